What follows belongs to an exercise in optimizing a design on an open flow for a short achievable clock period and few clock cycles; a production flow would make more cautious choices.
Where RTL was checked, it was by simulation tests only, not by an equivalence proof against the original.
Order is by start time. A run may have started before the one above it ended, and the first run may already hold edits.
The series may have gaps, and a smaller design here may also do less where the tests do not look.
Function not checked in run 1: the RTL went through the layout flow alone.
Power figures rest on the tool's default switching activity, not on a simulated workload.

`design/flow/design.v`:
```
module alu (
  input [32-1:0] a, b, 
  input [6-1:0] s,
  output [32-1:0] y,
  output zero );
  assign y = s==6'b100000 ? a+b:
	  s==6'b100010 ? a-b:
	  s==6'b100100 ? a & b:
	  s==6'b100101 ? a | b:
	  s==6'b100110 ? a ^ b:
	  s==6'b100111 ? ~ (a | b):
	  b;
  assign zero = (y == 32'b0);
endmodule
module rfile (
 input clk,
 input [5-1:0] a1, a2, a3,
 output [32-1:0] rd1, rd2,
 input [32-1:0] wd3,
 input we3);
	reg [32-1:0] rf[0:32-1];
	assign rd1 = |a1 == 0 ? 0 : rf[a1];
	assign rd2 = |a2 == 0 ? 0 : rf[a2];
	always @(negedge clk) 
		if(we3) rf[a3] <= wd3;
endmodule
module mipse(
input clk, rst_n,
input [32-1:0] instr,
input [32-1:0] readdata,
output reg [32-1:0] pc,
output [32-1:0] aluout,
output [32-1:0] writedata,
output memwrite);
reg [32-1:0] pcplus4D ;
wire [32-1:0] pcplus4F ;
wire [32-1:0] pcbranchD ;
reg [32-1:0] instrD ;
wire stall;
wire btakenD;
assign pcplus4F = pc + 4;
always @(posedge clk or negedge rst_n)
begin 
   if(!rst_n) instrD <= 0;
   else if(!stall) instrD <= instr;
end
always @(posedge clk or negedge rst_n)
begin 
   if(!rst_n) pcplus4D <= 0;
   else if(!stall) pcplus4D <= pcplus4F;
end
always @(posedge clk or negedge rst_n)
begin 
   if(!rst_n) pc <= 0;
   else if(!stall & btakenD)
     pc <= pcbranchD;
   else if(!stall)
     pc <= pcplus4F;
end
wire [5-1:0] rsD, rdD, rtD, cadrW;
wire [6-1:0] opcodeD;
wire [5-1:0] shamtD;
wire [6-1:0] funcD;
wire sw_opD, addi_opD, lw_opD, alu_opD;
wire lui_opD, ori_opD, beq_opD, bne_opD, branchD;
wire grade_opD;
wire regwriteD, memtoregD;
wire [6-1:0] alucomD;
wire [16-1:0] immD;
reg [5-1:0] writeregW;
wire [32-1:0] rd1D, rd2D, rd1fD, rd2fD;
wire memwriteD;
wire slti_opD;
reg [5-1:0] rsE, rtE, rdE;
wire [32-1:0] signimmD;
reg [32-1:0] signimmE, rd1E, rd2E;
wire [32-1:0] resultW;
reg [6-1:0] alucomE;
reg regwriteE, memtoregE, alusrcE, regdstE;
reg memtoregM;
reg memwriteE;
reg regwriteW;
reg [5-1:0] writeregM;
reg regwriteM;
reg [32-1:0] aluoutM;
wire mult_opD;
reg mult_opE;
wire [32-1:0] multoutE;
reg grade_opE;
wire [2:0] gradeoutE;
reg slti_opE;
wire [5-1:0] writeregE;
wire lwstall, branchstall;
assign {opcodeD, rsD, rtD, rdD, shamtD, funcD} = instrD;
assign immD = instrD[16-1:0];
assign sw_opD = (opcodeD == 6'b101011);
assign lw_opD = (opcodeD == 6'b100011);
assign alu_opD = (opcodeD == 6'b000000) & (
		(funcD[5:3] == 3'b100)|(funcD == 6'b011000) );
assign mult_opD = (opcodeD == 6'b000000) & (funcD == 6'b011000);
assign addi_opD = (opcodeD == 6'b001000);
assign ori_opD = (opcodeD == 6'b001101);
assign lui_opD = (opcodeD == 6'b001111);
assign grade_opD = (opcodeD == 6'b101100);
assign slti_opD = (opcodeD == 6'b001010);
assign beq_opD = (opcodeD == 6'b000100);
assign bne_opD = (opcodeD == 6'b000101);
assign branchD = beq_opD | bne_opD;
assign memwriteD = sw_opD | grade_opD;
rfile rfile_1(.clk(clk), .rd1(rd1D), .a1(rsD), .rd2(rd2D), .a2(rtD),
    .wd3(resultW), .a3(writeregW), .we3(regwriteW));
assign alucomD = (addi_opD|lw_opD|sw_opD|grade_opD) ?
		6'b100000: ori_opD ? 6'b100101:
		(lui_opD) ? 6'b000001: (slti_opD) ? 6'b100010: funcD;
assign regwriteD = lw_opD | alu_opD | lui_opD | addi_opD | ori_opD | slti_opD ;
assign memtoregD = lw_opD ;
assign lwstall = ( (rsD == rtE) | (rtD == rtE) ) & memtoregE ;
assign branchstall = (branchD & regwriteE & (writeregE == rsD | writeregE == rtD)) |
				(branchD & memtoregM & (writeregM == rsD | writeregM == rtD)) ;
assign stall = lwstall | branchstall;
assign rd1fD = (rsD !=0) & (rsD == writeregM) & regwriteM  ? aluoutM: rd1D ;
assign rd2fD = (rtD !=0) & (rtD == writeregM) & regwriteM  ? aluoutM: rd2D ;
assign btakenD = beq_opD & (rd1fD == rd2fD) | bne_opD & (rd1fD != rd2fD);
assign signimmD = ori_opD ?  {16'b0,immD} :
				lui_opD ? {immD, 16'b0} :
				{{16{immD[15]}},immD} ;
assign pcbranchD = pcplus4D + {signimmD[29:0],2'b00};
always @(posedge clk) begin
  if(!stall) begin
	slti_opE <= slti_opD;
	grade_opE <= grade_opD;
	mult_opE <= mult_opD;
	rd1E <= rd1fD;
	rd2E <= rd2fD;
	signimmE <= signimmD;
	alucomE <= alucomD;
	alusrcE <= ~alu_opD;
	regdstE <= alu_opD;  end
end
always @(posedge clk or negedge rst_n) begin
	if(!rst_n) begin
		rsE <= 0;
		rtE <= 0;
		rdE <= 0;
		memtoregE <= 0;
		regwriteE <= 0;
		memwriteE <= 0; end
	else if(stall) begin
		rsE <= 0;
		rtE <= 0;
		rdE <= 0;
		memtoregE <= 0;
		regwriteE <= 0;
		memwriteE <= 0; end
	else begin
		rsE <= rsD;
		rtE <= rtD;
		rdE <= rdD;
		memtoregE <= memtoregD;
		regwriteE <= regwriteD;
		memwriteE <= memwriteD; end
end
wire [32-1:0] srcaE, writedataE, srcbE, aluoutE;
reg [32-1:0] writedataM;
reg memwriteM;
assign srcaE = regwriteM & rsE!=0 & writeregM == rsE  ? aluoutM :
				regwriteW & rsE!=0 & writeregW == rsE ? resultW : rd1E;
assign writedataE = regwriteM & rtE!=0 & writeregM == rtE ? aluoutM :
				regwriteW & rtE!=0 & writeregW == rtE ? resultW : rd2E;
assign srcbE = alusrcE ? signimmE : writedataE;
assign writeregE = regdstE ? rdE: rtE;
assign multoutE = srcaE * srcbE;
assign gradeoutE =
	(writedataE >= 85) ? 5:
	(writedataE < 85 && writedataE >= 60) ? 4:
	(writedataE < 60 && writedataE >= 40) ? 3:
	(writedataE < 40 && writedataE >= 10) ? 2:
	1;
alu alu_1(.a(srcaE), .b(srcbE), .s(alucomE), .y(aluoutE));
always @(posedge clk) begin
	if(slti_opE) aluoutM <= {31'b0,aluoutE[31]};
	else if(mult_opE) aluoutM <= multoutE;
	else aluoutM <= aluoutE;
		memtoregM <= memtoregE;
	if(grade_opE) writedataM <= {{(32-3){1'b0}}, gradeoutE};
	else writedataM <= writedataE;
		writeregM <= writeregE;
end
always @(posedge clk or negedge rst_n) begin
	if(!rst_n) begin
		regwriteM <= 0;
		memwriteM <= 0; end
	else begin
		regwriteM <= regwriteE;
		memwriteM <= memwriteE; end
end
reg [32-1:0] readdataW, aluoutW;
reg memtoregW;
assign aluout = aluoutM;
assign writedata = writedataM;
assign memwrite = memwriteM;
always @(posedge clk) begin
	readdataW <= readdata;
	aluoutW <= aluoutM;
	memtoregW <= memtoregM;
	writeregW <= writeregM;
end
always @(posedge clk or negedge rst_n) begin
	if(!rst_n) 
		regwriteW <= 0;
	else 
		regwriteW <= regwriteM;
end
assign resultW = memtoregW ? readdataW: aluoutW;
endmodule
```
`design/flow/run.sh`:
```
#!/bin/bash
# synth_recipe.tcl (not shown) runs the flow's synth.tcl, then flattens the netlist and writes it again
# the make line also repeats each setting of config.mk as NAME=value (left out here)
make -C /OpenROAD-flow-scripts/flow DESIGN_CONFIG=/design/flow/config.mk WORK_HOME=/design/flow/orfs CLKGATE_MAP_FILE= SYNTH_SCRIPT=/design/flow/synth_recipe.tcl finish
```
`design/flow/config.mk`:
```
export PLATFORM = sky130hd
export DESIGN_NAME = mipse
export DESIGN_NICKNAME = mipse
export VERILOG_FILES = /design/flow/design.v
export SDC_FILE = /design/flow/constraint.sdc
export NUM_CORES = 4
export LEC_CHECK = 0
export CAP_MARGIN = 20
export CORE_MARGIN = 2
export CORE_UTILIZATION = 40
export SLEW_MARGIN = 20
```
`design/flow/constraint.sdc`:
```
create_clock -name core_clock -period 10.0 [get_ports {clk}]
set_input_delay 2.0000 -clock core_clock [delete_from_list [all_inputs] [get_ports {clk}]]
set_output_delay 2.0000 -clock core_clock [all_outputs]
set_load 0.01 [all_outputs]
```
==> summary.txt, run 1 <==
setup ws final slightly above 0.2 ns; power density over the cells just under 400 mW/mm^2; Max-cap violations 0; worst r2r path cells 14; io pins 163; HP Start memtoregM$_DFF_P_; pin count of the biggest net entering global routing 122; Worst-Margin Slew approximately 1.1 ns; first-pass GRT wire length ~430000 um; Final Cell Area 0.1008 mm^2; Core Util, Final 0.4799; arrival time worst endpoint roughly 10 ns; launch point of the worst path rfile_1.rf[31][26]$_DFFE_NP_; drt drc 0; die width ~460 um; Hold Fails Final Rpt 0; antenna viol nets, final 0; via count 61240; Gate power share 0.625; Synth Flop Type edfxtp_1; clock sinks about 1400; CP required roughly 11 ns; slew margin rel. 0.2454; clock slew at reported path FFs about 0.060 ns; leakage just over 40 nW; part of the power in registers 0.176; CTS Buffer Depth 3; Core Rows roughly 170; Layout Nets 8301; Area growth syn-to-layout 19.09%; Clk Latency, worst-skew pair between 0.8 and 0.9 ns; HP Class reg2reg; switch share 0.4645; first drt pass iteration count 6; top cell type's share of synthesized area 0.4014; Post-synth EDFFs 1131; GP Congestion around 0.99; PortBufs roughly 160; Int Power 0.02114 W; grt ovf 0; Area after DPL just over 0.09 mm^2; Crit Path Class reg2reg; CTS H-tree depth 4; initial antenna violation count 14; Die Span Y approximately 460 um; cell depth of the worst hold path 0; pre-CTS WS approximately 0.29 ns; GRT Overall Usage 0.2747; vias in the first global route 63740; core area about 0.21 mm^2; DR vias/cell 5.820; FFs w/ async S/R, synth 0.08429; drt wl/cell approximately 28 um; Seq/Total Area, Yosys 0.4691; Synth Area per Inst roughly 13 um^2; setup TNS 0 ns; most common cell after layout, fill and taps aside inv_1; Root Buffer Master clkbuf_16; CP startpoint kind flip-flop; CTS tree yes; Mapped Cells between 6000 and 7000; RSZ-0062 raised after global routing false; layout cells sized above 1 0.1851; DRT Wirelength 299000 um; Hold Path Sink memtoregW$_DFF_P_; status timing/DRC/antenna clean; Starting Density 0.4029; Clock Skews between 0.08 and 0.09 ns; Initial DRC Count 7062; Clock power frac 0.199; Final Max Tran Viols 0; most frequent cells in the layout inv_1 (1613), edfxtp_1 (1131), mux4_2 (640), nor2_1 (500), nand2_1 (461); Psw between 0.015 and 0.02 W; maximum vdd drop approximately 0.0015 V; HPWL Detailed between 200000 and 250000 um; Distinct cells, synth 93; Die ar. roughly 0.22 mm^2; Pwr Total ~0.039 W; CP endpoint kind flip-flop; critical-path cell list mux4_2, mux4_2, nand2_1, o21ai_0, a22o_1, xor2_1, nor4_1, nand4_1, nor2_1, buf_4, xnor2_1, nor2b_4, nand2_1, mux2_2; area leader, netlist edfxtp_1; peak per-stage delay on the critical path around 0.55 ns; crit-path max FO 11; slowest CP cell nor4_1; CTS Buf Count 159; Synth warnings 2; R2R setup slack 0.21 ns; synth top area cells edfxtp_1 (40%), mux4_2 (17%), fa_1 (9.7%); Worst R2R End pc[1]$_DFFE_PN0P_; final setup violation count 0; Synth Cell Area 0.08461 mm^2; synthesized flop and latch total 1388; FF-to-FF Start rfile_1.rf[31][26]$_DFFE_NP_
cells by family after synthesis:
logic type,count (synthesis),synth area share
AO/OA/AOI/OAI,878,0.06665
adder cells (fa/ha/maj),659,0.1339
AND/OR/NAND/NOR,1355,0.06993
buffers and inverters,980,0.04547
multiplexers,789,0.1896
flip-flops,1388,0.4691
XOR/XNOR,241,0.02529
worst max-delay path by stage:
stage / end / slack (ns) / depth (start not counted)
final: pc[1]$_DFFE_PN0P_ / 0.21 / 14
after global routing: aluoutM[28]$_SDFF_PP0_ / 0.008 / 36
after CTS: pc[1]$_DFFE_PN0P_ / 0.33 / 14
after detailed placement: aluoutM[28]$_SDFF_PP0_ / 0.29 / 32
after global placement: aluoutM[28]$_SDFF_PP0_ / 0.22 / 34
after floorplan: aluoutM[31]$_SDFF_PP0_ / 0.97 / 39
per-layer routing:
layer,wire [um],GRT usage,up-vias
li1,-,-,25700
met3,26870,0.06198,683
met4,15600,0.1500,2
met1,113000,0.3464,31520
met2,143500,0.4400,3332
met5,11,0,-
cells in the mapped netlist, drive strengths merged, types with 63 or more instances:
master	number
edfxtp	1131
mux4	640
inv	580
nor2	537
nand2	461
fa	411
o21ai	291
ha	248
clkbuf	244
a21oi	215
buf	147
xnor2	143
dfxtp	140
dfrtp	117
xor2	97
mux2	92
a22o	67
nor3	63
through the flow:
step,instances,hold WS (ns)
2_1_floorplan,6290,0.3249
3_3_place_gp,9185,0.3476
3_5_place_dp,9192,0.3504
4_1_cts,10510,0.3573
5_1_grt,10520,0.3588
6_report,10520,0.3539
state kept, by name, summed over array words and instances, names as in the netlist, 6 cells and up:
name / cells
rfile_1.rf: 1024
aluoutM: 32
aluoutW: 32
instrD: 32
pc: 32
pcplus4D: 32
rd1E: 32
rd2E: 32
readdataW: 32
signimmE: 32
writedataM: 32
alucomE: 6
timing repair:
| item | 4_1_cts | 5_1_grt |
|---|---|---|
| hold buffers | 0 | 0 |
| resized for setup | 0 | 3 |
| setup buffers | 0 | 5 |
| setup endpoints to repair | 0 | 3 |
power groups by stage:
stage / Sequential (W) / Combinational, W / Clock, W
after floorplan: 0.00692 / 0.0157 / 0.000606
after global placement: 0.00703 / 0.0240 / 0.000606
after detailed placement: 0.00703 / 0.0242 / 0.000606
after CTS: 0.00695 / 0.0244 / 0.00804
after global routing: 0.00697 / 0.0268 / 0.00859
final: 0.00695 / 0.0247 / 0.00787
area by class of cell:
cell class | instances | area [um^2]
Antenna cell | 10 | 25.02
Clock buffer | 179 | 4156
Clock inverter | 1136 | 5328
Fill cell | 18530 | 109200
Inverter | 588 | 2215
Multi-Input combinational cell | 3922 | 41410
Sequential cell | 1388 | 39730
Tap cell | 2805 | 3510
Timing Repair Buffer | 493 | 4399
critical path, delay by kind of cell, from the launching register on:
kind | cells | cell delay [ns]
buffers and inverters | 1 | 0.21
AO/OA/AOI/OAI | 2 | 0.55
XOR/XNOR | 2 | 0.26
flip-flops | 1 | 0.39
multiplexers | 3 | 1.43
AND/OR/NAND/NOR | 6 | 1.84
==> run 2, diff against run 1 <==
==> design/flow/design.v (replaced) <==
module alu (
  input [32-1:0] a, b,
  input [32-1:0] la, lb,
  input sub, slti, logic_op,
  input [2:0] lsel,            
  output [32-1:0] y);
  wire [32-1:0] sum = a + (sub ? ~b : b) + {31'b0, sub};
  reg [32-1:0] ly;
  always @* begin
    case (lsel)
      3'd0: ly = la & lb;
      3'd1: ly = la | lb;
      3'd2: ly = la ^ lb;
      3'd3: ly = ~(la | lb);
      default: ly = lb;
    endcase
  end
  assign y = logic_op ? ly : slti ? {31'b0, sum[31]} : sum;
endmodule
module mul_s1(input [31:0] a, input [31:0] b, output [166:0] cs);
  wire neg0 = b[1];
  wire one0 = b[0] ^ 1'b0;
  wire two0 = (b[1] & ~b[0] & ~1'b0) | (~b[1] & b[0] & 1'b0);
  wire pp1 = (one0 & a[0]) ^ neg0;
  wire pp2 = ((one0 & a[1]) | (two0 & a[0])) ^ neg0;
  wire pp3 = ((one0 & a[2]) | (two0 & a[1])) ^ neg0;
  wire pp4 = ((one0 & a[3]) | (two0 & a[2])) ^ neg0;
  wire pp5 = ((one0 & a[4]) | (two0 & a[3])) ^ neg0;
  wire pp6 = ((one0 & a[5]) | (two0 & a[4])) ^ neg0;
  wire pp7 = ((one0 & a[6]) | (two0 & a[5])) ^ neg0;
  wire pp8 = ((one0 & a[7]) | (two0 & a[6])) ^ neg0;
  wire pp9 = ((one0 & a[8]) | (two0 & a[7])) ^ neg0;
  wire pp10 = ((one0 & a[9]) | (two0 & a[8])) ^ neg0;
  wire pp11 = ((one0 & a[10]) | (two0 & a[9])) ^ neg0;
  wire pp12 = ((one0 & a[11]) | (two0 & a[10])) ^ neg0;
  wire pp13 = ((one0 & a[12]) | (two0 & a[11])) ^ neg0;
  wire pp14 = ((one0 & a[13]) | (two0 & a[12])) ^ neg0;
  wire pp15 = ((one0 & a[14]) | (two0 & a[13])) ^ neg0;
  wire pp16 = ((one0 & a[15]) | (two0 & a[14])) ^ neg0;
  wire pp17 = ((one0 & a[16]) | (two0 & a[15])) ^ neg0;
  wire pp18 = ((one0 & a[17]) | (two0 & a[16])) ^ neg0;
  wire pp19 = ((one0 & a[18]) | (two0 & a[17])) ^ neg0;
  wire pp20 = ((one0 & a[19]) | (two0 & a[18])) ^ neg0;
  wire pp21 = ((one0 & a[20]) | (two0 & a[19])) ^ neg0;
  wire pp22 = ((one0 & a[21]) | (two0 & a[20])) ^ neg0;
  wire pp23 = ((one0 & a[22]) | (two0 & a[21])) ^ neg0;
  wire pp24 = ((one0 & a[23]) | (two0 & a[22])) ^ neg0;
  wire pp25 = ((one0 & a[24]) | (two0 & a[23])) ^ neg0;
  wire pp26 = ((one0 & a[25]) | (two0 & a[24])) ^ neg0;
  wire pp27 = ((one0 & a[26]) | (two0 & a[25])) ^ neg0;
  wire pp28 = ((one0 & a[27]) | (two0 & a[26])) ^ neg0;
  wire pp29 = ((one0 & a[28]) | (two0 & a[27])) ^ neg0;
  wire pp30 = ((one0 & a[29]) | (two0 & a[28])) ^ neg0;
  wire pp31 = ((one0 & a[30]) | (two0 & a[29])) ^ neg0;
  wire pp32 = ((one0 & a[31]) | (two0 & a[30])) ^ neg0;
  wire neg1 = b[3];
  wire one1 = b[2] ^ b[1];
  wire two1 = (b[3] & ~b[2] & ~b[1]) | (~b[3] & b[2] & b[1]);
  wire pp33 = (one1 & a[0]) ^ neg1;
  wire pp34 = ((one1 & a[1]) | (two1 & a[0])) ^ neg1;
  wire pp35 = ((one1 & a[2]) | (two1 & a[1])) ^ neg1;
  wire pp36 = ((one1 & a[3]) | (two1 & a[2])) ^ neg1;
  wire pp37 = ((one1 & a[4]) | (two1 & a[3])) ^ neg1;
  wire pp38 = ((one1 & a[5]) | (two1 & a[4])) ^ neg1;
  wire pp39 = ((one1 & a[6]) | (two1 & a[5])) ^ neg1;
  wire pp40 = ((one1 & a[7]) | (two1 & a[6])) ^ neg1;
  wire pp41 = ((one1 & a[8]) | (two1 & a[7])) ^ neg1;
  wire pp42 = ((one1 & a[9]) | (two1 & a[8])) ^ neg1;
  wire pp43 = ((one1 & a[10]) | (two1 & a[9])) ^ neg1;
  wire pp44 = ((one1 & a[11]) | (two1 & a[10])) ^ neg1;
  wire pp45 = ((one1 & a[12]) | (two1 & a[11])) ^ neg1;
  wire pp46 = ((one1 & a[13]) | (two1 & a[12])) ^ neg1;
  wire pp47 = ((one1 & a[14]) | (two1 & a[13])) ^ neg1;
  wire pp48 = ((one1 & a[15]) | (two1 & a[14])) ^ neg1;
  wire pp49 = ((one1 & a[16]) | (two1 & a[15])) ^ neg1;
  wire pp50 = ((one1 & a[17]) | (two1 & a[16])) ^ neg1;
  wire pp51 = ((one1 & a[18]) | (two1 & a[17])) ^ neg1;
  wire pp52 = ((one1 & a[19]) | (two1 & a[18])) ^ neg1;
  wire pp53 = ((one1 & a[20]) | (two1 & a[19])) ^ neg1;
  wire pp54 = ((one1 & a[21]) | (two1 & a[20])) ^ neg1;
  wire pp55 = ((one1 & a[22]) | (two1 & a[21])) ^ neg1;
  wire pp56 = ((one1 & a[23]) | (two1 & a[22])) ^ neg1;
  wire pp57 = ((one1 & a[24]) | (two1 & a[23])) ^ neg1;
  wire pp58 = ((one1 & a[25]) | (two1 & a[24])) ^ neg1;
  wire pp59 = ((one1 & a[26]) | (two1 & a[25])) ^ neg1;
  wire pp60 = ((one1 & a[27]) | (two1 & a[26])) ^ neg1;
  wire pp61 = ((one1 & a[28]) | (two1 & a[27])) ^ neg1;
  wire pp62 = ((one1 & a[29]) | (two1 & a[28])) ^ neg1;
  wire neg2 = b[5];
  wire one2 = b[4] ^ b[3];
  wire two2 = (b[5] & ~b[4] & ~b[3]) | (~b[5] & b[4] & b[3]);
  wire pp63 = (one2 & a[0]) ^ neg2;
  wire pp64 = ((one2 & a[1]) | (two2 & a[0])) ^ neg2;
  wire pp65 = ((one2 & a[2]) | (two2 & a[1])) ^ neg2;
  wire pp66 = ((one2 & a[3]) | (two2 & a[2])) ^ neg2;
  wire pp67 = ((one2 & a[4]) | (two2 & a[3])) ^ neg2;
  wire pp68 = ((one2 & a[5]) | (two2 & a[4])) ^ neg2;
  wire pp69 = ((one2 & a[6]) | (two2 & a[5])) ^ neg2;
  wire pp70 = ((one2 & a[7]) | (two2 & a[6])) ^ neg2;
  wire pp71 = ((one2 & a[8]) | (two2 & a[7])) ^ neg2;
  wire pp72 = ((one2 & a[9]) | (two2 & a[8])) ^ neg2;
  wire pp73 = ((one2 & a[10]) | (two2 & a[9])) ^ neg2;
  wire pp74 = ((one2 & a[11]) | (two2 & a[10])) ^ neg2;
  wire pp75 = ((one2 & a[12]) | (two2 & a[11])) ^ neg2;
  wire pp76 = ((one2 & a[13]) | (two2 & a[12])) ^ neg2;
  wire pp77 = ((one2 & a[14]) | (two2 & a[13])) ^ neg2;
  wire pp78 = ((one2 & a[15]) | (two2 & a[14])) ^ neg2;
  wire pp79 = ((one2 & a[16]) | (two2 & a[15])) ^ neg2;
  wire pp80 = ((one2 & a[17]) | (two2 & a[16])) ^ neg2;
  wire pp81 = ((one2 & a[18]) | (two2 & a[17])) ^ neg2;
  wire pp82 = ((one2 & a[19]) | (two2 & a[18])) ^ neg2;
  wire pp83 = ((one2 & a[20]) | (two2 & a[19])) ^ neg2;
  wire pp84 = ((one2 & a[21]) | (two2 & a[20])) ^ neg2;
  wire pp85 = ((one2 & a[22]) | (two2 & a[21])) ^ neg2;
  wire pp86 = ((one2 & a[23]) | (two2 & a[22])) ^ neg2;
  wire pp87 = ((one2 & a[24]) | (two2 & a[23])) ^ neg2;
  wire pp88 = ((one2 & a[25]) | (two2 & a[24])) ^ neg2;
  wire pp89 = ((one2 & a[26]) | (two2 & a[25])) ^ neg2;
  wire pp90 = ((one2 & a[27]) | (two2 & a[26])) ^ neg2;
  wire neg3 = b[7];
  wire one3 = b[6] ^ b[5];
  wire two3 = (b[7] & ~b[6] & ~b[5]) | (~b[7] & b[6] & b[5]);
  wire pp91 = (one3 & a[0]) ^ neg3;
  wire pp92 = ((one3 & a[1]) | (two3 & a[0])) ^ neg3;
  wire pp93 = ((one3 & a[2]) | (two3 & a[1])) ^ neg3;
  wire pp94 = ((one3 & a[3]) | (two3 & a[2])) ^ neg3;
  wire pp95 = ((one3 & a[4]) | (two3 & a[3])) ^ neg3;
  wire pp96 = ((one3 & a[5]) | (two3 & a[4])) ^ neg3;
  wire pp97 = ((one3 & a[6]) | (two3 & a[5])) ^ neg3;
  wire pp98 = ((one3 & a[7]) | (two3 & a[6])) ^ neg3;
  wire pp99 = ((one3 & a[8]) | (two3 & a[7])) ^ neg3;
  wire pp100 = ((one3 & a[9]) | (two3 & a[8])) ^ neg3;
  wire pp101 = ((one3 & a[10]) | (two3 & a[9])) ^ neg3;
  wire pp102 = ((one3 & a[11]) | (two3 & a[10])) ^ neg3;
  wire pp103 = ((one3 & a[12]) | (two3 & a[11])) ^ neg3;
  wire pp104 = ((one3 & a[13]) | (two3 & a[12])) ^ neg3;
  wire pp105 = ((one3 & a[14]) | (two3 & a[13])) ^ neg3;
  wire pp106 = ((one3 & a[15]) | (two3 & a[14])) ^ neg3;
  wire pp107 = ((one3 & a[16]) | (two3 & a[15])) ^ neg3;
  wire pp108 = ((one3 & a[17]) | (two3 & a[16])) ^ neg3;
  wire pp109 = ((one3 & a[18]) | (two3 & a[17])) ^ neg3;
  wire pp110 = ((one3 & a[19]) | (two3 & a[18])) ^ neg3;
  wire pp111 = ((one3 & a[20]) | (two3 & a[19])) ^ neg3;
  wire pp112 = ((one3 & a[21]) | (two3 & a[20])) ^ neg3;
  wire pp113 = ((one3 & a[22]) | (two3 & a[21])) ^ neg3;
  wire pp114 = ((one3 & a[23]) | (two3 & a[22])) ^ neg3;
  wire pp115 = ((one3 & a[24]) | (two3 & a[23])) ^ neg3;
  wire pp116 = ((one3 & a[25]) | (two3 & a[24])) ^ neg3;
  wire neg4 = b[9];
  wire one4 = b[8] ^ b[7];
  wire two4 = (b[9] & ~b[8] & ~b[7]) | (~b[9] & b[8] & b[7]);
  wire pp117 = (one4 & a[0]) ^ neg4;
  wire pp118 = ((one4 & a[1]) | (two4 & a[0])) ^ neg4;
  wire pp119 = ((one4 & a[2]) | (two4 & a[1])) ^ neg4;
  wire pp120 = ((one4 & a[3]) | (two4 & a[2])) ^ neg4;
  wire pp121 = ((one4 & a[4]) | (two4 & a[3])) ^ neg4;
  wire pp122 = ((one4 & a[5]) | (two4 & a[4])) ^ neg4;
  wire pp123 = ((one4 & a[6]) | (two4 & a[5])) ^ neg4;
  wire pp124 = ((one4 & a[7]) | (two4 & a[6])) ^ neg4;
  wire pp125 = ((one4 & a[8]) | (two4 & a[7])) ^ neg4;
  wire pp126 = ((one4 & a[9]) | (two4 & a[8])) ^ neg4;
  wire pp127 = ((one4 & a[10]) | (two4 & a[9])) ^ neg4;
  wire pp128 = ((one4 & a[11]) | (two4 & a[10])) ^ neg4;
  wire pp129 = ((one4 & a[12]) | (two4 & a[11])) ^ neg4;
  wire pp130 = ((one4 & a[13]) | (two4 & a[12])) ^ neg4;
  wire pp131 = ((one4 & a[14]) | (two4 & a[13])) ^ neg4;
  wire pp132 = ((one4 & a[15]) | (two4 & a[14])) ^ neg4;
  wire pp133 = ((one4 & a[16]) | (two4 & a[15])) ^ neg4;
  wire pp134 = ((one4 & a[17]) | (two4 & a[16])) ^ neg4;
  wire pp135 = ((one4 & a[18]) | (two4 & a[17])) ^ neg4;
  wire pp136 = ((one4 & a[19]) | (two4 & a[18])) ^ neg4;
  wire pp137 = ((one4 & a[20]) | (two4 & a[19])) ^ neg4;
  wire pp138 = ((one4 & a[21]) | (two4 & a[20])) ^ neg4;
  wire pp139 = ((one4 & a[22]) | (two4 & a[21])) ^ neg4;
  wire pp140 = ((one4 & a[23]) | (two4 & a[22])) ^ neg4;
  wire neg5 = b[11];
  wire one5 = b[10] ^ b[9];
  wire two5 = (b[11] & ~b[10] & ~b[9]) | (~b[11] & b[10] & b[9]);
  wire pp141 = (one5 & a[0]) ^ neg5;
  wire pp142 = ((one5 & a[1]) | (two5 & a[0])) ^ neg5;
  wire pp143 = ((one5 & a[2]) | (two5 & a[1])) ^ neg5;
  wire pp144 = ((one5 & a[3]) | (two5 & a[2])) ^ neg5;
  wire pp145 = ((one5 & a[4]) | (two5 & a[3])) ^ neg5;
  wire pp146 = ((one5 & a[5]) | (two5 & a[4])) ^ neg5;
  wire pp147 = ((one5 & a[6]) | (two5 & a[5])) ^ neg5;
  wire pp148 = ((one5 & a[7]) | (two5 & a[6])) ^ neg5;
  wire pp149 = ((one5 & a[8]) | (two5 & a[7])) ^ neg5;
  wire pp150 = ((one5 & a[9]) | (two5 & a[8])) ^ neg5;
  wire pp151 = ((one5 & a[10]) | (two5 & a[9])) ^ neg5;
  wire pp152 = ((one5 & a[11]) | (two5 & a[10])) ^ neg5;
  wire pp153 = ((one5 & a[12]) | (two5 & a[11])) ^ neg5;
  wire pp154 = ((one5 & a[13]) | (two5 & a[12])) ^ neg5;
  wire pp155 = ((one5 & a[14]) | (two5 & a[13])) ^ neg5;
  wire pp156 = ((one5 & a[15]) | (two5 & a[14])) ^ neg5;
  wire pp157 = ((one5 & a[16]) | (two5 & a[15])) ^ neg5;
  wire pp158 = ((one5 & a[17]) | (two5 & a[16])) ^ neg5;
  wire pp159 = ((one5 & a[18]) | (two5 & a[17])) ^ neg5;
  wire pp160 = ((one5 & a[19]) | (two5 & a[18])) ^ neg5;
  wire pp161 = ((one5 & a[20]) | (two5 & a[19])) ^ neg5;
  wire pp162 = ((one5 & a[21]) | (two5 & a[20])) ^ neg5;
  wire neg6 = b[13];
  wire one6 = b[12] ^ b[11];
  wire two6 = (b[13] & ~b[12] & ~b[11]) | (~b[13] & b[12] & b[11]);
  wire pp163 = (one6 & a[0]) ^ neg6;
  wire pp164 = ((one6 & a[1]) | (two6 & a[0])) ^ neg6;
  wire pp165 = ((one6 & a[2]) | (two6 & a[1])) ^ neg6;
  wire pp166 = ((one6 & a[3]) | (two6 & a[2])) ^ neg6;
  wire pp167 = ((one6 & a[4]) | (two6 & a[3])) ^ neg6;
  wire pp168 = ((one6 & a[5]) | (two6 & a[4])) ^ neg6;
  wire pp169 = ((one6 & a[6]) | (two6 & a[5])) ^ neg6;
  wire pp170 = ((one6 & a[7]) | (two6 & a[6])) ^ neg6;
  wire pp171 = ((one6 & a[8]) | (two6 & a[7])) ^ neg6;
  wire pp172 = ((one6 & a[9]) | (two6 & a[8])) ^ neg6;
  wire pp173 = ((one6 & a[10]) | (two6 & a[9])) ^ neg6;
  wire pp174 = ((one6 & a[11]) | (two6 & a[10])) ^ neg6;
  wire pp175 = ((one6 & a[12]) | (two6 & a[11])) ^ neg6;
  wire pp176 = ((one6 & a[13]) | (two6 & a[12])) ^ neg6;
  wire pp177 = ((one6 & a[14]) | (two6 & a[13])) ^ neg6;
  wire pp178 = ((one6 & a[15]) | (two6 & a[14])) ^ neg6;
  wire pp179 = ((one6 & a[16]) | (two6 & a[15])) ^ neg6;
  wire pp180 = ((one6 & a[17]) | (two6 & a[16])) ^ neg6;
  wire pp181 = ((one6 & a[18]) | (two6 & a[17])) ^ neg6;
  wire pp182 = ((one6 & a[19]) | (two6 & a[18])) ^ neg6;
  wire neg7 = b[15];
  wire one7 = b[14] ^ b[13];
  wire two7 = (b[15] & ~b[14] & ~b[13]) | (~b[15] & b[14] & b[13]);
  wire pp183 = (one7 & a[0]) ^ neg7;
  wire pp184 = ((one7 & a[1]) | (two7 & a[0])) ^ neg7;
  wire pp185 = ((one7 & a[2]) | (two7 & a[1])) ^ neg7;
  wire pp186 = ((one7 & a[3]) | (two7 & a[2])) ^ neg7;
  wire pp187 = ((one7 & a[4]) | (two7 & a[3])) ^ neg7;
  wire pp188 = ((one7 & a[5]) | (two7 & a[4])) ^ neg7;
  wire pp189 = ((one7 & a[6]) | (two7 & a[5])) ^ neg7;
  wire pp190 = ((one7 & a[7]) | (two7 & a[6])) ^ neg7;
  wire pp191 = ((one7 & a[8]) | (two7 & a[7])) ^ neg7;
  wire pp192 = ((one7 & a[9]) | (two7 & a[8])) ^ neg7;
  wire pp193 = ((one7 & a[10]) | (two7 & a[9])) ^ neg7;
  wire pp194 = ((one7 & a[11]) | (two7 & a[10])) ^ neg7;
  wire pp195 = ((one7 & a[12]) | (two7 & a[11])) ^ neg7;
  wire pp196 = ((one7 & a[13]) | (two7 & a[12])) ^ neg7;
  wire pp197 = ((one7 & a[14]) | (two7 & a[13])) ^ neg7;
  wire pp198 = ((one7 & a[15]) | (two7 & a[14])) ^ neg7;
  wire pp199 = ((one7 & a[16]) | (two7 & a[15])) ^ neg7;
  wire pp200 = ((one7 & a[17]) | (two7 & a[16])) ^ neg7;
  wire neg8 = b[17];
  wire one8 = b[16] ^ b[15];
  wire two8 = (b[17] & ~b[16] & ~b[15]) | (~b[17] & b[16] & b[15]);
  wire pp201 = (one8 & a[0]) ^ neg8;
  wire pp202 = ((one8 & a[1]) | (two8 & a[0])) ^ neg8;
  wire pp203 = ((one8 & a[2]) | (two8 & a[1])) ^ neg8;
  wire pp204 = ((one8 & a[3]) | (two8 & a[2])) ^ neg8;
  wire pp205 = ((one8 & a[4]) | (two8 & a[3])) ^ neg8;
  wire pp206 = ((one8 & a[5]) | (two8 & a[4])) ^ neg8;
  wire pp207 = ((one8 & a[6]) | (two8 & a[5])) ^ neg8;
  wire pp208 = ((one8 & a[7]) | (two8 & a[6])) ^ neg8;
  wire pp209 = ((one8 & a[8]) | (two8 & a[7])) ^ neg8;
  wire pp210 = ((one8 & a[9]) | (two8 & a[8])) ^ neg8;
  wire pp211 = ((one8 & a[10]) | (two8 & a[9])) ^ neg8;
  wire pp212 = ((one8 & a[11]) | (two8 & a[10])) ^ neg8;
  wire pp213 = ((one8 & a[12]) | (two8 & a[11])) ^ neg8;
  wire pp214 = ((one8 & a[13]) | (two8 & a[12])) ^ neg8;
  wire pp215 = ((one8 & a[14]) | (two8 & a[13])) ^ neg8;
  wire pp216 = ((one8 & a[15]) | (two8 & a[14])) ^ neg8;
  wire neg9 = b[19];
  wire one9 = b[18] ^ b[17];
  wire two9 = (b[19] & ~b[18] & ~b[17]) | (~b[19] & b[18] & b[17]);
  wire pp217 = (one9 & a[0]) ^ neg9;
  wire pp218 = ((one9 & a[1]) | (two9 & a[0])) ^ neg9;
  wire pp219 = ((one9 & a[2]) | (two9 & a[1])) ^ neg9;
  wire pp220 = ((one9 & a[3]) | (two9 & a[2])) ^ neg9;
  wire pp221 = ((one9 & a[4]) | (two9 & a[3])) ^ neg9;
  wire pp222 = ((one9 & a[5]) | (two9 & a[4])) ^ neg9;
  wire pp223 = ((one9 & a[6]) | (two9 & a[5])) ^ neg9;
  wire pp224 = ((one9 & a[7]) | (two9 & a[6])) ^ neg9;
  wire pp225 = ((one9 & a[8]) | (two9 & a[7])) ^ neg9;
  wire pp226 = ((one9 & a[9]) | (two9 & a[8])) ^ neg9;
  wire pp227 = ((one9 & a[10]) | (two9 & a[9])) ^ neg9;
  wire pp228 = ((one9 & a[11]) | (two9 & a[10])) ^ neg9;
  wire pp229 = ((one9 & a[12]) | (two9 & a[11])) ^ neg9;
  wire pp230 = ((one9 & a[13]) | (two9 & a[12])) ^ neg9;
  wire neg10 = b[21];
  wire one10 = b[20] ^ b[19];
  wire two10 = (b[21] & ~b[20] & ~b[19]) | (~b[21] & b[20] & b[19]);
  wire pp231 = (one10 & a[0]) ^ neg10;
  wire pp232 = ((one10 & a[1]) | (two10 & a[0])) ^ neg10;
  wire pp233 = ((one10 & a[2]) | (two10 & a[1])) ^ neg10;
  wire pp234 = ((one10 & a[3]) | (two10 & a[2])) ^ neg10;
  wire pp235 = ((one10 & a[4]) | (two10 & a[3])) ^ neg10;
  wire pp236 = ((one10 & a[5]) | (two10 & a[4])) ^ neg10;
  wire pp237 = ((one10 & a[6]) | (two10 & a[5])) ^ neg10;
  wire pp238 = ((one10 & a[7]) | (two10 & a[6])) ^ neg10;
  wire pp239 = ((one10 & a[8]) | (two10 & a[7])) ^ neg10;
  wire pp240 = ((one10 & a[9]) | (two10 & a[8])) ^ neg10;
  wire pp241 = ((one10 & a[10]) | (two10 & a[9])) ^ neg10;
  wire pp242 = ((one10 & a[11]) | (two10 & a[10])) ^ neg10;
  wire neg11 = b[23];
  wire one11 = b[22] ^ b[21];
  wire two11 = (b[23] & ~b[22] & ~b[21]) | (~b[23] & b[22] & b[21]);
  wire pp243 = (one11 & a[0]) ^ neg11;
  wire pp244 = ((one11 & a[1]) | (two11 & a[0])) ^ neg11;
  wire pp245 = ((one11 & a[2]) | (two11 & a[1])) ^ neg11;
  wire pp246 = ((one11 & a[3]) | (two11 & a[2])) ^ neg11;
  wire pp247 = ((one11 & a[4]) | (two11 & a[3])) ^ neg11;
  wire pp248 = ((one11 & a[5]) | (two11 & a[4])) ^ neg11;
  wire pp249 = ((one11 & a[6]) | (two11 & a[5])) ^ neg11;
  wire pp250 = ((one11 & a[7]) | (two11 & a[6])) ^ neg11;
  wire pp251 = ((one11 & a[8]) | (two11 & a[7])) ^ neg11;
  wire pp252 = ((one11 & a[9]) | (two11 & a[8])) ^ neg11;
  wire neg12 = b[25];
  wire one12 = b[24] ^ b[23];
  wire two12 = (b[25] & ~b[24] & ~b[23]) | (~b[25] & b[24] & b[23]);
  wire pp253 = (one12 & a[0]) ^ neg12;
  wire pp254 = ((one12 & a[1]) | (two12 & a[0])) ^ neg12;
  wire pp255 = ((one12 & a[2]) | (two12 & a[1])) ^ neg12;
  wire pp256 = ((one12 & a[3]) | (two12 & a[2])) ^ neg12;
  wire pp257 = ((one12 & a[4]) | (two12 & a[3])) ^ neg12;
  wire pp258 = ((one12 & a[5]) | (two12 & a[4])) ^ neg12;
  wire pp259 = ((one12 & a[6]) | (two12 & a[5])) ^ neg12;
  wire pp260 = ((one12 & a[7]) | (two12 & a[6])) ^ neg12;
  wire neg13 = b[27];
  wire one13 = b[26] ^ b[25];
  wire two13 = (b[27] & ~b[26] & ~b[25]) | (~b[27] & b[26] & b[25]);
  wire pp261 = (one13 & a[0]) ^ neg13;
  wire pp262 = ((one13 & a[1]) | (two13 & a[0])) ^ neg13;
  wire pp263 = ((one13 & a[2]) | (two13 & a[1])) ^ neg13;
  wire pp264 = ((one13 & a[3]) | (two13 & a[2])) ^ neg13;
  wire pp265 = ((one13 & a[4]) | (two13 & a[3])) ^ neg13;
  wire pp266 = ((one13 & a[5]) | (two13 & a[4])) ^ neg13;
  wire neg14 = b[29];
  wire one14 = b[28] ^ b[27];
  wire two14 = (b[29] & ~b[28] & ~b[27]) | (~b[29] & b[28] & b[27]);
  wire pp267 = (one14 & a[0]) ^ neg14;
  wire pp268 = ((one14 & a[1]) | (two14 & a[0])) ^ neg14;
  wire pp269 = ((one14 & a[2]) | (two14 & a[1])) ^ neg14;
  wire pp270 = ((one14 & a[3]) | (two14 & a[2])) ^ neg14;
  wire neg15 = b[31];
  wire one15 = b[30] ^ b[29];
  wire two15 = (b[31] & ~b[30] & ~b[29]) | (~b[31] & b[30] & b[29]);
  wire pp271 = (one15 & a[0]) ^ neg15;
  wire pp272 = ((one15 & a[1]) | (two15 & a[0])) ^ neg15;
  wire s273 = pp25 ^ pp55;
  wire c274 = pp25 & pp55;
  wire s275 = pp26 ^ pp56;
  wire c276 = pp26 & pp56;
  wire s277 = pp27 ^ pp57 ^ pp85;
  wire c278 = (pp27 & pp57) | (pp27 & pp85) | (pp57 & pp85);
  wire s279 = pp111 ^ pp135;
  wire c280 = pp111 & pp135;
  wire s281 = pp28 ^ pp58 ^ pp86;
  wire c282 = (pp28 & pp58) | (pp28 & pp86) | (pp58 & pp86);
  wire s283 = pp112 ^ pp136;
  wire c284 = pp112 & pp136;
  wire s285 = pp29 ^ pp59 ^ pp87;
  wire c286 = (pp29 & pp59) | (pp29 & pp87) | (pp59 & pp87);
  wire s287 = pp113 ^ pp137 ^ pp159;
  wire c288 = (pp113 & pp137) | (pp113 & pp159) | (pp137 & pp159);
  wire s289 = pp179 ^ pp197;
  wire c290 = pp179 & pp197;
  wire s291 = pp30 ^ pp60 ^ pp88;
  wire c292 = (pp30 & pp60) | (pp30 & pp88) | (pp60 & pp88);
  wire s293 = pp114 ^ pp138 ^ pp160;
  wire c294 = (pp114 & pp138) | (pp114 & pp160) | (pp138 & pp160);
  wire s295 = pp180 ^ pp198;
  wire c296 = pp180 & pp198;
  wire s297 = pp31 ^ pp61 ^ pp89;
  wire c298 = (pp31 & pp61) | (pp31 & pp89) | (pp61 & pp89);
  wire s299 = pp115 ^ pp139 ^ pp161;
  wire c300 = (pp115 & pp139) | (pp115 & pp161) | (pp139 & pp161);
  wire s301 = pp181 ^ pp199 ^ pp215;
  wire c302 = (pp181 & pp199) | (pp181 & pp215) | (pp199 & pp215);
  wire s303 = pp229 ^ pp241;
  wire c304 = pp229 & pp241;
  wire s305 = pp32 ^ pp62 ^ pp90;
  wire c306 = (pp32 & pp62) | (pp32 & pp90) | (pp62 & pp90);
  wire s307 = pp116 ^ pp140 ^ pp162;
  wire c308 = (pp116 & pp140) | (pp116 & pp162) | (pp140 & pp162);
  wire s309 = pp182 ^ pp200 ^ pp216;
  wire c310 = (pp182 & pp200) | (pp182 & pp216) | (pp200 & pp216);
  wire s311 = pp230 ^ pp242;
  wire c312 = pp230 & pp242;
  wire s313 = pp17 ^ pp47;
  wire c314 = pp17 & pp47;
  wire s315 = pp18 ^ pp48;
  wire c316 = pp18 & pp48;
  wire s317 = pp19 ^ pp49 ^ pp77;
  wire c318 = (pp19 & pp49) | (pp19 & pp77) | (pp49 & pp77);
  wire s319 = pp103 ^ pp127;
  wire c320 = pp103 & pp127;
  wire s321 = pp20 ^ pp50 ^ pp78;
  wire c322 = (pp20 & pp50) | (pp20 & pp78) | (pp50 & pp78);
  wire s323 = pp104 ^ pp128;
  wire c324 = pp104 & pp128;
  wire s325 = pp21 ^ pp51 ^ pp79;
  wire c326 = (pp21 & pp51) | (pp21 & pp79) | (pp51 & pp79);
  wire s327 = pp105 ^ pp129 ^ pp151;
  wire c328 = (pp105 & pp129) | (pp105 & pp151) | (pp129 & pp151);
  wire s329 = pp171 ^ pp189;
  wire c330 = pp171 & pp189;
  wire s331 = pp22 ^ pp52 ^ pp80;
  wire c332 = (pp22 & pp52) | (pp22 & pp80) | (pp52 & pp80);
  wire s333 = pp106 ^ pp130 ^ pp152;
  wire c334 = (pp106 & pp130) | (pp106 & pp152) | (pp130 & pp152);
  wire s335 = pp172 ^ pp190;
  wire c336 = pp172 & pp190;
  wire s337 = pp23 ^ pp53 ^ pp81;
  wire c338 = (pp23 & pp53) | (pp23 & pp81) | (pp53 & pp81);
  wire s339 = pp107 ^ pp131 ^ pp153;
  wire c340 = (pp107 & pp131) | (pp107 & pp153) | (pp131 & pp153);
  wire s341 = pp173 ^ pp191 ^ pp207;
  wire c342 = (pp173 & pp191) | (pp173 & pp207) | (pp191 & pp207);
  wire s343 = pp221 ^ pp233;
  wire c344 = pp221 & pp233;
  wire s345 = pp24 ^ pp54 ^ pp82;
  wire c346 = (pp24 & pp54) | (pp24 & pp82) | (pp54 & pp82);
  wire s347 = pp108 ^ pp132 ^ pp154;
  wire c348 = (pp108 & pp132) | (pp108 & pp154) | (pp132 & pp154);
  wire s349 = pp174 ^ pp192 ^ pp208;
  wire c350 = (pp174 & pp192) | (pp174 & pp208) | (pp192 & pp208);
  wire s351 = pp222 ^ pp234;
  wire c352 = pp222 & pp234;
  wire s353 = s273 ^ pp83 ^ pp109;
  wire c354 = (s273 & pp83) | (s273 & pp109) | (pp83 & pp109);
  wire s355 = pp133 ^ pp155 ^ pp175;
  wire c356 = (pp133 & pp155) | (pp133 & pp175) | (pp155 & pp175);
  wire s357 = pp193 ^ pp209 ^ pp223;
  wire c358 = (pp193 & pp209) | (pp193 & pp223) | (pp209 & pp223);
  wire s359 = pp235 ^ pp245 ^ pp253;
  wire c360 = (pp235 & pp245) | (pp235 & pp253) | (pp245 & pp253);
  wire s361 = s275 ^ pp84 ^ pp110;
  wire c362 = (s275 & pp84) | (s275 & pp110) | (pp84 & pp110);
  wire s363 = pp134 ^ pp156 ^ pp176;
  wire c364 = (pp134 & pp156) | (pp134 & pp176) | (pp156 & pp176);
  wire s365 = pp194 ^ pp210 ^ pp224;
  wire c366 = (pp194 & pp210) | (pp194 & pp224) | (pp210 & pp224);
  wire s367 = pp236 ^ pp246 ^ pp254;
  wire c368 = (pp236 & pp246) | (pp236 & pp254) | (pp246 & pp254);
  wire s369 = s277 ^ s279 ^ pp157;
  wire c370 = (s277 & s279) | (s277 & pp157) | (s279 & pp157);
  wire s371 = pp177 ^ pp195 ^ pp211;
  wire c372 = (pp177 & pp195) | (pp177 & pp211) | (pp195 & pp211);
  wire s373 = pp225 ^ pp237 ^ pp247;
  wire c374 = (pp225 & pp237) | (pp225 & pp247) | (pp237 & pp247);
  wire s375 = pp255 ^ pp261 ^ neg13;
  wire c376 = (pp255 & pp261) | (pp255 & neg13) | (pp261 & neg13);
  wire s377 = s281 ^ s283 ^ pp158;
  wire c378 = (s281 & s283) | (s281 & pp158) | (s283 & pp158);
  wire s379 = pp178 ^ pp196 ^ pp212;
  wire c380 = (pp178 & pp196) | (pp178 & pp212) | (pp196 & pp212);
  wire s381 = pp226 ^ pp238 ^ pp248;
  wire c382 = (pp226 & pp238) | (pp226 & pp248) | (pp238 & pp248);
  wire s383 = pp256 ^ pp262 ^ c278;
  wire c384 = (pp256 & pp262) | (pp256 & c278) | (pp262 & c278);
  wire s385 = s285 ^ s287 ^ s289;
  wire c386 = (s285 & s287) | (s285 & s289) | (s287 & s289);
  wire s387 = pp213 ^ pp227 ^ pp239;
  wire c388 = (pp213 & pp227) | (pp213 & pp239) | (pp227 & pp239);
  wire s389 = pp249 ^ pp257 ^ pp263;
  wire c390 = (pp249 & pp257) | (pp249 & pp263) | (pp257 & pp263);
  wire s391 = pp267 ^ neg14 ^ c282;
  wire c392 = (pp267 & neg14) | (pp267 & c282) | (neg14 & c282);
  wire s393 = s291 ^ s293 ^ s295;
  wire c394 = (s291 & s293) | (s291 & s295) | (s293 & s295);
  wire s395 = pp214 ^ pp228 ^ pp240;
  wire c396 = (pp214 & pp228) | (pp214 & pp240) | (pp228 & pp240);
  wire s397 = pp250 ^ pp258 ^ pp264;
  wire c398 = (pp250 & pp258) | (pp250 & pp264) | (pp258 & pp264);
  wire s399 = pp268 ^ c286 ^ c288;
  wire c400 = (pp268 & c286) | (pp268 & c288) | (c286 & c288);
  wire s401 = s297 ^ s299 ^ s301;
  wire c402 = (s297 & s299) | (s297 & s301) | (s299 & s301);
  wire s403 = s303 ^ pp251 ^ pp259;
  wire c404 = (s303 & pp251) | (s303 & pp259) | (pp251 & pp259);
  wire s405 = pp265 ^ pp269 ^ pp271;
  wire c406 = (pp265 & pp269) | (pp265 & pp271) | (pp269 & pp271);
  wire s407 = neg15 ^ c292 ^ c294;
  wire c408 = (neg15 & c292) | (neg15 & c294) | (c292 & c294);
  wire s409 = s305 ^ s307 ^ s309;
  wire c410 = (s305 & s307) | (s305 & s309) | (s307 & s309);
  wire s411 = s311 ^ pp252 ^ pp260;
  wire c412 = (s311 & pp252) | (s311 & pp260) | (pp252 & pp260);
  wire s413 = pp266 ^ pp270 ^ pp272;
  wire c414 = (pp266 & pp270) | (pp266 & pp272) | (pp270 & pp272);
  wire s415 = c298 ^ c300 ^ c302;
  wire c416 = (c298 & c300) | (c298 & c302) | (c300 & c302);
  wire s417 = pp11 ^ pp41;
  wire c418 = pp11 & pp41;
  wire s419 = pp12 ^ pp42;
  wire c420 = pp12 & pp42;
  wire s421 = pp13 ^ pp43 ^ pp71;
  wire c422 = (pp13 & pp43) | (pp13 & pp71) | (pp43 & pp71);
  wire s423 = pp97 ^ pp121;
  wire c424 = pp97 & pp121;
  wire s425 = pp14 ^ pp44 ^ pp72;
  wire c426 = (pp14 & pp44) | (pp14 & pp72) | (pp44 & pp72);
  wire s427 = pp98 ^ pp122;
  wire c428 = pp98 & pp122;
  wire s429 = pp15 ^ pp45 ^ pp73;
  wire c430 = (pp15 & pp45) | (pp15 & pp73) | (pp45 & pp73);
  wire s431 = pp99 ^ pp123 ^ pp145;
  wire c432 = (pp99 & pp123) | (pp99 & pp145) | (pp123 & pp145);
  wire s433 = pp165 ^ pp183;
  wire c434 = pp165 & pp183;
  wire s435 = pp16 ^ pp46 ^ pp74;
  wire c436 = (pp16 & pp46) | (pp16 & pp74) | (pp46 & pp74);
  wire s437 = pp100 ^ pp124 ^ pp146;
  wire c438 = (pp100 & pp124) | (pp100 & pp146) | (pp124 & pp146);
  wire s439 = pp166 ^ pp184;
  wire c440 = pp166 & pp184;
  wire s441 = s313 ^ pp75 ^ pp101;
  wire c442 = (s313 & pp75) | (s313 & pp101) | (pp75 & pp101);
  wire s443 = pp125 ^ pp147 ^ pp167;
  wire c444 = (pp125 & pp147) | (pp125 & pp167) | (pp147 & pp167);
  wire s445 = pp185 ^ pp201 ^ neg8;
  wire c446 = (pp185 & pp201) | (pp185 & neg8) | (pp201 & neg8);
  wire s447 = s315 ^ pp76 ^ pp102;
  wire c448 = (s315 & pp76) | (s315 & pp102) | (pp76 & pp102);
  wire s449 = pp126 ^ pp148 ^ pp168;
  wire c450 = (pp126 & pp148) | (pp126 & pp168) | (pp148 & pp168);
  wire s451 = pp186 ^ pp202 ^ c314;
  wire c452 = (pp186 & pp202) | (pp186 & c314) | (pp202 & c314);
  wire s453 = s317 ^ s319 ^ pp149;
  wire c454 = (s317 & s319) | (s317 & pp149) | (s319 & pp149);
  wire s455 = pp169 ^ pp187 ^ pp203;
  wire c456 = (pp169 & pp187) | (pp169 & pp203) | (pp187 & pp203);
  wire s457 = pp217 ^ neg9 ^ c316;
  wire c458 = (pp217 & neg9) | (pp217 & c316) | (neg9 & c316);
  wire s459 = s321 ^ s323 ^ pp150;
  wire c460 = (s321 & s323) | (s321 & pp150) | (s323 & pp150);
  wire s461 = pp170 ^ pp188 ^ pp204;
  wire c462 = (pp170 & pp188) | (pp170 & pp204) | (pp188 & pp204);
  wire s463 = pp218 ^ c318 ^ c320;
  wire c464 = (pp218 & c318) | (pp218 & c320) | (c318 & c320);
  wire s465 = s325 ^ s327 ^ s329;
  wire c466 = (s325 & s327) | (s325 & s329) | (s327 & s329);
  wire s467 = pp205 ^ pp219 ^ pp231;
  wire c468 = (pp205 & pp219) | (pp205 & pp231) | (pp219 & pp231);
  wire s469 = neg10 ^ c322 ^ c324;
  wire c470 = (neg10 & c322) | (neg10 & c324) | (c322 & c324);
  wire s471 = s331 ^ s333 ^ s335;
  wire c472 = (s331 & s333) | (s331 & s335) | (s333 & s335);
  wire s473 = pp206 ^ pp220 ^ pp232;
  wire c474 = (pp206 & pp220) | (pp206 & pp232) | (pp220 & pp232);
  wire s475 = c326 ^ c328 ^ c330;
  wire c476 = (c326 & c328) | (c326 & c330) | (c328 & c330);
  wire s477 = s337 ^ s339 ^ s341;
  wire c478 = (s337 & s339) | (s337 & s341) | (s339 & s341);
  wire s479 = s343 ^ pp243 ^ neg11;
  wire c480 = (s343 & pp243) | (s343 & neg11) | (pp243 & neg11);
  wire s481 = c332 ^ c334 ^ c336;
  wire c482 = (c332 & c334) | (c332 & c336) | (c334 & c336);
  wire s483 = s345 ^ s347 ^ s349;
  wire c484 = (s345 & s347) | (s345 & s349) | (s347 & s349);
  wire s485 = s351 ^ pp244 ^ c338;
  wire c486 = (s351 & pp244) | (s351 & c338) | (pp244 & c338);
  wire s487 = c340 ^ c342 ^ c344;
  wire c488 = (c340 & c342) | (c340 & c344) | (c342 & c344);
  wire s489 = s353 ^ s355 ^ s357;
  wire c490 = (s353 & s355) | (s353 & s357) | (s355 & s357);
  wire s491 = s359 ^ neg12 ^ c346;
  wire c492 = (s359 & neg12) | (s359 & c346) | (neg12 & c346);
  wire s493 = c348 ^ c350 ^ c352;
  wire c494 = (c348 & c350) | (c348 & c352) | (c350 & c352);
  wire s495 = s361 ^ s363 ^ s365;
  wire c496 = (s361 & s363) | (s361 & s365) | (s363 & s365);
  wire s497 = s367 ^ c274 ^ c354;
  wire c498 = (s367 & c274) | (s367 & c354) | (c274 & c354);
  wire s499 = c356 ^ c358 ^ c360;
  wire c500 = (c356 & c358) | (c356 & c360) | (c358 & c360);
  wire s501 = s369 ^ s371 ^ s373;
  wire c502 = (s369 & s371) | (s369 & s373) | (s371 & s373);
  wire s503 = s375 ^ c276 ^ c362;
  wire c504 = (s375 & c276) | (s375 & c362) | (c276 & c362);
  wire s505 = c364 ^ c366 ^ c368;
  wire c506 = (c364 & c366) | (c364 & c368) | (c366 & c368);
  wire s507 = s377 ^ s379 ^ s381;
  wire c508 = (s377 & s379) | (s377 & s381) | (s379 & s381);
  wire s509 = s383 ^ c280 ^ c370;
  wire c510 = (s383 & c280) | (s383 & c370) | (c280 & c370);
  wire s511 = c372 ^ c374 ^ c376;
  wire c512 = (c372 & c374) | (c372 & c376) | (c374 & c376);
  wire s513 = s385 ^ s387 ^ s389;
  wire c514 = (s385 & s387) | (s385 & s389) | (s387 & s389);
  wire s515 = s391 ^ c284 ^ c378;
  wire c516 = (s391 & c284) | (s391 & c378) | (c284 & c378);
  wire s517 = c380 ^ c382 ^ c384;
  wire c518 = (c380 & c382) | (c380 & c384) | (c382 & c384);
  wire s519 = s393 ^ s395 ^ s397;
  wire c520 = (s393 & s395) | (s393 & s397) | (s395 & s397);
  wire s521 = s399 ^ c290 ^ c386;
  wire c522 = (s399 & c290) | (s399 & c386) | (c290 & c386);
  wire s523 = c388 ^ c390 ^ c392;
  wire c524 = (c388 & c390) | (c388 & c392) | (c390 & c392);
  wire s525 = s401 ^ s403 ^ s405;
  wire c526 = (s401 & s403) | (s401 & s405) | (s403 & s405);
  wire s527 = s407 ^ c296 ^ c394;
  wire c528 = (s407 & c296) | (s407 & c394) | (c296 & c394);
  wire s529 = c396 ^ c398 ^ c400;
  wire c530 = (c396 & c398) | (c396 & c400) | (c398 & c400);
  wire s531 = s409 ^ s411 ^ s413;
  wire c532 = (s409 & s411) | (s409 & s413) | (s411 & s413);
  wire s533 = s415 ^ c304 ^ c402;
  wire c534 = (s415 & c304) | (s415 & c402) | (c304 & c402);
  wire s535 = c404 ^ c406 ^ c408;
  wire c536 = (c404 & c406) | (c404 & c408) | (c406 & c408);
  assign cs = {c530, c528, c526, s535, s533, s531, c524, c522, c520, s529, s527, s525, c518, c516, c514, s523, s521, s519, c512, c510, c508, s517, s515, s513, c506, c504, c502, s511, s509, s507, c500, c498, c496, s505, s503, s501, c494, c492, c490, s499, s497, s495, c488, c486, c484, s493, s491, s489, c482, c480, c478, s487, s485, s483, c476, c474, c472, s481, s479, s477, c470, c468, c466, s475, s473, s471, c464, c462, c460, s469, s467, s465, c458, c456, c454, s463, s461, s459, c452, c450, c448, s457, s455, s453, c446, c444, c442, s451, s449, s447, c440, c438, c436, s445, s443, s441, c434, c432, c430, s439, s437, s435, c428, c426, neg7, s433, s431, s429, c424, c422, pp164, pp144, s427, s425, c420, neg6, pp163, pp143, s423, s421, c418, pp142, pp120, pp96, pp70, s419, neg5, pp141, pp119, pp95, pp69, s417, pp118, pp94, pp68, pp40, pp10, neg4, pp117, pp93, pp67, pp39, pp9, pp92, pp66, pp38, pp8, neg3, pp91, pp65, pp37, pp7, pp64, pp36, pp6, neg2, pp63, pp35, pp5, pp34, pp4, neg1, pp33, pp3, pp2, neg0, pp1};
endmodule
module mul_s2(input [166:0] cs, output [31:0] p);
  wire v0 = cs[0];
  wire v1 = cs[1];
  wire v2 = cs[2];
  wire v3 = cs[3];
  wire v4 = cs[4];
  wire v5 = cs[5];
  wire v6 = cs[6];
  wire v7 = cs[7];
  wire v8 = cs[8];
  wire v9 = cs[9];
  wire v10 = cs[10];
  wire v11 = cs[11];
  wire v12 = cs[12];
  wire v13 = cs[13];
  wire v14 = cs[14];
  wire v15 = cs[15];
  wire v16 = cs[16];
  wire v17 = cs[17];
  wire v18 = cs[18];
  wire v19 = cs[19];
  wire v20 = cs[20];
  wire v21 = cs[21];
  wire v22 = cs[22];
  wire v23 = cs[23];
  wire v24 = cs[24];
  wire v25 = cs[25];
  wire v26 = cs[26];
  wire v27 = cs[27];
  wire v28 = cs[28];
  wire v29 = cs[29];
  wire v30 = cs[30];
  wire v31 = cs[31];
  wire v32 = cs[32];
  wire v33 = cs[33];
  wire v34 = cs[34];
  wire v35 = cs[35];
  wire v36 = cs[36];
  wire v37 = cs[37];
  wire v38 = cs[38];
  wire v39 = cs[39];
  wire v40 = cs[40];
  wire v41 = cs[41];
  wire v42 = cs[42];
  wire v43 = cs[43];
  wire v44 = cs[44];
  wire v45 = cs[45];
  wire v46 = cs[46];
  wire v47 = cs[47];
  wire v48 = cs[48];
  wire v49 = cs[49];
  wire v50 = cs[50];
  wire v51 = cs[51];
  wire v52 = cs[52];
  wire v53 = cs[53];
  wire v54 = cs[54];
  wire v55 = cs[55];
  wire v56 = cs[56];
  wire v57 = cs[57];
  wire v58 = cs[58];
  wire v59 = cs[59];
  wire v60 = cs[60];
  wire v61 = cs[61];
  wire v62 = cs[62];
  wire v63 = cs[63];
  wire v64 = cs[64];
  wire v65 = cs[65];
  wire v66 = cs[66];
  wire v67 = cs[67];
  wire v68 = cs[68];
  wire v69 = cs[69];
  wire v70 = cs[70];
  wire v71 = cs[71];
  wire v72 = cs[72];
  wire v73 = cs[73];
  wire v74 = cs[74];
  wire v75 = cs[75];
  wire v76 = cs[76];
  wire v77 = cs[77];
  wire v78 = cs[78];
  wire v79 = cs[79];
  wire v80 = cs[80];
  wire v81 = cs[81];
  wire v82 = cs[82];
  wire v83 = cs[83];
  wire v84 = cs[84];
  wire v85 = cs[85];
  wire v86 = cs[86];
  wire v87 = cs[87];
  wire v88 = cs[88];
  wire v89 = cs[89];
  wire v90 = cs[90];
  wire v91 = cs[91];
  wire v92 = cs[92];
  wire v93 = cs[93];
  wire v94 = cs[94];
  wire v95 = cs[95];
  wire v96 = cs[96];
  wire v97 = cs[97];
  wire v98 = cs[98];
  wire v99 = cs[99];
  wire v100 = cs[100];
  wire v101 = cs[101];
  wire v102 = cs[102];
  wire v103 = cs[103];
  wire v104 = cs[104];
  wire v105 = cs[105];
  wire v106 = cs[106];
  wire v107 = cs[107];
  wire v108 = cs[108];
  wire v109 = cs[109];
  wire v110 = cs[110];
  wire v111 = cs[111];
  wire v112 = cs[112];
  wire v113 = cs[113];
  wire v114 = cs[114];
  wire v115 = cs[115];
  wire v116 = cs[116];
  wire v117 = cs[117];
  wire v118 = cs[118];
  wire v119 = cs[119];
  wire v120 = cs[120];
  wire v121 = cs[121];
  wire v122 = cs[122];
  wire v123 = cs[123];
  wire v124 = cs[124];
  wire v125 = cs[125];
  wire v126 = cs[126];
  wire v127 = cs[127];
  wire v128 = cs[128];
  wire v129 = cs[129];
  wire v130 = cs[130];
  wire v131 = cs[131];
  wire v132 = cs[132];
  wire v133 = cs[133];
  wire v134 = cs[134];
  wire v135 = cs[135];
  wire v136 = cs[136];
  wire v137 = cs[137];
  wire v138 = cs[138];
  wire v139 = cs[139];
  wire v140 = cs[140];
  wire v141 = cs[141];
  wire v142 = cs[142];
  wire v143 = cs[143];
  wire v144 = cs[144];
  wire v145 = cs[145];
  wire v146 = cs[146];
  wire v147 = cs[147];
  wire v148 = cs[148];
  wire v149 = cs[149];
  wire v150 = cs[150];
  wire v151 = cs[151];
  wire v152 = cs[152];
  wire v153 = cs[153];
  wire v154 = cs[154];
  wire v155 = cs[155];
  wire v156 = cs[156];
  wire v157 = cs[157];
  wire v158 = cs[158];
  wire v159 = cs[159];
  wire v160 = cs[160];
  wire v161 = cs[161];
  wire v162 = cs[162];
  wire v163 = cs[163];
  wire v164 = cs[164];
  wire v165 = cs[165];
  wire v166 = cs[166];
  wire s1 = v15 ^ v16;
  wire c2 = v15 & v16;
  wire s3 = v20 ^ v21;
  wire c4 = v20 & v21;
  wire s5 = v24 ^ v25 ^ v26;
  wire c6 = (v24 & v25) | (v24 & v26) | (v25 & v26);
  wire s7 = v27 ^ v28;
  wire c8 = v27 & v28;
  wire s9 = v30 ^ v31 ^ v32;
  wire c10 = (v30 & v31) | (v30 & v32) | (v31 & v32);
  wire s11 = v33 ^ v34;
  wire c12 = v33 & v34;
  wire s13 = v35 ^ v36 ^ v37;
  wire c14 = (v35 & v36) | (v35 & v37) | (v36 & v37);
  wire s15 = v38 ^ v39 ^ v40;
  wire c16 = (v38 & v39) | (v38 & v40) | (v39 & v40);
  wire s17 = v41 ^ v42 ^ v43;
  wire c18 = (v41 & v42) | (v41 & v43) | (v42 & v43);
  wire s19 = v44 ^ v45 ^ v46;
  wire c20 = (v44 & v45) | (v44 & v46) | (v45 & v46);
  wire s21 = v47 ^ v48 ^ v49;
  wire c22 = (v47 & v48) | (v47 & v49) | (v48 & v49);
  wire s23 = v50 ^ v51 ^ v52;
  wire c24 = (v50 & v51) | (v50 & v52) | (v51 & v52);
  wire s25 = v53 ^ v54 ^ v55;
  wire c26 = (v53 & v54) | (v53 & v55) | (v54 & v55);
  wire s27 = v56 ^ v57 ^ v58;
  wire c28 = (v56 & v57) | (v56 & v58) | (v57 & v58);
  wire s29 = v59 ^ v60 ^ v61;
  wire c30 = (v59 & v60) | (v59 & v61) | (v60 & v61);
  wire s31 = v62 ^ v63 ^ v64;
  wire c32 = (v62 & v63) | (v62 & v64) | (v63 & v64);
  wire s33 = v65 ^ v66 ^ v67;
  wire c34 = (v65 & v66) | (v65 & v67) | (v66 & v67);
  wire s35 = v68 ^ v69 ^ v70;
  wire c36 = (v68 & v69) | (v68 & v70) | (v69 & v70);
  wire s37 = v71 ^ v72 ^ v73;
  wire c38 = (v71 & v72) | (v71 & v73) | (v72 & v73);
  wire s39 = v74 ^ v75 ^ v76;
  wire c40 = (v74 & v75) | (v74 & v76) | (v75 & v76);
  wire s41 = v77 ^ v78 ^ v79;
  wire c42 = (v77 & v78) | (v77 & v79) | (v78 & v79);
  wire s43 = v80 ^ v81 ^ v82;
  wire c44 = (v80 & v81) | (v80 & v82) | (v81 & v82);
  wire s45 = v83 ^ v84 ^ v85;
  wire c46 = (v83 & v84) | (v83 & v85) | (v84 & v85);
  wire s47 = v86 ^ v87 ^ v88;
  wire c48 = (v86 & v87) | (v86 & v88) | (v87 & v88);
  wire s49 = v89 ^ v90 ^ v91;
  wire c50 = (v89 & v90) | (v89 & v91) | (v90 & v91);
  wire s51 = v92 ^ v93 ^ v94;
  wire c52 = (v92 & v93) | (v92 & v94) | (v93 & v94);
  wire s53 = v95 ^ v96 ^ v97;
  wire c54 = (v95 & v96) | (v95 & v97) | (v96 & v97);
  wire s55 = v98 ^ v99 ^ v100;
  wire c56 = (v98 & v99) | (v98 & v100) | (v99 & v100);
  wire s57 = v101 ^ v102 ^ v103;
  wire c58 = (v101 & v102) | (v101 & v103) | (v102 & v103);
  wire s59 = v104 ^ v105 ^ v106;
  wire c60 = (v104 & v105) | (v104 & v106) | (v105 & v106);
  wire s61 = v107 ^ v108 ^ v109;
  wire c62 = (v107 & v108) | (v107 & v109) | (v108 & v109);
  wire s63 = v110 ^ v111 ^ v112;
  wire c64 = (v110 & v111) | (v110 & v112) | (v111 & v112);
  wire s65 = v113 ^ v114 ^ v115;
  wire c66 = (v113 & v114) | (v113 & v115) | (v114 & v115);
  wire s67 = v116 ^ v117 ^ v118;
  wire c68 = (v116 & v117) | (v116 & v118) | (v117 & v118);
  wire s69 = v119 ^ v120 ^ v121;
  wire c70 = (v119 & v120) | (v119 & v121) | (v120 & v121);
  wire s71 = v122 ^ v123 ^ v124;
  wire c72 = (v122 & v123) | (v122 & v124) | (v123 & v124);
  wire s73 = v125 ^ v126 ^ v127;
  wire c74 = (v125 & v126) | (v125 & v127) | (v126 & v127);
  wire s75 = v128 ^ v129 ^ v130;
  wire c76 = (v128 & v129) | (v128 & v130) | (v129 & v130);
  wire s77 = v131 ^ v132 ^ v133;
  wire c78 = (v131 & v132) | (v131 & v133) | (v132 & v133);
  wire s79 = v134 ^ v135 ^ v136;
  wire c80 = (v134 & v135) | (v134 & v136) | (v135 & v136);
  wire s81 = v137 ^ v138 ^ v139;
  wire c82 = (v137 & v138) | (v137 & v139) | (v138 & v139);
  wire s83 = v140 ^ v141 ^ v142;
  wire c84 = (v140 & v141) | (v140 & v142) | (v141 & v142);
  wire s85 = v143 ^ v144 ^ v145;
  wire c86 = (v143 & v144) | (v143 & v145) | (v144 & v145);
  wire s87 = v146 ^ v147 ^ v148;
  wire c88 = (v146 & v147) | (v146 & v148) | (v147 & v148);
  wire s89 = v149 ^ v150 ^ v151;
  wire c90 = (v149 & v150) | (v149 & v151) | (v150 & v151);
  wire s91 = v152 ^ v153 ^ v154;
  wire c92 = (v152 & v153) | (v152 & v154) | (v153 & v154);
  wire s93 = v155 ^ v156 ^ v157;
  wire c94 = (v155 & v156) | (v155 & v157) | (v156 & v157);
  wire s95 = v158 ^ v159 ^ v160;
  wire c96 = (v158 & v159) | (v158 & v160) | (v159 & v160);
  wire s97 = v161 ^ v162 ^ v163;
  wire c98 = (v161 & v162) | (v161 & v163) | (v162 & v163);
  wire s99 = v164 ^ v165 ^ v166;
  wire c100 = (v164 & v165) | (v164 & v166) | (v165 & v166);
  wire s101 = v8 ^ v9;
  wire c102 = v8 & v9;
  wire s103 = v12 ^ v13;
  wire c104 = v12 & v13;
  wire s105 = s1 ^ v17 ^ v18;
  wire c106 = (s1 & v17) | (s1 & v18) | (v17 & v18);
  wire s107 = s3 ^ v22 ^ v23;
  wire c108 = (s3 & v22) | (s3 & v23) | (v22 & v23);
  wire s109 = s5 ^ s7 ^ v29;
  wire c110 = (s5 & s7) | (s5 & v29) | (s7 & v29);
  wire s111 = s9 ^ s11 ^ c6;
  wire c112 = (s9 & s11) | (s9 & c6) | (s11 & c6);
  wire s113 = s13 ^ s15 ^ c10;
  wire c114 = (s13 & s15) | (s13 & c10) | (s15 & c10);
  wire s115 = s17 ^ s19 ^ c14;
  wire c116 = (s17 & s19) | (s17 & c14) | (s19 & c14);
  wire s117 = s21 ^ s23 ^ c18;
  wire c118 = (s21 & s23) | (s21 & c18) | (s23 & c18);
  wire s119 = s25 ^ s27 ^ c22;
  wire c120 = (s25 & s27) | (s25 & c22) | (s27 & c22);
  wire s121 = s29 ^ s31 ^ c26;
  wire c122 = (s29 & s31) | (s29 & c26) | (s31 & c26);
  wire s123 = s33 ^ s35 ^ c30;
  wire c124 = (s33 & s35) | (s33 & c30) | (s35 & c30);
  wire s125 = s37 ^ s39 ^ c34;
  wire c126 = (s37 & s39) | (s37 & c34) | (s39 & c34);
  wire s127 = s41 ^ s43 ^ c38;
  wire c128 = (s41 & s43) | (s41 & c38) | (s43 & c38);
  wire s129 = s45 ^ s47 ^ c42;
  wire c130 = (s45 & s47) | (s45 & c42) | (s47 & c42);
  wire s131 = s49 ^ s51 ^ c46;
  wire c132 = (s49 & s51) | (s49 & c46) | (s51 & c46);
  wire s133 = s53 ^ s55 ^ c50;
  wire c134 = (s53 & s55) | (s53 & c50) | (s55 & c50);
  wire s135 = s57 ^ s59 ^ c54;
  wire c136 = (s57 & s59) | (s57 & c54) | (s59 & c54);
  wire s137 = s61 ^ s63 ^ c58;
  wire c138 = (s61 & s63) | (s61 & c58) | (s63 & c58);
  wire s139 = s65 ^ s67 ^ c62;
  wire c140 = (s65 & s67) | (s65 & c62) | (s67 & c62);
  wire s141 = s69 ^ s71 ^ c66;
  wire c142 = (s69 & s71) | (s69 & c66) | (s71 & c66);
  wire s143 = s73 ^ s75 ^ c70;
  wire c144 = (s73 & s75) | (s73 & c70) | (s75 & c70);
  wire s145 = s77 ^ s79 ^ c74;
  wire c146 = (s77 & s79) | (s77 & c74) | (s79 & c74);
  wire s147 = s81 ^ s83 ^ c78;
  wire c148 = (s81 & s83) | (s81 & c78) | (s83 & c78);
  wire s149 = s85 ^ s87 ^ c82;
  wire c150 = (s85 & s87) | (s85 & c82) | (s87 & c82);
  wire s151 = s89 ^ s91 ^ c86;
  wire c152 = (s89 & s91) | (s89 & c86) | (s91 & c86);
  wire s153 = s93 ^ s95 ^ c90;
  wire c154 = (s93 & s95) | (s93 & c90) | (s95 & c90);
  wire s155 = s97 ^ s99 ^ c94;
  wire c156 = (s97 & s99) | (s97 & c94) | (s99 & c94);
  wire s157 = v3 ^ v4;
  wire c158 = v3 & v4;
  wire s159 = v6 ^ v7;
  wire c160 = v6 & v7;
  wire s161 = s101 ^ v10 ^ v11;
  wire c162 = (s101 & v10) | (s101 & v11) | (v10 & v11);
  wire s163 = s103 ^ v14 ^ c102;
  wire c164 = (s103 & v14) | (s103 & c102) | (v14 & c102);
  wire s165 = s105 ^ v19 ^ c104;
  wire c166 = (s105 & v19) | (s105 & c104) | (v19 & c104);
  wire s167 = s107 ^ c2 ^ c106;
  wire c168 = (s107 & c2) | (s107 & c106) | (c2 & c106);
  wire s169 = s109 ^ c4 ^ c108;
  wire c170 = (s109 & c4) | (s109 & c108) | (c4 & c108);
  wire s171 = s111 ^ c8 ^ c110;
  wire c172 = (s111 & c8) | (s111 & c110) | (c8 & c110);
  wire s173 = s113 ^ c12 ^ c112;
  wire c174 = (s113 & c12) | (s113 & c112) | (c12 & c112);
  wire s175 = s115 ^ c16 ^ c114;
  wire c176 = (s115 & c16) | (s115 & c114) | (c16 & c114);
  wire s177 = s117 ^ c20 ^ c116;
  wire c178 = (s117 & c20) | (s117 & c116) | (c20 & c116);
  wire s179 = s119 ^ c24 ^ c118;
  wire c180 = (s119 & c24) | (s119 & c118) | (c24 & c118);
  wire s181 = s121 ^ c28 ^ c120;
  wire c182 = (s121 & c28) | (s121 & c120) | (c28 & c120);
  wire s183 = s123 ^ c32 ^ c122;
  wire c184 = (s123 & c32) | (s123 & c122) | (c32 & c122);
  wire s185 = s125 ^ c36 ^ c124;
  wire c186 = (s125 & c36) | (s125 & c124) | (c36 & c124);
  wire s187 = s127 ^ c40 ^ c126;
  wire c188 = (s127 & c40) | (s127 & c126) | (c40 & c126);
  wire s189 = s129 ^ c44 ^ c128;
  wire c190 = (s129 & c44) | (s129 & c128) | (c44 & c128);
  wire s191 = s131 ^ c48 ^ c130;
  wire c192 = (s131 & c48) | (s131 & c130) | (c48 & c130);
  wire s193 = s133 ^ c52 ^ c132;
  wire c194 = (s133 & c52) | (s133 & c132) | (c52 & c132);
  wire s195 = s135 ^ c56 ^ c134;
  wire c196 = (s135 & c56) | (s135 & c134) | (c56 & c134);
  wire s197 = s137 ^ c60 ^ c136;
  wire c198 = (s137 & c60) | (s137 & c136) | (c60 & c136);
  wire s199 = s139 ^ c64 ^ c138;
  wire c200 = (s139 & c64) | (s139 & c138) | (c64 & c138);
  wire s201 = s141 ^ c68 ^ c140;
  wire c202 = (s141 & c68) | (s141 & c140) | (c68 & c140);
  wire s203 = s143 ^ c72 ^ c142;
  wire c204 = (s143 & c72) | (s143 & c142) | (c72 & c142);
  wire s205 = s145 ^ c76 ^ c144;
  wire c206 = (s145 & c76) | (s145 & c144) | (c76 & c144);
  wire s207 = s147 ^ c80 ^ c146;
  wire c208 = (s147 & c80) | (s147 & c146) | (c80 & c146);
  wire s209 = s149 ^ c84 ^ c148;
  wire c210 = (s149 & c84) | (s149 & c148) | (c84 & c148);
  wire s211 = s151 ^ c88 ^ c150;
  wire c212 = (s151 & c88) | (s151 & c150) | (c88 & c150);
  wire s213 = s153 ^ c92 ^ c152;
  wire c214 = (s153 & c92) | (s153 & c152) | (c92 & c152);
  wire s215 = s155 ^ c96 ^ c154;
  wire c216 = (s155 & c96) | (s155 & c154) | (c96 & c154);
  wire [31:0] ra = {s215, s213, s211, s209, s207, s205, s203, s201, s199, s197, s195, s193, s191, s189, s187, s185, s183, s181, s179, s177, s175, s173, s171, s169, s167, s165, s163, s161, s159, s157, v2, v0};
  wire [31:0] rb = {c214, c212, c210, c208, c206, c204, c202, c200, c198, c196, c194, c192, c190, c188, c186, c184, c182, c180, c178, c176, c174, c172, c170, c168, c166, c164, c162, c160, c158, v5, 1'b0, v1};
  assign p = ra + rb;
endmodule
module rfile (
 input clk,
 input [5-1:0] a1, a2, a3,
 output [32-1:0] rd1, rd2,
 input [32-1:0] wd3,
 input we3);
	reg [32-1:0] rf[1:32-1];
	assign rd1 = a1 == 0 ? 0 : rf[a1];
	assign rd2 = a2 == 0 ? 0 : rf[a2];
	always @(posedge clk)
		if(we3 && a3 != 0) rf[a3] <= wd3;
endmodule
module mipse(
input clk, rst_n,
input [32-1:0] instr,
input [32-1:0] readdata,
output reg [32-1:0] pc,
output [32-1:0] aluout,
output [32-1:0] writedata,
output memwrite);
reg [32-1:0] instrD, pcplus4D;
wire stall, mispredE, predD;
wire [32-1:0] pcplus4F = pc + 4;
wire [32-1:0] targetD, redirE;
always @(posedge clk or negedge rst_n) begin
  if (!rst_n) pc <= 0;
  else if (mispredE) pc <= redirE;
  else if (!stall) pc <= predD ? targetD : pcplus4F;
end
always @(posedge clk or negedge rst_n) begin
  if (!rst_n) begin
    instrD <= 0;
    pcplus4D <= 0;
  end else if (!stall) begin
    instrD <= mispredE ? 32'b0 : instr;
    pcplus4D <= pcplus4F;
  end
end
wire [6-1:0] opD = instrD[31:26];
wire [5-1:0] rsD = instrD[25:21], rtD = instrD[20:16], rdD = instrD[15:11];
wire [5:0] fnD = instrD[5:0];
wire [16-1:0] immD = instrD[15:0];
wire rtypeD = (opD == 6'b000000);
wire r_aluD = rtypeD & (fnD[5:3] == 3'b100);
wire r_logD = r_aluD & fnD[2];
wire multD = rtypeD & (fnD == 6'b011000);
wire lwD = (opD == 6'b100011);
wire swD = (opD == 6'b101011);
wire gradeD = (opD == 6'b101100);
wire luiD = (opD == 6'b001111);
wire addiD = (opD == 6'b001000);
wire oriD = (opD == 6'b001101);
wire sltiD = (opD == 6'b001010);
wire beqD = (opD == 6'b000100);
wire bneD = (opD == 6'b000101);
wire branchD = beqD | bneD;
wire [5-1:0] dstD = rtypeD ? rdD : rtD;
wire wrD = (lwD | r_aluD | multD | luiD | addiD | oriD | sltiD) & (dstD != 0);
wire memwD = swD | gradeD;
wire subD = (r_aluD & ~fnD[2] & fnD[1]) | sltiD;
wire logicD = r_logD | oriD | luiD;
wire [2:0] lselD = r_aluD ? {1'b0, fnD[1:0]} : oriD ? 3'd1 : 3'd4;
wire [32-1:0] immxD = oriD ? {16'b0, immD} :
                           luiD ? {immD, 16'b0} :
                           {{16{immD[15]}}, immD};
wire [32-1:0] sextD = {{16{immD[15]}}, immD};
assign targetD = pcplus4D + {sextD[29:0], 2'b00};
assign predD = branchD & immD[15];
wire usesA = ~luiD;
wire usesB = rtypeD | swD | gradeD | branchD;
wire fastA = r_logD | oriD;
wire fastB = r_logD | swD;
reg wrE, memwE, lwE, multE, branchE;
reg [5-1:0] dstE;
reg wrM, memwM, lwM, multM;
reg [5-1:0] dstM;
reg wrW;
reg [5-1:0] dstW;
reg [32-1:0] resultW;
wire matchAE = usesA & wrE & (dstE == rsD);
wire matchBE = usesB & wrE & (dstE == rtD);
assign stall = (matchAE & (multE | (lwE & ~fastA))) |
               (matchBE & (multE | (lwE & ~fastB)));
wire fAM_D = matchAE & ~lwE;
wire fARD_D = matchAE & lwE;
wire fAW_D = ~matchAE & wrM & (dstM == rsD);
wire fBM_D = matchBE & ~lwE;
wire fBRD_D = matchBE & lwE;
wire fBW_D = ~matchBE & wrM & (dstM == rtD);
wire [32-1:0] rf1, rf2;
rfile rfile_1(.clk(clk), .a1(rsD), .rd1(rf1), .a2(rtD), .rd2(rf2),
    .wd3(resultW), .a3(dstW), .we3(wrW));
wire [32-1:0] rd1D = (wrW & (dstW == rsD)) ? resultW : rf1;
wire [32-1:0] rd2D = (wrW & (dstW == rtD)) ? resultW : rf2;
reg [32-1:0] rd1E, rd2E, immE, targetE;
reg subE, sltiE, logicE, useImmE, gradeE, bneE, predE;
reg [2:0] lselE;
reg fAM, fARD, fAW, fBM, fBRD, fBW;
always @(posedge clk) begin
  if (!stall) begin
    rd1E <= rd1D;
    rd2E <= rd2D;
    immE <= immxD;
    targetE <= targetD;
    subE <= subD;
    sltiE <= sltiD;
    logicE <= logicD;
    lselE <= lselD;
    useImmE <= ~rtypeD;
    gradeE <= gradeD;
    bneE <= bneD;
    predE <= predD;
    dstE <= dstD;
    fAM <= fAM_D; fARD <= fARD_D; fAW <= fAW_D;
    fBM <= fBM_D; fBRD <= fBRD_D; fBW <= fBW_D;
  end
end
always @(posedge clk or negedge rst_n) begin
  if (!rst_n) begin
    wrE <= 0; memwE <= 0; lwE <= 0; multE <= 0; branchE <= 0;
  end else if (stall) begin
    wrE <= 0; memwE <= 0; lwE <= 0; multE <= 0; branchE <= 0;
  end else begin
    wrE <= wrD; memwE <= memwD; lwE <= lwD; multE <= multD; branchE <= branchD;
  end
end
reg [32-1:0] aluoutM, writedataM;
reg [167-1:0] csM;
wire [32-1:0] srcA = fAM ? aluoutM : fAW ? resultW : rd1E;
wire [32-1:0] srcB = fBM ? aluoutM : fBW ? resultW : rd2E;
wire [32-1:0] op2 = useImmE ? immE : srcB;
wire [32-1:0] la = fARD ? readdata : srcA;
wire [32-1:0] lb = fBRD ? readdata : op2;
wire [32-1:0] aluoutE;
alu alu_1(.a(srcA), .b(op2), .la(la), .lb(lb), .sub(subE), .slti(sltiE),
    .logic_op(logicE), .lsel(lselE), .y(aluoutE));
wire [2:0] gradeoutE =
	(srcB >= 85) ? 3'd5 :
	(srcB >= 60) ? 3'd4 :
	(srcB >= 40) ? 3'd3 :
	(srcB >= 10) ? 3'd2 : 3'd1;
wire [32-1:0] wdE = gradeE ? {29'b0, gradeoutE} : fBRD ? readdata : srcB;
wire eqE = (srcA == srcB);
wire takenE = bneE ? ~eqE : eqE;
assign mispredE = branchE & (takenE ^ predE);
assign redirE = predE ? pcplus4D : targetE;
wire [167-1:0] csE;
mul_s1 mul_s1_1(.a(srcA), .b(srcB), .cs(csE));
always @(posedge clk) begin
  aluoutM <= aluoutE;
  writedataM <= wdE;
  csM <= csE;
  dstM <= dstE;
  lwM <= lwE;
  multM <= multE;
end
always @(posedge clk or negedge rst_n) begin
  if (!rst_n) begin
    wrM <= 0; memwM <= 0;
  end else begin
    wrM <= wrE; memwM <= memwE;
  end
end
assign aluout = aluoutM;
assign writedata = writedataM;
assign memwrite = memwM;
wire [32-1:0] multP;
mul_s2 mul_s2_1(.cs(csM), .p(multP));
wire [32-1:0] resultM = lwM ? readdata : multM ? multP : aluoutM;
always @(posedge clk) begin
  resultW <= resultM;
  dstW <= dstM;
end
always @(posedge clk or negedge rst_n) begin
  if (!rst_n) wrW <= 0;
  else wrW <= wrM;
end
endmodule
--- a/design/flow/config.mk
+++ b/design/flow/config.mk
@@ -9,3 +9,4 @@
 export CORE_MARGIN = 2
 export CORE_UTILIZATION = 40
+export SETUP_SLACK_MARGIN = 5
 export SLEW_MARGIN = 20
==> summary.txt, run 2 <==
Synth Area per Inst 12.45 um^2 (was 13.45 um^2); synthesized flop and latch total 1520 (was 1388); drt drc 0 (unchanged); min cycle time layout between 4 and 5 ns; Layout fillers 18940 (was 18530); status timing/DRC/antenna clean (unchanged); layout cells sized above 1 0.1427 (was 0.1851); Core Rows 169 (was 168); synth top area cells edfxtp_1 (40%), mux4_2 (10%), dfxtp_1 (6.4%) (was edfxtp_1 (40%), mux4_2 (17%), fa_1 (9.7%)); Core Util, Final 0.4525 (was 0.4799); leakage 34.73 nW (was 41.55 nW); Synth Flop Type edfxtp_1 (unchanged); pin count of the biggest net entering global routing 127 (was 122); Distinct cells, synth 86 (was 93); final worst path period share 0.4978; crit-path most repeated cell fa_1; CTS H-tree depth 4 (unchanged); initial antenna violation count 12 (was 14); Hold Fails Final Rpt 0 (unchanged); CP required 10.63 ns (was 10.67 ns); CP bufs+invs 2 (was 1); CTS Buffer Depth 3 (unchanged); grt ovf 0 (unchanged); Worst R2R End resultW[26]$_DFF_P_ (was pc[1]$_DFFE_PN0P_); DRT Wirelength 297600 um (was 299000 um); Mapped Cells 6855 (was 6290); Synth Cell Area 0.08536 mm^2 (was 0.08461 mm^2); Crit Path Class reg2reg (unchanged); setup TNS 0 ns (unchanged); most common cell after layout, fill and taps aside edfxtp_1 (was inv_1); most frequent cells in the layout edfxtp_1 (1141), nand2_1 (540), mux2i_1 (419), inv_1 (384), mux4_2 (381) (was inv_1 (1613), edfxtp_1 (1131), mux4_2 (640), nor2_1 (500), nand2_1 (461)); Max Clk Rate around 200 MHz; first drt pass iteration count 7 (was 6); RSZ-0062 raised after global routing true (was false); slowest CP cell o21ai_0 (was nor4_1); maximum vdd drop 0.0009167 V (was 0.001490 V); Post-synth EDFFs 1141 (was 1131); most instantiated cells after synthesis edfxtp_1 (1141), nand2_1 (541), mux2i_1 (420) (was edfxtp_1 (1131), mux4_2 (640), inv_1 (571)); worst hold margin 0.3615 ns (was 0.3539 ns); area leader, netlist edfxtp_1 (unchanged); Synth warnings 3 (was 2); worst r2r path cells 14 (unchanged); HP Start memwE$_DFF_PN0_ (was memtoregM$_DFF_P_); io pins 163 (unchanged); critical-path cell list inv_1, fa_1, inv_1, fa_1, fa_1, ha_1, and3_1, a221o_1, a21oi_1, a31oi_4, a21o_1, a21oi_1, xor2_2, o21ai_0 (was mux4_2, mux4_2, nand2_1, o21ai_0, a22o_1, xor2_1, nor4_1, nand4_1, nor2_1, buf_4, xnor2_1, nor2b_4, nand2_1, mux2_2); slew margin rel. 0.2065 (was 0.2454); via count 60580 (was 61240); HPWL Detailed 190400 um (was 204300 um); Area after DPL 0.09023 mm^2 (was 0.09120 mm^2); Final Cell Area 0.09597 mm^2 (was 0.1008 mm^2); power density over the cells 342.0 mW/mm^2 (was 391.8 mW/mm^2); clock slew at reported path FFs 0.06 ns (about the same); Top delay family on crit path compound AO/OA/AOI/OAI gates (was simple AND/OR/NAND/NOR gates); clock sinks 1520 (was 1388); Starting Density 0.4025 (was 0.4029); drt wl/cell 30.26 um (was 28.42 um); Clock Skews 0.03301 ns (was 0.08465 ns); crit-path max FO 5 (was 11); HP Class reg2reg (unchanged); GP Congestion 0.9710 (was 0.9898); DR vias/cell 6.159 (was 5.820); CTS tree yes (unchanged); core area 0.2121 mm^2 (was 0.2100 mm^2); Seq/Total Area, Yosys 0.4964 (was 0.4691); Clk Latency, worst-skew pair 0.84 ns (was 0.83 ns); Root Buffer Master clkbuf_16 (unchanged); max reg flops 992 (was 1024); CTS Buf Count 167 (was 159); GRT Overall Usage 0.2683 (was 0.2747); final setup violation count 0 (unchanged); Layout Nets 7327 (was 8301); Final Max Tran Viols 0 (unchanged); Worst-Margin Slew 1.157 ns (was 1.129 ns); Area growth syn-to-layout 12.43% (was 19.09%); Max-cap violations 0 (unchanged); Die ar. 0.2171 mm^2 (was 0.2152 mm^2); Most flops, register rfile_1.rf (unchanged); Die Span Y 465.9 um (was 463.9 um); largest registers rfile_1.rf: 992 flops, csM: 167 flops; Pwr Total 0.03282 W (was 0.03948 W); die width 465.9 um (was 463.9 um); Hold Path Sink memwM$_DFF_PN0_ (was memtoregW$_DFF_P_); first-pass GRT wire length 424700 um (was 429000 um); antenna viol nets, final 0 (unchanged); CP startpoint kind flip-flop (unchanged); FF-to-FF Start csM[47]$_DFF_P_ (was rfile_1.rf[31][26]$_DFFE_NP_); top cell type's share of synthesized area 0.4014 (about the same); Initial DRC Count 7760 (was 7062); CP endpoint kind flip-flop (unchanged); arrival time worst endpoint 5.61 ns (was 10.47 ns); vias in the first global route 59980 (was 63740); cell depth of the worst hold path 0 (unchanged); PortBufs 162 (unchanged); FFs w/ async S/R, synth 0.06842 (was 0.08429); count leader, synth edfxtp_1 (unchanged); peak per-stage delay on the critical path 0.70 ns (was 0.55 ns); R2R setup slack 5.02 ns (was 0.21 ns)
[run 2: routing by layer]
metal	track usage	vias to the layer above	share of wire
met4	0.1194	12	0.050
met3	0.05364	687	0.093
li1	-	25540	-
met1	0.3609	31040	0.40
met5	0	-	0.00025
met2	0.4204	3298	0.46
[run 2: cells by family (layout without fill, tap and decap cells)]
family | count (synthesis) | in the layout | share of synthesized area
DFF | 1520 | 1520 | 0.4964
AOI/OAI and AO/OA | 1479 | 1479 | 0.1150
and+or+nand+nor | 1208 | 1208 | 0.06281
buffers and inverters | 911 | 1066 | 0.04163
muxes | 873 | 873 | 0.1612
xor gates and xnor gates | 471 | 471 | 0.04833
adders and majority gates | 393 | 393 | 0.07458
other | 0 | 5 | 0
[run 2: cell type report]
cell class,instances,area [um^2],area share
diodes,5,12.51,0.0001304
clock buffers,226,4573,0.04765
clock inverters,85,830.8,0.008657
inverters,407,1551,0.01617
multi-input cells,4424,39920,0.4159
flip-flops and latches,1520,42410,0.4419
well taps,2821,3530,0.03678
repair buffers,345,3128,0.03259
repair inverters,3,15.01,0.0001565
[run 2: worst max-delay path by stage]
stage	startpoint	endpoint	slack, ns	cells after the start
floorplan	instrD[26]$_DFFE_PN0P_	bneE$_DFFE_PP_	5.44	10
global placement	fAW$_DFFE_PP_	aluoutM[30]$_DFF_P_	4.03	16
detailed placement	fAW$_DFFE_PP_	aluoutM[31]$_DFF_P_	3.89	14
CTS	csM[47]$_DFF_P_	resultW[28]$_DFF_P_	5.00	15
global route	csM[47]$_DFF_P_	resultW[26]$_DFF_P_	4.88	14
finish	csM[47]$_DFF_P_	resultW[26]$_DFF_P_	5.02	14
[run 2: stage by stage]
step                setup slack, ns  instances
floorplan                     5.438       6855
global placement              4.027       9503
detailed placement            3.888       9504
CTS                           5.000       9829
global route                  4.877       9832
finish                        5.022       9836
[run 2: repair_timing]
action / in CTS / in global routing
endpoints found under the setup margin: 157 / 37
endpoints found under the hold margin: 0 / 0
gates resized for setup: 22 / 21
hold buffers: 0 / 0
setup buffers: 12 / 0
pin swaps: 1 / 3
gates cloned: 2 / 1
[run 2: power by group]
part | switching [W] | leakage [nW] | internal (W)
Combinational | 0.0114 | 18.0 | 0.00655
Sequential | 0.000625 | 14.1 | 0.00807
Clock | 0.00266 | 2.65 | 0.00351
Testbench counts for the RTL of run 2, summed over its fixed seeds: cycles 16,224.
==> run 3, diff against run 2 <==
==> design/flow/flow/run.sh (new file) <==
#!/bin/bash
set -euo pipefail
cd "$(dirname "$0")/.."
MARGIN=$(cat flow/margin.txt)
bash standard.sh SETUP_SLACK_MARGIN=$MARGIN finish > make_finish.log 2>&1
==> design/flow/flow/margin.txt (new file) <==
6.5
==> design/flow/standard.sh (new file) <==
#!/bin/bash
# synth_recipe.tcl (not shown) runs the flow's synth.tcl, then flattens the netlist and writes it again
# the make line also repeats each setting of config.mk as NAME=value (left out here)
make -C /OpenROAD-flow-scripts/flow DESIGN_CONFIG=/design/flow/config.mk WORK_HOME=/design/flow/orfs CLKGATE_MAP_FILE= SYNTH_SCRIPT=/design/flow/synth_recipe.tcl "${@:-finish}"
--- a/design/flow/config.mk
+++ b/design/flow/config.mk
@@ -9,4 +9,3 @@
 export CORE_MARGIN = 2
 export CORE_UTILIZATION = 40
-export SETUP_SLACK_MARGIN = 5
 export SLEW_MARGIN = 20
removed: design/flow/run.sh
==> summary.txt, run 3 <==
Die ar. 0.2171 mm^2 (unchanged); Synth Cell Area 0.08536 mm^2 (unchanged); Worst-Margin Slew 1.181 ns (was 1.157 ns); Final Max Tran Viols 0 (unchanged); min cycle time layout 4.581 ns (was 4.978 ns); Layout Nets 7696 (was 7327); Synth warnings 3 (unchanged); final worst path period share 0.4581 (was 0.4978); most frequent cells in the layout edfxtp_1 (1141), nand2_1 (518), mux2i_1 (402), mux4_2 (381), inv_1 (352) (was edfxtp_1 (1141), nand2_1 (540), mux2i_1 (419), inv_1 (384), mux4_2 (381)); part of the power in registers 0.219 (was 0.265); via count 63210 (was 60580); Initial DRC Count 8020 (was 7760); Psw 0.01812 W (was 0.01469 W); synth top area cells edfxtp_1 (40%), mux4_2 (10%), dfxtp_1 (6.4%) (unchanged); Multi-input gate area 0.04346 mm^2 (was 0.03992 mm^2); met2 Resource Use GR 0.4329 (was 0.4204); GP Congestion 0.9551 (was 0.9710); Max Clk Rate 218.3 MHz (was 200.9 MHz); Root Buffer Master clkbuf_16 (unchanged); DRT Wirelength 316300 um (was 297600 um); Layout Cells excl Fill 10200 (was 9836); setup TNS 0 ns (unchanged); Gate power share 0.623 (was 0.547); slew margin rel. 0.2108 (was 0.2065); Distinct cells, synth 86 (unchanged); Int Power 0.02272 W (was 0.01813 W); CTS Buffer Depth 3 (unchanged); worst r2r path cells 15 (was 14); post-cts hold buffer count 0 (unchanged); DR vias/cell 6.195 (was 6.159); Most flops, register rfile_1.rf (unchanged); antenna viol nets, final 0 (unchanged); Crit Path Class reg2reg (unchanged); PortBufs 162 (unchanged); cell depth of the worst hold path 0 (unchanged); CTS H-tree depth 4 (unchanged); R2R setup slack 5.42 ns (was 5.02 ns); Layout fillers 18010 (was 18940); CP endpoint kind flip-flop (unchanged); Die Span Y 465.9 um (unchanged); Core Util, Final 0.4910 (was 0.4525); Max-cap violations 0 (unchanged); pin count of the biggest net entering global routing 121 (was 127); drt drc 0 (unchanged); clock sinks 1520 (unchanged); Synth Area per Inst 12.45 um^2 (unchanged); met1 Usage GRT 0.3795 (was 0.3609); power density over the cells 392.2 mW/mm^2 (was 342.0 mW/mm^2); Mapped Cells 6855 (unchanged); largest registers rfile_1.rf: 992 flops, csM: 167 flops (unchanged); HP Class reg2reg (unchanged); CP required 10.68 ns (was 10.63 ns); first drt pass iteration count 7 (unchanged); GRT Overall Usage 0.2845 (was 0.2683); first-pass GRT wire length 446800 um (was 424700 um); leakage 38.05 nW (was 34.73 nW); CTS Buf Count 168 (was 167); FFs w/ async S/R, synth 0.06842 (unchanged); area of all sequential standard cells 0.04260 mm^2 (was 0.04241 mm^2); drt wl/cell 31.00 um (was 30.26 um); core area 0.2121 mm^2 (unchanged); count leader, synth edfxtp_1 (unchanged); top cell type's share of synthesized area 0.4014 (unchanged); vias in the first global route 62190 (was 59980); clock slew at reported path FFs 0.06 ns (about the same); Worst R2R End resultW[28]$_DFF_P_ (was resultW[26]$_DFF_P_); status timing/DRC/antenna clean (unchanged); HP Start memwE$_DFF_PN0_ (unchanged); Synth Flop Type edfxtp_1 (unchanged); Placed Cells 9484 (was 9504); maximum vdd drop 0.001800 V (was 0.0009167 V); FF-to-FF Start csM[41]$_DFF_P_ (was csM[47]$_DFF_P_); layout cells sized above 1 0.2764 (was 0.1427); grt ovf 0 (unchanged); Hold Fails Final Rpt 0 (unchanged); switch share 0.4437 (was 0.4476); Core Rows 169 (unchanged); arrival time worst endpoint 5.26 ns (was 5.61 ns); CTS tree yes (unchanged); Seq/Total Area, Yosys 0.4964 (unchanged); synthesized flop and latch total 1520 (unchanged); Hold Path Sink memwM$_DFF_PN0_ (unchanged); most instantiated cells after synthesis edfxtp_1 (1141), nand2_1 (541), mux2i_1 (420) (unchanged); Clock power frac 0.158 (was 0.188); initial antenna violation count 8 (was 12); Post-synth EDFFs 1141 (unchanged); Starting Density 0.4025 (unchanged); M3 GR Usage 0.06644 (was 0.05364); CP startpoint kind flip-flop (unchanged); HPWL Detailed 186600 um (was 190400 um); most crowded layer after global routing met2 (unchanged); Clock Skews 0.04614 ns (was 0.03301 ns); crit-path max FO 3 (was 5); RSZ-0062 raised after global routing true (unchanged); area leader, netlist edfxtp_1 (unchanged); max reg flops 992 (unchanged); Area after DPL 0.09054 mm^2 (was 0.09023 mm^2); most common cell after layout, fill and taps aside edfxtp_1 (unchanged); Final Cell Area 0.1041 mm^2 (was 0.09597 mm^2); Clk Latency, worst-skew pair 0.84 ns (about the same); final setup violation count 0 (unchanged); io pins 163 (unchanged); Area growth syn-to-layout 21.99% (was 12.43%); worst hold margin 0.3507 ns (was 0.3615 ns); die width 465.9 um (unchanged)
[run 3: metal layers]
layer / share of wire / vias up
li1: - / 26360
met1: 0.39 / 32110
met2: 0.44 / 3808
met3: 0.10 / 915
met4: 0.062 / 8
met5: 0.00047 / -
[run 3: power groups by stage]
stage	Clock, W	Combinational (W)	Sequential (W)
2_1_floorplan	0	0.0114	0.00881
3_3_place_gp	0	0.0171	0.00909
3_5_place_dp	0	0.0173	0.00912
4_1_cts	0.00651	0.0233	0.00893
5_1_grt	0.00675	0.0270	0.00903
6_report	0.00644	0.0255	0.00895
[run 3: how the worst max path moves through the flow]
stage	from	endpoint	depth (start not counted)
floorplan	csM[44]$_DFF_P_	resultW[28]$_DFF_P_	15
global placement	fBM$_DFFE_PP_	csM[149]$_DFF_P_	13
detailed placement	resultW[6]$_DFF_P_	pc[20]$_DFFE_PN0P_	11
CTS	csM[41]$_DFF_P_	resultW[30]$_DFF_P_	15
global route	csM[38]$_DFF_P_	resultW[30]$_DFF_P_	15
finish	csM[41]$_DFF_P_	resultW[28]$_DFF_P_	15
[run 3: repair_timing]
action	4_1_cts	5_1_grt
hold endpoints to repair	0	0
endpoints found under the setup margin	545	296
cloned	41	0
pin swaps	212	217
buffers inserted	289	74
resized for setup	1074	306
[run 3: final cells by class]
cell class                      instances  share of cell area
Clock inverter                        100             0.01110
Timing Repair inverter                  5           0.0002764
Antenna cell                            4          0.00009613
Multi-Input combinational cell       4442              0.4174
Sequential cell                      1520              0.4091
Tap cell                             2821             0.03390
Inverter                              407             0.01605
Timing Repair Buffer                  693             0.06859
Clock buffer                          211             0.04350
[run 3: metrics by stage]
step	setup WS, ns	power, W
floorplan	6.021	0.02016
global placement	4.709	0.02614
detailed placement	4.568	0.02637
CTS	5.410	0.03879
global route	5.337	0.04281
finish	5.419	0.04084
[run 3: critical path, stage by stage, from the launching register on]
cell and delay [ns]:
dfxtp_2 0.32, inv_2 0.03, fa_1 0.53, inv_1 0.06, fa_2 0.52, fa_1 0.45, ha_4 0.25, and3_4 0.18
a221o_1 0.34, a21oi_2 0.21, a31oi_4 0.16, a21o_4 0.28, a211oi_2 0.27, xnor2_2 0.20, mux2_2 0.31, mux2_2 0.31
[run 3: logic make-up (layout without fill, tap and decap cells)]
group / Yosys count / count (layout) / share of synthesized area
compound gates: 1479 / 1481 / 0.1150
simple gates: 1208 / 1224 / 0.06281
mux: 873 / 873 / 0.1612
flops: 1520 / 1520 / 0.4964
fa+ha+maj: 393 / 393 / 0.07458
xor+xnor: 471 / 471 / 0.04833
buf+inv: 911 / 1416 / 0.04163
other cells: 0 / 4 / 0
==> run 4, diff against run 3 <==
--- a/design/flow/design.v
+++ b/design/flow/design.v
@@ -995,11 +995,22 @@
 module rfile (
  input clk,
- input [5-1:0] a1, a2, a3,
+ input [32-1:1] s1, s2,
+ input [5-1:0] a3,
  output [32-1:0] rd1, rd2,
  input [32-1:0] wd3,
  input we3);
 	reg [32-1:0] rf[1:32-1];
-	assign rd1 = a1 == 0 ? 0 : rf[a1];
-	assign rd2 = a2 == 0 ? 0 : rf[a2];
+	reg [32-1:0] r1, r2;
+	integer i;
+	always @* begin
+		r1 = 0;
+		r2 = 0;
+		for (i = 1; i < 32; i = i + 1) begin
+			r1 = r1 | ({32{s1[i]}} & rf[i]);
+			r2 = r2 | ({32{s2[i]}} & rf[i]);
+		end
+	end
+	assign rd1 = r1;
+	assign rd2 = r2;
 	always @(posedge clk)
 		if(we3 && a3 != 0) rf[a3] <= wd3;
@@ -1022,13 +1033,32 @@
   else if (!stall) pc <= predD ? targetD : pcplus4F;
 end
+reg validD;
 always @(posedge clk or negedge rst_n) begin
   if (!rst_n) begin
     instrD <= 0;
     pcplus4D <= 0;
+    validD <= 0;
   end else if (!stall) begin
-    instrD <= mispredE ? 32'b0 : instr;
+    instrD <= instr;
     pcplus4D <= pcplus4F;
+    validD <= ~mispredE;
   end
 end
+reg [32-1:1] sel1D, sel2D;
+reg byp1D, byp2D;
+wire wrM_w;
+wire [5-1:0] dstM_w;
+wire [5-1:0] rsF = instr[25:21], rtF = instr[20:16];
+wire [5-1:0] rsH = instrD[25:21], rtH = instrD[20:16];
+integer k;
+always @(posedge clk) begin
+  if (!stall)
+    for (k = 1; k < 32; k = k + 1) begin
+      sel1D[k] <= (rsF == k);
+      sel2D[k] <= (rtF == k);
+    end
+  byp1D <= wrM_w & (dstM_w == (stall ? rsH : rsF));
+  byp2D <= wrM_w & (dstM_w == (stall ? rtH : rtF));
+end
 wire [6-1:0] opD = instrD[31:26];
 wire [5-1:0] rsD = instrD[25:21], rtD = instrD[20:16], rdD = instrD[15:11];
@@ -1050,6 +1080,6 @@
 wire branchD = beqD | bneD;
 wire [5-1:0] dstD = rtypeD ? rdD : rtD;
-wire wrD = (lwD | r_aluD | multD | luiD | addiD | oriD | sltiD) & (dstD != 0);
-wire memwD = swD | gradeD;
+wire wrD = validD & (lwD | r_aluD | multD | luiD | addiD | oriD | sltiD) & (dstD != 0);
+wire memwD = validD & (swD | gradeD);
 wire subD = (r_aluD & ~fnD[2] & fnD[1]) | sltiD;
 wire logicD = r_logD | oriD | luiD;
@@ -1060,5 +1090,5 @@
 wire [32-1:0] sextD = {{16{immD[15]}}, immD};
 assign targetD = pcplus4D + {sextD[29:0], 2'b00};
-assign predD = branchD & immD[15];
+assign predD = validD & branchD & immD[15];
 wire usesA = ~luiD;
 wire usesB = rtypeD | swD | gradeD | branchD;
@@ -1067,9 +1097,10 @@
 reg wrE, memwE, lwE, multE, branchE;
 reg [5-1:0] dstE;
-reg wrM, memwM, lwM, multM;
+reg wrM, memwM, lwM, multM, aluM;
 reg [5-1:0] dstM;
 reg wrW;
 reg [5-1:0] dstW;
-reg [32-1:0] resultW;
+reg [32-1:0] resultW;   
+reg [32-1:0] wdW;       
 wire matchAE = usesA & wrE & (dstE == rsD);
 wire matchBE = usesB & wrE & (dstE == rtD);
@@ -1083,12 +1114,12 @@
 wire fBW_D = ~matchBE & wrM & (dstM == rtD);
 wire [32-1:0] rf1, rf2;
-rfile rfile_1(.clk(clk), .a1(rsD), .rd1(rf1), .a2(rtD), .rd2(rf2),
-    .wd3(resultW), .a3(dstW), .we3(wrW));
-wire [32-1:0] rd1D = (wrW & (dstW == rsD)) ? resultW : rf1;
-wire [32-1:0] rd2D = (wrW & (dstW == rtD)) ? resultW : rf2;
+rfile rfile_1(.clk(clk), .s1(sel1D), .rd1(rf1), .s2(sel2D), .rd2(rf2),
+    .wd3(wdW), .a3(dstW), .we3(wrW));
+wire [32-1:0] rd1D = byp1D ? wdW : rf1;
+wire [32-1:0] rd2D = byp2D ? wdW : rf2;
 reg [32-1:0] rd1E, rd2E, immE, targetE;
-reg subE, sltiE, logicE, useImmE, gradeE, bneE, predE;
+reg subE, sltiE, logicE, useImmE, gradeE, kE, predE;
 reg [2:0] lselE;
-reg fAM, fARD, fAW, fBM, fBRD, fBW;
+reg fAM, fARD, fAW, fAR, fBM, fBRD, fBW, fBR;
 always @(posedge clk) begin
   if (!stall) begin
@@ -1103,9 +1134,9 @@
     useImmE <= ~rtypeD;
     gradeE <= gradeD;
-    bneE <= bneD;
+    kE <= bneD ^ predD;
     predE <= predD;
     dstE <= dstD;
-    fAM <= fAM_D; fARD <= fARD_D; fAW <= fAW_D;
-    fBM <= fBM_D; fBRD <= fBRD_D; fBW <= fBW_D;
+    fAM <= fAM_D; fARD <= fARD_D; fAW <= fAW_D; fAR <= ~fAM_D & ~fAW_D;
+    fBM <= fBM_D; fBRD <= fBRD_D; fBW <= fBW_D; fBR <= ~fBM_D & ~fBW_D;
   end
 end
@@ -1116,11 +1147,14 @@
     wrE <= 0; memwE <= 0; lwE <= 0; multE <= 0; branchE <= 0;
   end else begin
-    wrE <= wrD; memwE <= memwD; lwE <= lwD; multE <= multD; branchE <= branchD;
+    wrE <= wrD; memwE <= memwD; lwE <= validD & lwD; multE <= validD & multD;
+    branchE <= validD & branchD;
   end
 end
 reg [32-1:0] aluoutM, writedataM;
 reg [167-1:0] csM;
-wire [32-1:0] srcA = fAM ? aluoutM : fAW ? resultW : rd1E;
-wire [32-1:0] srcB = fBM ? aluoutM : fBW ? resultW : rd2E;
+wire [32-1:0] srcA = ({32{fAM}} & aluoutM) | ({32{fAW}} & resultW) |
+                          ({32{fAR}} & rd1E);
+wire [32-1:0] srcB = ({32{fBM}} & aluoutM) | ({32{fBW}} & resultW) |
+                          ({32{fBR}} & rd2E);
 wire [32-1:0] op2 = useImmE ? immE : srcB;
 wire [32-1:0] la = fARD ? readdata : srcA;
@@ -1136,6 +1170,5 @@
 wire [32-1:0] wdE = gradeE ? {29'b0, gradeoutE} : fBRD ? readdata : srcB;
 wire eqE = (srcA == srcB);
-wire takenE = bneE ? ~eqE : eqE;
-assign mispredE = branchE & (takenE ^ predE);
+assign mispredE = branchE & (eqE ^ kE);
 assign redirE = predE ? pcplus4D : targetE;
 wire [167-1:0] csE;
@@ -1148,5 +1181,8 @@
   lwM <= lwE;
   multM <= multE;
+  aluM <= ~lwE & ~multE;
 end
+assign wrM_w = wrM;
+assign dstM_w = dstM;
 always @(posedge clk or negedge rst_n) begin
   if (!rst_n) begin
@@ -1161,7 +1197,9 @@
 wire [32-1:0] multP;
 mul_s2 mul_s2_1(.cs(csM), .p(multP));
-wire [32-1:0] resultM = lwM ? readdata : multM ? multP : aluoutM;
+wire [32-1:0] resultM = ({32{lwM}} & readdata) | ({32{multM}} & multP) |
+                             ({32{aluM}} & aluoutM);
 always @(posedge clk) begin
   resultW <= resultM;
+  if (wrM) wdW <= resultM;
   dstW <= dstM;
 end
==> summary.txt, run 4 <==
status timing/DRC/antenna clean (unchanged); Multi-input gate area 0.03612 mm^2 (was 0.04346 mm^2); final setup violation count 0 (unchanged); FFs w/ async S/R, synth 0.06481 (was 0.06842); min cycle time layout 4.574 ns (was 4.581 ns); Core Util, Final 0.4972 (was 0.4910); HPWL Detailed 224200 um (was 186600 um); CTS Buf Count 172 (was 168); clock sinks 1620 (was 1520); met1 Usage GRT 0.4420 (was 0.3795); peak per-stage delay on the critical path 0.73 ns (was 0.53 ns); CTS Buffer Depth 3 (unchanged); met2 Resource Use GR 0.4960 (was 0.4329); top cell type's share of synthesized area 0.4547 (was 0.4014); Max-cap violations 0 (unchanged); CTS H-tree depth 4 (unchanged); pin count of the biggest net entering global routing 97 (was 121); PortBufs 162 (unchanged); CP required 10.80 ns (was 10.68 ns); max reg flops 992 (unchanged); most common cell after layout, fill and taps aside edfxtp_1 (unchanged); launch point of the worst path fAR$_DFFE_PN_ (was csM[41]$_DFF_P_); CP endpoint kind flip-flop (unchanged); Die Span Y 455.9 um (was 465.9 um); synthesized flop and latch total 1620 (was 1520); io pins 163 (unchanged); Distinct cells, synth 86 (unchanged); crit-path max FO 32 (was 3); most frequent cells in the layout edfxtp_1 (1237), buf_4 (455), a22oi_1 (378), inv_1 (354), a221oi_1 (323) (was edfxtp_1 (1141), nand2_1 (518), mux2i_1 (402), mux4_2 (381), inv_1 (352)); Synth Area per Inst 11.99 um^2 (was 12.45 um^2); power density over the cells 423.0 mW/mm^2 (was 392.2 mW/mm^2); Initial DRC Count 13900 (was 8020); most instantiated cells after synthesis edfxtp_1 (1237), clkbuf_1 (419), a22oi_1 (416) (was edfxtp_1 (1141), nand2_1 (541), mux2i_1 (420)); area leader, netlist edfxtp_1 (unchanged); Die ar. 0.2079 mm^2 (was 0.2171 mm^2); CP startpoint kind flip-flop (unchanged); slowest CP cell clkinv_1 (was fa_1); arrival time worst endpoint 5.37 ns (was 5.26 ns); DRT Wirelength 383600 um (was 316300 um); initial antenna violation count 34 (was 8); Final Max Tran Viols 0 (unchanged); vias in the first global route 67270 (was 62190); Seq/Total Area, Yosys 0.5550 (was 0.4964); drt wl/cell 37.83 um (was 31.00 um); Clk Latency, worst-skew pair 0.87 ns (was 0.84 ns); core area 0.2025 mm^2 (was 0.2121 mm^2); count leader, synth edfxtp_1 (unchanged); drt drc 0 (unchanged); final worst path period share 0.4574 (was 0.4581); maximum vdd drop 0.0009803 V (was 0.001800 V); post-cts hold buffer count 0 (unchanged); Hold Fails Final Rpt 0 (unchanged); CTS tree yes (unchanged); area of all sequential standard cells 0.04549 mm^2 (was 0.04260 mm^2); M3 GR Usage 0.1428 (was 0.06644); Most flops, register rfile_1.rf (unchanged); setup TNS 0 ns (unchanged); Max Clk Rate 218.6 MHz (was 218.3 MHz); die width 455.9 um (was 465.9 um); layout cells sized above 1 0.2216 (was 0.2764); first drt pass iteration count 22 (was 7); DR vias/cell 6.940 (was 6.195); Area growth syn-to-layout 23.27% (was 21.99%); GRT Overall Usage 0.3539 (was 0.2845); leakage 37.17 nW (was 38.05 nW); Crit Path Class reg2reg (unchanged); first-pass GRT wire length 520400 um (was 446800 um); Pwr Total 0.04260 W (was 0.04084 W); Synth Cell Area 0.08169 mm^2 (was 0.08536 mm^2); Top delay family on crit path buffers and inverters (was adder cells); antenna viol nets, final 0 (unchanged); RSZ-0062 raised after global routing true (unchanged); grt ovf 0 (unchanged); HP Start memwE$_DFF_PN0_ (unchanged); synth top area cells edfxtp_1 (45%), dfxtp_1 (6.8%), fa_1 (4.7%) (was edfxtp_1 (40%), mux4_2 (10%), dfxtp_1 (6.4%)); Layout Nets 7767 (was 7696); Mapped Cells 6811 (was 6855); Layout fillers 17320 (was 18010); most crowded layer after global routing met2 (unchanged); CP bufs+invs 5 (was 2); Synth Flop Type edfxtp_1 (unchanged); crit-path most repeated cell buf_4; Starting Density 0.4033 (was 0.4025); slew margin rel. 0.09966 (was 0.2108); Core Rows 165 (was 169); via count 70380 (was 63210); HP Class reg2reg (unchanged); Synth warnings 3 (unchanged); FF-to-FF Start fAR$_DFFE_PN_ (was csM[41]$_DFF_P_); clock slew at reported path FFs 0.07 ns (was 0.06 ns); GP Congestion 1.005 (was 0.9551); Root Buffer Master clkbuf_16 (unchanged); Worst-Margin Slew 1.351 ns (was 1.181 ns); critical-path cell list buf_4, a222oi_1, buf_4, clkinv_1, ha_1, o21ai_0, nor2_1, a211oi_4, buf_4, buf_4, nor2b_1, a31o_2, a211oi_2, or4_1, o21ai_1 (was inv_2, fa_1, inv_1, fa_2, fa_1, ha_4, and3_4, a221o_1, a21oi_2, a31oi_4, a21o_4, a211oi_2, xnor2_2, mux2_2, mux2_2); largest registers rfile_1.rf: 992 flops, csM: 167 flops (unchanged); Post-synth EDFFs 1237 (was 1141); Clock Skews 0.03875 ns (was 0.04614 ns)
[run 4: final timing paths]
| path | endpoint | slack [ns] | depth (start not counted) |
|---|---|---|---|
| worst max-delay path | aluoutM[26]$_DFF_P_ | 5.43 | 15 |
| worst min-delay path | memwM$_DFF_PN0_ | 0.35 | 0 |
| worst max register to register | aluoutM[26]$_DFF_P_ | 5.43 | 15 |
| worst min register to register | memwM$_DFF_PN0_ | 0.35 | 0 |
| max in group asynchronous | pc[3]$_DFFE_PN0P_ | 7.42 | 2 |
| min in group asynchronous | pc[23]$_DFFE_PN0P_ | 1.13 | 1 |
[run 4: cells by family (layout without fill, tap and decap cells)]
| logic type | Yosys count | in the layout | share of synthesized area |
|---|---|---|---|
| xor+xnor | 476 | 476 | 0.05104 |
| simple gates | 1228 | 1229 | 0.07352 |
| compound gates | 2075 | 2075 | 0.1848 |
| mux | 121 | 121 | 0.01575 |
| fa+ha+maj | 393 | 393 | 0.07793 |
| other cells | 0 | 17 | 0 |
| buf+inv | 898 | 1538 | 0.04191 |
| flops | 1620 | 1620 | 0.5550 |
[run 4: power breakdown]
part / internal [W] / switching [W]
logic: 0.0118 / 0.0152
registers: 0.00812 / 0.000666
clock network: 0.00389 / 0.00292
[run 4: final cells by class]
class | instances | area share
multi-input cells | 4294 | 0.3587
clock inverters | 112 | 0.01351
repair buffers | 809 | 0.08057
well taps | 2672 | 0.03320
flip-flops and latches | 1620 | 0.4518
diodes | 17 | 0.0004225
repair inverters | 3 | 0.0002609
inverters | 408 | 0.01617
clock buffers | 206 | 0.04544
[run 4: through the flow]
step / cell area (um^2) / std cells / hold slack, ns / setup WS, ns
global placement: 87170 / 9400 / 0.3350 / 4.785
CTS: 98270 / 10010 / 0.3523 / 5.409
floorplan: 82220 / 6811 / 0.3312 / 5.763
detailed placement: 87170 / 9400 / 0.3395 / 4.562
global route: 100700 / 10130 / 0.3771 / 5.282
finish: 100700 / 10140 / 0.3539 / 5.426
[run 4: what timing repair did]
| item | CTS | global route |
|---|---|---|
| setup endpoints to repair | 460 | 243 |
| setup buffers | 265 | 91 |
| cloned | 30 | 5 |
| pin swaps | 188 | 173 |
| resized for setup | 940 | 305 |
[run 4: layer usage]
layer | vias to the layer above | part of all wire
met3 | 1952 | 0.16
met1 | 34340 | 0.35
met5 | - | 0.0021
met2 | 6982 | 0.40
met4 | 34 | 0.087
li1 | 27070 | -
Testbench counts for the RTL of run 4, summed over its fixed seeds: cycles 16,224.
==> run 5, diff against run 4 <==
--- a/design/flow/design.v
+++ b/design/flow/design.v
@@ -1097,10 +1097,10 @@
 reg wrE, memwE, lwE, multE, branchE;
 reg [5-1:0] dstE;
-reg wrM, memwM, lwM, multM, aluM;
+reg wrM, memwM, lwM, multM;
 reg [5-1:0] dstM;
 reg wrW;
 reg [5-1:0] dstW;
-reg [32-1:0] resultW;   
-reg [32-1:0] wdW;       
+reg [32-1:0] resultW, multW;
+reg mulW;
 wire matchAE = usesA & wrE & (dstE == rsD);
 wire matchBE = usesB & wrE & (dstE == rtD);
@@ -1109,9 +1109,14 @@
 wire fAM_D = matchAE & ~lwE;
 wire fARD_D = matchAE & lwE;
-wire fAW_D = ~matchAE & wrM & (dstM == rsD);
+wire mAW_D = ~matchAE & wrM & (dstM == rsD);
+wire fAW_D = mAW_D & ~multM;
+wire fAX_D = mAW_D & multM;
 wire fBM_D = matchBE & ~lwE;
 wire fBRD_D = matchBE & lwE;
-wire fBW_D = ~matchBE & wrM & (dstM == rtD);
+wire mBW_D = ~matchBE & wrM & (dstM == rtD);
+wire fBW_D = mBW_D & ~multM;
+wire fBX_D = mBW_D & multM;
 wire [32-1:0] rf1, rf2;
+wire [32-1:0] wdW = mulW ? multW : resultW;
 rfile rfile_1(.clk(clk), .s1(sel1D), .rd1(rf1), .s2(sel2D), .rd2(rf2),
     .wd3(wdW), .a3(dstW), .we3(wrW));
@@ -1121,5 +1126,5 @@
 reg subE, sltiE, logicE, useImmE, gradeE, kE, predE;
 reg [2:0] lselE;
-reg fAM, fARD, fAW, fAR, fBM, fBRD, fBW, fBR;
+reg fAM, fARD, fAW, fAX, fAR, fBM, fBRD, fBW, fBX, fBR;
 always @(posedge clk) begin
   if (!stall) begin
@@ -1137,6 +1142,6 @@
     predE <= predD;
     dstE <= dstD;
-    fAM <= fAM_D; fARD <= fARD_D; fAW <= fAW_D; fAR <= ~fAM_D & ~fAW_D;
-    fBM <= fBM_D; fBRD <= fBRD_D; fBW <= fBW_D; fBR <= ~fBM_D & ~fBW_D;
+    fAM <= fAM_D; fARD <= fARD_D; fAW <= fAW_D; fAX <= fAX_D; fAR <= ~fAM_D & ~mAW_D;
+    fBM <= fBM_D; fBRD <= fBRD_D; fBW <= fBW_D; fBX <= fBX_D; fBR <= ~fBM_D & ~mBW_D;
   end
 end
@@ -1154,7 +1159,7 @@
 reg [167-1:0] csM;
 wire [32-1:0] srcA = ({32{fAM}} & aluoutM) | ({32{fAW}} & resultW) |
-                          ({32{fAR}} & rd1E);
+                          ({32{fAX}} & multW) | ({32{fAR}} & rd1E);
 wire [32-1:0] srcB = ({32{fBM}} & aluoutM) | ({32{fBW}} & resultW) |
-                          ({32{fBR}} & rd2E);
+                          ({32{fBX}} & multW) | ({32{fBR}} & rd2E);
 wire [32-1:0] op2 = useImmE ? immE : srcB;
 wire [32-1:0] la = fARD ? readdata : srcA;
@@ -1181,5 +1186,4 @@
   lwM <= lwE;
   multM <= multE;
-  aluM <= ~lwE & ~multE;
 end
 assign wrM_w = wrM;
@@ -1197,9 +1201,9 @@
 wire [32-1:0] multP;
 mul_s2 mul_s2_1(.cs(csM), .p(multP));
-wire [32-1:0] resultM = ({32{lwM}} & readdata) | ({32{multM}} & multP) |
-                             ({32{aluM}} & aluoutM);
+wire [32-1:0] resultM = lwM ? readdata : aluoutM;
 always @(posedge clk) begin
   resultW <= resultM;
-  if (wrM) wdW <= resultM;
+  multW <= multP;
+  mulW <= multM;
   dstW <= dstM;
 end
==> design/flow/flow/run.sh (replaced) <==
#!/bin/bash
set -euo pipefail
cd "$(dirname "$0")/.."
MARGIN=$(cat flow/margin.txt)
bash standard.sh ADDER_MAP_FILE= SETUP_SLACK_MARGIN=$MARGIN finish > make_finish.log 2>&1
==> summary.txt, run 5 <==
status timing/DRC/antenna clean (unchanged); crit-path max FO 7 (was 32); Synth warnings 3 (unchanged); Clk Latency, worst-skew pair 0.87 ns (about the same); core area 0.2195 mm^2 (was 0.2025 mm^2); Most flops, register rfile_1.rf (unchanged); setup TNS 0 ns (unchanged); via count 84320 (was 70380); Core Rows 172 (was 165); Starting Density 0.4023 (was 0.4033); CP startpoint kind flip-flop (unchanged); max reg flops 992 (unchanged); Max Clk Rate 231.6 MHz (was 218.6 MHz); GP Congestion 1.012 (was 1.005); die width 473.9 um (was 455.9 um); most instantiated cells after synthesis edfxtp_1 (1207), clkbuf_1 (626), o21ai_0 (562) (was edfxtp_1 (1237), clkbuf_1 (419), a22oi_1 (416)); Hold Fails Final Rpt 0 (unchanged); Max-cap violations 0 (unchanged); Mapped Cells 8368 (was 6811); power density over the cells 384.7 mW/mm^2 (was 423.0 mW/mm^2); CTS Buf Count 174 (was 172); io pins 163 (unchanged); Synth Cell Area 0.08830 mm^2 (was 0.08169 mm^2); CTS H-tree depth 4 (unchanged); drt drc 0 (unchanged); pin count of the biggest net entering global routing 96 (was 97); Layout Nets 8665 (was 7767); top cell type's share of synthesized area 0.4105 (was 0.4547); CTS Buffer Depth 3 (unchanged); HP Start multM$_DFF_P_ (was memwE$_DFF_PN0_); DRT Wirelength 430200 um (was 383600 um); initial antenna violation count 24 (was 34); first drt pass iteration count 12 (was 22); largest registers rfile_1.rf: 992 flops, csM: 167 flops (unchanged); vias in the first global route 77170 (was 67270); area leader, netlist edfxtp_1 (unchanged); R2R setup slack 5.68 ns (was 5.43 ns); slowest CP cell edfxtp_1 (was clkinv_1); DR vias/cell 7.249 (was 6.940); antenna viol nets, final 0 (unchanged); FF-to-FF Start fBM$_DFFE_PN_ (was fAR$_DFFE_PN_); Root Buffer Master clkbuf_16 (unchanged); Layout Cells excl Fill 11630 (was 10140); setup ws final 5.682 ns (was 5.426 ns); maximum vdd drop 0.001181 V (was 0.0009803 V); CP endpoint kind flip-flop (unchanged); cell depth of the worst hold path 0 (unchanged); FFs w/ async S/R, synth 0.06473 (was 0.06481); Worst-Margin Slew 1.372 ns (was 1.351 ns); launch point of the worst path fBM$_DFFE_PN_ (was fAR$_DFFE_PN_); synthesized flop and latch total 1622 (was 1620); Crit Path Class reg2reg (unchanged); clock slew at reported path FFs 0.06 ns (was 0.07 ns); HPWL Detailed 243700 um (was 224200 um); leakage 37.00 nW (was 37.17 nW); CTS tree yes (unchanged); final worst path period share 0.4318 (was 0.4574); Distinct cells, synth 103 (was 86); first-pass GRT wire length 582700 um (was 520400 um); peak per-stage delay on the critical path 0.45 ns (was 0.73 ns); Post-synth EDFFs 1207 (was 1237); Area after DPL 0.09324 mm^2 (was 0.08717 mm^2); Seq/Total Area, Yosys 0.5105 (was 0.5550); clock sinks 1622 (was 1620); synth top area cells edfxtp_1 (41%), dfxtp_1 (7.0%), xnor2_1 (5.3%) (was edfxtp_1 (45%), dfxtp_1 (6.8%), fa_1 (4.7%)); Clock Skews 0.07014 ns (was 0.03875 ns); Layout fillers 19480 (was 17320); Die ar. 0.2245 mm^2 (was 0.2079 mm^2); CP required 10.77 ns (was 10.80 ns); grt ovf 0 (unchanged); most frequent cells in the layout edfxtp_1 (1207), o21ai_0 (503), a21oi_1 (480), nand2_1 (475), buf_4 (461) (was edfxtp_1 (1237), buf_4 (455), a22oi_1 (378), inv_1 (354), a221oi_1 (323)); arrival time worst endpoint 5.09 ns (was 5.37 ns); drt wl/cell 36.98 um (was 37.83 um); Synth Area per Inst 10.55 um^2 (was 11.99 um^2); most common cell after layout, fill and taps aside edfxtp_1 (unchanged); layout cells sized above 1 0.2101 (was 0.2216); Die Span Y 473.9 um (was 455.9 um); Final Cell Area 0.1076 mm^2 (was 0.1007 mm^2); Synth Flop Type edfxtp_1 (unchanged); final setup violation count 0 (unchanged); Initial DRC Count 17390 (was 13900); slew margin rel. 0.05936 (was 0.09966); HP Class reg2reg (unchanged); Area growth syn-to-layout 21.82% (was 23.27%); GRT Overall Usage 0.3637 (was 0.3539); Final Max Tran Viols 0 (unchanged); PortBufs 162 (unchanged); worst r2r path cells 18 (was 15); pre-CTS WS 4.734 ns (was 4.562 ns); RSZ-0062 raised after global routing true (unchanged); min cycle time layout 4.318 ns (was 4.574 ns); count leader, synth edfxtp_1 (unchanged); critical-path cell list buf_12, buf_4, a22o_4, o31ai_4, xnor2_1, nand2_1, a31oi_1, o21ai_0, nor2_2, o31ai_4, a21o_4, a311oi_4, buf_4, o21ai_4, o211ai_1, a21oi_2, maj3_1, o221ai_1 (was buf_4, a222oi_1, buf_4, clkinv_1, ha_1, o21ai_0, nor2_1, a211oi_4, buf_4, buf_4, nor2b_1, a31o_2, a211oi_2, or4_1, o21ai_1); Placed Cells 10910 (was 9400); Core Util, Final 0.4900 (was 0.4972)
## run 5: cell types whose count changed after synthesis, moves of 193 or more
| cell | change |
|---|---|
| nand2_1 | +227 |
| a21oi_1 | +214 |
| ha_1 | -200 |
| clkbuf_1 | +207 |
| o21ai_0 | +320 |
| fa_1 | -193 |
| inv_1 | -277 |
## run 5: kinds of logic (layout without fill, tap and decap cells)
group                      Yosys count  in the layout  synth area share
DFF                               1622           1622            0.5105
muxes                              186            186           0.02234
buffers and inverters              878           1251           0.03780
adders and majority gates          160            160           0.01843
and+or+nand+nor                   1738           1739           0.09254
other                                0             18                 0
AOI/OAI and AO/OA                 3048           3048            0.2401
xor gates and xnor gates           736            736           0.07833
## run 5: final timing paths
| path | endpoint |
|---|---|
| setup / recovery | aluoutM[30]$_DFF_P_ |
| hold / removal | mulW$_DFF_P_ |
| setup reg to reg | aluoutM[30]$_DFF_P_ |
| hold reg to reg | mulW$_DFF_P_ |
| max in group asynchronous | instrD[2]$_DFFE_PN0N_ |
| min in group asynchronous | pc[20]$_DFFE_PN0P_ |
## run 5: where the power goes
part	switching, W	internal, W
Combinational	0.0148	0.0100
Sequential	0.000980	0.00882
Clock	0.00292	0.00385
Total	0.0187	0.0227
## run 5: through the flow
step	power [W]	hold slack (ns)
finish	0.04138	0.3919
global route	0.04259	0.4036
CTS	0.03770	0.3941
detailed placement	0.02789	0.3885
global placement	0.02762	0.3834
floorplan	0.02123	0.3312
## run 5: area by class of cell
cell class,instances,area (um^2),share of cell area
diodes,18,45.04,0.0004187
clock buffers,225,4677,0.04348
clock inverters,94,1246,0.01159
inverters,115,515.5,0.004792
multi-input cells,5869,43750,0.4067
flip-flops and latches,1622,45240,0.4206
well taps,2871,3592,0.03339
repair buffers,814,8472,0.07876
repair inverters,3,26.28,0.0002443
## run 5: timing repair
item	4_1_cts	5_1_grt
endpoints found under the hold margin	0	0
hold buffers	0	0
cloned	37	12
pin swaps	155	194
setup buffers	206	131
setup endpoints to repair	483	175
gates resized for setup	1013	427
## run 5: metal layers
| layer | vias up | global-route usage | wire length [um] |
|---|---|---|---|
| li1 | 33120 | - | - |
| met1 | 40360 | 0.4502 | 147200 |
| met2 | 8405 | 0.5067 | 171400 |
| met3 | 2408 | 0.1529 | 71100 |
| met4 | 29 | 0.2576 | 39780 |
| met5 | - | 0.009301 | 720 |
## run 5: critical path: cells and delay by family, from the launching register on
kind,cells,cell delay (ns)
buf+inv,3,0.51
xor+xnor,1,0.25
fa+ha+maj,1,0.39
simple gates,2,0.38
compound gates,11,2.27
flops,1,0.45
Testbench counts for the RTL of run 5, summed over its fixed seeds: cycles 16,224.
==> run 6, diff against run 5 <==
--- a/design/flow/design.v
+++ b/design/flow/design.v
@@ -5,5 +5,5 @@
   input [2:0] lsel,            
   output [32-1:0] y);
-  wire [32-1:0] sum = a + (sub ? ~b : b) + {31'b0, sub};
+  wire [32-1:0] sum = a + b + {31'b0, sub};
   reg [32-1:0] ly;
   always @* begin
@@ -18,5 +18,20 @@
   assign y = logic_op ? ly : slti ? {31'b0, sum[31]} : sum;
 endmodule
-module mul_s1(input [31:0] a, input [31:0] b, output [166:0] cs);
+module add32 (
+  input [32-1:0] a, b,
+  output [32-1:0] y);
+  assign y = a + b;
+endmodule
+module inc4 (
+  input [32-1:0] a,
+  output [32-1:0] y);
+  assign y = a + 4;
+endmodule
+module eq32 (
+  input [32-1:0] a, b,
+  output y);
+  assign y = (a == b);
+endmodule
+module mul_s1(input [31:0] a, input [31:0] b, output [118:0] cs);
   wire neg0 = b[1];
   wire one0 = b[0] ^ 1'b0;
@@ -603,7 +618,107 @@
   wire s535 = c404 ^ c406 ^ c408;
   wire c536 = (c404 & c406) | (c404 & c408) | (c406 & c408);
-  assign cs = {c530, c528, c526, s535, s533, s531, c524, c522, c520, s529, s527, s525, c518, c516, c514, s523, s521, s519, c512, c510, c508, s517, s515, s513, c506, c504, c502, s511, s509, s507, c500, c498, c496, s505, s503, s501, c494, c492, c490, s499, s497, s495, c488, c486, c484, s493, s491, s489, c482, c480, c478, s487, s485, s483, c476, c474, c472, s481, s479, s477, c470, c468, c466, s475, s473, s471, c464, c462, c460, s469, s467, s465, c458, c456, c454, s463, s461, s459, c452, c450, c448, s457, s455, s453, c446, c444, c442, s451, s449, s447, c440, c438, c436, s445, s443, s441, c434, c432, c430, s439, s437, s435, c428, c426, neg7, s433, s431, s429, c424, c422, pp164, pp144, s427, s425, c420, neg6, pp163, pp143, s423, s421, c418, pp142, pp120, pp96, pp70, s419, neg5, pp141, pp119, pp95, pp69, s417, pp118, pp94, pp68, pp40, pp10, neg4, pp117, pp93, pp67, pp39, pp9, pp92, pp66, pp38, pp8, neg3, pp91, pp65, pp37, pp7, pp64, pp36, pp6, neg2, pp63, pp35, pp5, pp34, pp4, neg1, pp33, pp3, pp2, neg0, pp1};
+  wire s537 = pp7 ^ pp37;
+  wire c538 = pp7 & pp37;
+  wire s539 = pp8 ^ pp38;
+  wire c540 = pp8 & pp38;
+  wire s541 = pp9 ^ pp39 ^ pp67;
+  wire c542 = (pp9 & pp39) | (pp9 & pp67) | (pp39 & pp67);
+  wire s543 = pp93 ^ pp117;
+  wire c544 = pp93 & pp117;
+  wire s545 = pp10 ^ pp40 ^ pp68;
+  wire c546 = (pp10 & pp40) | (pp10 & pp68) | (pp40 & pp68);
+  wire s547 = pp94 ^ pp118;
+  wire c548 = pp94 & pp118;
+  wire s549 = s417 ^ pp69 ^ pp95;
+  wire c550 = (s417 & pp69) | (s417 & pp95) | (pp69 & pp95);
+  wire s551 = pp119 ^ pp141 ^ neg5;
+  wire c552 = (pp119 & pp141) | (pp119 & neg5) | (pp141 & neg5);
+  wire s553 = s419 ^ pp70 ^ pp96;
+  wire c554 = (s419 & pp70) | (s419 & pp96) | (pp70 & pp96);
+  wire s555 = pp120 ^ pp142 ^ c418;
+  wire c556 = (pp120 & pp142) | (pp120 & c418) | (pp142 & c418);
+  wire s557 = s421 ^ s423 ^ pp143;
+  wire c558 = (s421 & s423) | (s421 & pp143) | (s423 & pp143);
+  wire s559 = pp163 ^ neg6 ^ c420;
+  wire c560 = (pp163 & neg6) | (pp163 & c420) | (neg6 & c420);
+  wire s561 = s425 ^ s427 ^ pp144;
+  wire c562 = (s425 & s427) | (s425 & pp144) | (s427 & pp144);
+  wire s563 = pp164 ^ c422 ^ c424;
+  wire c564 = (pp164 & c422) | (pp164 & c424) | (c422 & c424);
+  wire s565 = s429 ^ s431 ^ s433;
+  wire c566 = (s429 & s431) | (s429 & s433) | (s431 & s433);
+  wire s567 = neg7 ^ c426 ^ c428;
+  wire c568 = (neg7 & c426) | (neg7 & c428) | (c426 & c428);
+  wire s569 = s435 ^ s437 ^ s439;
+  wire c570 = (s435 & s437) | (s435 & s439) | (s437 & s439);
+  wire s571 = c430 ^ c432 ^ c434;
+  wire c572 = (c430 & c432) | (c430 & c434) | (c432 & c434);
+  wire s573 = s441 ^ s443 ^ s445;
+  wire c574 = (s441 & s443) | (s441 & s445) | (s443 & s445);
+  wire s575 = c436 ^ c438 ^ c440;
+  wire c576 = (c436 & c438) | (c436 & c440) | (c438 & c440);
+  wire s577 = s447 ^ s449 ^ s451;
+  wire c578 = (s447 & s449) | (s447 & s451) | (s449 & s451);
+  wire s579 = c442 ^ c444 ^ c446;
+  wire c580 = (c442 & c444) | (c442 & c446) | (c444 & c446);
+  wire s581 = s453 ^ s455 ^ s457;
+  wire c582 = (s453 & s455) | (s453 & s457) | (s455 & s457);
+  wire s583 = c448 ^ c450 ^ c452;
+  wire c584 = (c448 & c450) | (c448 & c452) | (c450 & c452);
+  wire s585 = s459 ^ s461 ^ s463;
+  wire c586 = (s459 & s461) | (s459 & s463) | (s461 & s463);
+  wire s587 = c454 ^ c456 ^ c458;
+  wire c588 = (c454 & c456) | (c454 & c458) | (c456 & c458);
+  wire s589 = s465 ^ s467 ^ s469;
+  wire c590 = (s465 & s467) | (s465 & s469) | (s467 & s469);
+  wire s591 = c460 ^ c462 ^ c464;
+  wire c592 = (c460 & c462) | (c460 & c464) | (c462 & c464);
+  wire s593 = s471 ^ s473 ^ s475;
+  wire c594 = (s471 & s473) | (s471 & s475) | (s473 & s475);
+  wire s595 = c466 ^ c468 ^ c470;
+  wire c596 = (c466 & c468) | (c466 & c470) | (c468 & c470);
+  wire s597 = s477 ^ s479 ^ s481;
+  wire c598 = (s477 & s479) | (s477 & s481) | (s479 & s481);
+  wire s599 = c472 ^ c474 ^ c476;
+  wire c600 = (c472 & c474) | (c472 & c476) | (c474 & c476);
+  wire s601 = s483 ^ s485 ^ s487;
+  wire c602 = (s483 & s485) | (s483 & s487) | (s485 & s487);
+  wire s603 = c478 ^ c480 ^ c482;
+  wire c604 = (c478 & c480) | (c478 & c482) | (c480 & c482);
+  wire s605 = s489 ^ s491 ^ s493;
+  wire c606 = (s489 & s491) | (s489 & s493) | (s491 & s493);
+  wire s607 = c484 ^ c486 ^ c488;
+  wire c608 = (c484 & c486) | (c484 & c488) | (c486 & c488);
+  wire s609 = s495 ^ s497 ^ s499;
+  wire c610 = (s495 & s497) | (s495 & s499) | (s497 & s499);
+  wire s611 = c490 ^ c492 ^ c494;
+  wire c612 = (c490 & c492) | (c490 & c494) | (c492 & c494);
+  wire s613 = s501 ^ s503 ^ s505;
+  wire c614 = (s501 & s503) | (s501 & s505) | (s503 & s505);
+  wire s615 = c496 ^ c498 ^ c500;
+  wire c616 = (c496 & c498) | (c496 & c500) | (c498 & c500);
+  wire s617 = s507 ^ s509 ^ s511;
+  wire c618 = (s507 & s509) | (s507 & s511) | (s509 & s511);
+  wire s619 = c502 ^ c504 ^ c506;
+  wire c620 = (c502 & c504) | (c502 & c506) | (c504 & c506);
+  wire s621 = s513 ^ s515 ^ s517;
+  wire c622 = (s513 & s515) | (s513 & s517) | (s515 & s517);
+  wire s623 = c508 ^ c510 ^ c512;
+  wire c624 = (c508 & c510) | (c508 & c512) | (c510 & c512);
+  wire s625 = s519 ^ s521 ^ s523;
+  wire c626 = (s519 & s521) | (s519 & s523) | (s521 & s523);
+  wire s627 = c514 ^ c516 ^ c518;
+  wire c628 = (c514 & c516) | (c514 & c518) | (c516 & c518);
+  wire s629 = s525 ^ s527 ^ s529;
+  wire c630 = (s525 & s527) | (s525 & s529) | (s527 & s529);
+  wire s631 = c520 ^ c522 ^ c524;
+  wire c632 = (c520 & c522) | (c520 & c524) | (c522 & c524);
+  wire s633 = s531 ^ s533 ^ s535;
+  wire c634 = (s531 & s533) | (s531 & s535) | (s533 & s535);
+  wire s635 = c526 ^ c528 ^ c530;
+  wire c636 = (c526 & c528) | (c526 & c530) | (c528 & c530);
+  assign cs = {c632, c630, s635, s633, c628, c626, s631, s629, c624, c622, s627, s625, c620, c618, s623, s621, c616, c614, s619, s617, c612, c610, s615, s613, c608, c606, s611, s609, c604, c602, s607, s605, c600, c598, s603, s601, c596, c594, s599, s597, c592, c590, s595, s593, c588, c586, s591, s589, c584, c582, s587, s585, c580, c578, s583, s581, c576, c574, s579, s577, c572, c570, s575, s573, c568, c566, s571, s569, c564, c562, s567, s565, c560, c558, s563, s561, c556, c554, s559, s557, c552, c550, s555, s553, c548, c546, s551, s549, c544, c542, s547, s545, c540, neg4, s543, s541, c538, pp92, pp66, s539, neg3, pp91, pp65, s537, pp64, pp36, pp6, neg2, pp63, pp35, pp5, pp34, pp4, neg1, pp33, pp3, pp2, neg0, pp1};
 endmodule
-module mul_s2(input [166:0] cs, output [31:0] p);
+module mul_s2(input [118:0] cs, output [31:0] p);
   wire v0 = cs[0];
   wire v1 = cs[1];
@@ -725,270 +840,122 @@
   wire v117 = cs[117];
   wire v118 = cs[118];
-  wire v119 = cs[119];
-  wire v120 = cs[120];
-  wire v121 = cs[121];
-  wire v122 = cs[122];
-  wire v123 = cs[123];
-  wire v124 = cs[124];
-  wire v125 = cs[125];
-  wire v126 = cs[126];
-  wire v127 = cs[127];
-  wire v128 = cs[128];
-  wire v129 = cs[129];
-  wire v130 = cs[130];
-  wire v131 = cs[131];
-  wire v132 = cs[132];
-  wire v133 = cs[133];
-  wire v134 = cs[134];
-  wire v135 = cs[135];
-  wire v136 = cs[136];
-  wire v137 = cs[137];
-  wire v138 = cs[138];
-  wire v139 = cs[139];
-  wire v140 = cs[140];
-  wire v141 = cs[141];
-  wire v142 = cs[142];
-  wire v143 = cs[143];
-  wire v144 = cs[144];
-  wire v145 = cs[145];
-  wire v146 = cs[146];
-  wire v147 = cs[147];
-  wire v148 = cs[148];
-  wire v149 = cs[149];
-  wire v150 = cs[150];
-  wire v151 = cs[151];
-  wire v152 = cs[152];
-  wire v153 = cs[153];
-  wire v154 = cs[154];
-  wire v155 = cs[155];
-  wire v156 = cs[156];
-  wire v157 = cs[157];
-  wire v158 = cs[158];
-  wire v159 = cs[159];
-  wire v160 = cs[160];
-  wire v161 = cs[161];
-  wire v162 = cs[162];
-  wire v163 = cs[163];
-  wire v164 = cs[164];
-  wire v165 = cs[165];
-  wire v166 = cs[166];
-  wire s1 = v15 ^ v16;
-  wire c2 = v15 & v16;
-  wire s3 = v20 ^ v21;
-  wire c4 = v20 & v21;
-  wire s5 = v24 ^ v25 ^ v26;
-  wire c6 = (v24 & v25) | (v24 & v26) | (v25 & v26);
-  wire s7 = v27 ^ v28;
-  wire c8 = v27 & v28;
-  wire s9 = v30 ^ v31 ^ v32;
-  wire c10 = (v30 & v31) | (v30 & v32) | (v31 & v32);
-  wire s11 = v33 ^ v34;
-  wire c12 = v33 & v34;
-  wire s13 = v35 ^ v36 ^ v37;
-  wire c14 = (v35 & v36) | (v35 & v37) | (v36 & v37);
-  wire s15 = v38 ^ v39 ^ v40;
-  wire c16 = (v38 & v39) | (v38 & v40) | (v39 & v40);
-  wire s17 = v41 ^ v42 ^ v43;
-  wire c18 = (v41 & v42) | (v41 & v43) | (v42 & v43);
-  wire s19 = v44 ^ v45 ^ v46;
-  wire c20 = (v44 & v45) | (v44 & v46) | (v45 & v46);
+  wire s1 = v8 ^ v9;
+  wire c2 = v8 & v9;
+  wire s3 = v12 ^ v13;
+  wire c4 = v12 & v13;
+  wire s5 = v15 ^ v16 ^ v17;
+  wire c6 = (v15 & v16) | (v15 & v17) | (v16 & v17);
+  wire s7 = v19 ^ v20 ^ v21;
+  wire c8 = (v19 & v20) | (v19 & v21) | (v20 & v21);
+  wire s9 = v23 ^ v24 ^ v25;
+  wire c10 = (v23 & v24) | (v23 & v25) | (v24 & v25);
+  wire s11 = v27 ^ v28 ^ v29;
+  wire c12 = (v27 & v28) | (v27 & v29) | (v28 & v29);
+  wire s13 = v31 ^ v32 ^ v33;
+  wire c14 = (v31 & v32) | (v31 & v33) | (v32 & v33);
+  wire s15 = v35 ^ v36 ^ v37;
+  wire c16 = (v35 & v36) | (v35 & v37) | (v36 & v37);
+  wire s17 = v39 ^ v40 ^ v41;
+  wire c18 = (v39 & v40) | (v39 & v41) | (v40 & v41);
+  wire s19 = v43 ^ v44 ^ v45;
+  wire c20 = (v43 & v44) | (v43 & v45) | (v44 & v45);
   wire s21 = v47 ^ v48 ^ v49;
   wire c22 = (v47 & v48) | (v47 & v49) | (v48 & v49);
-  wire s23 = v50 ^ v51 ^ v52;
-  wire c24 = (v50 & v51) | (v50 & v52) | (v51 & v52);
-  wire s25 = v53 ^ v54 ^ v55;
-  wire c26 = (v53 & v54) | (v53 & v55) | (v54 & v55);
-  wire s27 = v56 ^ v57 ^ v58;
-  wire c28 = (v56 & v57) | (v56 & v58) | (v57 & v58);
-  wire s29 = v59 ^ v60 ^ v61;
-  wire c30 = (v59 & v60) | (v59 & v61) | (v60 & v61);
-  wire s31 = v62 ^ v63 ^ v64;
-  wire c32 = (v62 & v63) | (v62 & v64) | (v63 & v64);
-  wire s33 = v65 ^ v66 ^ v67;
-  wire c34 = (v65 & v66) | (v65 & v67) | (v66 & v67);
-  wire s35 = v68 ^ v69 ^ v70;
-  wire c36 = (v68 & v69) | (v68 & v70) | (v69 & v70);
-  wire s37 = v71 ^ v72 ^ v73;
-  wire c38 = (v71 & v72) | (v71 & v73) | (v72 & v73);
-  wire s39 = v74 ^ v75 ^ v76;
-  wire c40 = (v74 & v75) | (v74 & v76) | (v75 & v76);
-  wire s41 = v77 ^ v78 ^ v79;
-  wire c42 = (v77 & v78) | (v77 & v79) | (v78 & v79);
-  wire s43 = v80 ^ v81 ^ v82;
-  wire c44 = (v80 & v81) | (v80 & v82) | (v81 & v82);
-  wire s45 = v83 ^ v84 ^ v85;
-  wire c46 = (v83 & v84) | (v83 & v85) | (v84 & v85);
-  wire s47 = v86 ^ v87 ^ v88;
-  wire c48 = (v86 & v87) | (v86 & v88) | (v87 & v88);
-  wire s49 = v89 ^ v90 ^ v91;
-  wire c50 = (v89 & v90) | (v89 & v91) | (v90 & v91);
-  wire s51 = v92 ^ v93 ^ v94;
-  wire c52 = (v92 & v93) | (v92 & v94) | (v93 & v94);
-  wire s53 = v95 ^ v96 ^ v97;
-  wire c54 = (v95 & v96) | (v95 & v97) | (v96 & v97);
-  wire s55 = v98 ^ v99 ^ v100;
-  wire c56 = (v98 & v99) | (v98 & v100) | (v99 & v100);
-  wire s57 = v101 ^ v102 ^ v103;
-  wire c58 = (v101 & v102) | (v101 & v103) | (v102 & v103);
-  wire s59 = v104 ^ v105 ^ v106;
-  wire c60 = (v104 & v105) | (v104 & v106) | (v105 & v106);
-  wire s61 = v107 ^ v108 ^ v109;
-  wire c62 = (v107 & v108) | (v107 & v109) | (v108 & v109);
-  wire s63 = v110 ^ v111 ^ v112;
-  wire c64 = (v110 & v111) | (v110 & v112) | (v111 & v112);
-  wire s65 = v113 ^ v114 ^ v115;
-  wire c66 = (v113 & v114) | (v113 & v115) | (v114 & v115);
-  wire s67 = v116 ^ v117 ^ v118;
-  wire c68 = (v116 & v117) | (v116 & v118) | (v117 & v118);
-  wire s69 = v119 ^ v120 ^ v121;
-  wire c70 = (v119 & v120) | (v119 & v121) | (v120 & v121);
-  wire s71 = v122 ^ v123 ^ v124;
-  wire c72 = (v122 & v123) | (v122 & v124) | (v123 & v124);
-  wire s73 = v125 ^ v126 ^ v127;
-  wire c74 = (v125 & v126) | (v125 & v127) | (v126 & v127);
-  wire s75 = v128 ^ v129 ^ v130;
-  wire c76 = (v128 & v129) | (v128 & v130) | (v129 & v130);
-  wire s77 = v131 ^ v132 ^ v133;
-  wire c78 = (v131 & v132) | (v131 & v133) | (v132 & v133);
-  wire s79 = v134 ^ v135 ^ v136;
-  wire c80 = (v134 & v135) | (v134 & v136) | (v135 & v136);
-  wire s81 = v137 ^ v138 ^ v139;
-  wire c82 = (v137 & v138) | (v137 & v139) | (v138 & v139);
-  wire s83 = v140 ^ v141 ^ v142;
-  wire c84 = (v140 & v141) | (v140 & v142) | (v141 & v142);
-  wire s85 = v143 ^ v144 ^ v145;
-  wire c86 = (v143 & v144) | (v143 & v145) | (v144 & v145);
-  wire s87 = v146 ^ v147 ^ v148;
-  wire c88 = (v146 & v147) | (v146 & v148) | (v147 & v148);
-  wire s89 = v149 ^ v150 ^ v151;
-  wire c90 = (v149 & v150) | (v149 & v151) | (v150 & v151);
-  wire s91 = v152 ^ v153 ^ v154;
-  wire c92 = (v152 & v153) | (v152 & v154) | (v153 & v154);
-  wire s93 = v155 ^ v156 ^ v157;
-  wire c94 = (v155 & v156) | (v155 & v157) | (v156 & v157);
-  wire s95 = v158 ^ v159 ^ v160;
-  wire c96 = (v158 & v159) | (v158 & v160) | (v159 & v160);
-  wire s97 = v161 ^ v162 ^ v163;
-  wire c98 = (v161 & v162) | (v161 & v163) | (v162 & v163);
-  wire s99 = v164 ^ v165 ^ v166;
-  wire c100 = (v164 & v165) | (v164 & v166) | (v165 & v166);
-  wire s101 = v8 ^ v9;
-  wire c102 = v8 & v9;
-  wire s103 = v12 ^ v13;
-  wire c104 = v12 & v13;
-  wire s105 = s1 ^ v17 ^ v18;
-  wire c106 = (s1 & v17) | (s1 & v18) | (v17 & v18);
-  wire s107 = s3 ^ v22 ^ v23;
-  wire c108 = (s3 & v22) | (s3 & v23) | (v22 & v23);
-  wire s109 = s5 ^ s7 ^ v29;
-  wire c110 = (s5 & s7) | (s5 & v29) | (s7 & v29);
-  wire s111 = s9 ^ s11 ^ c6;
-  wire c112 = (s9 & s11) | (s9 & c6) | (s11 & c6);
-  wire s113 = s13 ^ s15 ^ c10;
-  wire c114 = (s13 & s15) | (s13 & c10) | (s15 & c10);
-  wire s115 = s17 ^ s19 ^ c14;
-  wire c116 = (s17 & s19) | (s17 & c14) | (s19 & c14);
-  wire s117 = s21 ^ s23 ^ c18;
-  wire c118 = (s21 & s23) | (s21 & c18) | (s23 & c18);
-  wire s119 = s25 ^ s27 ^ c22;
-  wire c120 = (s25 & s27) | (s25 & c22) | (s27 & c22);
-  wire s121 = s29 ^ s31 ^ c26;
-  wire c122 = (s29 & s31) | (s29 & c26) | (s31 & c26);
-  wire s123 = s33 ^ s35 ^ c30;
-  wire c124 = (s33 & s35) | (s33 & c30) | (s35 & c30);
-  wire s125 = s37 ^ s39 ^ c34;
-  wire c126 = (s37 & s39) | (s37 & c34) | (s39 & c34);
-  wire s127 = s41 ^ s43 ^ c38;
-  wire c128 = (s41 & s43) | (s41 & c38) | (s43 & c38);
-  wire s129 = s45 ^ s47 ^ c42;
-  wire c130 = (s45 & s47) | (s45 & c42) | (s47 & c42);
-  wire s131 = s49 ^ s51 ^ c46;
-  wire c132 = (s49 & s51) | (s49 & c46) | (s51 & c46);
-  wire s133 = s53 ^ s55 ^ c50;
-  wire c134 = (s53 & s55) | (s53 & c50) | (s55 & c50);
-  wire s135 = s57 ^ s59 ^ c54;
-  wire c136 = (s57 & s59) | (s57 & c54) | (s59 & c54);
-  wire s137 = s61 ^ s63 ^ c58;
-  wire c138 = (s61 & s63) | (s61 & c58) | (s63 & c58);
-  wire s139 = s65 ^ s67 ^ c62;
-  wire c140 = (s65 & s67) | (s65 & c62) | (s67 & c62);
-  wire s141 = s69 ^ s71 ^ c66;
-  wire c142 = (s69 & s71) | (s69 & c66) | (s71 & c66);
-  wire s143 = s73 ^ s75 ^ c70;
-  wire c144 = (s73 & s75) | (s73 & c70) | (s75 & c70);
-  wire s145 = s77 ^ s79 ^ c74;
-  wire c146 = (s77 & s79) | (s77 & c74) | (s79 & c74);
-  wire s147 = s81 ^ s83 ^ c78;
-  wire c148 = (s81 & s83) | (s81 & c78) | (s83 & c78);
-  wire s149 = s85 ^ s87 ^ c82;
-  wire c150 = (s85 & s87) | (s85 & c82) | (s87 & c82);
-  wire s151 = s89 ^ s91 ^ c86;
-  wire c152 = (s89 & s91) | (s89 & c86) | (s91 & c86);
-  wire s153 = s93 ^ s95 ^ c90;
-  wire c154 = (s93 & s95) | (s93 & c90) | (s95 & c90);
-  wire s155 = s97 ^ s99 ^ c94;
-  wire c156 = (s97 & s99) | (s97 & c94) | (s99 & c94);
-  wire s157 = v3 ^ v4;
-  wire c158 = v3 & v4;
-  wire s159 = v6 ^ v7;
-  wire c160 = v6 & v7;
-  wire s161 = s101 ^ v10 ^ v11;
-  wire c162 = (s101 & v10) | (s101 & v11) | (v10 & v11);
-  wire s163 = s103 ^ v14 ^ c102;
-  wire c164 = (s103 & v14) | (s103 & c102) | (v14 & c102);
-  wire s165 = s105 ^ v19 ^ c104;
-  wire c166 = (s105 & v19) | (s105 & c104) | (v19 & c104);
-  wire s167 = s107 ^ c2 ^ c106;
-  wire c168 = (s107 & c2) | (s107 & c106) | (c2 & c106);
-  wire s169 = s109 ^ c4 ^ c108;
-  wire c170 = (s109 & c4) | (s109 & c108) | (c4 & c108);
-  wire s171 = s111 ^ c8 ^ c110;
-  wire c172 = (s111 & c8) | (s111 & c110) | (c8 & c110);
-  wire s173 = s113 ^ c12 ^ c112;
-  wire c174 = (s113 & c12) | (s113 & c112) | (c12 & c112);
-  wire s175 = s115 ^ c16 ^ c114;
-  wire c176 = (s115 & c16) | (s115 & c114) | (c16 & c114);
-  wire s177 = s117 ^ c20 ^ c116;
-  wire c178 = (s117 & c20) | (s117 & c116) | (c20 & c116);
-  wire s179 = s119 ^ c24 ^ c118;
-  wire c180 = (s119 & c24) | (s119 & c118) | (c24 & c118);
-  wire s181 = s121 ^ c28 ^ c120;
-  wire c182 = (s121 & c28) | (s121 & c120) | (c28 & c120);
-  wire s183 = s123 ^ c32 ^ c122;
-  wire c184 = (s123 & c32) | (s123 & c122) | (c32 & c122);
-  wire s185 = s125 ^ c36 ^ c124;
-  wire c186 = (s125 & c36) | (s125 & c124) | (c36 & c124);
-  wire s187 = s127 ^ c40 ^ c126;
-  wire c188 = (s127 & c40) | (s127 & c126) | (c40 & c126);
-  wire s189 = s129 ^ c44 ^ c128;
-  wire c190 = (s129 & c44) | (s129 & c128) | (c44 & c128);
-  wire s191 = s131 ^ c48 ^ c130;
-  wire c192 = (s131 & c48) | (s131 & c130) | (c48 & c130);
-  wire s193 = s133 ^ c52 ^ c132;
-  wire c194 = (s133 & c52) | (s133 & c132) | (c52 & c132);
-  wire s195 = s135 ^ c56 ^ c134;
-  wire c196 = (s135 & c56) | (s135 & c134) | (c56 & c134);
-  wire s197 = s137 ^ c60 ^ c136;
-  wire c198 = (s137 & c60) | (s137 & c136) | (c60 & c136);
-  wire s199 = s139 ^ c64 ^ c138;
-  wire c200 = (s139 & c64) | (s139 & c138) | (c64 & c138);
-  wire s201 = s141 ^ c68 ^ c140;
-  wire c202 = (s141 & c68) | (s141 & c140) | (c68 & c140);
-  wire s203 = s143 ^ c72 ^ c142;
-  wire c204 = (s143 & c72) | (s143 & c142) | (c72 & c142);
-  wire s205 = s145 ^ c76 ^ c144;
-  wire c206 = (s145 & c76) | (s145 & c144) | (c76 & c144);
-  wire s207 = s147 ^ c80 ^ c146;
-  wire c208 = (s147 & c80) | (s147 & c146) | (c80 & c146);
-  wire s209 = s149 ^ c84 ^ c148;
-  wire c210 = (s149 & c84) | (s149 & c148) | (c84 & c148);
-  wire s211 = s151 ^ c88 ^ c150;
-  wire c212 = (s151 & c88) | (s151 & c150) | (c88 & c150);
-  wire s213 = s153 ^ c92 ^ c152;
-  wire c214 = (s153 & c92) | (s153 & c152) | (c92 & c152);
-  wire s215 = s155 ^ c96 ^ c154;
-  wire c216 = (s155 & c96) | (s155 & c154) | (c96 & c154);
-  wire [31:0] ra = {s215, s213, s211, s209, s207, s205, s203, s201, s199, s197, s195, s193, s191, s189, s187, s185, s183, s181, s179, s177, s175, s173, s171, s169, s167, s165, s163, s161, s159, s157, v2, v0};
-  wire [31:0] rb = {c214, c212, c210, c208, c206, c204, c202, c200, c198, c196, c194, c192, c190, c188, c186, c184, c182, c180, c178, c176, c174, c172, c170, c168, c166, c164, c162, c160, c158, v5, 1'b0, v1};
+  wire s23 = v51 ^ v52 ^ v53;
+  wire c24 = (v51 & v52) | (v51 & v53) | (v52 & v53);
+  wire s25 = v55 ^ v56 ^ v57;
+  wire c26 = (v55 & v56) | (v55 & v57) | (v56 & v57);
+  wire s27 = v59 ^ v60 ^ v61;
+  wire c28 = (v59 & v60) | (v59 & v61) | (v60 & v61);
+  wire s29 = v63 ^ v64 ^ v65;
+  wire c30 = (v63 & v64) | (v63 & v65) | (v64 & v65);
+  wire s31 = v67 ^ v68 ^ v69;
+  wire c32 = (v67 & v68) | (v67 & v69) | (v68 & v69);
+  wire s33 = v71 ^ v72 ^ v73;
+  wire c34 = (v71 & v72) | (v71 & v73) | (v72 & v73);
+  wire s35 = v75 ^ v76 ^ v77;
+  wire c36 = (v75 & v76) | (v75 & v77) | (v76 & v77);
+  wire s37 = v79 ^ v80 ^ v81;
+  wire c38 = (v79 & v80) | (v79 & v81) | (v80 & v81);
+  wire s39 = v83 ^ v84 ^ v85;
+  wire c40 = (v83 & v84) | (v83 & v85) | (v84 & v85);
+  wire s41 = v87 ^ v88 ^ v89;
+  wire c42 = (v87 & v88) | (v87 & v89) | (v88 & v89);
+  wire s43 = v91 ^ v92 ^ v93;
+  wire c44 = (v91 & v92) | (v91 & v93) | (v92 & v93);
+  wire s45 = v95 ^ v96 ^ v97;
+  wire c46 = (v95 & v96) | (v95 & v97) | (v96 & v97);
+  wire s47 = v99 ^ v100 ^ v101;
+  wire c48 = (v99 & v100) | (v99 & v101) | (v100 & v101);
+  wire s49 = v103 ^ v104 ^ v105;
+  wire c50 = (v103 & v104) | (v103 & v105) | (v104 & v105);
+  wire s51 = v107 ^ v108 ^ v109;
+  wire c52 = (v107 & v108) | (v107 & v109) | (v108 & v109);
+  wire s53 = v111 ^ v112 ^ v113;
+  wire c54 = (v111 & v112) | (v111 & v113) | (v112 & v113);
+  wire s55 = v115 ^ v116 ^ v117;
+  wire c56 = (v115 & v116) | (v115 & v117) | (v116 & v117);
+  wire s57 = v3 ^ v4;
+  wire c58 = v3 & v4;
+  wire s59 = v6 ^ v7;
+  wire c60 = v6 & v7;
+  wire s61 = s1 ^ v10 ^ v11;
+  wire c62 = (s1 & v10) | (s1 & v11) | (v10 & v11);
+  wire s63 = s3 ^ v14 ^ c2;
+  wire c64 = (s3 & v14) | (s3 & c2) | (v14 & c2);
+  wire s65 = s5 ^ v18 ^ c4;
+  wire c66 = (s5 & v18) | (s5 & c4) | (v18 & c4);
+  wire s67 = s7 ^ v22 ^ c6;
+  wire c68 = (s7 & v22) | (s7 & c6) | (v22 & c6);
+  wire s69 = s9 ^ v26 ^ c8;
+  wire c70 = (s9 & v26) | (s9 & c8) | (v26 & c8);
+  wire s71 = s11 ^ v30 ^ c10;
+  wire c72 = (s11 & v30) | (s11 & c10) | (v30 & c10);
+  wire s73 = s13 ^ v34 ^ c12;
+  wire c74 = (s13 & v34) | (s13 & c12) | (v34 & c12);
+  wire s75 = s15 ^ v38 ^ c14;
+  wire c76 = (s15 & v38) | (s15 & c14) | (v38 & c14);
+  wire s77 = s17 ^ v42 ^ c16;
+  wire c78 = (s17 & v42) | (s17 & c16) | (v42 & c16);
+  wire s79 = s19 ^ v46 ^ c18;
+  wire c80 = (s19 & v46) | (s19 & c18) | (v46 & c18);
+  wire s81 = s21 ^ v50 ^ c20;
+  wire c82 = (s21 & v50) | (s21 & c20) | (v50 & c20);
+  wire s83 = s23 ^ v54 ^ c22;
+  wire c84 = (s23 & v54) | (s23 & c22) | (v54 & c22);
+  wire s85 = s25 ^ v58 ^ c24;
+  wire c86 = (s25 & v58) | (s25 & c24) | (v58 & c24);
+  wire s87 = s27 ^ v62 ^ c26;
+  wire c88 = (s27 & v62) | (s27 & c26) | (v62 & c26);
+  wire s89 = s29 ^ v66 ^ c28;
+  wire c90 = (s29 & v66) | (s29 & c28) | (v66 & c28);
+  wire s91 = s31 ^ v70 ^ c30;
+  wire c92 = (s31 & v70) | (s31 & c30) | (v70 & c30);
+  wire s93 = s33 ^ v74 ^ c32;
+  wire c94 = (s33 & v74) | (s33 & c32) | (v74 & c32);
+  wire s95 = s35 ^ v78 ^ c34;
+  wire c96 = (s35 & v78) | (s35 & c34) | (v78 & c34);
+  wire s97 = s37 ^ v82 ^ c36;
+  wire c98 = (s37 & v82) | (s37 & c36) | (v82 & c36);
+  wire s99 = s39 ^ v86 ^ c38;
+  wire c100 = (s39 & v86) | (s39 & c38) | (v86 & c38);
+  wire s101 = s41 ^ v90 ^ c40;
+  wire c102 = (s41 & v90) | (s41 & c40) | (v90 & c40);
+  wire s103 = s43 ^ v94 ^ c42;
+  wire c104 = (s43 & v94) | (s43 & c42) | (v94 & c42);
+  wire s105 = s45 ^ v98 ^ c44;
+  wire c106 = (s45 & v98) | (s45 & c44) | (v98 & c44);
+  wire s107 = s47 ^ v102 ^ c46;
+  wire c108 = (s47 & v102) | (s47 & c46) | (v102 & c46);
+  wire s109 = s49 ^ v106 ^ c48;
+  wire c110 = (s49 & v106) | (s49 & c48) | (v106 & c48);
+  wire s111 = s51 ^ v110 ^ c50;
+  wire c112 = (s51 & v110) | (s51 & c50) | (v110 & c50);
+  wire s113 = s53 ^ v114 ^ c52;
+  wire c114 = (s53 & v114) | (s53 & c52) | (v114 & c52);
+  wire s115 = s55 ^ v118 ^ c54;
+  wire c116 = (s55 & v118) | (s55 & c54) | (v118 & c54);
+  wire [31:0] ra = {s115, s113, s111, s109, s107, s105, s103, s101, s99, s97, s95, s93, s91, s89, s87, s85, s83, s81, s79, s77, s75, s73, s71, s69, s67, s65, s63, s61, s59, s57, v2, v0};
+  wire [31:0] rb = {c114, c112, c110, c108, c106, c104, c102, c100, c98, c96, c94, c92, c90, c88, c86, c84, c82, c80, c78, c76, c74, c72, c70, c68, c66, c64, c62, c60, c58, v5, 1'b0, v1};
   assign p = ra + rb;
 endmodule
@@ -1026,5 +993,6 @@
 reg [32-1:0] instrD, pcplus4D;
 wire stall, mispredE, predD;
-wire [32-1:0] pcplus4F = pc + 4;
+wire [32-1:0] pcplus4F;
+inc4 inc4_1(.a(pc), .y(pcplus4F));
 wire [32-1:0] targetD, redirE;
 always @(posedge clk or negedge rst_n) begin
@@ -1089,5 +1057,7 @@
                            {{16{immD[15]}}, immD};
 wire [32-1:0] sextD = {{16{immD[15]}}, immD};
-assign targetD = pcplus4D + {sextD[29:0], 2'b00};
+wire [32-1:0] immaD = sltiD ? ~sextD : immxD;
+wire subRD = r_aluD & ~fnD[2] & fnD[1];
+add32 add32_1(.a(pcplus4D), .b({sextD[29:0], 2'b00}), .y(targetD));
 assign predD = validD & branchD & immD[15];
 wire usesA = ~luiD;
@@ -1105,6 +1075,9 @@
 wire matchAE = usesA & wrE & (dstE == rsD);
 wire matchBE = usesB & wrE & (dstE == rtD);
+wire matchAM = usesA & ~matchAE & wrM & (dstM == rsD);
+wire matchBM = usesB & ~matchBE & wrM & (dstM == rtD);
 assign stall = (matchAE & (multE | (lwE & ~fastA))) |
-               (matchBE & (multE | (lwE & ~fastB)));
+               (matchBE & (multE | (lwE & ~fastB))) |
+               (branchD & multM & (matchAM | matchBM));
 wire fAM_D = matchAE & ~lwE;
 wire fARD_D = matchAE & lwE;
@@ -1123,13 +1096,30 @@
 wire [32-1:0] rd1D = byp1D ? wdW : rf1;
 wire [32-1:0] rd2D = byp2D ? wdW : rf2;
-reg [32-1:0] rd1E, rd2E, immE, targetE;
-reg subE, sltiE, logicE, useImmE, gradeE, kE, predE;
+wire [32-1:0] aluoutE, resultM;
+wire [32-1:0] opA_D = ({32{fAM_D}} & aluoutE) | ({32{fAW_D}} & resultM) |
+                           ({32{~fAM_D & ~fAW_D}} & rd1D);
+wire [32-1:0] opB_D = ({32{fBM_D}} & aluoutE) | ({32{fBW_D}} & resultM) |
+                           ({32{~fBM_D & ~fBW_D}} & rd2D);
+wire selRB_D = ~fBM_D & ~fBW_D;
+wire hE = rtypeD & fBM_D & ~subRD, hEn = rtypeD & fBM_D & subRD;
+wire hM = rtypeD & fBW_D & ~subRD, hMn = rtypeD & fBW_D & subRD;
+wire hR = rtypeD & selRB_D & ~subRD, hRn = rtypeD & selRB_D & subRD;
+wire [32-1:0] op2_D =
+  ({32{hE}} & aluoutE) | ({32{hEn}} & ~aluoutE) |
+  ({32{hM}} & resultM) | ({32{hMn}} & ~resultM) |
+  ({32{hR}} & rd2D)    | ({32{hRn}} & ~rd2D) |
+  ({32{~rtypeD}} & immaD);
+reg [32-1:0] opA_E, opB_E, op2_E, targetE;
+reg subE, sltiE, logicE, gradeE, kE, predE;
 reg [2:0] lselE;
-reg fAM, fARD, fAW, fAX, fAR, fBM, fBRD, fBW, fBX, fBR;
+reg fARD, fAX, fBRD, fBX, gX, gXn;
+reg fAXm, fBXm;
+always @(posedge clk) begin
+  opA_E <= opA_D;
+  opB_E <= opB_D;
+  op2_E <= op2_D;
+end
 always @(posedge clk) begin
   if (!stall) begin
-    rd1E <= rd1D;
-    rd2E <= rd2D;
-    immE <= immxD;
     targetE <= targetD;
     subE <= subD;
@@ -1137,11 +1127,14 @@
     logicE <= logicD;
     lselE <= lselD;
-    useImmE <= ~rtypeD;
     gradeE <= gradeD;
     kE <= bneD ^ predD;
     predE <= predD;
     dstE <= dstD;
-    fAM <= fAM_D; fARD <= fARD_D; fAW <= fAW_D; fAX <= fAX_D; fAR <= ~fAM_D & ~mAW_D;
-    fBM <= fBM_D; fBRD <= fBRD_D; fBW <= fBW_D; fBX <= fBX_D; fBR <= ~fBM_D & ~mBW_D;
+    fARD <= fARD_D; fAX <= fAX_D & ~multD;
+    fBRD <= fBRD_D; fBX <= fBX_D & ~multD;
+    fAXm <= fAX_D & multD;
+    fBXm <= fBX_D & multD;
+    gX <= rtypeD & ~subRD & fBX_D;
+    gXn <= rtypeD & subRD & fBX_D;
   end
 end
@@ -1157,14 +1150,11 @@
 end
 reg [32-1:0] aluoutM, writedataM;
-reg [167-1:0] csM;
-wire [32-1:0] srcA = ({32{fAM}} & aluoutM) | ({32{fAW}} & resultW) |
-                          ({32{fAX}} & multW) | ({32{fAR}} & rd1E);
-wire [32-1:0] srcB = ({32{fBM}} & aluoutM) | ({32{fBW}} & resultW) |
-                          ({32{fBX}} & multW) | ({32{fBR}} & rd2E);
-wire [32-1:0] op2 = useImmE ? immE : srcB;
+reg [119-1:0] csM;
+wire [32-1:0] srcA = fAX ? multW : opA_E;
+wire [32-1:0] srcB = fBX ? multW : opB_E;
+wire [32-1:0] op2x = gX ? multW : gXn ? ~multW : op2_E;
 wire [32-1:0] la = fARD ? readdata : srcA;
-wire [32-1:0] lb = fBRD ? readdata : op2;
-wire [32-1:0] aluoutE;
-alu alu_1(.a(srcA), .b(op2), .la(la), .lb(lb), .sub(subE), .slti(sltiE),
+wire [32-1:0] lb = fBRD ? readdata : op2x;
+alu alu_1(.a(srcA), .b(op2x), .la(la), .lb(lb), .sub(subE), .slti(sltiE),
     .logic_op(logicE), .lsel(lselE), .y(aluoutE));
 wire [2:0] gradeoutE =
@@ -1174,9 +1164,12 @@
 	(srcB >= 10) ? 3'd2 : 3'd1;
 wire [32-1:0] wdE = gradeE ? {29'b0, gradeoutE} : fBRD ? readdata : srcB;
-wire eqE = (srcA == srcB);
+wire eqE;
+eq32 eq32_1(.a(opA_E), .b(opB_E), .y(eqE));
 assign mispredE = branchE & (eqE ^ kE);
 assign redirE = predE ? pcplus4D : targetE;
-wire [167-1:0] csE;
-mul_s1 mul_s1_1(.a(srcA), .b(srcB), .cs(csE));
+wire [119-1:0] csE;
+wire [32-1:0] srcAm = fAXm ? multW : opA_E;
+wire [32-1:0] srcBm = fBXm ? multW : opB_E;
+mul_s1 mul_s1_1(.a(srcAm), .b(srcBm), .cs(csE));
 always @(posedge clk) begin
   aluoutM <= aluoutE;
@@ -1201,5 +1194,5 @@
 wire [32-1:0] multP;
 mul_s2 mul_s2_1(.cs(csM), .p(multP));
-wire [32-1:0] resultM = lwM ? readdata : aluoutM;
+assign resultM = lwM ? readdata : aluoutM;
 always @(posedge clk) begin
   resultW <= resultM;
==> design/flow/flow/run.sh (replaced) <==
#!/bin/bash
# The standard layout (standard.sh: the standard flow's synthesis script, so the
# same registers with the same names), with these changes to how the layout
# is made:
#  - synthesis: ADDER_MAP_FILE empty, so adders and the multiplier's
#    compressor trees are mapped by ABC like the rest of the logic instead of
#    to fa/ha cells; and ABC may not use the slow 4-input OR/NOR and the
#    non-inverting AND-OR / OR-AND cells listed in flow/synth_dont_use.txt
#    (on top of the platform's own don't-use list);
set -euo pipefail
cd "$(dirname "$0")/.."
MARGIN=$(cat flow/margin.txt)
# the platform's own don't-use list (make's command line replaces it):
# the sky130_fd_sc_hd__ cells of DONT_USE_CELLS in platforms/sky130hd/config.mk
# (the lines of that assignment: it continues while a line ends in a backslash)
PLAT=$(awk '/^export DONT_USE_CELLS \+= / {on=1} on {print; if ($0 !~ /\\$/) exit}' \
  "$FLOW_HOME/platforms/sky130hd/config.mk" | grep -o 'sky130_fd_sc_hd__[a-z0-9_]*' | tr '\n' ' ')
EXTRA=""
for c in $(cat flow/synth_dont_use.txt); do
  for s in 0 1 2 4; do EXTRA="$EXTRA sky130_fd_sc_hd__${c}_$s"; done
done
echo "synthesis don't-use list: $PLAT $EXTRA" > synth_dont_use.log
bash standard.sh ADDER_MAP_FILE= "DONT_USE_CELLS=$PLAT $EXTRA" synth > make_synth.log 2>&1
bash standard.sh SETUP_SLACK_MARGIN=$MARGIN finish > make_finish.log 2>&1
==> design/flow/flow/synth_dont_use.txt (new file) <==
or4 or4b or4bb nor4 nor4b nor4bb or3 or3b a21o a21bo a22o a2bb2o a211o a221o a2111o a31o a32o a311o a41o o21a o21ba o22a o2bb2a o211a o221a o2111a o31a o32a o311a o41a and4 and4b and4bb
--- a/design/flow/config.mk
+++ b/design/flow/config.mk
@@ -8,4 +8,6 @@
 export CAP_MARGIN = 20
 export CORE_MARGIN = 2
-export CORE_UTILIZATION = 40
+export CORE_UTILIZATION = 55
+export PLACE_DENSITY = 0.72
 export SLEW_MARGIN = 20
+export SYNTH_HIERARCHICAL = 1
==> summary.txt, run 6 <==
status timing/DRC/antenna clean (unchanged); HP Class reg2reg (unchanged); first-pass GRT wire length 502700 um (was 582700 um); fraction of the mapped netlist area in adder cells 0.02901 (was 0.01843); FF-to-FF Start gXn$_DFFE_PN_ (was fBM$_DFFE_PN_); Worst path depth 20 (was 18); Synth Area per Inst 9.898 um^2 (was 10.55 um^2); Hold Fails Final Rpt 0 (unchanged); final setup violation count 0 (unchanged); Die ar. 0.1716 mm^2 (was 0.2245 mm^2); max reg flops 992 (unchanged); top cell type's share of synthesized area 0.3595 (was 0.4105); Layout Nets 9463 (was 8665); arrival time worst endpoint 4.81 ns (was 5.09 ns); Area growth syn-to-layout 16.55% (was 21.82%); synthesized flop and latch total 1571 (was 1622); xor and xnor area share after synthesis 0.07806 (was 0.07833); slew margin rel. 0.08299 (was 0.05936); CTS Buf Count 166 (was 174); core area 0.1672 mm^2 (was 0.2195 mm^2); CP endpoint op2_E[12]$_DFF_P_ (was aluoutM[30]$_DFF_P_); setup ws final 5.930 ns (was 5.682 ns); GRT Overall Usage 0.3903 (was 0.3637); count leader, synth edfxtp_1 (unchanged); leakage 37.40 nW (was 37.00 nW); Core Rows 150 (was 172); Synth Flop Type edfxtp_1 (unchanged); Core Util, Final 0.6450 (was 0.4900); maximum vdd drop 0.0003485 V (was 0.001181 V); Synth Area in Simple Gates 0.1284 (was 0.09254); slowest CP cell edfxtp_1 (unchanged); Layout fillers 12680 (was 19480); CTS H-tree depth 4 (unchanged); final worst path period share 0.4070 (was 0.4318); most instantiated cells after synthesis edfxtp_1 (1108), a22oi_1 (1033), nand2_1 (887) (was edfxtp_1 (1207), clkbuf_1 (626), o21ai_0 (562)); largest family of logic cells by synthesized area compound AO/OA/AOI/OAI gates (unchanged); Initial DRC Count 13400 (was 17390); Clk Latency, worst-skew pair 0.87 ns (about the same); Max Clk Rate 245.7 MHz (was 231.6 MHz); worst r2r path cells 20 (was 18); initial antenna violation count 13 (was 24); Worst-Margin Slew 1.361 ns (was 1.372 ns); pre-CTS WS 5.391 ns (was 4.734 ns); most frequent cells in the layout edfxtp_1 (1108), a22oi_1 (1016), nand2_1 (873), nor2_1 (649), xnor2_1 (472) (was edfxtp_1 (1207), o21ai_0 (503), a21oi_1 (480), nand2_1 (475), buf_4 (461)); Synth warnings 9 (was 3); CP bufs+invs 5 (was 3); FFs w/ async S/R, synth 0.06684 (was 0.06473); Synth Cell Area 0.09255 mm^2 (was 0.08830 mm^2); via count 83740 (was 84320); setup TNS 0 ns (unchanged); CP startpoint kind flip-flop (unchanged); CP endpoint kind flip-flop (unchanged); pin count of the biggest net entering global routing 100 (was 96); clock slew at reported path FFs 0.06 ns (about the same); clock sinks 1571 (was 1622); R2R setup slack 5.93 ns (was 5.68 ns); die width 414.2 um (was 473.9 um); most common cell after layout, fill and taps aside edfxtp_1 (unchanged); drt drc 0 (unchanged); CP required 10.74 ns (was 10.77 ns); largest registers rfile_1.rf: 992 flops, csM: 119 flops (was rfile_1.rf: 992 flops, csM: 167 flops); io pins 163 (unchanged); launch point of the worst path gXn$_DFFE_PN_ (was fBM$_DFFE_PN_); drt wl/cell 30.82 um (was 36.98 um); grt ovf 0 (unchanged); mux cell area share after synthesis 0.03431 (was 0.02235); area leader, netlist edfxtp_1 (unchanged); post-cts hold buffer count 0 (unchanged); power density over the cells 319.5 mW/mm^2 (was 384.7 mW/mm^2); DRT Wirelength 362000 um (was 430200 um); Clock Skews 0.05333 ns (was 0.07014 ns); PortBufs 162 (unchanged); GP Congestion 1.030 (was 1.012); Synth Area in Compound Gates 0.2104 (was 0.2401); peak per-stage delay on the critical path 0.41 ns (was 0.45 ns); DR vias/cell 7.129 (was 7.249); critical-path cell list buf_6, buf_12, buf_16, nand2b_4, o211ai_1, buf_4, xor2_1, and2_4, buf_4, nand2_4, o21ai_4, a21oi_4, o31ai_4, maj3_2, maj3_2, xnor2_2, o22ai_4, nor2_1, a221oi_1, nand3_1 (was buf_12, buf_4, a22o_4, o31ai_4, xnor2_1, nand2_1, a31oi_1, o21ai_0, nor2_2, o31ai_4, a21o_4, a311oi_4, buf_4, o21ai_4, o211ai_1, a21oi_2, maj3_1, o221ai_1); crit-path max FO 7 (unchanged); worst hold margin 0.3521 ns (was 0.3919 ns); Worst R2R End op2_E[12]$_DFF_P_ (was aluoutM[30]$_DFF_P_); Final Max Tran Viols 0 (unchanged); first drt pass iteration count 13 (was 12); Crit Path Class reg2reg (unchanged); HPWL Detailed 205900 um (was 243700 um); CTS Buffer Depth 3 (unchanged); synth top area cells edfxtp_1 (36%), a22oi_1 (8.4%), dfxtp_1 (7.7%) (was edfxtp_1 (41%), dfxtp_1 (7.0%), xnor2_1 (5.3%)); antenna viol nets, final 0 (unchanged); Most flops, register rfile_1.rf (unchanged); Seq/Total Area, Yosys 0.4653 (was 0.5105); RSZ-0062 raised after global routing true (unchanged); CTS tree yes (unchanged); Max-cap violations 0 (unchanged); min cycle time layout 4.070 ns (was 4.318 ns); Post-synth EDFFs 1108 (was 1207); Starting Density 0.5534 (was 0.4023); Distinct cells, synth 107 (was 103); layout cells sized above 1 0.1890 (was 0.2101); Die Span Y 414.2 um (was 473.9 um); vias in the first global route 77460 (was 77170); Mapped Cells 9350 (was 8368); Root Buffer Master clkbuf_16 (unchanged); Top delay family on crit path compound AO/OA/AOI/OAI gates (unchanged)
[run 6: per-layer routing]
| metal | share of wire | global-route usage | routed length (um) | vias up |
|---|---|---|---|---|
| met1 | 0.33 | 0.4683 | 120800 | 39720 |
| met2 | 0.43 | 0.5920 | 155300 | 6960 |
| met3 | 0.14 | 0.1240 | 51560 | 1959 |
| met5 | 0.00011 | 0 | 40 | - |
| li1 | - | - | - | 35100 |
| met4 | 0.095 | 0.2841 | 34320 | 6 |
[run 6: timing repair]
item | CTS | global route
pin swaps | 117 | 224
gates resized for setup | 641 | 501
buffers inserted | 154 | 173
setup endpoints to repair | 502 | 258
hold endpoints to repair | 0 | 0
gates cloned | 36 | 29
[run 6: layout make-up]
class	instances	area, um^2	share of cell area
multi-input combinational	6760	48470	0.4494
sequential	1571	43170	0.4002
timing repair buffer	698	7041	0.06527
clock buffer	205	4476	0.04149
tap	2204	2758	0.02557
clock inverter	100	1135	0.01052
inverter	199	783.3	0.007262
antenna	8	20.02	0.0001856
timing repair inverter	1	7.507	0.00006960
[run 6: worst min-delay path by stage]
stage / from / endpoint / slack [ns] / depth (start not counted)
after floorplan: dstM[1]$_DFF_P_ / dstW[1]$_DFF_P_ / 0.33 / 0
after global placement: memwE$_DFF_PN0_ / memwM$_DFF_PN0_ / 0.34 / 0
after detailed placement: memwE$_DFF_PN0_ / memwM$_DFF_PN0_ / 0.34 / 0
after CTS: memwE$_DFF_PN0_ / memwM$_DFF_PN0_ / 0.35 / 0
after global routing: memwE$_DFF_PN0_ / memwM$_DFF_PN0_ / 0.36 / 0
final: memwE$_DFF_PN0_ / memwM$_DFF_PN0_ / 0.35 / 0
[run 6: cell families (layout without fill, tap and decap cells)]
group,Yosys count,count (layout)
xor+xnor,775,775
mux,291,311
compound gates,2850,2850
fa+ha+maj,265,265
simple gates,2548,2553
flops,1571,1571
other cells,1,14
buf+inv,1049,1203
[run 6: modules after synthesis (local to each module, per instance)]
module / copies in the design / cells / area (um^2) / flops+latches
eq32: 1 / 46 / 367.9 / 0
inc4: 1 / 87 / 605.6 / 0
mul_s2: 1 / 527 / 3849 / 0
rfile: 1 / 2639 / 40380 / 992
mipse: 1 / 2549 / 24660 / 579
alu: 1 / 624 / 3862 / 0
mul_s1: 1 / 2600 / 16900 / 0
add32: 1 / 278 / 1913 / 0
[run 6: through the flow]
step	cells	area, um^2	total power, W
after global routing	11740	107800	0.03562
after CTS	11540	103700	0.03177
after floorplan	9355	92760	0.02097
after detailed placement	11040	94380	0.02414
after global placement	11040	94380	0.02381
final	11750	107900	0.03447
[run 6: power breakdown]
group / internal [W] / total [W] / switching [W]
clock network: 0.00361 / 0.00636 / 0.00275
logic: 0.00756 / 0.0185 / 0.0109
registers: 0.00855 / 0.00960 / 0.00106
Testbench counts for the RTL of run 6, summed over its fixed seeds: cycles 16,224.
==> run 7, diff against run 6 <==
--- a/design/flow/config.mk
+++ b/design/flow/config.mk
@@ -8,6 +8,6 @@
 export CAP_MARGIN = 20
 export CORE_MARGIN = 2
-export CORE_UTILIZATION = 55
-export PLACE_DENSITY = 0.72
+export CORE_UTILIZATION = 45
+export PLACE_DENSITY = 0.65
 export SLEW_MARGIN = 20
 export SYNTH_HIERARCHICAL = 1
==> summary.txt, run 7 <==
min cycle time layout 3.999 ns (was 4.070 ns); most frequent cells in the layout edfxtp_1 (1108), a22oi_1 (1030), nand2_1 (875), nor2_1 (658), xnor2_1 (485) (was edfxtp_1 (1108), a22oi_1 (1016), nand2_1 (873), nor2_1 (649), xnor2_1 (472)); synth top area cells edfxtp_1 (36%), a22oi_1 (8.4%), dfxtp_1 (7.7%) (unchanged); worst r2r path cells 19 (was 20); Crit Path Class reg2reg (unchanged); crit-path max FO 8 (was 7); pre-CTS WS 5.153 ns (was 5.391 ns); drt wl/cell 29.98 um (was 30.82 um); Hold Fails Final Rpt 0 (unchanged); Core Rows 166 (was 150); Top delay family on crit path compound AO/OA/AOI/OAI gates (unchanged); Placed Cells 11520 (was 11040); CP bufs+invs 5 (unchanged); Pwr Total 0.03429 W (was 0.03447 W); core area 0.2046 mm^2 (was 0.1672 mm^2); crit-path most repeated cell buf_4; setup TNS 0 ns (unchanged); Root Buffer Master clkbuf_16 (unchanged); first drt pass iteration count 12 (was 13); Max Clk Rate 250.0 MHz (was 245.7 MHz); HP Class reg2reg (unchanged); area leader, netlist edfxtp_1 (unchanged); FF-to-FF Start gX$_DFFE_PN_ (was gXn$_DFFE_PN_); power density over the cells 321.6 mW/mm^2 (was 319.5 mW/mm^2); most instantiated cells after synthesis edfxtp_1 (1108), a22oi_1 (1033), nand2_1 (887) (unchanged); Post-synth EDFFs 1108 (unchanged); via count 82110 (was 83740); grt ovf 0 (unchanged); layout cells sized above 1 0.1703 (was 0.1890); Hold Path Sink memwM$_DFF_PN0_ (unchanged); vias in the first global route 76480 (was 77460); first-pass GRT wire length 507400 um (was 502700 um); critical-path cell list buf_6, buf_12, nand2b_4, o211ai_1, buf_4, a21oi_2, o221ai_2, nand2_1, a211oi_2, o211ai_1, buf_4, o21ai_4, a21oi_2, a211oi_2, xnor2_2, o22ai_2, buf_4, a22oi_2, o21ai_1 (was buf_6, buf_12, buf_16, nand2b_4, o211ai_1, buf_4, xor2_1, and2_4, buf_4, nand2_4, o21ai_4, a21oi_4, o31ai_4, maj3_2, maj3_2, xnor2_2, o22ai_4, nor2_1, a221oi_1, nand3_1); leakage 36.61 nW (was 37.40 nW); setup ws final 6.001 ns (was 5.930 ns); Layout fillers 17870 (was 12680); Final Max Tran Viols 0 (unchanged); CP required 10.70 ns (was 10.74 ns); CTS tree yes (unchanged); Synth Area per Inst 9.898 um^2 (unchanged); maximum vdd drop 0.001106 V (was 0.0003485 V); initial antenna violation count 14 (was 13); Mapped Cells 9350 (unchanged); Clock Skews 0.07491 ns (was 0.05333 ns); Core Util, Final 0.5212 (was 0.6450); clock sinks 1571 (unchanged); Seq/Total Area, Yosys 0.4653 (unchanged); CTS Buffer Depth 3 (unchanged); cell depth of the worst hold path 0 (unchanged); slew margin rel. 0.1923 (was 0.08299); CP endpoint kind flip-flop (unchanged); drt drc 0 (unchanged); Max-cap violations 0 (unchanged); Layout Nets 9391 (was 9463); arrival time worst endpoint 4.70 ns (was 4.81 ns); Most flops, register rfile_1.rf (unchanged); DR vias/cell 6.754 (was 7.129); FFs w/ async S/R, synth 0.06684 (unchanged); Clk Latency, worst-skew pair 0.85 ns (was 0.87 ns); CTS Buf Count 167 (was 166); DR WL met3 46140 um (was 51560 um); top cell type's share of synthesized area 0.3595 (unchanged); Area growth syn-to-layout 15.21% (was 16.55%); Synth Flop Type edfxtp_1 (unchanged); slowest CP cell edfxtp_1 (unchanged); GP Congestion 1.033 (was 1.030); max reg flops 992 (unchanged); Layout Cells excl Fill 12160 (was 11750); Worst-Margin Slew 1.209 ns (was 1.361 ns); count leader, synth edfxtp_1 (unchanged); RSZ-0062 raised after global routing true (unchanged); CP startpoint kind flip-flop (unchanged); final setup violation count 0 (unchanged); DRT Wirelength 364500 um (was 362000 um); largest registers rfile_1.rf: 992 flops, csM: 119 flops (unchanged); Initial DRC Count 12910 (was 13400); Synth warnings 9 (unchanged); die width 457.5 um (was 414.2 um); PortBufs 162 (unchanged); HP Start memwE$_DFF_PN0_ (unchanged); Worst R2R End opA_E[31]$_DFF_P_ (was op2_E[12]$_DFF_P_); io pins 163 (unchanged); final worst path period share 0.3999 (was 0.4070); GRT Overall Usage 0.3249 (was 0.3903); R2R setup slack 6.00 ns (was 5.93 ns); pin count of the biggest net entering global routing 96 (was 100); Max Used Layer met5 (unchanged); Synth Cell Area 0.09255 mm^2 (unchanged); Die Span Y 457.5 um (was 414.2 um); most common cell after layout, fill and taps aside edfxtp_1 (unchanged); Die ar. 0.2093 mm^2 (was 0.1716 mm^2); clock slew at reported path FFs 0.07 ns (was 0.06 ns); antenna viol nets, final 0 (unchanged); met2 WL post-DR 157700 um (was 155300 um); peak per-stage delay on the critical path 0.41 ns (about the same); Starting Density 0.4524 (was 0.5534); status timing/DRC/antenna clean (unchanged); synthesized flop and latch total 1571 (unchanged); M1 WL 128600 um (was 120800 um); HPWL Detailed 211900 um (was 205900 um); CTS H-tree depth 4 (unchanged); Distinct cells, synth 107 (unchanged)
==> run 7: cell types whose count changed in the layout (fill, tap and decap cells not counted), sizes merged, moves of 3 or more <==
| cell | change |
|---|---|
| clkbuf | +17 |
| diode | +4 |
| bufbuf | -3 |
| clkdlybuf4s15 | -5 |
| bufinv | -6 |
| clkinv | -11 |
| inv | -7 |
| dlygate4sd2 | +9 |
| buf | -72 |
==> run 7: per-module statistics from Yosys (local to each module, per instance) <==
module  flops+latches  area (um^2)  cells inside
rfile             992        40380          2639
mul_s1              0        16900          2600
eq32                0        367.9            46
alu                 0         3862           624
add32               0         1913           278
inc4                0        605.6            87
mipse             579        24660          2549
mul_s2              0         3849           527
==> run 7: logic make-up after synthesis <==
kind of cell,Yosys count,synth area share
AOI/OAI and AO/OA,2850,0.2104
and+or+nand+nor,2548,0.1284
DFF,1571,0.4653
buffers and inverters,1049,0.05444
xor gates and xnor gates,775,0.07806
muxes,291,0.03431
adders and majority gates,265,0.02901
other,1,0.00004052
==> run 7: worst max path at each step <==
stage                            from                end  slack (ns)  depth (start not counted)
floorplan           dstE[0]$_DFFE_PN_  dstE[0]$_DFFE_PN_        6.37                          7
global route             gX$_DFFE_PN_  op2_E[31]$_DFF_P_        5.87                         19
CTS                      gX$_DFFE_PN_   op2_E[0]$_DFF_P_        6.19                         18
detailed placement     fBXm$_DFFE_PN_    csM[83]$_DFF_P_        5.15                         11
global placement       fBXm$_DFFE_PN_    csM[83]$_DFF_P_        5.29                         11
finish                   gX$_DFFE_PN_  opA_E[31]$_DFF_P_        6.00                         19
==> run 7: area by class of cell <==
class / count / area [um^2] / share of cell area
repair inverters: 2 / 16.27 / 0.0001526
diodes: 12 / 30.03 / 0.0002816
repair buffers: 624 / 6077 / 0.05700
flip-flops and latches: 1571 / 43170 / 0.4049
well taps: 2688 / 3363 / 0.03154
multi-input cells: 6760 / 47720 / 0.4475
clock inverters: 74 / 805.8 / 0.007557
clock buffers: 226 / 4647 / 0.04358
inverters: 199 / 795.8 / 0.007463
==> run 7: where the power goes <==
part,switching (W),total (W),internal (W)
registers,0.00108,0.00962,0.00854
clock network,0.00274,0.00625,0.00351
logic,0.0109,0.0184,0.00752
total,0.0147,0.0343,0.0196
==> run 7: what timing repair did <==
| action | 4_1_cts | 5_1_grt |
|---|---|---|
| pin swaps | 110 | 162 |
| buffers inserted | 151 | 115 |
| gates cloned | 30 | 24 |
| endpoints found under the setup margin | 520 | 199 |
| gates resized for setup | 589 | 350 |
| hold buffers | 0 | 0 |
==> run 7: per-stage QoR <==
stage	hold WS, ns	cell area [um^2]
after floorplan	0.3290	92760
after global placement	0.3427	94990
after detailed placement	0.3425	94990
after CTS	0.3565	103500
after global routing	0.3589	106600
final	0.3552	106600
==> run 7: worst reg2reg max path, cell delays in order (launching register included) <==
cell,delay (ns)
edfxtp_1,0.41
buf_6,0.16
buf_12,0.14
nand2b_4,0.19
o211ai_1,0.37
buf_4,0.21
a21oi_2,0.04
o221ai_2,0.18
nand2_1,0.13
a211oi_2,0.33
o211ai_1,0.14
buf_4,0.19
o21ai_4,0.17
a21oi_2,0.06
a211oi_2,0.36
xnor2_2,0.18
o22ai_2,0.15
buf_4,0.23
a22oi_2,0.16
o21ai_1,0.08
==> run 7: layer usage <==
| layer | up-vias | GRT usage |
|---|---|---|
| met5 | - | 0.004822 |
| met4 | 16 | 0.2236 |
| met3 | 1680 | 0.08788 |
| met2 | 6082 | 0.4966 |
| met1 | 39410 | 0.3996 |
| li1 | 34920 | - |
==> run 8, diff against run 7 <==
--- a/design/flow/design.v
+++ b/design/flow/design.v
@@ -33,5 +33,5 @@
   assign y = (a == b);
 endmodule
-module mul_s1(input [31:0] a, input [31:0] b, output [118:0] cs);
+module mul_s1(input [31:0] a, input [31:0] b, output [91:0] cs);
   wire neg0 = b[1];
   wire one0 = b[0] ^ 1'b0;
@@ -718,7 +718,63 @@
   wire s635 = c526 ^ c528 ^ c530;
   wire c636 = (c526 & c528) | (c526 & c530) | (c528 & c530);
-  assign cs = {c632, c630, s635, s633, c628, c626, s631, s629, c624, c622, s627, s625, c620, c618, s623, s621, c616, c614, s619, s617, c612, c610, s615, s613, c608, c606, s611, s609, c604, c602, s607, s605, c600, c598, s603, s601, c596, c594, s599, s597, c592, c590, s595, s593, c588, c586, s591, s589, c584, c582, s587, s585, c580, c578, s583, s581, c576, c574, s579, s577, c572, c570, s575, s573, c568, c566, s571, s569, c564, c562, s567, s565, c560, c558, s563, s561, c556, c554, s559, s557, c552, c550, s555, s553, c548, c546, s551, s549, c544, c542, s547, s545, c540, neg4, s543, s541, c538, pp92, pp66, s539, neg3, pp91, pp65, s537, pp64, pp36, pp6, neg2, pp63, pp35, pp5, pp34, pp4, neg1, pp33, pp3, pp2, neg0, pp1};
+  wire s637 = pp5 ^ pp35;
+  wire c638 = pp5 & pp35;
+  wire s639 = pp6 ^ pp36;
+  wire c640 = pp6 & pp36;
+  wire s641 = s537 ^ pp65 ^ pp91;
+  wire c642 = (s537 & pp65) | (s537 & pp91) | (pp65 & pp91);
+  wire s643 = s539 ^ pp66 ^ pp92;
+  wire c644 = (s539 & pp66) | (s539 & pp92) | (pp66 & pp92);
+  wire s645 = s541 ^ s543 ^ neg4;
+  wire c646 = (s541 & s543) | (s541 & neg4) | (s543 & neg4);
+  wire s647 = s545 ^ s547 ^ c542;
+  wire c648 = (s545 & s547) | (s545 & c542) | (s547 & c542);
+  wire s649 = s549 ^ s551 ^ c546;
+  wire c650 = (s549 & s551) | (s549 & c546) | (s551 & c546);
+  wire s651 = s553 ^ s555 ^ c550;
+  wire c652 = (s553 & s555) | (s553 & c550) | (s555 & c550);
+  wire s653 = s557 ^ s559 ^ c554;
+  wire c654 = (s557 & s559) | (s557 & c554) | (s559 & c554);
+  wire s655 = s561 ^ s563 ^ c558;
+  wire c656 = (s561 & s563) | (s561 & c558) | (s563 & c558);
+  wire s657 = s565 ^ s567 ^ c562;
+  wire c658 = (s565 & s567) | (s565 & c562) | (s567 & c562);
+  wire s659 = s569 ^ s571 ^ c566;
+  wire c660 = (s569 & s571) | (s569 & c566) | (s571 & c566);
+  wire s661 = s573 ^ s575 ^ c570;
+  wire c662 = (s573 & s575) | (s573 & c570) | (s575 & c570);
+  wire s663 = s577 ^ s579 ^ c574;
+  wire c664 = (s577 & s579) | (s577 & c574) | (s579 & c574);
+  wire s665 = s581 ^ s583 ^ c578;
+  wire c666 = (s581 & s583) | (s581 & c578) | (s583 & c578);
+  wire s667 = s585 ^ s587 ^ c582;
+  wire c668 = (s585 & s587) | (s585 & c582) | (s587 & c582);
+  wire s669 = s589 ^ s591 ^ c586;
+  wire c670 = (s589 & s591) | (s589 & c586) | (s591 & c586);
+  wire s671 = s593 ^ s595 ^ c590;
+  wire c672 = (s593 & s595) | (s593 & c590) | (s595 & c590);
+  wire s673 = s597 ^ s599 ^ c594;
+  wire c674 = (s597 & s599) | (s597 & c594) | (s599 & c594);
+  wire s675 = s601 ^ s603 ^ c598;
+  wire c676 = (s601 & s603) | (s601 & c598) | (s603 & c598);
+  wire s677 = s605 ^ s607 ^ c602;
+  wire c678 = (s605 & s607) | (s605 & c602) | (s607 & c602);
+  wire s679 = s609 ^ s611 ^ c606;
+  wire c680 = (s609 & s611) | (s609 & c606) | (s611 & c606);
+  wire s681 = s613 ^ s615 ^ c610;
+  wire c682 = (s613 & s615) | (s613 & c610) | (s615 & c610);
+  wire s683 = s617 ^ s619 ^ c614;
+  wire c684 = (s617 & s619) | (s617 & c614) | (s619 & c614);
+  wire s685 = s621 ^ s623 ^ c618;
+  wire c686 = (s621 & s623) | (s621 & c618) | (s623 & c618);
+  wire s687 = s625 ^ s627 ^ c622;
+  wire c688 = (s625 & s627) | (s625 & c622) | (s627 & c622);
+  wire s689 = s629 ^ s631 ^ c626;
+  wire c690 = (s629 & s631) | (s629 & c626) | (s631 & c626);
+  wire s691 = s633 ^ s635 ^ c630;
+  wire c692 = (s633 & s635) | (s633 & c630) | (s635 & c630);
+  assign cs = {c690, c632, s691, c688, c628, s689, c686, c624, s687, c684, c620, s685, c682, c616, s683, c680, c612, s681, c678, c608, s679, c676, c604, s677, c674, c600, s675, c672, c596, s673, c670, c592, s671, c668, c588, s669, c666, c584, s667, c664, c580, s665, c662, c576, s663, c660, c572, s661, c658, c568, s659, c656, c564, s657, c654, c560, s655, c652, c556, s653, c650, c552, s651, c648, c548, s649, c646, c544, s647, c644, c540, s645, c642, c538, s643, c640, neg3, s641, c638, pp64, s639, neg2, pp63, s637, pp34, pp4, neg1, pp33, pp3, pp2, neg0, pp1};
 endmodule
-module mul_s2(input [118:0] cs, output [31:0] p);
+module mul_s2(input [91:0] cs, output [31:0] p);
   wire v0 = cs[0];
   wire v1 = cs[1];
@@ -813,149 +869,66 @@
   wire v90 = cs[90];
   wire v91 = cs[91];
-  wire v92 = cs[92];
-  wire v93 = cs[93];
-  wire v94 = cs[94];
-  wire v95 = cs[95];
-  wire v96 = cs[96];
-  wire v97 = cs[97];
-  wire v98 = cs[98];
-  wire v99 = cs[99];
-  wire v100 = cs[100];
-  wire v101 = cs[101];
-  wire v102 = cs[102];
-  wire v103 = cs[103];
-  wire v104 = cs[104];
-  wire v105 = cs[105];
-  wire v106 = cs[106];
-  wire v107 = cs[107];
-  wire v108 = cs[108];
-  wire v109 = cs[109];
-  wire v110 = cs[110];
-  wire v111 = cs[111];
-  wire v112 = cs[112];
-  wire v113 = cs[113];
-  wire v114 = cs[114];
-  wire v115 = cs[115];
-  wire v116 = cs[116];
-  wire v117 = cs[117];
-  wire v118 = cs[118];
-  wire s1 = v8 ^ v9;
-  wire c2 = v8 & v9;
-  wire s3 = v12 ^ v13;
-  wire c4 = v12 & v13;
-  wire s5 = v15 ^ v16 ^ v17;
-  wire c6 = (v15 & v16) | (v15 & v17) | (v16 & v17);
-  wire s7 = v19 ^ v20 ^ v21;
-  wire c8 = (v19 & v20) | (v19 & v21) | (v20 & v21);
-  wire s9 = v23 ^ v24 ^ v25;
-  wire c10 = (v23 & v24) | (v23 & v25) | (v24 & v25);
-  wire s11 = v27 ^ v28 ^ v29;
-  wire c12 = (v27 & v28) | (v27 & v29) | (v28 & v29);
-  wire s13 = v31 ^ v32 ^ v33;
-  wire c14 = (v31 & v32) | (v31 & v33) | (v32 & v33);
-  wire s15 = v35 ^ v36 ^ v37;
-  wire c16 = (v35 & v36) | (v35 & v37) | (v36 & v37);
-  wire s17 = v39 ^ v40 ^ v41;
-  wire c18 = (v39 & v40) | (v39 & v41) | (v40 & v41);
-  wire s19 = v43 ^ v44 ^ v45;
-  wire c20 = (v43 & v44) | (v43 & v45) | (v44 & v45);
-  wire s21 = v47 ^ v48 ^ v49;
-  wire c22 = (v47 & v48) | (v47 & v49) | (v48 & v49);
-  wire s23 = v51 ^ v52 ^ v53;
-  wire c24 = (v51 & v52) | (v51 & v53) | (v52 & v53);
-  wire s25 = v55 ^ v56 ^ v57;
-  wire c26 = (v55 & v56) | (v55 & v57) | (v56 & v57);
-  wire s27 = v59 ^ v60 ^ v61;
-  wire c28 = (v59 & v60) | (v59 & v61) | (v60 & v61);
-  wire s29 = v63 ^ v64 ^ v65;
-  wire c30 = (v63 & v64) | (v63 & v65) | (v64 & v65);
-  wire s31 = v67 ^ v68 ^ v69;
-  wire c32 = (v67 & v68) | (v67 & v69) | (v68 & v69);
-  wire s33 = v71 ^ v72 ^ v73;
-  wire c34 = (v71 & v72) | (v71 & v73) | (v72 & v73);
-  wire s35 = v75 ^ v76 ^ v77;
-  wire c36 = (v75 & v76) | (v75 & v77) | (v76 & v77);
-  wire s37 = v79 ^ v80 ^ v81;
-  wire c38 = (v79 & v80) | (v79 & v81) | (v80 & v81);
-  wire s39 = v83 ^ v84 ^ v85;
-  wire c40 = (v83 & v84) | (v83 & v85) | (v84 & v85);
-  wire s41 = v87 ^ v88 ^ v89;
-  wire c42 = (v87 & v88) | (v87 & v89) | (v88 & v89);
-  wire s43 = v91 ^ v92 ^ v93;
-  wire c44 = (v91 & v92) | (v91 & v93) | (v92 & v93);
-  wire s45 = v95 ^ v96 ^ v97;
-  wire c46 = (v95 & v96) | (v95 & v97) | (v96 & v97);
-  wire s47 = v99 ^ v100 ^ v101;
-  wire c48 = (v99 & v100) | (v99 & v101) | (v100 & v101);
-  wire s49 = v103 ^ v104 ^ v105;
-  wire c50 = (v103 & v104) | (v103 & v105) | (v104 & v105);
-  wire s51 = v107 ^ v108 ^ v109;
-  wire c52 = (v107 & v108) | (v107 & v109) | (v108 & v109);
-  wire s53 = v111 ^ v112 ^ v113;
-  wire c54 = (v111 & v112) | (v111 & v113) | (v112 & v113);
-  wire s55 = v115 ^ v116 ^ v117;
-  wire c56 = (v115 & v116) | (v115 & v117) | (v116 & v117);
-  wire s57 = v3 ^ v4;
-  wire c58 = v3 & v4;
-  wire s59 = v6 ^ v7;
-  wire c60 = v6 & v7;
-  wire s61 = s1 ^ v10 ^ v11;
-  wire c62 = (s1 & v10) | (s1 & v11) | (v10 & v11);
-  wire s63 = s3 ^ v14 ^ c2;
-  wire c64 = (s3 & v14) | (s3 & c2) | (v14 & c2);
-  wire s65 = s5 ^ v18 ^ c4;
-  wire c66 = (s5 & v18) | (s5 & c4) | (v18 & c4);
-  wire s67 = s7 ^ v22 ^ c6;
-  wire c68 = (s7 & v22) | (s7 & c6) | (v22 & c6);
-  wire s69 = s9 ^ v26 ^ c8;
-  wire c70 = (s9 & v26) | (s9 & c8) | (v26 & c8);
-  wire s71 = s11 ^ v30 ^ c10;
-  wire c72 = (s11 & v30) | (s11 & c10) | (v30 & c10);
-  wire s73 = s13 ^ v34 ^ c12;
-  wire c74 = (s13 & v34) | (s13 & c12) | (v34 & c12);
-  wire s75 = s15 ^ v38 ^ c14;
-  wire c76 = (s15 & v38) | (s15 & c14) | (v38 & c14);
-  wire s77 = s17 ^ v42 ^ c16;
-  wire c78 = (s17 & v42) | (s17 & c16) | (v42 & c16);
-  wire s79 = s19 ^ v46 ^ c18;
-  wire c80 = (s19 & v46) | (s19 & c18) | (v46 & c18);
-  wire s81 = s21 ^ v50 ^ c20;
-  wire c82 = (s21 & v50) | (s21 & c20) | (v50 & c20);
-  wire s83 = s23 ^ v54 ^ c22;
-  wire c84 = (s23 & v54) | (s23 & c22) | (v54 & c22);
-  wire s85 = s25 ^ v58 ^ c24;
-  wire c86 = (s25 & v58) | (s25 & c24) | (v58 & c24);
-  wire s87 = s27 ^ v62 ^ c26;
-  wire c88 = (s27 & v62) | (s27 & c26) | (v62 & c26);
-  wire s89 = s29 ^ v66 ^ c28;
-  wire c90 = (s29 & v66) | (s29 & c28) | (v66 & c28);
-  wire s91 = s31 ^ v70 ^ c30;
-  wire c92 = (s31 & v70) | (s31 & c30) | (v70 & c30);
-  wire s93 = s33 ^ v74 ^ c32;
-  wire c94 = (s33 & v74) | (s33 & c32) | (v74 & c32);
-  wire s95 = s35 ^ v78 ^ c34;
-  wire c96 = (s35 & v78) | (s35 & c34) | (v78 & c34);
-  wire s97 = s37 ^ v82 ^ c36;
-  wire c98 = (s37 & v82) | (s37 & c36) | (v82 & c36);
-  wire s99 = s39 ^ v86 ^ c38;
-  wire c100 = (s39 & v86) | (s39 & c38) | (v86 & c38);
-  wire s101 = s41 ^ v90 ^ c40;
-  wire c102 = (s41 & v90) | (s41 & c40) | (v90 & c40);
-  wire s103 = s43 ^ v94 ^ c42;
-  wire c104 = (s43 & v94) | (s43 & c42) | (v94 & c42);
-  wire s105 = s45 ^ v98 ^ c44;
-  wire c106 = (s45 & v98) | (s45 & c44) | (v98 & c44);
-  wire s107 = s47 ^ v102 ^ c46;
-  wire c108 = (s47 & v102) | (s47 & c46) | (v102 & c46);
-  wire s109 = s49 ^ v106 ^ c48;
-  wire c110 = (s49 & v106) | (s49 & c48) | (v106 & c48);
-  wire s111 = s51 ^ v110 ^ c50;
-  wire c112 = (s51 & v110) | (s51 & c50) | (v110 & c50);
-  wire s113 = s53 ^ v114 ^ c52;
-  wire c114 = (s53 & v114) | (s53 & c52) | (v114 & c52);
-  wire s115 = s55 ^ v118 ^ c54;
-  wire c116 = (s55 & v118) | (s55 & c54) | (v118 & c54);
-  wire [31:0] ra = {s115, s113, s111, s109, s107, s105, s103, s101, s99, s97, s95, s93, s91, s89, s87, s85, s83, s81, s79, s77, s75, s73, s71, s69, s67, s65, s63, s61, s59, s57, v2, v0};
-  wire [31:0] rb = {c114, c112, c110, c108, c106, c104, c102, c100, c98, c96, c94, c92, c90, c88, c86, c84, c82, c80, c78, c76, c74, c72, c70, c68, c66, c64, c62, c60, c58, v5, 1'b0, v1};
+  wire s1 = v3 ^ v4;
+  wire c2 = v3 & v4;
+  wire s3 = v6 ^ v7;
+  wire c4 = v6 & v7;
+  wire s5 = v8 ^ v9 ^ v10;
+  wire c6 = (v8 & v9) | (v8 & v10) | (v9 & v10);
+  wire s7 = v11 ^ v12 ^ v13;
+  wire c8 = (v11 & v12) | (v11 & v13) | (v12 & v13);
+  wire s9 = v14 ^ v15 ^ v16;
+  wire c10 = (v14 & v15) | (v14 & v16) | (v15 & v16);
+  wire s11 = v17 ^ v18 ^ v19;
+  wire c12 = (v17 & v18) | (v17 & v19) | (v18 & v19);
+  wire s13 = v20 ^ v21 ^ v22;
+  wire c14 = (v20 & v21) | (v20 & v22) | (v21 & v22);
+  wire s15 = v23 ^ v24 ^ v25;
+  wire c16 = (v23 & v24) | (v23 & v25) | (v24 & v25);
+  wire s17 = v26 ^ v27 ^ v28;
+  wire c18 = (v26 & v27) | (v26 & v28) | (v27 & v28);
+  wire s19 = v29 ^ v30 ^ v31;
+  wire c20 = (v29 & v30) | (v29 & v31) | (v30 & v31);
+  wire s21 = v32 ^ v33 ^ v34;
+  wire c22 = (v32 & v33) | (v32 & v34) | (v33 & v34);
+  wire s23 = v35 ^ v36 ^ v37;
+  wire c24 = (v35 & v36) | (v35 & v37) | (v36 & v37);
+  wire s25 = v38 ^ v39 ^ v40;
+  wire c26 = (v38 & v39) | (v38 & v40) | (v39 & v40);
+  wire s27 = v41 ^ v42 ^ v43;
+  wire c28 = (v41 & v42) | (v41 & v43) | (v42 & v43);
+  wire s29 = v44 ^ v45 ^ v46;
+  wire c30 = (v44 & v45) | (v44 & v46) | (v45 & v46);
+  wire s31 = v47 ^ v48 ^ v49;
+  wire c32 = (v47 & v48) | (v47 & v49) | (v48 & v49);
+  wire s33 = v50 ^ v51 ^ v52;
+  wire c34 = (v50 & v51) | (v50 & v52) | (v51 & v52);
+  wire s35 = v53 ^ v54 ^ v55;
+  wire c36 = (v53 & v54) | (v53 & v55) | (v54 & v55);
+  wire s37 = v56 ^ v57 ^ v58;
+  wire c38 = (v56 & v57) | (v56 & v58) | (v57 & v58);
+  wire s39 = v59 ^ v60 ^ v61;
+  wire c40 = (v59 & v60) | (v59 & v61) | (v60 & v61);
+  wire s41 = v62 ^ v63 ^ v64;
+  wire c42 = (v62 & v63) | (v62 & v64) | (v63 & v64);
+  wire s43 = v65 ^ v66 ^ v67;
+  wire c44 = (v65 & v66) | (v65 & v67) | (v66 & v67);
+  wire s45 = v68 ^ v69 ^ v70;
+  wire c46 = (v68 & v69) | (v68 & v70) | (v69 & v70);
+  wire s47 = v71 ^ v72 ^ v73;
+  wire c48 = (v71 & v72) | (v71 & v73) | (v72 & v73);
+  wire s49 = v74 ^ v75 ^ v76;
+  wire c50 = (v74 & v75) | (v74 & v76) | (v75 & v76);
+  wire s51 = v77 ^ v78 ^ v79;
+  wire c52 = (v77 & v78) | (v77 & v79) | (v78 & v79);
+  wire s53 = v80 ^ v81 ^ v82;
+  wire c54 = (v80 & v81) | (v80 & v82) | (v81 & v82);
+  wire s55 = v83 ^ v84 ^ v85;
+  wire c56 = (v83 & v84) | (v83 & v85) | (v84 & v85);
+  wire s57 = v86 ^ v87 ^ v88;
+  wire c58 = (v86 & v87) | (v86 & v88) | (v87 & v88);
+  wire s59 = v89 ^ v90 ^ v91;
+  wire c60 = (v89 & v90) | (v89 & v91) | (v90 & v91);
+  wire [31:0] ra = {s59, s57, s55, s53, s51, s49, s47, s45, s43, s41, s39, s37, s35, s33, s31, s29, s27, s25, s23, s21, s19, s17, s15, s13, s11, s9, s7, s5, s3, s1, v2, v0};
+  wire [31:0] rb = {c58, c56, c54, c52, c50, c48, c46, c44, c42, c40, c38, c36, c34, c32, c30, c28, c26, c24, c22, c20, c18, c16, c14, c12, c10, c8, c6, c4, c2, v5, 1'b0, v1};
   assign p = ra + rb;
 endmodule
@@ -1096,16 +1069,19 @@
 wire [32-1:0] rd1D = byp1D ? wdW : rf1;
 wire [32-1:0] rd2D = byp2D ? wdW : rf2;
-wire [32-1:0] aluoutE, resultM;
+wire [32-1:0] aluoutE, resultM, multP;
+wire selRA_D = ~fAM_D & ~mAW_D;
+wire selRB_D = ~fBM_D & ~mBW_D;
 wire [32-1:0] opA_D = ({32{fAM_D}} & aluoutE) | ({32{fAW_D}} & resultM) |
-                           ({32{~fAM_D & ~fAW_D}} & rd1D);
+                           ({32{fAX_D}} & multP) | ({32{selRA_D}} & rd1D);
 wire [32-1:0] opB_D = ({32{fBM_D}} & aluoutE) | ({32{fBW_D}} & resultM) |
-                           ({32{~fBM_D & ~fBW_D}} & rd2D);
-wire selRB_D = ~fBM_D & ~fBW_D;
+                           ({32{fBX_D}} & multP) | ({32{selRB_D}} & rd2D);
 wire hE = rtypeD & fBM_D & ~subRD, hEn = rtypeD & fBM_D & subRD;
 wire hM = rtypeD & fBW_D & ~subRD, hMn = rtypeD & fBW_D & subRD;
+wire hX = rtypeD & fBX_D & ~subRD, hXn = rtypeD & fBX_D & subRD;
 wire hR = rtypeD & selRB_D & ~subRD, hRn = rtypeD & selRB_D & subRD;
 wire [32-1:0] op2_D =
   ({32{hE}} & aluoutE) | ({32{hEn}} & ~aluoutE) |
   ({32{hM}} & resultM) | ({32{hMn}} & ~resultM) |
+  ({32{hX}} & multP)   | ({32{hXn}} & ~multP) |
   ({32{hR}} & rd2D)    | ({32{hRn}} & ~rd2D) |
   ({32{~rtypeD}} & immaD);
@@ -1113,6 +1089,5 @@
 reg subE, sltiE, logicE, gradeE, kE, predE;
 reg [2:0] lselE;
-reg fARD, fAX, fBRD, fBX, gX, gXn;
-reg fAXm, fBXm;
+reg fARD, fBRD;
 always @(posedge clk) begin
   opA_E <= opA_D;
@@ -1131,10 +1106,6 @@
     predE <= predD;
     dstE <= dstD;
-    fARD <= fARD_D; fAX <= fAX_D & ~multD;
-    fBRD <= fBRD_D; fBX <= fBX_D & ~multD;
-    fAXm <= fAX_D & multD;
-    fBXm <= fBX_D & multD;
-    gX <= rtypeD & ~subRD & fBX_D;
-    gXn <= rtypeD & subRD & fBX_D;
+    fARD <= fARD_D;
+    fBRD <= fBRD_D;
   end
 end
@@ -1150,8 +1121,8 @@
 end
 reg [32-1:0] aluoutM, writedataM;
-reg [119-1:0] csM;
-wire [32-1:0] srcA = fAX ? multW : opA_E;
-wire [32-1:0] srcB = fBX ? multW : opB_E;
-wire [32-1:0] op2x = gX ? multW : gXn ? ~multW : op2_E;
+reg [92-1:0] csM;
+wire [32-1:0] srcA = opA_E;
+wire [32-1:0] srcB = opB_E;
+wire [32-1:0] op2x = op2_E;
 wire [32-1:0] la = fARD ? readdata : srcA;
 wire [32-1:0] lb = fBRD ? readdata : op2x;
@@ -1168,8 +1139,6 @@
 assign mispredE = branchE & (eqE ^ kE);
 assign redirE = predE ? pcplus4D : targetE;
-wire [119-1:0] csE;
-wire [32-1:0] srcAm = fAXm ? multW : opA_E;
-wire [32-1:0] srcBm = fBXm ? multW : opB_E;
-mul_s1 mul_s1_1(.a(srcAm), .b(srcBm), .cs(csE));
+wire [92-1:0] csE;
+mul_s1 mul_s1_1(.a(opA_E), .b(opB_E), .cs(csE));
 always @(posedge clk) begin
   aluoutM <= aluoutE;
@@ -1192,5 +1161,4 @@
 assign writedata = writedataM;
 assign memwrite = memwM;
-wire [32-1:0] multP;
 mul_s2 mul_s2_1(.cs(csM), .p(multP));
 assign resultM = lwM ? readdata : aluoutM;
==> summary.txt, run 8 <==
status timing/DRC/antenna clean (unchanged); worst r2r path cells 16 (was 19); Seq/Total Area, Yosys 0.4669 (was 0.4653); Starting Density 0.4533 (was 0.4524); launch point of the worst path csM[13]$_DFF_P_ (was gX$_DFFE_PN_); clock sinks 1538 (was 1571); Most flops, register rfile_1.rf (unchanged); via count 78980 (was 82110); DRT Wirelength 350100 um (was 364500 um); power density over the cells 327.3 mW/mm^2 (was 321.6 mW/mm^2); CTS H-tree depth 4 (unchanged); Hold Fails Final Rpt 0 (unchanged); CP bufs+invs 3 (was 5); Top delay family on crit path compound AO/OA/AOI/OAI gates (unchanged); post-cts hold buffer count 0 (unchanged); Final Cell Area 0.1038 mm^2 (was 0.1066 mm^2); Synth warnings 9 (unchanged); antenna viol nets, final 0 (unchanged); Max-cap violations 0 (unchanged); Crit Path Class reg2reg (unchanged); Synth Flop Type edfxtp_1 (unchanged); slew margin rel. 0.1771 (was 0.1923); GP Congestion 0.9599 (was 1.033); CP startpoint kind flip-flop (unchanged); Layout Nets 9029 (was 9391); Synth Cell Area 0.09069 mm^2 (was 0.09255 mm^2); cell depth of the worst hold path 0 (unchanged); HP Class reg2reg (unchanged); synthesized flop and latch total 1538 (was 1571); fraction of the mapped netlist area in adder cells 0.02924 (was 0.02901); top cell type's share of synthesized area 0.3649 (was 0.3595); CP endpoint kind flip-flop (unchanged); Post-synth EDFFs 1102 (was 1108); Core Util, Final 0.5187 (was 0.5212); CTS tree yes (unchanged); DR vias/cell 6.713 (was 6.754); Core Rows 164 (was 166); PortBufs 162 (unchanged); Area after DPL 0.09363 mm^2 (was 0.09499 mm^2); Distinct cells, synth 110 (was 107); leakage 35.62 nW (was 36.61 nW); count leader, synth edfxtp_1 (unchanged); Die ar. 0.2051 mm^2 (was 0.2093 mm^2); clock slew at reported path FFs 0.06 ns (was 0.07 ns); min cycle time layout 3.645 ns (was 3.999 ns); pre-CTS WS 5.437 ns (was 5.153 ns); most instantiated cells after synthesis edfxtp_1 (1102), a22oi_1 (1015), nand2_1 (705) (was edfxtp_1 (1108), a22oi_1 (1033), nand2_1 (887)); final worst path period share 0.3645 (was 0.3999); HPWL Detailed 206400 um (was 211900 um); largest family of logic cells by synthesized area compound AO/OA/AOI/OAI gates (unchanged); FF-to-FF Start csM[13]$_DFF_P_ (was gX$_DFFE_PN_); largest registers rfile_1.rf: 992 flops, csM: 92 flops (was rfile_1.rf: 992 flops, csM: 119 flops); crit-path max FO 4 (was 8); die width 452.9 um (was 457.5 um); CP endpoint op2_E[29]$_DFF_P_ (was opA_E[31]$_DFF_P_); drt drc 0 (unchanged); drt wl/cell 29.76 um (was 29.98 um); Clock Skews 0.03535 ns (was 0.07491 ns); Initial DRC Count 13220 (was 12910); Layout fillers 17530 (was 17870); CP required 10.66 ns (was 10.70 ns); setup ws final 6.355 ns (was 6.001 ns); max reg flops 992 (unchanged); area leader, netlist edfxtp_1 (unchanged); Worst R2R End op2_E[29]$_DFF_P_ (was opA_E[31]$_DFF_P_); xor and xnor area share after synthesis 0.08326 (was 0.07806); most common cell after layout, fill and taps aside edfxtp_1 (unchanged); Mapped Cells 9056 (was 9350); slowest CP cell a311oi_4 (was edfxtp_1); first drt pass iteration count 10 (was 12); Clk Latency, worst-skew pair 0.84 ns (was 0.85 ns); R2R setup slack 6.36 ns (was 6.00 ns); grt ovf 0 (unchanged); Area growth syn-to-layout 14.43% (was 15.21%); first-pass GRT wire length 491400 um (was 507400 um); Final Max Tran Viols 0 (unchanged); crit-path most repeated cell maj3_2 (was buf_4); RSZ-0062 raised after global routing true (unchanged); CTS Buffer Depth 3 (unchanged); io pins 163 (unchanged); final setup violation count 0 (unchanged); Synth Area in Compound Gates 0.2120 (was 0.2104); peak per-stage delay on the critical path 0.35 ns (was 0.41 ns); initial antenna violation count 21 (was 14); most frequent cells in the layout edfxtp_1 (1102), a22oi_1 (1002), nand2_1 (689), nor2_1 (656), a21oi_1 (591) (was edfxtp_1 (1108), a22oi_1 (1030), nand2_1 (875), nor2_1 (658), xnor2_1 (485)); arrival time worst endpoint 4.31 ns (was 4.70 ns); Max Clk Rate 274.4 MHz (was 250.0 MHz); setup TNS 0 ns (unchanged); layout cells sized above 1 0.1562 (was 0.1703); CTS Buf Count 167 (unchanged); Die Span Y 452.9 um (was 457.5 um); GRT Overall Usage 0.3224 (was 0.3249); critical-path cell list maj3_2, maj3_2, a211oi_4, maj3_4, o311ai_4, buf_12, nand3_4, a31oi_4, a311oi_4, buf_6, o211ai_1, buf_4, nand2_1, o21ai_1, a21oi_2, o221ai_1 (was buf_6, buf_12, nand2b_4, o211ai_1, buf_4, a21oi_2, o221ai_2, nand2_1, a211oi_2, o211ai_1, buf_4, o21ai_4, a21oi_2, a211oi_2, xnor2_2, o22ai_2, buf_4, a22oi_2, o21ai_1); FFs w/ async S/R, synth 0.06827 (was 0.06684); Synth Area per Inst 10.01 um^2 (was 9.898 um^2); core area 0.2001 mm^2 (was 0.2046 mm^2); Root Buffer Master clkbuf_16 (unchanged); Worst-Margin Slew 1.234 ns (was 1.209 ns); Pwr Total 0.03397 W (was 0.03429 W); mux cell area share after synthesis 0.02850 (was 0.03431); Synth Area in Simple Gates 0.1256 (was 0.1284); Worst path depth 16 (was 19); vias in the first global route 73400 (was 76480); synth top area cells edfxtp_1 (36%), a22oi_1 (8.4%), dfxtp_1 (7.3%) (was edfxtp_1 (36%), a22oi_1 (8.4%), dfxtp_1 (7.7%)); pin count of the biggest net entering global routing 139 (was 96); maximum vdd drop 0.0004874 V (was 0.001106 V)
## run 8: how the worst min path moves through the flow
stage | end | slack [ns] | from
final | memwM$_DFF_PN0_ | 0.35 | memwE$_DFF_PN0_
after global routing | memwM$_DFF_PN0_ | 0.37 | memwE$_DFF_PN0_
after CTS | memwM$_DFF_PN0_ | 0.35 | memwE$_DFF_PN0_
after detailed placement | memwM$_DFF_PN0_ | 0.34 | memwE$_DFF_PN0_
after global placement | memwM$_DFF_PN0_ | 0.34 | memwE$_DFF_PN0_
after floorplan | dstW[0]$_DFF_P_ | 0.33 | dstM[0]$_DFF_P_
## run 8: layout make-up
| type | count | area, um^2 | share of cell area |
|---|---|---|---|
| Multi-Input combinational cell | 6482 | 45870 | 0.4420 |
| Sequential cell | 1538 | 42570 | 0.4102 |
| Timing Repair Buffer | 546 | 5559 | 0.05357 |
| Clock buffer | 217 | 4489 | 0.04326 |
| Tap cell | 2656 | 3323 | 0.03202 |
| Clock inverter | 93 | 1065 | 0.01026 |
| Inverter | 228 | 884.6 | 0.008524 |
| Antenna cell | 5 | 12.51 | 0.0001206 |
## run 8: stage by stage
stage	cells	hold slack, ns
finish	11770	0.3508
global route	11760	0.3688
CTS	11660	0.3521
detailed placement	11260	0.3435
global placement	11260	0.3395
floorplan	9061	0.3290
## run 8: metal layers
metal / part of all wire / GRT usage / routed length, um
met1: 0.37 / 0.4248 / 129100
met2: 0.43 / 0.4776 / 149800
met3: 0.14 / 0.08221 / 47450
met4: 0.068 / 0.1913 / 23710
met5: 0.00028 / 0 / 99
## run 8: cells by family (layout without fill, tap and decap cells)
| kind of cell | after synthesis | in the layout |
|---|---|---|
| muxes | 236 | 236 |
| DFF | 1538 | 1538 |
| xor gates and xnor gates | 783 | 783 |
| buffers and inverters | 1041 | 1084 |
| other | 1 | 11 |
| adders and majority gates | 260 | 260 |
| AOI/OAI and AO/OA | 2800 | 2800 |
| and+or+nand+nor | 2397 | 2397 |
## run 8: report_power, final
| group | internal [W] | switching [W] | leakage, nW |
|---|---|---|---|
| clock network | 0.00361 | 0.00272 | 2.69 |
| registers | 0.00828 | 0.000754 | 14.3 |
| logic | 0.00771 | 0.0109 | 18.6 |
## run 8: per-module statistics from Yosys, one instance, submodules excluded, a selection
| module | times used | cells inside |
|---|---|---|
| rfile | 1 | 2636 |
| mipse | 1 | 2259 |
| mul_s1 | 1 | 2656 |
| alu | 1 | 624 |
| mul_s2 | 1 | 470 |
| add32 | 1 | 278 |
| eq32 | 1 | 46 |
## run 8: repair_timing
action	CTS	global route
hold endpoints to repair	0	0
buffers inserted	86	85
cloned	5	10
pin swaps	46	144
resized for setup	531	355
endpoints found under the setup margin	264	141
Testbench counts for the RTL of run 8, summed over its fixed seeds: cycles 16,224.
==> run 9, diff against run 8 <==
--- a/design/flow/design.v
+++ b/design/flow/design.v
@@ -1032,4 +1032,5 @@
 wire [32-1:0] immaD = sltiD ? ~sextD : immxD;
 wire subRD = r_aluD & ~fnD[2] & fnD[1];
+wire addRD = r_aluD & ~fnD[2] & ~fnD[1];
 add32 add32_1(.a(pcplus4D), .b({sextD[29:0], 2'b00}), .y(targetD));
 assign predD = validD & branchD & immD[15];
@@ -1052,5 +1053,6 @@
 assign stall = (matchAE & (multE | (lwE & ~fastA))) |
                (matchBE & (multE | (lwE & ~fastB))) |
-               (branchD & multM & (matchAM | matchBM));
+               (branchD & multM & (matchAM | matchBM)) |
+               (multM & matchAM) | (multM & matchBM & ~addRD);
 wire fAM_D = matchAE & ~lwE;
 wire fARD_D = matchAE & lwE;
@@ -1073,15 +1075,15 @@
 wire selRB_D = ~fBM_D & ~mBW_D;
 wire [32-1:0] opA_D = ({32{fAM_D}} & aluoutE) | ({32{fAW_D}} & resultM) |
-                           ({32{fAX_D}} & multP) | ({32{selRA_D}} & rd1D);
+                           ({32{selRA_D}} & rd1D);
 wire [32-1:0] opB_D = ({32{fBM_D}} & aluoutE) | ({32{fBW_D}} & resultM) |
-                           ({32{fBX_D}} & multP) | ({32{selRB_D}} & rd2D);
+                           ({32{selRB_D}} & rd2D);
 wire hE = rtypeD & fBM_D & ~subRD, hEn = rtypeD & fBM_D & subRD;
 wire hM = rtypeD & fBW_D & ~subRD, hMn = rtypeD & fBW_D & subRD;
-wire hX = rtypeD & fBX_D & ~subRD, hXn = rtypeD & fBX_D & subRD;
+wire hX = addRD & fBX_D;
 wire hR = rtypeD & selRB_D & ~subRD, hRn = rtypeD & selRB_D & subRD;
 wire [32-1:0] op2_D =
   ({32{hE}} & aluoutE) | ({32{hEn}} & ~aluoutE) |
   ({32{hM}} & resultM) | ({32{hMn}} & ~resultM) |
-  ({32{hX}} & multP)   | ({32{hXn}} & ~multP) |
+  ({32{hX}} & multP)   |
   ({32{hR}} & rd2D)    | ({32{hRn}} & ~rd2D) |
   ({32{~rtypeD}} & immaD);
==> summary.txt, run 9 <==
final setup violation count 0 (unchanged); count leader, synth edfxtp_1 (unchanged); pre-CTS WS 5.380 ns (was 5.437 ns); Die Span Y 451.3 um (was 452.9 um); setup TNS 0 ns (unchanged); Max Clk Rate 275.8 MHz (was 274.4 MHz); most instantiated cells after synthesis edfxtp_1 (1102), a22oi_1 (1028), nor2_1 (674) (was edfxtp_1 (1102), a22oi_1 (1015), nand2_1 (705)); power density over the cells 313.1 mW/mm^2 (was 327.3 mW/mm^2); Worst-Margin Slew 1.156 ns (was 1.234 ns); Synth warnings 9 (unchanged); CP required 10.76 ns (was 10.66 ns); DRT Wirelength 349800 um (was 350100 um); part of the power in registers 0.285 (was 0.266); CTS tree yes (unchanged); Final Max Tran Viols 0 (unchanged); Hold Fails Final Rpt 0 (unchanged); Die ar. 0.2037 mm^2 (was 0.2051 mm^2); post-cts hold buffer count 0 (unchanged); CTS Buf Count 167 (unchanged); Seq/Total Area, Yosys 0.4702 (was 0.4669); Root Buffer Master clkbuf_16 (unchanged); Max-cap violations 0 (unchanged); Area growth syn-to-layout 13.86% (was 14.43%); HPWL Detailed 208300 um (was 206400 um); GP Congestion 0.9418 (was 0.9599); Final Cell Area 0.1025 mm^2 (was 0.1038 mm^2); Clock Skews 0.05693 ns (was 0.03535 ns); via count 78230 (was 78980); max reg flops 992 (unchanged); Synth Cell Area 0.09005 mm^2 (was 0.09069 mm^2); fraction of the mapped netlist area in adder cells 0.02944 (was 0.02924); initial antenna violation count 21 (unchanged); Layout fillers 17360 (was 17530); Placed Cells 11140 (was 11260); Clk Latency, worst-skew pair 0.84 ns (about the same); layout cells sized above 1 0.1522 (was 0.1562); first-pass GRT wire length 486500 um (was 491400 um); drt wl/cell 30.08 um (was 29.76 um); leakage 34.66 nW (was 35.62 nW); CP endpoint kind flip-flop (unchanged); GRT Overall Usage 0.3206 (was 0.3224); PortBufs 162 (unchanged); mux cell area share after synthesis 0.02616 (was 0.02850); min cycle time layout 3.626 ns (was 3.645 ns); Synth Area per Inst 10.09 um^2 (was 10.01 um^2); most frequent cells in the layout edfxtp_1 (1102), a22oi_1 (1023), nor2_1 (629), nand2_1 (624), a21oi_1 (596) (was edfxtp_1 (1102), a22oi_1 (1002), nand2_1 (689), nor2_1 (656), a21oi_1 (591)); CTS H-tree depth 4 (unchanged); io pins 163 (unchanged); arrival time worst endpoint 4.39 ns (was 4.31 ns); vias in the first global route 72240 (was 73400); Clock power frac 0.196 (was 0.186); grt ovf 0 (unchanged); most common cell after layout, fill and taps aside edfxtp_1 (unchanged); Distinct cells, synth 114 (was 110); top cell type's share of synthesized area 0.3675 (was 0.3649); Layout Cells excl Fill 11630 (was 11770); synthesized flop and latch total 1538 (unchanged); largest family of logic cells by synthesized area compound AO/OA/AOI/OAI gates (unchanged); DR vias/cell 6.727 (was 6.713); HP Class reg2reg (unchanged); crit-path max FO 5 (was 4); Synth Area in Simple Gates 0.1214 (was 0.1256); largest registers rfile_1.rf: 992 flops, csM: 92 flops (unchanged); FFs w/ async S/R, synth 0.06827 (unchanged); CTS Buffer Depth 3 (unchanged); Most flops, register rfile_1.rf (unchanged); Gate power share 0.519 (was 0.548); area leader, netlist edfxtp_1 (unchanged); Psw 0.01327 W (was 0.01437 W); core area 0.1992 mm^2 (was 0.2001 mm^2); Synth Area in Compound Gates 0.2157 (was 0.2120); Synth Flop Type edfxtp_1 (unchanged); Layout Nets 8893 (was 9029); xor and xnor area share after synthesis 0.08337 (was 0.08326); maximum vdd drop 0.0003808 V (was 0.0004874 V); drt drc 0 (unchanged); CP startpoint kind flip-flop (unchanged); Mapped Cells 8926 (was 9056); switch share 0.4134 (was 0.4230); Area after DPL 0.09298 mm^2 (was 0.09363 mm^2); Crit Path Class reg2reg (unchanged); status timing/DRC/antenna clean (unchanged); setup ws final 6.374 ns (was 6.355 ns); antenna viol nets, final 0 (unchanged); Core Rows 164 (unchanged); worst hold margin 0.3459 ns (was 0.3508 ns); Starting Density 0.4520 (was 0.4533); clock sinks 1538 (unchanged); RSZ-0062 raised after global routing true (unchanged); clock slew at reported path FFs 0.06 ns (about the same); final worst path period share 0.3626 (was 0.3645); die width 451.3 um (was 452.9 um); Initial DRC Count 11570 (was 13220); synth top area cells edfxtp_1 (37%), a22oi_1 (8.6%), dfxtp_1 (7.4%) (was edfxtp_1 (36%), a22oi_1 (8.4%), dfxtp_1 (7.3%)); Int Power 0.01883 W (was 0.01960 W); slew margin rel. 0.2214 (was 0.1771); first drt pass iteration count 9 (was 10); pin count of the biggest net entering global routing 84 (was 139); Post-synth EDFFs 1102 (unchanged)
==> run 9: kinds of logic after synthesis <==
kind of cell	Yosys count
AO/OA/AOI/OAI	2841
AND/OR/NAND/NOR	2274
flip-flops	1538
buffers and inverters	1017
XOR/XNOR	778
adder cells (fa/ha/maj)	260
multiplexers	217
other	1
==> run 9: final timing paths <==
path	start	end	cells after the start	slack (ns)
max in group asynchronous	rst_n	pc[26]$_DFFE_PN0P_	2	7.54
min in group asynchronous	rst_n	instrD[11]$_DFFE_PN0N_	1	1.31
setup reg to reg	csM[37]$_DFF_P_	op2_E[31]$_DFF_P_	14	6.37
setup / recovery	csM[37]$_DFF_P_	op2_E[31]$_DFF_P_	14	6.37
hold / removal	memwE$_DFF_PN0_	memwM$_DFF_PN0_	0	0.35
hold reg to reg	memwE$_DFF_PN0_	memwM$_DFF_PN0_	0	0.35
==> run 9: timing repair <==
| item | CTS | global route |
|---|---|---|
| pin swaps | 29 | 95 |
| setup endpoints to repair | 386 | 238 |
| buffers inserted | 75 | 72 |
| gates resized for setup | 510 | 305 |
| cloned | 7 | 15 |
==> run 9: modules after synthesis (local to each module, per instance) <==
module / flops+latches / cell area (um^2)
eq32: 0 / 367.9
mul_s1: 0 / 17700
mipse: 546 / 21830
inc4: 0 / 605.6
add32: 0 / 1913
mul_s2: 0 / 3417
alu: 0 / 3862
rfile: 992 / 40360
==> run 9: power groups by stage <==
stage          sequential [W]  clock [W]  combinational, W
2_1_floorplan         0.00891          0            0.0124
3_3_place_gp          0.00928          0            0.0140
3_5_place_dp          0.00930          0            0.0143
4_1_cts               0.00912    0.00632            0.0151
5_1_grt               0.00920    0.00659            0.0176
6_report              0.00916    0.00629            0.0167
==> run 9: final cells by class <==
cell class	instances	area [um^2]	share of cell area
flip-flops and latches	1538	42570	0.4152
repair buffers	531	5421	0.05288
well taps	2656	3323	0.03241
inverters	212	808.3	0.007883
repair inverters	1	5.005	0.00004881
multi-input cells	6376	44860	0.4375
clock inverters	90	950.9	0.009274
diodes	12	30.03	0.0002929
clock buffers	214	4563	0.04450
==> run 9: critical path, cell delays in order (launching register included) <==
cell       delay (ns)
dfxtp_2          0.38
xnor3_2          0.46
buf_4            0.17
xnor2_4          0.18
o2111ai_2        0.18
a311oi_2         0.36
o21bai_2         0.13
a31oi_4          0.32
a311oi_4         0.14
buf_4            0.18
buf_6            0.11
o311ai_4         0.44
a22oi_2          0.18
o211ai_1         0.17
nand3b_1         0.13
==> run 9: stage by stage <==
step / total power [W] / utilization
6_report: 0.03210 / 0.5146
5_1_grt: 0.03335 / 0.5146
4_1_cts: 0.03058 / 0.5031
3_5_place_dp: 0.02356 / 0.4667
3_3_place_gp: 0.02329 / 0.4667
2_1_floorplan: 0.02134 / -
==> run 9: routing by layer <==
metal	global-route usage	up-vias	wire, um
li1	-	33430	-
met1	0.3939	37720	123400
met2	0.4971	5654	154900
met3	0.07847	1419	42680
met4	0.2216	8	28850
met5	0	-	42
Testbench counts for the RTL of run 9, summed over its fixed seeds: cycles 16,224.

-- what the ideal ports hide --
The flow's constraints put no driver on any port. The routed layouts listed below were extracted and timed again, unchanged, in two steps. Step 1 assumes that a clkbuf_16 drives the clock port and a buf_2 every other input. Step 2, shift: input delay + t, output delay - t, t = (earliest + latest rising clock arrival at the registers) / 2. This alone moves slack from input paths to output paths. Slacks: no drivers / after step 1 / after step 2; pairs: no drivers / after step 1.
| run | t (ns) | setup WS [ns] | worst setup path at the end |
|---|---|---|---|
| run 2 | 0.916 | 5.022 / 5.022 / 5.022 | register to register |
| run 3 | 0.909 | 5.419 / 5.419 / 5.419 | register to register |
| run 4 | 0.945 | 5.426 / 5.426 / 5.426 | register to register |
| run 5 | 0.936 | 5.682 / 5.682 / 5.091 | input to register |
| run 6 | 0.927 | 5.930 / 5.930 / 5.450 | input to register |
| run 7 | 0.899 | 6.001 / 6.001 / 5.417 | input to register |
| run 8 | 0.926 | 6.355 / 6.355 / 5.563 | input to register |
| run 9 | 0.909 | 6.374 / 6.374 / 5.597 | input to register |
After both steps setup and hold are still met in every run listed. For run 8, which loses most, drivers alone change the setup slack by 0.000 ns; drivers and shift together by -0.792 ns.
